From an optimization exercise on the open Yosys and OpenROAD flow, aimed at small area; shortcuts taken in it are not production practice.
Where RTL was checked, it was by simulation tests only, not by an equivalence proof against the original.
The runs stand in the order in which they began. Some may have run side by side, so a run need not build on the results above it, and the first need not be the original design.
Not every run is shown, and edits may drop behaviour that the tests do not exercise.
Function not checked in runs 7, 8 and 12: the RTL went through the layout flow alone.
In runs 11 to 19 the design's own scripts or RTL, not TritonCTS, make the clock network.
The clock port is modelled as an ideal driver, which makes a skipped or thinned clock tree look cheaper than it is; a real chip needs a root buffer or a tree.
Power is estimated from default activity; no workload was simulated.

`design/flow/config.mk`:
```
export PLATFORM = sky130hd
export DESIGN_NAME = drvAd56x3
export DESIGN_NICKNAME = drvAd56x3
export VERILOG_FILES = /design/flow/design.v
export SDC_FILE = /design/flow/constraint.sdc
export NUM_CORES = 4
export LEC_CHECK = 0
export CAP_MARGIN = 20
export CORE_MARGIN = 2
export CORE_UTILIZATION = 40
export SLEW_MARGIN = 20
```
`design/flow/constraint.sdc`:
```
create_clock -name core_clock -period 10.0 [get_ports {clk}]
set_input_delay 2.0000 -clock core_clock [delete_from_list [all_inputs] [get_ports {clk}]]
set_output_delay 2.0000 -clock core_clock [all_outputs]
set_load 0.01 [all_outputs]
```
`design/flow/design.v`:
```
module drvAd56x3_parm
    (input  logic                 clk,
     input  logic                 reset,
     input  logic         [2 : 0] avsAdr,
     input  logic                 avsWr,
     input  logic        [15 : 0] avsWrData,
     input  logic                 avsRd,
     output logic        [15 : 0] avsRdData,
     output logic                 genSel,
     output logic                 chSwap,
     output logic        [15 : 0] ceDivider,
     output logic signed [15 : 0] incrRate0,
     output logic signed [15 : 0] incrRate1);
    localparam logic DEFAULT_GEN_SEL = 1'b0;
    localparam logic DEFAULT_CH_SWAP = 1'b0;
    localparam int DEFAULT_CE_DIVIDER = 125;
    localparam int DEFAULT_INCR_RATE0 = +1;
    localparam int DEFAULT_INCR_RATE1 = -1;
    always_ff @(posedge clk, posedge reset)
    if (reset) begin
        avsRdData <= '0;
        genSel    <= DEFAULT_GEN_SEL;
        chSwap    <= DEFAULT_CH_SWAP;
        ceDivider <= (16)'(DEFAULT_CE_DIVIDER);
        incrRate0 <= (16)'(DEFAULT_INCR_RATE0);
        incrRate1 <= (16)'(DEFAULT_INCR_RATE1);
    end else begin
        if (avsWr) begin
            case (avsAdr)
                4'd0: begin
                    if (avsWrData[0]) begin
                        genSel    <= DEFAULT_GEN_SEL;
                        chSwap    <= DEFAULT_CH_SWAP;
                        ceDivider <= (16)'(DEFAULT_CE_DIVIDER);
                        incrRate0 <= (16)'(DEFAULT_INCR_RATE0);
                        incrRate1 <= (16)'(DEFAULT_INCR_RATE1);
                    end
                end
                4'd1: genSel    <= avsWrData[0];
                4'd2: chSwap    <= avsWrData[0];
                4'd3: ceDivider <= avsWrData;
                4'd4: incrRate0 <= avsWrData;
                4'd5: incrRate1 <= avsWrData;
                default: ;
            endcase            
        end
        if (avsRd) begin
            case (avsAdr)
                4'd1: avsRdData <= genSel;
                4'd2: avsRdData <= chSwap;
                4'd3: avsRdData <= ceDivider;
                4'd4: avsRdData <= incrRate0;
                4'd5: avsRdData <= incrRate1;
                default: avsRdData <= '0;
            endcase        
        end
    end
endmodule
module drvAd56x3_gen
   #(parameter DATA_WIDTH = 14)
    (input  logic                           clk,
     input  logic                           reset,
     input logic                   [15 : 0] ceDivider,
     input logic signed            [15 : 0] incrRate0,
     input logic signed            [15 : 0] incrRate1,
     output logic                           genValid0,
     output logic signed [DATA_WIDTH-1 : 0] genData0,
     input  logic                           genRdy0,
     output logic                           genValid1,
     output logic signed [DATA_WIDTH-1 : 0] genData1,
     input  logic                           genRdy1);
    logic genValid;
    logic [15 : 0] cnt; 
    always_ff @(posedge clk, posedge reset)
    if (reset) begin        
        genData0 <= '0;
        genData1 <= '0;
        cnt      <= '0;
    end else begin
        if (cnt == ceDivider - 1'd1) begin
            if (genRdy0 & genRdy1) begin
                cnt      <= '0;
                genData0 <= genData0 + incrRate0[DATA_WIDTH-1 : 0];
                genData1 <= genData1 + incrRate1[DATA_WIDTH-1 : 0];
            end
        end else begin
            cnt <= cnt + 1'd1;
        end
    end
    assign genValid = genRdy0 & genRdy1 & (cnt == ceDivider - 1'd1);
    assign genValid0 = genValid;
    assign genValid1 = genValid;
endmodule
module drvAd56x3_core
   #( parameter SIGN_A = "UNSIGNED",  
                SIGN_B = "UNSIGNED",         
                DATA_WIDTH    = 14,   
                SCLK_DIVIDER  = 2,    
                SYNC_DURATION = 5)    
    (input logic                    clk,
     input logic                    reset,
     input logic                    coreValid0,
     input logic [DATA_WIDTH-1 : 0] coreData0,
     output logic                   coreRdy0,    
     input logic                    coreValid1,
     input logic [DATA_WIDTH-1 : 0] coreData1,
     output logic                   coreRdy1, 
     output logic                   dacSync,                                                   
     output logic                   dacSclk,    
     output logic                   dacDin);       
    localparam logic [2 : 0] COMMAND_WORD_A = 3'b000;  
    localparam logic [2 : 0] COMMAND_WORD_B = 3'b010;
    localparam logic [2 : 0] ADDRESS_WORD_A = 3'b000;
    localparam logic [2 : 0] ADDRESS_WORD_B = 3'b001;
    localparam XOR_A = (SIGN_A == "SIGNED") ? 1'b1 : 1'b0;
    localparam XOR_B = (SIGN_B == "SIGNED") ? 1'b1 : 1'b0;
    localparam SHIFT_WIDTH = 24;
    logic [SHIFT_WIDTH-1 : 0] shiftReg, shiftAReg, shiftBReg;  
    logic [$clog2(SHIFT_WIDTH)-1 : 0] shiftCnt;  
    logic [$clog2(SYNC_DURATION)-1 : 0] syncCnt;  
    logic startData;
    logic channel;   
    logic [DATA_WIDTH-1 : 0] dataAReg, dataBReg;  
    logic coreRdy;
    logic sclkSync;
    generate    
        if (SCLK_DIVIDER == 1) begin
            assign sclkSync = 1'b1;
            assign dacSclk = clk;
        end else if (SCLK_DIVIDER == 2) begin
            always_ff @(posedge clk, posedge reset)
            if (reset)
                sclkSync <= 1'b0;
            else 
                sclkSync <= ~sclkSync;            
            assign dacSclk = ~sclkSync;
        end else begin  
            initial begin
                if ((SCLK_DIVIDER % 2) != 0) begin  
                    $error("SCLK_DIVIDER must be even.");
                    $stop;
                end
            end
            logic [$clog2(SCLK_DIVIDER)-1 : 0] sclkCnt;
            always_ff @(posedge clk, posedge reset)
            if (reset) begin
                sclkCnt <= '0;
            end else begin
                if (sclkCnt == SCLK_DIVIDER-1)
                    sclkCnt <= '0;                    
                else
                    sclkCnt <= sclkCnt + 1;                                                        
            end
            assign sclkSync = (sclkCnt == SCLK_DIVIDER - 1) ? 1'b1 : 1'b0; 
            assign dacSclk = (sclkCnt <= SCLK_DIVIDER/2 - 1) ? 1'b1 : 1'b0;
        end
    endgenerate       
    always_ff @(posedge clk, posedge reset)
    if (reset) begin
        dataAReg  <= '0;
        dataBReg  <= '0;
        startData <= 1'b0;
    end else begin
        if (coreValid0 & coreRdy) begin
            dataAReg  <= coreData0;
            startData <= 1'b1;
        end else if (sclkSync) begin
            startData <= 1'b0;
        end
        if (coreValid1) begin
            dataBReg <= coreData1;
        end
    end
    always_comb
    begin
        shiftAReg <= {2'b00,  
                      COMMAND_WORD_A,
                      ADDRESS_WORD_A,
                      XOR_A ^ dataAReg[$left(dataAReg)],
                      dataAReg[$left(dataAReg)-1 : 0],
                      {16 - DATA_WIDTH{1'b0}}};
        shiftBReg <= {2'b00,
                      COMMAND_WORD_B,
                      ADDRESS_WORD_B,
                      XOR_B ^ dataBReg[$left(dataBReg)],
                      dataBReg[$left(dataBReg)-1 : 0],
                      {16 - DATA_WIDTH{1'b0}}};
    end       
    always_ff @(posedge clk, posedge reset)
    if (reset) begin
        shiftCnt <= '0;
        dacSync <= 1'b1;
        syncCnt <= '0;
        channel <= 1'b0;
        shiftReg <= '0;        
    end else begin        
        if (sclkSync) begin
            if (dacSync) begin  
                shiftCnt <= '0;                                
                if (syncCnt == SYNC_DURATION-1) begin
                    if (~channel) begin
                        shiftReg <= shiftAReg;
                        if (startData)
                            dacSync <= 1'b0;
                    end else begin
                        shiftReg <= shiftBReg;
                        dacSync <= 1'b0;
                    end
                end else begin
                    syncCnt <= syncCnt + 1'd1;
                end
            end else begin  
                syncCnt <= '0;
                shiftReg <= shiftReg << 1;
                shiftCnt <= shiftCnt + 1'd1;
                if (shiftCnt == SHIFT_WIDTH-1) begin                    
                    channel <= ~channel;   
                    dacSync <= 1'b1;
                end
            end            
        end
    end
    assign coreRdy = dacSync & ~channel & ~startData & (syncCnt == SYNC_DURATION - 1);
    assign coreRdy0 = coreRdy;
    assign coreRdy1 = coreRdy;
    assign dacDin = shiftReg[$left(shiftReg)];
endmodule
module drvAd56x3    
   #( parameter SIGN_A = "UNSIGNED",  
                SIGN_B = "UNSIGNED",         
                DATA_WIDTH    = 14,   
                SCLK_DIVIDER  = 2,    
                SYNC_DURATION = 5)    
    (input logic                     clk,    
     input logic                     reset,
     input  logic            [2 : 0] avsAdr,
     input  logic                    avsWr,
     input  logic           [15 : 0] avsWrData,
     input  logic                    avsRd,
     output logic           [15 : 0] avsRdData,
     input  logic                    asiValid0,       
     input  logic [DATA_WIDTH-1 : 0] asiData0,
     output logic                    asiRdy0,    
     input  logic                    asiValid1,
     input  logic [DATA_WIDTH-1 : 0] asiData1,
     output logic                    asiRdy1, 
     output logic                    dacSync,         
     output logic                    dacSclk,         
     output logic                    dacDin);         
    logic          genSel;
    logic          chSwap;  
    logic [15 : 0] ceDivider;
    logic [15 : 0] incrRate0;
    logic [15 : 0] incrRate1;    
    logic                           genValid0, genValid1;
    logic signed [DATA_WIDTH-1 : 0] genData0, genData1;
    logic                           genRdy0, genRdy1;
    logic                           chValid0, chValid1;
    logic signed [DATA_WIDTH-1 : 0] chData0, chData1;
    logic                           chRdy0, chRdy1;    
    logic                           coreValid0, coreValid1;
    logic signed [DATA_WIDTH-1 : 0] coreData0, coreData1;
    logic                           coreRdy0, coreRdy1;
    drvAd56x3_parm
    drvAd56x3_parmInst
         (.clk      (clk      ),
          .reset    (reset    ),
          .avsAdr   (avsAdr   ),
          .avsWr    (avsWr    ),
          .avsWrData(avsWrData),
          .avsRd    (avsRd    ),
          .avsRdData(avsRdData),
          .genSel   (genSel   ),
          .chSwap   (chSwap   ),
          .ceDivider(ceDivider),
          .incrRate0(incrRate0),
          .incrRate1(incrRate1));
    drvAd56x3_gen
        #(.DATA_WIDTH(DATA_WIDTH))
    drvAd56x3_genInst
         (.clk      (clk      ),
          .reset    (reset    ),
          .ceDivider(ceDivider),
          .incrRate0(incrRate0),
          .incrRate1(incrRate1),
          .genValid0(genValid0),
          .genData0 (genData0 ),
          .genRdy0  (genRdy0  ),
          .genValid1(genValid1),
          .genData1 (genData1 ),
          .genRdy1  (genRdy1  ));
    drvAd56x3_core
       #(.SIGN_A       (SIGN_A       ),          
         .SIGN_B       (SIGN_B       ),                
         .DATA_WIDTH   (DATA_WIDTH   ),                  
         .SCLK_DIVIDER (SCLK_DIVIDER ), 
         .SYNC_DURATION(SYNC_DURATION))
    drvAd56x3_coreInst
        (.clk       (clk       ),
         .reset     (reset     ),
         .coreValid0(coreValid0),
         .coreData0 (coreData0 ),
         .coreRdy0  (coreRdy0  ),
         .coreValid1(coreValid1),
         .coreData1 (coreData1 ),
         .coreRdy1  (coreRdy1  ),
         .dacSync   (dacSync   ),
         .dacSclk   (dacSclk   ),
         .dacDin    (dacDin    ));
    assign chValid0 = (genSel) ? genValid0 : asiValid0;
    assign chData0  = (genSel) ? genData0  : asiData0;
    assign chValid1 = (genSel) ? genValid1 : asiValid1;
    assign chData1  = (genSel) ? genData1  : asiData1;    
    assign coreValid0 = (chSwap) ? chValid1 : chValid0;
    assign coreData0  = (chSwap) ? chData1  : chData0;
    assign coreValid1 = (chSwap) ? chValid0 : chValid1;
    assign coreData1  = (chSwap) ? chData0  : chData1;
    assign chRdy0 = (chSwap) ? coreRdy1 : coreRdy0;    
    assign chRdy1 = (chSwap) ? coreRdy0 : coreRdy1;
    assign genRdy0 = genSel & chRdy0;
    assign genRdy1 = genSel & chRdy1;    
    assign asiRdy0 = ~genSel & chRdy0;
    assign asiRdy1 = ~genSel & chRdy1;
endmodule
```
`design/flow/run.sh`:
```
#!/bin/bash
# synth_recipe.tcl (not shown) runs the flow's synth.tcl, then flattens the netlist and writes it again
# the make line also repeats each setting of config.mk as NAME=value (left out here)
make -C /OpenROAD-flow-scripts/flow DESIGN_CONFIG=/design/flow/config.mk WORK_HOME=/design/flow/orfs CLKGATE_MAP_FILE= SYNTH_SCRIPT=/design/flow/synth_recipe.tcl finish
```
==> results.txt, run 1 <==
- Outcome: complete, no violations
- Initial antenna violation count: 0
- Global-route wire length before repair: 39340 um
- Worst slew margin: 0.3395
- Placeable Area: 24320 um^2
- Most common cell in the netlist: dfrtp_1
- Post-synth top cells: dfrtp_1 (148), nand2_1 (93), o21ai_0 (66)
- Max-slew violation count: 0
- Cts hold-fix bufs: 0
- Yosys cell types: 76
- Critical path startpoint category: register
- GP Congestion: 0.8212
- R2R depth: 10
- Max clock buf depth: 2
- CTS tree: yes
- Measured slew at the worst slew-check pin: 990.8 ps
- FMAX: 0.2152 GHz
- Synth Area per Inst: 9.954 um^2
- PnR worst setup slack: 5353 ps
- Beginning of the worst hold path: drvAd56x3_coreInst.shiftReg[12]
- Critical R2R Launch: drvAd56x3_parmInst.ceDivider[1]
- Synth Register Bits: 172
- Total Wirelength: 24360 um
- Vias post-DR: 7536
- PwrDens: 172.4 nW/um^2
- Pre-CTS setup slack: 5733 ps
- VDD IR-drop max: 0.0001267 V
- Post-CTS setup buffer count: 0
- Antenna-violating nets left: 0
- Drt drc: 0
- Mapped Nets: 1084
- Multi-input logic area: 5169 um^2
- Finished Layout Cells: 1370
- Clk slew on worst S/H paths: 80 ps
- Final Instance Area: 11410 um^2
- CP startpoint: drvAd56x3_coreInst.dacSync
- Wire length per cell: 17.78 um
- Synth top area cells: dfrtp_1 (37%), dfstp_2 (6.3%), mux2_2 (6.1%), mux2i_1 (6.0%), ha_1 (3.9%)
- Fraction of layout cells with a size suffix above 1: 0.1319
- DR iter-0 viols: 436
- GRT Util Overall: 0.1911
- Critical path type: reg2out
- Largest net degree at the start of global routing: 92
- Post-synth EDFFs: 0
- Storage element area: 4335 um^2
- Area added between synthesis and finish: 14.84%
- Gr ovfl total: 0
- H-tree depth: 4
- Unrepaired setup endpoints after global routing: false
- Sequential share of the synthesized area: 0.4363
- Num CTS Buffers: 17
- Root buffer cell: clkbuf_16
- Setup TNS: 0 ps
- Worst Hold Class: reg2reg
- FP Rows: 57
- Layout fillers: 2296
- Die width: 161.6 um
- Prevailing post-synth register cell: dfrtp_1
- Skew final: 14.47 ps
- Vias/cell: 5.501
- Vias in the first global route: 7251
- Max-cap violations: 0
- Crit path arrival time: 2650 ps
- Share of the synthesized area in the top cell type: 0.3728
- Final period utilization: 0.4647
- Worst-skew pair later-pin latency: 430 ps
- Ant diodes: 0
- Die Span Y: 161.6 um
- Drt pass-1 iters: 5
- CP endpoint: asiRdy0
- Synth warnings: 3
- Worst hold slack: 476.8 ps
- Max FO, Critical Path: 40
- WP data required: 8000 ps
- DP HPWL: 17590 um
- Worst reg2reg endpoint: drvAd56x3_coreInst.dataAReg[10]
- Total power: 1.967 mW
- Cell taking the most area after synthesis: dfrtp_1
- Static leakage: 5.095 nW
- Initial Util: 0.4085
- Final nets: 1119
- PortBufs: 73
- Crit. End Element: primary output
- Final min period: 4647 ps
- DP Cell Count: 1338
- Final hold viol count: 0
- Synth async-reset ratio: 1.000
- Synth Instances: 998
- R2R setup slack: 6120 ps
- Number of gates resized after CTS: 0
- Die ar.: 26110 um^2
- IO Pins: 74
- Final core utilization: 0.4691
- Final setup viols: 0
- Clock sinks: 172
- Placed instance area: 10850 um^2
- Mapped Area: 9935 um^2
[cells by family after synthesis]
| group | after synthesis | synth area share |
|---|---|---|
| muxes | 125 | 0.1345 |
| and+or+nand+nor | 269 | 0.1344 |
| AOI/OAI and AO/OA | 253 | 0.1719 |
| xor gates and xnor gates | 41 | 0.03615 |
| DFF | 172 | 0.4363 |
| buffers and inverters | 105 | 0.04370 |
| adders and majority gates | 33 | 0.04307 |
[cell type report]
class,count,share of cell area
Multi-Input combinational cell,721,0.4531
Sequential cell,172,0.3800
Timing Repair Buffer,80,0.06898
Clock buffer,18,0.03762
Tap cell,324,0.03553
Inverter,41,0.01393
Clock inverter,14,0.01086
[power by group]
part | internal (mW) | switching (mW) | leakage, nW
clock | 0.328 | 0.309 | 0.262
combinational | 0.215 | 0.220 | 2.61
sequential | 0.789 | 0.106 | 2.22
total | 1.33 | 0.635 | 5.10
[state kept, by name (all words and copies together), names as in the netlist]
name / cells
drvAd56x3_genInst.cnt: 16
drvAd56x3_coreInst.syncCnt: 3
drvAd56x3_parmInst.ceDivider: 16
drvAd56x3_coreInst.dataAReg: 14
drvAd56x3_genInst.genData1: 14
drvAd56x3_coreInst.shiftCnt: 5
drvAd56x3_parmInst.avsRdData: 16
drvAd56x3_genInst.genData0: 14
drvAd56x3_coreInst.shiftReg: 22
drvAd56x3_coreInst.dataBReg: 14
drvAd56x3_coreInst.sclkSync: 1
drvAd56x3_coreInst.channel: 1
drvAd56x3_parmInst.chSwap: 1
drvAd56x3_parmInst.genSel: 1
drvAd56x3_parmInst.incrRate1: 16
drvAd56x3_parmInst.incrRate0: 16
drvAd56x3_coreInst.dacSync: 1
drvAd56x3_coreInst.startData: 1
[cells in the final DEF (no fill, tap or decap), drive strengths merged, types with 8 or more instances in the layout]
cell           count
dfrtp            148
nand2             95
clkdlybuf4s50     73
o21ai             66
mux2              65
mux2i             60
nor2              58
a21oi             53
inv               50
ha                31
a22o              29
xnor2             26
dfstp             24
o22a              21
nand3             21
nor3              18
clkbuf            18
o22ai             17
xor2              15
and3              15
nor4              14
a21o              11
o31ai              9
nand2b             8
a31oi              8
[worst min path at each step]
stage | to | slack [ps] | cells past startpoint
2_1_floorplan | drvAd56x3_genInst.genData1[13] | 440 | 1
3_3_place_gp | drvAd56x3_coreInst.shiftReg[12] | 460 | 2
3_5_place_dp | drvAd56x3_coreInst.shiftReg[12] | 470 | 2
4_1_cts | drvAd56x3_coreInst.shiftReg[12] | 480 | 2
5_1_grt | drvAd56x3_genInst.genData1[13] | 500 | 1
6_report | drvAd56x3_coreInst.shiftReg[12] | 480 | 2
[worst max-delay path: stages, from the launching register on]
cell	delay [ps]
dfstp_2	950
nand3_1	230
nor4_1	400
clkdlybuf4s50_1	620
[routing by layer]
metal  vias to the layer above  GRT usage  wire, um
li1                       3684          -         -
met1                      3693     0.2684     11610
met2                       143     0.3147     11790
met3                        16    0.02799       699
met4                         0    0.04058       250
met5                         -          0         0
==> inputs of run 2 (changes only) <==
==> design/flow/design.v (replaced) <==
module drvAd56x3_parm
    (input  logic                 clk,
     input  logic                 reset,
     input  logic         [2 : 0] avsAdr,
     input  logic                 avsWr,
     input  logic        [15 : 0] avsWrData,
     input  logic                 avsRd,
     output logic        [15 : 0] avsRdData,
     output logic                 genSel,
     output logic                 chSwap,
     output logic        [15 : 0] ceDivider,
     output logic signed [15 : 0] incrRate0,
     output logic signed [15 : 0] incrRate1);
    localparam logic DEFAULT_GEN_SEL = 1'b0;
    localparam logic DEFAULT_CH_SWAP = 1'b0;
    localparam int DEFAULT_CE_DIVIDER = 125;
    localparam int DEFAULT_INCR_RATE0 = +1;
    localparam int DEFAULT_INCR_RATE1 = -1;
    always_ff @(posedge clk, posedge reset)
    if (reset) begin
        avsRdData <= '0;
        genSel    <= DEFAULT_GEN_SEL;
        chSwap    <= DEFAULT_CH_SWAP;
        ceDivider <= (16)'(DEFAULT_CE_DIVIDER);
        incrRate0 <= (16)'(DEFAULT_INCR_RATE0);
        incrRate1 <= (16)'(DEFAULT_INCR_RATE1);
    end else begin
        if (avsWr) begin
            case (avsAdr)
                4'd0: begin
                    if (avsWrData[0]) begin
                        genSel    <= DEFAULT_GEN_SEL;
                        chSwap    <= DEFAULT_CH_SWAP;
                        ceDivider <= (16)'(DEFAULT_CE_DIVIDER);
                        incrRate0 <= (16)'(DEFAULT_INCR_RATE0);
                        incrRate1 <= (16)'(DEFAULT_INCR_RATE1);
                    end
                end
                4'd1: genSel    <= avsWrData[0];
                4'd2: chSwap    <= avsWrData[0];
                4'd3: ceDivider <= avsWrData;
                4'd4: incrRate0 <= avsWrData;
                4'd5: incrRate1 <= avsWrData;
                default: ;
            endcase            
        end
        if (avsRd) begin
            case (avsAdr)
                4'd1: avsRdData <= genSel;
                4'd2: avsRdData <= chSwap;
                4'd3: avsRdData <= ceDivider;
                4'd4: avsRdData <= incrRate0;
                4'd5: avsRdData <= incrRate1;
                default: avsRdData <= '0;
            endcase        
        end
    end
endmodule
module drvAd56x3_gen
   #(parameter DATA_WIDTH = 14)
    (input  logic                           clk,
     input  logic                           reset,
     input  logic                  [15 : 0] ceDivider,
     input  logic                  [15 : 0] incrRate0,
     input  logic                  [15 : 0] incrRate1,
     input  logic                           genRdy,    
     output logic                           genValid,
     output logic          [DATA_WIDTH-1 : 0] genData0,
     output logic          [DATA_WIDTH-1 : 0] genData1);
    logic [15 : 0] cntP1;
    logic          cntEnd;
    assign cntEnd   = (cntP1 == ceDivider);
    assign genValid = genRdy & cntEnd;
    always_ff @(posedge clk, posedge reset)
    if (reset) begin
        genData0 <= '0;
        genData1 <= '0;
        cntP1    <= 16'd1;
    end else begin
        if (cntEnd) begin
            if (genRdy) begin
                cntP1    <= 16'd1;
                genData0 <= genData0 + incrRate0[DATA_WIDTH-1 : 0];
                genData1 <= genData1 + incrRate1[DATA_WIDTH-1 : 0];
            end
        end else begin
            cntP1 <= cntP1 + 1'd1;
        end
    end
endmodule
module drvAd56x3_core
   #(parameter DATA_WIDTH = 14)
    (input  logic                    clk,
     input  logic                    reset,
     input  logic                    coreValid0,
     input  logic [DATA_WIDTH-1 : 0] coreData0,
     input  logic                    coreValid1,
     input  logic [DATA_WIDTH-1 : 0] coreData1,
     output logic                    coreRdy,
     output logic                    dacSync,
     output logic                    dacSclk,
     output logic                    dacDin);
    logic [5 : 0] phase;
    logic [4 : 0] bitCnt;
    logic         sclkSync;
    logic         channel;    
    logic         startData;
    logic         waitEnd;    
    logic [DATA_WIDTH-1 : 0] dataReg, dataBReg;
    logic         bitSel;
    assign bitCnt   = phase[5 : 1];
    assign sclkSync = phase[0];
    assign dacSclk  = ~sclkSync;
    assign dacSync  = bitCnt[4] & bitCnt[3];
    assign waitEnd  = (phase == 6'd57);
    assign coreRdy  = (bitCnt == 5'd28) & ~channel & ~startData;
    always_ff @(posedge clk, posedge reset)
    if (reset) begin
        phase     <= 6'd48;
        channel   <= 1'b0;
        startData <= 1'b0;
        dataBReg  <= '0;
    end else begin
        if (waitEnd)
            phase <= (channel | startData) ? 6'd0 : 6'd56;
        else
            phase <= phase + 1'd1;
        if (phase == 6'd47)
            channel <= ~channel;
        if (coreValid0 & coreRdy)
            startData <= 1'b1;
        else if (sclkSync)
            startData <= 1'b0;
        if (coreValid1)
            dataBReg <= coreData1;
    end
    always_ff @(posedge clk)
    if (coreValid0 & coreRdy)
        dataReg <= coreData0;
    else if (waitEnd & channel)
        dataReg <= dataBReg;
    always_comb
    begin
        if (bitCnt[4:3] == 2'b00)
            bitSel = channel & bitCnt[1] & bitCnt[0];
        else if (bitCnt[4:3] == 2'b01)
            bitSel = dataReg[13 - bitCnt[2:0]];
        else if (bitCnt[4:3] == 2'b10 && bitCnt[2:0] < 3'd6)
            bitSel = dataReg[5 - bitCnt[2:0]];
        else
            bitSel = 1'b0;
    end
    assign dacDin = bitSel;
endmodule
module drvAd56x3
   #( parameter SIGN_A = "UNSIGNED",  
                SIGN_B = "UNSIGNED",
                DATA_WIDTH    = 14,   
                SCLK_DIVIDER  = 2,    
                SYNC_DURATION = 5)    
    (input logic                     clk,
     input logic                     reset,
     input  logic            [2 : 0] avsAdr,
     input  logic                    avsWr,
     input  logic           [15 : 0] avsWrData,
     input  logic                    avsRd,
     output logic           [15 : 0] avsRdData,
     input  logic                    asiValid0,
     input  logic [DATA_WIDTH-1 : 0] asiData0,
     output logic                    asiRdy0,
     input  logic                    asiValid1,
     input  logic [DATA_WIDTH-1 : 0] asiData1,
     output logic                    asiRdy1,
     output logic                    dacSync,
     output logic                    dacSclk,
     output logic                    dacDin);
    localparam logic XOR_A = (SIGN_A == "SIGNED") ? 1'b1 : 1'b0;
    localparam logic XOR_B = (SIGN_B == "SIGNED") ? 1'b1 : 1'b0;
    logic          genSel;
    logic          chSwap;
    logic [15 : 0] ceDivider;
    logic [15 : 0] incrRate0;
    logic [15 : 0] incrRate1;
    logic                    genValid;
    logic [DATA_WIDTH-1 : 0] genData0, genData1;
    logic                    chValid0, chValid1;
    logic [DATA_WIDTH-1 : 0] chData0, chData1;
    logic                    coreValid0, coreValid1;
    logic [DATA_WIDTH-1 : 0] coreData0, coreData1;
    logic                    coreRdy;
    drvAd56x3_parm
    drvAd56x3_parmInst
         (.clk      (clk      ),
          .reset    (reset    ),
          .avsAdr   (avsAdr   ),
          .avsWr    (avsWr    ),
          .avsWrData(avsWrData),
          .avsRd    (avsRd    ),
          .avsRdData(avsRdData),
          .genSel   (genSel   ),
          .chSwap   (chSwap   ),
          .ceDivider(ceDivider),
          .incrRate0(incrRate0),
          .incrRate1(incrRate1));
    drvAd56x3_gen
        #(.DATA_WIDTH(DATA_WIDTH))
    drvAd56x3_genInst
         (.clk      (clk      ),
          .reset    (reset    ),
          .ceDivider(ceDivider),
          .incrRate0(incrRate0),
          .incrRate1(incrRate1),
          .genRdy   (genSel & coreRdy),
          .genValid (genValid ),
          .genData0 (genData0 ),
          .genData1 (genData1 ));
    drvAd56x3_core
        #(.DATA_WIDTH(DATA_WIDTH))
    drvAd56x3_coreInst
        (.clk       (clk       ),
         .reset     (reset     ),
         .coreValid0(coreValid0),
         .coreData0 (coreData0 ),
         .coreValid1(coreValid1),
         .coreData1 (coreData1 ),
         .coreRdy   (coreRdy   ),
         .dacSync   (dacSync   ),
         .dacSclk   (dacSclk   ),
         .dacDin    (dacDin    ));
    assign chValid0 = (genSel) ? genValid : asiValid0;
    assign chData0  = (genSel) ? genData0 : asiData0;
    assign chValid1 = (genSel) ? genValid : asiValid1;
    assign chData1  = (genSel) ? genData1 : asiData1;
    assign coreValid0 = (chSwap) ? chValid1 : chValid0;
    assign coreData0  = ((chSwap) ? chData1 : chData0) ^ {XOR_A, {DATA_WIDTH-1{1'b0}}};
    assign coreValid1 = (chSwap) ? chValid0 : chValid1;
    assign coreData1  = ((chSwap) ? chData0 : chData1) ^ {XOR_B, {DATA_WIDTH-1{1'b0}}};
    assign asiRdy0 = ~genSel & coreRdy;
    assign asiRdy1 = ~genSel & coreRdy;
endmodule
==> run 2 against run 1 <==
  * Setup slack gained 64 ps
  * Critical path type unchanged
  * Critical endpoint is now dacDin
  * Total power shrank 7.7%
  * First-iteration DRC count shrank 6.2%
  * Fmax grew 1.4%
  * Synthesized area shrank 14%
  * Still clean
  * Sequential power shrank 12%
  * Register-to-register slack gained 550 ps
==> results.txt, run 2 <==
- Die ar.: 22460 um^2 (-14%)
- Worst Path Buf+Inv: 1 (unchanged)
- CTS tree: yes
- WP data required: 8000 ps (about the same)
- Crit path arrival time: 2580 ps (-70 ps)
- Worst slew margin: 0.3858 (+0.04634)
- Critical R2R Launch: drvAd56x3_parmInst.ceDivider[2]
- Crit-path cells: mux4_2, mux2_2, a31oi_1, o22ai_1, clkdlybuf4s50_1
- Synth Register Bits: 146 (-15%)
- Global-route wire length before repair: 34690 um (-12%)
- Antenna-violating nets left: 0 (unchanged)
- Max-cap violations: 0 (unchanged)
- Mapped Area: 8511 um^2 (-14%)
- Share of the synthesized area in the top cell type: 0.3117 (-0.06112)
- Critical path startpoint category: register
- Mux contribution to synthesized area: 0.1580 (+0.02353)
- Synth Instances: 765 (-23%)
- Number of gates resized after CTS: 0 (unchanged)
- R2R setup slack: 6670 ps (+550 ps)
- Initial Util: 0.4061 (-0.002361)
- Fraction of layout cells with a size suffix above 1: 0.1619 (+0.02994)
- Post-synth top cells: dfrtp_1 (106), nand2_1 (68), nor2_1 (54)
- DR iter-0 viols: 409 (-6.2%)
- Ant diodes: 0 (unchanged)
- PortBufs: 73 (unchanged)
- Global routing's busiest layer: met2
- H-tree depth: 4 (unchanged)
- DP HPWL: 15630 um (-11%)
- Beginning of the worst hold path: drvAd56x3_coreInst.dataBReg[4]
- Placeable Area: 20960 um^2 (-14%)
- Vias in the first global route: 6219 (-14%)
- VDD IR-drop max: 0.0001142 V (-9.8%)
- Family with the most delay on the worst path: multiplexers
- Worst Hold Class: reg2reg
- Pre-CTS setup slack: 5743 ps (+10.16 ps)
- Num CTS Buffers: 17 (unchanged)
- Vias post-DR: 6273 (-17%)
- Slowest-stage cell, CP: dfrtp_1
- FMAX: 0.2182 GHz (+1.4%)
- Final min period: 4583 ps (-64.13 ps)
- Static leakage: 4.115 nW (-19%)
- Largest family of logic cells by synthesized area: multiplexers
- Setup TNS: 0 ps (unchanged)
- Clock sinks: 146 (-15%)
- Die width: 149.9 um (-7.3%)
- Max-slew violation count: 0 (unchanged)
- Vias/cell: 5.656 (+2.8%)
- Crit. End Element: primary output
- Outcome: complete, no violations
- PwrDens: 180.8 nW/um^2 (+4.9%)
- Worst Hold Depth: 1 (-1)
- Cts hold-fix bufs: 0 (unchanged)
- Initial antenna violation count: 0 (unchanged)
- Most common cell after layout, fill and taps aside: dfrtp_1
- Post-Synth XOR/XNOR Area: 0.04484 (+0.008694)
- IO Pins: 74 (unchanged)
- Max FO, Critical Path: 9 (-78%)
- Drt drc: 0 (unchanged)
- Met1 usage: 0.2953 (+0.02692)
- Worst reg2reg endpoint: drvAd56x3_coreInst.dataReg[8]
- FP Rows: 53 (-7.0%)
- Post-CTS setup buffer count: 0 (unchanged)
- Synth Area per Inst: 11.13 um^2 (+12%)
- Yosys cell types: 63 (-17%)
- GP Congestion: 0.8504 (+3.6%)
- Most common cell in the netlist: dfrtp_1
- Unrepaired setup endpoints after global routing: false
- Worst hold slack: 508.0 ps (+31.17 ps)
- Synth warnings: 3 (unchanged)
- Sequential share of the synthesized area: 0.4413 (+0.005069)
- R2R depth: 6 (-4)
- Synth Area in Compound Gates: 0.1555 (-0.01637)
- Met2 Use GR: 0.3078 (-0.006923)
- Synth Area in Simple Gates: 0.1106 (-0.02383)
- Clk slew on worst S/H paths: 70 ps (about the same)
- Met3 Resource Use GR: 0.04085 (+0.01286)
- Worst-skew pair later-pin latency: 430 ps (about the same)
- Final period utilization: 0.4583 (-0.006413)
- Gr ovfl total: 0 (unchanged)
- Hold EP: drvAd56x3_coreInst.dataBReg[4]
- GRT Util Overall: 0.2027 (+0.01164)
- Synth async-reset ratio: 0.9041 (-0.09589)
- Final nets: 908 (-19%)
- Cell taking the most area after synthesis: dfrtp_1
- Synth top area cells: dfrtp_1 (31%), mux4_2 (8.2%), dfstp_2 (8.0%), edfxtp_1 (4.9%), ha_1 (4.7%)
- Final core utilization: 0.4790 (+0.009937)
- Total Wirelength: 21410 um (-12%)
- Root buffer cell: clkbuf_16
- Skew final: 9.689 ps (-4.781 ps)
- Largest net degree at the start of global routing: 72 (-22%)
- Adder-Cell Fraction of Synth Area: 0.05175 (+0.008676)
- Post-synth EDFFs: 14 (+14)
- Drt pass-1 iters: 6 (+1)
- Prevailing post-synth register cell: dfrtp_1
- Critical path type: reg2out
- Commonest non-fill, non-tap cells in the layout: dfrtp_1 (105), clkdlybuf4s50_1 (73), nand2_1 (68)
- Max clock buf depth: 2 (unchanged)
- Wire length per cell: 19.31 um (+8.6%)
- Mapped Nets: 852 (-21%)
- Layout fillers: 1941 (-15%)
- PnR worst setup slack: 5417 ps (+64.13 ps)
- Area added between synthesis and finish: 17.95%
- Final hold viol count: 0 (unchanged)
- Die Span Y: 149.9 um (-7.3%)
- Final setup viols: 0 (unchanged)
- Measured slew at the worst slew-check pin: 917.9 ps (-72.91 ps)
- Worst path max stage delay: 580 ps (-370 ps)
## run 2: changes by cell type after synthesis, sizes merged, moves of 11 or more
cell / before / now
clkbuf: 46 / 29
dfrtp: 148 / 106
mux4: 0 / 31
a21oi: 53 / 36
nor3: 18 / 4
edfxtp: 0 / 14
o21ai: 66 / 42
nand2: 95 / 68
inv: 41 / 30
nor4: 14 / 3
mux2: 65 / 31
mux2i: 60 / 26
## run 2: report_power, final
| group | leakage [nW] | internal (mW) | switching [mW] |
|---|---|---|---|
| logic | 2.03 | 0.206 | 0.173 |
| registers | 1.80 | 0.698 | 0.0855 |
| clock network | 0.286 | 0.391 | 0.261 |
| total | 4.12 | 1.30 | 0.520 |
## run 2: final cells by class
cell class | count | area, um^2 | share of cell area
multi-input combinational | 547 | 4444 | 0.4427
sequential | 146 | 3757 | 0.3743
timing repair buffer | 79 | 775.7 | 0.07728
clock buffer | 22 | 475.5 | 0.04736
tap | 275 | 344.1 | 0.03428
clock inverter | 10 | 123.9 | 0.01234
inverter | 30 | 117.6 | 0.01172
## run 2: worst max path at each step
stage	from	endpoint	cells past startpoint
after global placement	asiValid1	drvAd56x3_coreInst.dataReg[9]	4
after detailed placement	asiValid1	drvAd56x3_coreInst.dataReg[13]	4
after floorplan	reset	drvAd56x3_coreInst.channel	1
after global routing	drvAd56x3_coreInst.phase[1]	dacDin	5
after CTS	drvAd56x3_coreInst.phase[1]	dacDin	5
final	drvAd56x3_coreInst.phase[1]	dacDin	5
## run 2: stage by stage
step	power, mW	cell area (um^2)	instances
after floorplan	1.056	8511	765
after global placement	1.168	9434	1077
after detailed placement	1.174	9434	1077
after CTS	1.830	10030	1109
after global routing	1.904	10040	1109
final	1.815	10040	1109
## run 2: worst register-to-register path: stages, from the launching register on
cell and delay, ps:
dfstp_2 590, xnor2_1 140, nand4_1 200, nor4_4 620, nor2_1 170, a211oi_4 730
a21o_1 500
## run 2: per-layer routing
layer / vias to the layer above / wire (um)
li1: 2958 / -
met1: 3140 / 10650
met2: 161 / 9550
met3: 14 / 958
met4: 0 / 250
met5: - / 0
## run 2: cells by family after synthesis
kind of cell | after synthesis
flops | 146
compound gates | 191
mux | 88
buf+inv | 72
fa+ha+maj | 34
simple gates | 193
xor+xnor | 41
==> inputs of run 3 (changes only) <==
==> design/flow/flow/run.sh (new file) <==
#!/bin/bash
# Own layout flow: the standard synthesis with an area-oriented ABC script
# (only the ABC mapping script differs), then the standard ORFS layout with
# buf_1 port buffers. Each tool's output goes to a log file in this folder.
set -euo pipefail
W=$PWD
rm -rf "$W/synscripts"
cp -r "$FLOW_HOME/scripts" "$W/synscripts"
cp "$W/flow/abc_area.script" "$W/synscripts/abc_speed.script"
bash standard.sh SCRIPTS_DIR="$W/synscripts" synth > "$W/synth.log" 2>&1
bash standard.sh 'BUFFER_PORTS_ARGS=-buffer_cell sky130_fd_sc_hd__buf_1' finish > "$W/layout.log" 2>&1
==> design/flow/flow/abc_area.script (new file) <==
strash
ifraig
dc2
dch -f
amap -m -F 4 -A 8
topo
==> design/flow/standard.sh (new file) <==
#!/bin/bash
# synth_recipe.tcl (not shown) runs the flow's synth.tcl, then flattens the netlist and writes it again
# the make line also repeats each setting of config.mk as NAME=value (left out here)
make -C /OpenROAD-flow-scripts/flow DESIGN_CONFIG=/design/flow/config.mk WORK_HOME=/design/flow/orfs CLKGATE_MAP_FILE= SYNTH_SCRIPT=/design/flow/synth_recipe.tcl "${@:-finish}"
--- a/design/flow/config.mk
+++ b/design/flow/config.mk
@@ -5,7 +5,8 @@
 export SDC_FILE = /design/flow/constraint.sdc
 export NUM_CORES = 4
 export LEC_CHECK = 0
-export CAP_MARGIN = 20
+export CAP_MARGIN = 0
 export CORE_MARGIN = 2
 export CORE_UTILIZATION = 40
-export SLEW_MARGIN = 20
+export CTS_BUF_LIST = sky130_fd_sc_hd__clkbuf_8
+export SLEW_MARGIN = 0
removed: design/flow/run.sh
==> run 3 against run 2 <==
  * Synthesized area fell by 13%
  * Hold slack got worse by 22 ps
  * Largest power group unchanged
  * Cell count rose by 1.5%
  * Count of clock-buffer cells in the layout fell by 5
  * Register-to-register slack got worse by 550 ps
  * Total power fell by 13%
  * Wire length fell by 6.3%
  * Non-clock buffer count rose by 4
  * Synthesized cell count rose by 2.4%
  * Global-route usage rose by 1.0 points
==> results.txt, run 3 <==
- Clock sinks: 146 (unchanged)
- Critical path type: in2reg
- Root buffer cell: clkbuf_8
- Critical R2R Launch: drvAd56x3_genInst.cntP1[0]
- WP data required: 10310 ps (+2310 ps)
- Int Pwr: 1.053 mW (-19%)
- H-tree depth: 4 (unchanged)
- Hold EP: drvAd56x3_parmInst.incrRate0[0]
- Layout fillers: 1780 (-8.3%)
- Post-synth top cells: clkinv_1 (112), dfrtp_1 (106), nor2_1 (102)
- Crit path arrival time: 4990 ps (+2410 ps)
- Mapped Nets: 870 (+2.1%)
- Synth top area cells: dfrtp_1 (36%), dfstp_2 (9.2%), o22ai_1 (6.8%), clkinv_1 (5.7%), edfxtp_1 (5.7%)
- Critical path startpoint category: input pin
- Ant diodes: 0 (unchanged)
- Family with the most delay on the worst path: simple AND/OR/NAND/NOR gates
- Sw Ratio: 0.3308 (+0.04439)
- Final Instance Area: 8456 um^2 (-16%)
- Die ar.: 19620 um^2 (-13%)
- Crit. End Element: register
- Seq pwr share: 0.494 (+0.062)
- Drt pass-1 iters: 22 (+16)
- Worst hold slack: 486.4 ps (-21.58 ps)
- Final min period: 4672 ps (+89.02 ps)
- Area added between synthesis and finish: 14.19%
- CTS tree: yes
- PwrDens: 186.1 nW/um^2 (+2.9%)
- FP Rows: 49 (-7.5%)
- Cell mode on critical path: clkinv_1
- Placeable Area: 18090 um^2 (-14%)
- IO Pins: 74 (unchanged)
- Worst slew margin: 0.2462 (-0.1396)
- Global-route wire length before repair: 32570 um (-6.1%)
- Synth Area per Inst: 9.457 um^2 (-15%)
- R2R setup slack: 6120 ps (-550 ps)
- P_sw: 0.5206 mW (+0.14%)
- Vias in the first global route: 6056 (-2.6%)
- Synth async-reset ratio: 0.9041 (unchanged)
- FMAX: 0.2140 GHz (-1.9%)
- Multi-input logic area: 3236 um^2 (-27%)
- Clk slew on worst S/H paths: 90 ps (+20 ps)
- Most common cell in the netlist: clkinv_1
- Comb pwr share: 0.194 (-0.015)
- Number of gates resized after CTS: 0 (unchanged)
- Cell taking the most area after synthesis: dfrtp_1
- Die Span Y: 140.1 um (-6.5%)
- R2R depth: 12 (+6)
- Unrepaired setup endpoints after global routing: false
- Wire length per cell: 17.82 um (-7.7%)
- GRT Util Overall: 0.2132 (+0.01044)
- Fraction of layout cells with a size suffix above 1: 0.08027 (-0.08160)
- Synth warnings: 3 (unchanged)
- Finished Layout Cells: 1126 (+1.5%)
- Beginning of the worst hold path: drvAd56x3_parmInst.incrRate0[0]
- Die width: 140.1 um (-6.5%)
- Max-cap violations: 0 (unchanged)
- Crit-path cells: buf_1, clkinv_1, nor3_2, nor2b_1, clkinv_1, o21ai_1, o22ai_1
- Worst Hold Depth: 2 (+1)
- Initial Util: 0.4094 (+0.003271)
- Synth Register Bits: 146 (unchanged)
- DP HPWL: 14840 um (-5.1%)
- Mapped Area: 7405 um^2 (-13%)
- Num CTS Buffers: 17 (unchanged)
- Synth Instances: 783 (+2.4%)
- Commonest non-fill, non-tap cells in the layout: clkinv_1 (111), dfrtp_1 (106), nor2_1 (102)
- Total Wirelength: 20070 um (-6.3%)
- Initial antenna violation count: 0 (unchanged)
- Yosys cell types: 38 (-40%)
- Static leakage: 3.428 nW (-17%)
- Total power: 1.574 mW (-13%)
- Worst Hold Class: reg2reg
- Share of the synthesized area in the top cell type: 0.3582 (+0.04656)
- Final period utilization: 0.4672 (+0.008902)
- Storage element area: 3756 um^2 (about the same)
- Worst path max stage delay: 770 ps (+190 ps)
- Max clock buf depth: 2 (unchanged)
- GP Congestion: 0.9042 (+6.3%)
- Prevailing post-synth register cell: dfrtp_1
- Worst Path Buf+Inv: 3 (+2)
- Most common cell after layout, fill and taps aside: clkinv_1
- Post-synth EDFFs: 14 (unchanged)
- Drt drc: 0 (unchanged)
- VDD IR-drop max: 0.00009728 V (-15%)
- Post-CTS setup buffer count: 0 (unchanged)
- Setup TNS: 0 ps (unchanged)
- Worst reg2reg endpoint: drvAd56x3_coreInst.dataReg[6]
- Slowest-stage cell, CP: nor3_2
- Largest net degree at the start of global routing: 70 (-2.8%)
- Placed instance area: 8053 um^2 (-15%)
- Final nets: 971 (+6.9%)
- DP Cell Count: 1094 (+1.6%)
- Skew final: 12.93 ps (+3.246 ps)
- Final setup viols: 0 (unchanged)
- Worst-skew pair later-pin latency: 470 ps (+40 ps)
- Gr ovfl total: 0 (unchanged)
- PortBufs: 73 (unchanged)
- Max FO, Critical Path: 17 (+8)
- DR iter-0 viols: 604 (+48%)
- Final hold viol count: 0 (unchanged)
- Antenna-violating nets left: 0 (unchanged)
- Vias/cell: 5.702 (+0.80%)
- Measured slew at the worst slew-check pin: 1123 ps (+205.2 ps)
- Max-slew violation count: 0 (unchanged)
- Cts hold-fix bufs: 0 (unchanged)
- Sequential share of the synthesized area: 0.5073 (+0.06593)
- Outcome: complete, no violations
- Vias post-DR: 6420 (+2.3%)
- Clock network fraction of design power: 0.312 (-0.047)
run 3: area by class of cell:
type,count,area share
clock buffer,17,0.02767
inverter,112,0.05031
timing repair buffer,83,0.04128
multi-input combinational,524,0.3827
tap,229,0.03389
clock inverter,15,0.01998
sequential,146,0.4442
run 3: how the worst max path moves through the flow:
stage	cells past startpoint	end	start
4_1_cts	7	drvAd56x3_parmInst.ceDivider[12]	avsAdr[1]
6_report	7	drvAd56x3_parmInst.ceDivider[12]	avsAdr[1]
2_1_floorplan	6	drvAd56x3_coreInst.dataReg[0]	drvAd56x3_parmInst.genSel
5_1_grt	8	drvAd56x3_parmInst.ceDivider[4]	avsAdr[1]
3_3_place_gp	7	drvAd56x3_parmInst.incrRate1[10]	avsAdr[2]
3_5_place_dp	7	drvAd56x3_parmInst.ceDivider[12]	avsAdr[1]
run 3: cells by family after synthesis:
family	share of synthesized area
buffers and inverters	0.05779
DFF	0.5073
adders and majority gates	0.05948
and+or+nand+nor	0.1044
AOI/OAI and AO/OA	0.2710
run 3: power groups by stage:
| stage | clock network (mW) | registers [mW] | logic, mW |
|---|---|---|---|
| final | 0.491 | 0.777 | 0.306 |
| after global routing | 0.525 | 0.788 | 0.348 |
| after CTS | 0.498 | 0.777 | 0.307 |
| after detailed placement | 0 | 0.787 | 0.305 |
| after global placement | 0 | 0.786 | 0.301 |
| after floorplan | 0 | 0.770 | 0.215 |
run 3: stage by stage:
step,setup slack (ps),utilization
floorplan,3964,-
global placement,4906,0.4452
detailed placement,4879,0.4452
CTS,5385,0.4675
global route,4989,0.4675
finish,5328,0.4675
run 3: worst reg2reg max path: stages, from the launching register on:
cell and delay [ps]:
dfstp_2 570, clkinv_1 100, nand2_1 70, o21ai_0 90, nor4_1 290, nand4_1 440, nor3_2 410, a21oi_1 100
a221oi_1 300, buf_4 250, clkinv_1 460, o21ai_1 230, buf_4 260
run 3: layer usage:
metal | GRT usage | vias up | wire, um
met4 | 0.07071 | 0 | 293
met3 | 0.04137 | 17 | 1095
li1 | - | 3129 | -
met2 | 0.3313 | 215 | 9196
met5 | 0 | - | 0
met1 | 0.3013 | 3059 | 9480
==> inputs of run 4 (changes only) <==
--- a/design/flow/design.v
+++ b/design/flow/design.v
@@ -69,23 +69,23 @@
      output logic          [DATA_WIDTH-1 : 0] genData1);
     logic [15 : 0] cntP1;
     logic          cntEnd;
+    logic [DATA_WIDTH-1 : 0] step0, step1;
     assign cntEnd   = (cntP1 == ceDivider);
     assign genValid = genRdy & cntEnd;
+    assign step0    = incrRate0[DATA_WIDTH-1 : 0] & {DATA_WIDTH{genValid}};
+    assign step1    = incrRate1[DATA_WIDTH-1 : 0] & {DATA_WIDTH{genValid}};
     always_ff @(posedge clk, posedge reset)
     if (reset) begin
         genData0 <= '0;
         genData1 <= '0;
         cntP1    <= 16'd1;
     end else begin
-        if (cntEnd) begin
-            if (genRdy) begin
-                cntP1    <= 16'd1;
-                genData0 <= genData0 + incrRate0[DATA_WIDTH-1 : 0];
-                genData1 <= genData1 + incrRate1[DATA_WIDTH-1 : 0];
-            end
-        end else begin
-            cntP1 <= cntP1 + 1'd1;
-        end
+        genData0 <= genData0 + step0;
+        genData1 <= genData1 + step1;
+        if (genValid)
+            cntP1 <= 16'd1;
+        else
+            cntP1 <= cntP1 + {15'd0, ~cntEnd};
     end
 endmodule
 module drvAd56x3_core
==> design/flow/flow/run.sh (replaced) <==
#!/bin/bash
# Own layout flow. Synthesis is the standard synthesis with two changes to
# the combinational mapping only: ripple-carry adders (lcu_ripple.v) and an
# area-oriented ABC script. Layout is the standard ORFS flow with buf_1 port
# buffers and CTS without dummy loads. Each tool's output goes to its own log.
set -euo pipefail
W=$PWD
rm -rf "$W/synscripts"
cp -r "$FLOW_HOME/scripts" "$W/synscripts"
cp "$W/flow/abc_area.script" "$W/synscripts/abc_speed.script"
bash standard.sh SCRIPTS_DIR="$W/synscripts" \
  "SYNTH_OPERATIONS_ARGS=-extra-map $W/flow/lcu_ripple.v" \
  synth > "$W/synth.log" 2>&1
bash standard.sh \
  'BUFFER_PORTS_ARGS=-buffer_cell sky130_fd_sc_hd__buf_1' \
  'CTS_ARGS=-sink_clustering_enable -repair_clock_nets -buf_list sky130_fd_sc_hd__clkbuf_8 -dont_use_dummy_load' \
  finish > "$W/layout.log" 2>&1
==> design/flow/flow/lcu_ripple.v (new file) <==
// ripple-carry lookahead unit: the carries of $alu are built as a chain
(* techmap_celltype = "$lcu" *)
module _80_lcu_ripple (P, G, CI, CO);
	parameter WIDTH = 2;
	(* force_downto *)
	input [WIDTH-1:0] P, G;
	input CI;
	(* force_downto *)
	output [WIDTH-1:0] CO;
	genvar i;
	generate
		for (i = 0; i < WIDTH; i = i + 1) begin : chain
			if (i == 0)
				assign CO[i] = G[i] | (P[i] & CI);
			else
				assign CO[i] = G[i] | (P[i] & CO[i-1]);
		end
	endgenerate
endmodule
--- a/design/flow/config.mk
+++ b/design/flow/config.mk
@@ -8,5 +8,4 @@
 export CAP_MARGIN = 0
 export CORE_MARGIN = 2
 export CORE_UTILIZATION = 40
-export CTS_BUF_LIST = sky130_fd_sc_hd__clkbuf_8
 export SLEW_MARGIN = 0
==> run 4 against run 3 <==
  * Still clean on timing, DRC and antenna
  * Non-clock buffer count decreased by 1
  * Die area decreased by 6.5%
  * Total power decreased by 15%
  * Wire length decreased by 14%
  * Critical path type is now reg2reg
  * Largest cell class unchanged
==> results.txt, run 4 <==
- Outcome: complete, no violations
- Cell taking the most area after synthesis: dfrtp_1
- FP Rows: 48 (-2.0%)
- Synth top area cells: dfrtp_1 (38%), dfstp_2 (9.9%), fa_1 (7.0%), o22ai_1 (6.5%), edfxtp_1 (6.1%)
- Commonest non-fill, non-tap cells in the layout: dfrtp_1 (106), clkinv_1 (78), buf_1 (73)
- Vias/cell: 5.625 (-1.4%)
- Critical path startpoint category: register
- Worst slew margin: 0.2357 (-0.01054)
- Initial antenna violation count: 0 (unchanged)
- Setup TNS: 0 ps (unchanged)
- Clock network fraction of design power: 0.249 (-0.063)
- CP startpoint: drvAd56x3_parmInst.genSel
- Skew final: 34.12 ps (+21.19 ps)
- VDD IR-drop max: 0.0001136 V (+17%)
- Yosys cell types: 35 (-7.9%)
- FMAX: 0.1305 GHz (-39%)
- CTS tree: yes
- Sw Ratio: 0.2892 (-0.04164)
- Most common cell in the netlist: dfrtp_1
- Slowest-stage cell, CP: dfrtp_1
- Post-synth EDFFs: 14 (unchanged)
- DP Cell Count: 910 (-17%)
- Multi-input logic area: 2863 um^2 (-12%)
- Met3 Resource Use GR: 0.04003 (-0.001338)
- Cell mode on critical path: fa_1
- Die ar.: 18350 um^2 (-6.5%)
- Crit. End Element: register
- Critical R2R Launch: drvAd56x3_parmInst.genSel
- Synth async-reset ratio: 0.9041 (unchanged)
- Post-synth top cells: dfrtp_1 (106), clkinv_1 (79), o22ai_1 (72)
- Comb pwr share: 0.187 (-0.007)
- Static leakage: 3.275 nW (-4.5%)
- Worst Hold Class: reg2reg
- Largest net degree at the start of global routing: 75 (+7.1%)
- Final hold viol count: 0 (unchanged)
- Vias in the first global route: 5273 (-13%)
- Finished Layout Cells: 927 (-18%)
- Synth Instances: 604 (-23%)
- DR iter-0 viols: 605 (+0.17%)
- DP HPWL: 12760 um (-14%)
- Mapped Nets: 706 (-19%)
- Initial Util: 0.4039 (-0.005534)
- Die width: 135.5 um (-3.3%)
- Gr ovfl total: 0 (unchanged)
- Total power: 1.342 mW (-15%)
- IO Pins: 74 (unchanged)
- Share of the synthesized area in the top cell type: 0.3837 (+0.02548)
- Cts hold-fix bufs: 0 (unchanged)
- H-tree depth: 4 (unchanged)
- Pre-CTS setup slack: 2359 ps (-2520 ps)
- Fraction of layout cells with a size suffix above 1: 0.07835 (-0.001920)
- Final min period: 7665 ps (+2993 ps)
- R2R setup slack: 2330 ps (-3790 ps)
- PortBufs: 73 (unchanged)
- WP data required: 10380 ps (+70 ps)
- Die Span Y: 135.5 um (-3.3%)
- Num CTS Buffers: 17 (unchanged)
- Crit. path cell count: 21 (+14)
- GRT Util Overall: 0.2042 (-0.008919)
- GP Congestion: 0.8576 (-5.2%)
- Int Pwr: 0.9538 mW (-9.4%)
- Final period utilization: 0.7665 (+0.2993)
- Vias post-DR: 5214 (-19%)
- Critical path type: reg2reg
- Mapped Area: 6913 um^2 (-6.6%)
- Ant diodes: 0 (unchanged)
- Synth warnings: 3 (unchanged)
- Area added between synthesis and finish: 12.47%
- CP endpoint: drvAd56x3_genInst.genData0[13]
- Worst Path Buf+Inv: 3 (unchanged)
- Global routing's busiest layer: met2
- Unrepaired setup endpoints after global routing: false
- Family with the most delay on the worst path: adder cells
- R2R depth: 21 (+9)
- Crit path arrival time: 8040 ps (+3050 ps)
- Wire length per cell: 18.69 um (+4.9%)
- Max-slew violation count: 0 (unchanged)
- Placed instance area: 7541 um^2 (-6.4%)
- Global-route wire length before repair: 28380 um (-13%)
- Most common cell after layout, fill and taps aside: dfrtp_1
- Final setup viols: 0 (unchanged)
- Placeable Area: 17120 um^2 (-5.4%)
- Worst path max stage delay: 720 ps (-50 ps)
- Max FO, Critical Path: 32 (+15)
- Final Instance Area: 7775 um^2 (-8.0%)
- Crit-path cells: clkinv_1, nor3_2, buf_4, clkinv_1, nor2_1, ha_1, fa_1, fa_1, fa_1, fa_1, fa_1, fa_1, fa_1, fa_1, fa_1, fa_1, fa_1, fa_1, a21oi_1, nor2_1, a21oi_1
- Max-cap violations: 0 (unchanged)
- Prevailing post-synth register cell: dfrtp_1
- Final core utilization: 0.4542 (-0.01328)
- Final nets: 806 (-17%)
- Clk slew on worst S/H paths: 70 ps (-20 ps)
- Root buffer cell: clkbuf_8
- Storage element area: 3756 um^2 (unchanged)
- Post-CTS setup buffer count: 0 (unchanged)
- Worst hold slack: 488.3 ps (+1.876 ps)
- P_sw: 0.3881 mW (-25%)
- Drt drc: 0 (unchanged)
- Drt pass-1 iters: 5 (-77%)
- Total Wirelength: 17330 um (-14%)
- PwrDens: 172.6 nW/um^2 (-7.3%)
- Clock sinks: 146 (unchanged)
- Number of gates resized after CTS: 0 (unchanged)
- Layout fillers: 1658 (-6.9%)
- Seq pwr share: 0.564 (+0.070)
- Worst-skew pair later-pin latency: 460 ps (about the same)
- Synth Register Bits: 146 (unchanged)
- Max clock buf depth: 2 (unchanged)
- Met1 usage: 0.2792 (-0.02208)
- Worst reg2reg endpoint: drvAd56x3_genInst.genData0[13]
- Synth Area per Inst: 11.45 um^2 (+21%)
- Sequential share of the synthesized area: 0.5433 (+0.03608)
- Antenna-violating nets left: 0 (unchanged)
- Met2 Use GR: 0.3254 (-0.005908)
- PnR worst setup slack: 2335 ps (-2993 ps)
- Measured slew at the worst slew-check pin: 1139 ps (+15.70 ps)
## run 4: cell types whose count changed after synthesis, sizes merged, moves of 12 or more
| cell | before | now |
|---|---|---|
| o21ai | 56 | 44 |
| nor2b | 2 | 27 |
| clkinv | 112 | 79 |
| nor2 | 102 | 36 |
| a22o | 18 | 4 |
| a21oi | 71 | 11 |
| o22a | 20 | 34 |
| fa | 2 | 24 |
## run 4: worst reg2reg max path, delay by kind of cell, from the launching register on
family	cells	cell delay [ps]
and+or+nand+nor	3	270
adders and majority gates	13	5010
buffers and inverters	3	1310
DFF	1	720
AOI/OAI and AO/OA	2	310
## run 4: kinds of logic after synthesis
| family | Yosys count | synth area share |
|---|---|---|
| compound gates | 216 | 0.2214 |
| simple gates | 112 | 0.07529 |
| buf+inv | 80 | 0.04398 |
| xor+xnor | 1 | 0.001267 |
| flops | 146 | 0.5433 |
| fa+ha+maj | 49 | 0.1148 |
## run 4: worst min-delay path by stage
stage | from | endpoint | cells after the start
after floorplan | drvAd56x3_genInst.cntP1[15] | drvAd56x3_genInst.cntP1[15] | 1
after global placement | drvAd56x3_parmInst.avsRdData[15] | drvAd56x3_parmInst.avsRdData[15] | 2
after detailed placement | drvAd56x3_parmInst.avsRdData[5] | drvAd56x3_parmInst.avsRdData[5] | 2
after CTS | drvAd56x3_parmInst.avsRdData[4] | drvAd56x3_parmInst.avsRdData[4] | 2
after global routing | drvAd56x3_parmInst.avsRdData[12] | drvAd56x3_parmInst.avsRdData[12] | 2
final | drvAd56x3_parmInst.avsRdData[4] | drvAd56x3_parmInst.avsRdData[4] | 2
## run 4: final cells by class
type / instances / area share
Inverter: 79 / 0.03846
Timing Repair Buffer: 82 / 0.04393
Clock buffer: 17 / 0.03009
Multi-Input combinational cell: 378 / 0.3682
Sequential cell: 146 / 0.4831
Tap cell: 225 / 0.03621
## run 4: power by group through the flow
stage | clock network (mW) | logic, mW | registers [mW]
floorplan | 0 | 0.178 | 0.752
finish | 0.335 | 0.251 | 0.757
CTS | 0.344 | 0.251 | 0.756
global route | 0.366 | 0.287 | 0.768
detailed placement | 0 | 0.250 | 0.766
global placement | 0 | 0.245 | 0.763
## run 4: per-layer routing
| metal | vias up | part of all wire |
|---|---|---|
| met3 | 28 | 0.053 |
| met5 | - | 0 |
| met2 | 165 | 0.49 |
| li1 | 2453 | - |
| met1 | 2568 | 0.44 |
| met4 | 0 | 0.019 |
==> inputs of run 5 (changes only) <==
--- a/design/flow/flow/run.sh
+++ b/design/flow/flow/run.sh
@@ -13,5 +13,5 @@
   synth > "$W/synth.log" 2>&1
 bash standard.sh \
   'BUFFER_PORTS_ARGS=-buffer_cell sky130_fd_sc_hd__buf_1' \
-  'CTS_ARGS=-sink_clustering_enable -repair_clock_nets -buf_list sky130_fd_sc_hd__clkbuf_8 -dont_use_dummy_load' \
+  'CTS_ARGS=-sink_clustering_enable -repair_clock_nets -buf_list sky130_fd_sc_hd__clkbuf_16 -sink_clustering_size 50 -sink_clustering_max_diameter 300 -dont_use_dummy_load' \
   finish > "$W/layout.log" 2>&1
==> run 5 against run 4 <==
  * Clock power is 49% higher
  * Largest power group unchanged
  * Hold slack worse by 3.0 ps
  * Synthesized cell count did not move
  * Critical path type unchanged
  * Synthesized area unchanged
  * Total power rose by 12%
  * Critical path depth is the same
==> results.txt, run 5 <==
- Outcome: complete, no violations
- Final setup viols: 0 (unchanged)
- Max-cap violations: 0 (unchanged)
- Max FO, Critical Path: 32 (unchanged)
- Placeable Area: 17120 um^2 (unchanged)
- Commonest non-fill, non-tap cells in the layout: dfrtp_1 (106), clkinv_1 (78), buf_1 (73)
- Cell taking the most area after synthesis: dfrtp_1
- Largest net degree at the start of global routing: 75 (unchanged)
- Worst slew margin: 0.2305 (-0.005212)
- Layout fillers: 1633 (-1.5%)
- Root buffer cell: clkbuf_16
- Clock sinks: 146 (unchanged)
- WP data required: 10350 ps (-30 ps)
- Area added between synthesis and finish: 15.24%
- Unrepaired setup endpoints after global routing: false
- Synth top area cells: dfrtp_1 (38%), dfstp_2 (9.9%), fa_1 (7.0%), o22ai_1 (6.5%), edfxtp_1 (6.1%)
- Final hold viol count: 0 (unchanged)
- Share of the synthesized area in the top cell type: 0.3837 (unchanged)
- Die ar.: 18350 um^2 (unchanged)
- Max-slew violation count: 0 (unchanged)
- Vias/cell: 5.665 (+0.71%)
- CTS tree: yes
- Wire length per cell: 18.76 um (+0.38%)
- Most common cell after layout, fill and taps aside: dfrtp_1
- PnR worst setup slack: 2330 ps (-5.090 ps)
- Critical path startpoint category: register
- Global-route wire length before repair: 28390 um (about the same)
- Cts hold-fix bufs: 0 (unchanged)
- Total Wirelength: 17390 um (+0.38%)
- Slowest-stage cell, CP: dfrtp_1
- Final nets: 806 (unchanged)
- GP Congestion: 0.8576 (unchanged)
- Prevailing post-synth register cell: dfrtp_1
- H-tree depth: 4 (unchanged)
- Final min period: 7670 ps (+5.090 ps)
- Mapped Area: 6913 um^2 (unchanged)
- Worst Hold Class: reg2reg
- Crit-path cells: clkinv_1, nor3_2, buf_4, clkinv_1, nor2_1, ha_1, fa_1, fa_1, fa_1, fa_1, fa_1, fa_1, fa_1, fa_1, fa_1, fa_1, fa_1, fa_1, a21oi_1, nor2_1, a21oi_1
- IO Pins: 74 (unchanged)
- Number of gates resized after CTS: 0 (unchanged)
- Synth Register Bits: 146 (unchanged)
- Drt pass-1 iters: 5 (unchanged)
- R2R depth: 21 (unchanged)
- Clk slew on worst S/H paths: 60 ps (about the same)
- FP Rows: 48 (unchanged)
- Synth Instances: 604 (unchanged)
- Num CTS Buffers: 17 (unchanged)
- DP HPWL: 12760 um (unchanged)
- Worst path max stage delay: 710 ps (about the same)
- Initial Util: 0.4039 (unchanged)
- Initial antenna violation count: 0 (unchanged)
- Skew final: 24.15 ps (-9.970 ps)
- Mapped Nets: 706 (unchanged)
- Synth async-reset ratio: 0.9041 (unchanged)
- Post-CTS setup buffer count: 0 (unchanged)
- Post-synth EDFFs: 14 (unchanged)
- Critical path type: reg2reg
- Post-synth top cells: dfrtp_1 (106), clkinv_1 (79), o22ai_1 (72)
- Drt drc: 0 (unchanged)
- Ant diodes: 0 (unchanged)
- PortBufs: 73 (unchanged)
- Synth warnings: 3 (unchanged)
- Cell mode on critical path: fa_1
- GRT Util Overall: 0.2047 (+0.0005176)
- Worst Hold Depth: 2 (unchanged)
- Die width: 135.5 um (unchanged)
- Yosys cell types: 35 (unchanged)
- PwrDens: 189.2 nW/um^2 (+9.6%)
- Static leakage: 3.362 nW (+2.7%)
- FMAX: 0.1304 GHz (about the same)
- Sequential share of the synthesized area: 0.5433 (unchanged)
- Crit. path cell count: 21 (unchanged)
- Max clock buf depth: 2 (unchanged)
- Die Span Y: 135.5 um (unchanged)
- VDD IR-drop max: 0.0001314 V (+16%)
- Final period utilization: 0.7670 (about the same)
- Antenna-violating nets left: 0 (unchanged)
- Setup TNS: 0 ps (unchanged)
- Gr ovfl total: 0 (unchanged)
- Most common cell in the netlist: dfrtp_1
- Worst-skew pair later-pin latency: 420 ps (-40 ps)
- Vias post-DR: 5251 (+0.71%)
- Vias in the first global route: 5285 (+0.23%)
- Crit. End Element: register
- Worst Path Buf+Inv: 3 (unchanged)
- DR iter-0 viols: 634 (+4.8%)
- Crit path arrival time: 8020 ps (-20 ps)
- Synth Area per Inst: 11.45 um^2 (unchanged)
- Fraction of layout cells with a size suffix above 1: 0.07835 (unchanged)
- Measured slew at the worst slew-check pin: 1147 ps (+7.766 ps)
- Pre-CTS setup slack: 2359 ps (unchanged)
- Family with the most delay on the worst path: adder cells
## run 5: final timing paths
path,slack (ps),to,startpoint
worst max-delay path,2330,drvAd56x3_genInst.genData0[13],drvAd56x3_parmInst.genSel
worst min-delay path,490,drvAd56x3_parmInst.avsRdData[4],drvAd56x3_parmInst.avsRdData[4]
worst max register to register,2330,drvAd56x3_genInst.genData0[13],drvAd56x3_parmInst.genSel
worst min register to register,490,drvAd56x3_parmInst.avsRdData[4],drvAd56x3_parmInst.avsRdData[4]
max in group asynchronous,6890,drvAd56x3_genInst.cntP1[13],reset
min in group asynchronous,1720,drvAd56x3_coreInst.dataBReg[2],reset
## run 5: cell families (layout without fill, tap and decap cells)
group                    Yosys count  in the layout  share of synthesized area
adder cells (fa/ha/maj)           49             49                     0.1148
buffers and inverters             80            178                    0.04398
AND/OR/NAND/NOR                  112            112                    0.07529
AO/OA/AOI/OAI                    216            216                     0.2214
XOR/XNOR                           1              1                   0.001267
flip-flops                       146            146                     0.5433
## run 5: area by class of cell
class	instances	area, um^2	area share
inverters	79	299.0	0.03754
repair buffers	82	341.6	0.04288
multi-input cells	378	2863	0.3594
clock buffers	17	425.4	0.05340
flip-flops and latches	146	3756	0.4715
well taps	225	281.5	0.03534
## run 5: through the flow
step	instances	power [mW]	area (um^2)	utilization	hold slack, ps
2_1_floorplan	604	0.9293	6913	-	465.1
3_3_place_gp	910	1.008	7541	0.4406	466.5
3_5_place_dp	910	1.016	7541	0.4406	471.2
4_1_cts	927	1.519	7966	0.4654	484.7
5_1_grt	927	1.589	7966	0.4654	502.5
6_report	927	1.507	7966	0.4654	485.3
## run 5: where the power goes
part | internal, mW | switching (mW) | total, mW
clock network | 0.293 | 0.205 | 0.498
logic | 0.108 | 0.143 | 0.251
registers | 0.697 | 0.0608 | 0.758
## run 5: routing by layer
metal  wire length (um)  vias to the layer above  GRT usage
li1                   -                     2452          -
met1               7682                     2620     0.2759
met2               8518                      147     0.3302
met3                834                       32    0.04265
met4                359                        0    0.07292
met5                  0                        -          0
## run 5: worst register-to-register path: cells and delay by family (launching register included)
kind / cells / cell delay [ps]
buf+inv: 3 / 1310
flops: 1 / 710
fa+ha+maj: 13 / 5010
compound gates: 2 / 310
simple gates: 3 / 270
==> inputs of run 6 (changes only) <==
--- a/design/flow/design.v
+++ b/design/flow/design.v
@@ -9,52 +9,42 @@
      output logic                 genSel,
      output logic                 chSwap,
      output logic        [15 : 0] ceDivider,
-     output logic signed [15 : 0] incrRate0,
-     output logic signed [15 : 0] incrRate1);
-    localparam logic DEFAULT_GEN_SEL = 1'b0;
-    localparam logic DEFAULT_CH_SWAP = 1'b0;
-    localparam int DEFAULT_CE_DIVIDER = 125;
-    localparam int DEFAULT_INCR_RATE0 = +1;
-    localparam int DEFAULT_INCR_RATE1 = -1;
+     output logic        [15 : 0] incrRate0,
+     output logic        [15 : 0] incrRate1);
+    localparam logic [15 : 0] DEFAULT_CE_DIVIDER = 16'd125;
+    localparam logic [15 : 0] DEFAULT_INCR_RATE0 = 16'h0001;
+    localparam logic [15 : 0] DEFAULT_INCR_RATE1 = 16'hFFFF;
+    logic       init;      
+    logic [5:1] wrSel;     
+    logic [5:1] keep;      
+    assign init = reset | (avsWr & (avsAdr == 3'd0) & avsWrData[0]);
+    always_comb
+        for (int a = 1; a <= 5; a++) begin
+            wrSel[a] = ~reset & avsWr & (avsAdr == 3'(a));
+            keep[a]  = ~init & ~wrSel[a];
+        end
+    always_ff @(posedge clk) begin
+        genSel    <= (wrSel[1] & avsWrData[0]) | (keep[1] & genSel);
+        chSwap    <= (wrSel[2] & avsWrData[0]) | (keep[2] & chSwap);
+        ceDivider <= ({16{wrSel[3]}} & avsWrData) | ({16{keep[3]}} & ceDivider) |
+                     ({16{init}} & DEFAULT_CE_DIVIDER);
+        incrRate0 <= ({16{wrSel[4]}} & avsWrData) | ({16{keep[4]}} & incrRate0) |
+                     ({16{init}} & DEFAULT_INCR_RATE0);
+        incrRate1 <= ({16{wrSel[5]}} & avsWrData) | ({16{keep[5]}} & incrRate1) |
+                     ({16{init}} & DEFAULT_INCR_RATE1);
+    end
     always_ff @(posedge clk, posedge reset)
-    if (reset) begin
+    if (reset)
         avsRdData <= '0;
-        genSel    <= DEFAULT_GEN_SEL;
-        chSwap    <= DEFAULT_CH_SWAP;
-        ceDivider <= (16)'(DEFAULT_CE_DIVIDER);
-        incrRate0 <= (16)'(DEFAULT_INCR_RATE0);
-        incrRate1 <= (16)'(DEFAULT_INCR_RATE1);
-    end else begin
-        if (avsWr) begin
-            case (avsAdr)
-                4'd0: begin
-                    if (avsWrData[0]) begin
-                        genSel    <= DEFAULT_GEN_SEL;
-                        chSwap    <= DEFAULT_CH_SWAP;
-                        ceDivider <= (16)'(DEFAULT_CE_DIVIDER);
-                        incrRate0 <= (16)'(DEFAULT_INCR_RATE0);
-                        incrRate1 <= (16)'(DEFAULT_INCR_RATE1);
-                    end
-                end
-                4'd1: genSel    <= avsWrData[0];
-                4'd2: chSwap    <= avsWrData[0];
-                4'd3: ceDivider <= avsWrData;
-                4'd4: incrRate0 <= avsWrData;
-                4'd5: incrRate1 <= avsWrData;
-                default: ;
-            endcase            
-        end
-        if (avsRd) begin
-            case (avsAdr)
-                4'd1: avsRdData <= genSel;
-                4'd2: avsRdData <= chSwap;
-                4'd3: avsRdData <= ceDivider;
-                4'd4: avsRdData <= incrRate0;
-                4'd5: avsRdData <= incrRate1;
-                default: avsRdData <= '0;
-            endcase        
-        end
-    end
+    else if (avsRd)
+        case (avsAdr)
+            3'd1: avsRdData <= {15'd0, genSel};
+            3'd2: avsRdData <= {15'd0, chSwap};
+            3'd3: avsRdData <= ceDivider;
+            3'd4: avsRdData <= incrRate0;
+            3'd5: avsRdData <= incrRate1;
+            default: avsRdData <= '0;
+        endcase
 endmodule
 module drvAd56x3_gen
    #(parameter DATA_WIDTH = 14)
@@ -78,15 +68,15 @@
     if (reset) begin
         genData0 <= '0;
         genData1 <= '0;
-        cntP1    <= 16'd1;
     end else begin
         genData0 <= genData0 + step0;
         genData1 <= genData1 + step1;
-        if (genValid)
-            cntP1 <= 16'd1;
-        else
-            cntP1 <= cntP1 + {15'd0, ~cntEnd};
-    end
+    end
+    always_ff @(posedge clk)
+    if (reset | genValid)
+        cntP1 <= 16'd1;
+    else
+        cntP1 <= cntP1 + {15'd0, ~cntEnd};
 endmodule
 module drvAd56x3_core
    #(parameter DATA_WIDTH = 14)
@@ -115,24 +105,17 @@
     assign waitEnd  = (phase == 6'd57);
     assign coreRdy  = (bitCnt == 5'd28) & ~channel & ~startData;
     always_ff @(posedge clk, posedge reset)
-    if (reset) begin
-        phase     <= 6'd48;
-        channel   <= 1'b0;
-        startData <= 1'b0;
-        dataBReg  <= '0;
-    end else begin
-        if (waitEnd)
-            phase <= (channel | startData) ? 6'd0 : 6'd56;
-        else
-            phase <= phase + 1'd1;
-        if (phase == 6'd47)
-            channel <= ~channel;
-        if (coreValid0 & coreRdy)
-            startData <= 1'b1;
-        else if (sclkSync)
-            startData <= 1'b0;
-        if (coreValid1)
-            dataBReg <= coreData1;
+    if (reset)
+        phase <= 6'd48;
+    else if (waitEnd)
+        phase <= (channel | startData) ? 6'd0 : 6'd56;
+    else
+        phase <= phase + 1'd1;
+    always_ff @(posedge clk) begin
+        channel   <= ~reset & (channel ^ (phase == 6'd47));
+        startData <= ~reset & ((coreValid0 & coreRdy) | (startData & ~sclkSync));
+        dataBReg  <= ({DATA_WIDTH{~reset & coreValid1}} & coreData1) |
+                     ({DATA_WIDTH{~reset & ~coreValid1}} & dataBReg);
     end
     always_ff @(posedge clk)
     if (coreValid0 & coreRdy)
--- a/design/flow/flow/run.sh
+++ b/design/flow/flow/run.sh
@@ -13,5 +13,5 @@
   synth > "$W/synth.log" 2>&1
 bash standard.sh \
   'BUFFER_PORTS_ARGS=-buffer_cell sky130_fd_sc_hd__buf_1' \
-  'CTS_ARGS=-sink_clustering_enable -repair_clock_nets -buf_list sky130_fd_sc_hd__clkbuf_16 -sink_clustering_size 50 -sink_clustering_max_diameter 300 -dont_use_dummy_load' \
+  'CTS_ARGS=-sink_clustering_enable -repair_clock_nets -buf_list sky130_fd_sc_hd__clkbuf_8 -dont_use_dummy_load' \
   finish > "$W/layout.log" 2>&1
==> run 6 against run 5 <==
  * Combinational power shrank 65%
  * Die area fell by 5.1%
  * Synthesized cell count rose by 4.1%
  * Largest cell class unchanged
  * Largest power group unchanged
==> results.txt, run 6 <==
- Worst-skew pair later-pin latency: 460 ps (+40 ps)
- Die width: 132.0 um (-2.6%)
- Initial Util: 0.4110 (+0.007129)
- Sequential share of the synthesized area: 0.5060 (-0.03733)
- FMAX: 0.1313 GHz (+0.74%)
- Critical path type: reg2reg
- Final core utilization: 0.4637 (-0.001682)
- Synth Instances: 629 (+4.1%)
- Synth async-reset ratio: 0.3425 (-0.5616)
- Drt drc: 0 (unchanged)
- Number of gates resized after CTS: 0 (unchanged)
- GP Congestion: 0.8583 (about the same)
- Cts hold-fix bufs: 0 (unchanged)
- IO Pins: 74 (unchanged)
- WP data required: 10320 ps (-30 ps)
- Synth Area per Inst: 10.42 um^2 (-9.0%)
- GRT Util Overall: 0.2045 (-0.0002919)
- DP HPWL: 12410 um (-2.7%)
- Vias in the first global route: 5431 (+2.8%)
- Most common cell after layout, fill and taps aside: clkinv_1
- Fraction of layout cells with a size suffix above 1: 0.04132 (-0.03703)
- Setup TNS: 0 ps (unchanged)
- Die Span Y: 132.0 um (-2.6%)
- Commonest non-fill, non-tap cells in the layout: clkinv_1 (91), dfxtp_1 (82), o22ai_1 (77)
- Wire length per cell: 17.99 um (-4.1%)
- H-tree depth: 4 (unchanged)
- Synth top area cells: dfxtp_1 (25%), dfrtp_1 (18%), o22ai_1 (7.4%), fa_1 (7.3%), edfxtp_1 (6.4%)
- Max clock buf depth: 2 (unchanged)
- Ant diodes: 0 (unchanged)
- PwrDens: 141.7 nW/um^2 (-25%)
- Post-CTS setup buffer count: 0 (unchanged)
- Final period utilization: 0.7614 (-0.005606)
- Antenna-violating nets left: 0 (unchanged)
- Max-slew violation count: 0 (unchanged)
- Synth warnings: 3 (unchanged)
- Finished Layout Cells: 942 (+1.6%)
- Crit path arrival time: 7930 ps (-90 ps)
- Unrepaired setup endpoints after global routing: false
- Root buffer cell: clkbuf_8
- VDD IR-drop max: 0.00008268 V (-37%)
- Total Wirelength: 16950 um (-2.6%)
- Crit. End Element: register
- Vias/cell: 5.672 (+0.13%)
- Skew final: 25.70 ps (+1.544 ps)
- PortBufs: 73 (unchanged)
- Synth Register Bits: 146 (unchanged)
- Total power: 1.047 mW (-31%)
- Mapped Area: 6553 um^2 (-5.2%)
- Global-route wire length before repair: 27880 um (-1.8%)
- Initial antenna violation count: 0 (unchanged)
- Max-cap violations: 0 (unchanged)
- Yosys cell types: 39 (+11%)
- DP Cell Count: 925 (+1.6%)
- Max FO, Critical Path: 32 (unchanged)
- Die ar.: 17420 um^2 (-5.1%)
- Placeable Area: 15940 um^2 (-6.9%)
- Final min period: 7614 ps (-56.06 ps)
- Num CTS Buffers: 17 (unchanged)
- Area added between synthesis and finish: 12.83%
- Cell taking the most area after synthesis: dfxtp_1
- Clock sinks: 146 (unchanged)
- Final hold viol count: 0 (unchanged)
- Post-synth top cells: clkinv_1 (92), dfxtp_1 (82), o22ai_1 (77)
- Vias post-DR: 5343 (+1.8%)
- CTS tree: yes
- DR iter-0 viols: 398 (-37%)
- Critical path startpoint category: register
- Measured slew at the worst slew-check pin: 1336 ps (+189.3 ps)
- PnR worst setup slack: 2386 ps (+56.06 ps)
- Post-synth EDFFs: 14 (unchanged)
- Final nets: 830 (+3.0%)
- Most common cell in the netlist: clkinv_1
- Static leakage: 3.091 nW (-8.1%)
- Mapped Nets: 731 (+3.5%)
- Share of the synthesized area in the top cell type: 0.2505 (-0.1332)
- Drt pass-1 iters: 5 (unchanged)
- Final setup viols: 0 (unchanged)
- FP Rows: 46 (-4.2%)
- Gr ovfl total: 0 (unchanged)
- R2R setup slack: 2390 ps (+60 ps)
- Prevailing post-synth register cell: dfxtp_1
- Pre-CTS setup slack: 2351 ps (-8.030 ps)
- Worst slew margin: 0.1045 (-0.1259)
- Outcome: complete, no violations
- Largest net degree at the start of global routing: 69 (-8.0%)
- Worst Hold Class: reg2reg
- Clk slew on worst S/H paths: 80 ps (+20 ps)
## run 6: cell count changes in the layout (fill, tap and decap cells not counted), moves of 24 or more
cell     previous run  this run
a22o_1              4        29
o22a_1             34         0
dfrtp_1           106        48
dfstp_2            26         2
dfxtp_1             0        82
nor2b_1            27         1
## run 6: final timing paths
check / start / endpoint / cells past startpoint
worst max-delay path: drvAd56x3_parmInst.genSel / drvAd56x3_genInst.genData1[13] / 19
worst min-delay path: drvAd56x3_coreInst.startData / drvAd56x3_coreInst.startData / 2
worst max register to register: drvAd56x3_parmInst.genSel / drvAd56x3_genInst.genData1[13] / 19
worst min register to register: drvAd56x3_coreInst.startData / drvAd56x3_coreInst.startData / 2
max in group asynchronous: reset / drvAd56x3_parmInst.avsRdData[7] / 3
min in group asynchronous: reset / drvAd56x3_coreInst.phase[2] / 3
## run 6: area by class of cell
class,count,area (um^2)
inverter,92,345.3
multi-input combinational,390,2894
timing repair buffer,81,334.1
sequential,146,3316
fill,1538,8549
clock buffer,17,234.0
tap,216,270.3
## run 6: critical path, cell delays in order, from the launching register on
cell      delay [ps]
dfxtp_1          680
clkinv_1         670
nor3_1           190
clkinv_1         190
nor2_1            70
ha_1             220
fa_1             420
fa_1             430
fa_1             430
fa_1             430
fa_1             430
fa_1             420
fa_1             420
fa_1             420
fa_1             420
fa_1             440
fa_1             430
fa_1             410
o21ai_0          220
o21ai_0          130
## run 6: logic make-up after synthesis
family	after synthesis	share of synthesized area
flip-flops	146	0.5060
adder cells (fa/ha/maj)	49	0.1211
AND/OR/NAND/NOR	127	0.08688
buffers and inverters	93	0.05385
AO/OA/AOI/OAI	214	0.2322
## run 6: per-stage QoR
step / instance area [um^2] / hold slack, ps
3_3_place_gp: 7159 / 450.2
4_1_cts: 7393 / 470.2
5_1_grt: 7393 / 484.5
3_5_place_dp: 7159 / 461.9
6_report: 7393 / 468.0
2_1_floorplan: 6553 / 434.8
## run 6: layer usage
metal | routed length, um | track usage | share of wire
met1 | 7628 | 0.2689 | 0.45
met2 | 7859 | 0.3215 | 0.46
met3 | 1014 | 0.04614 | 0.060
met4 | 446 | 0.09601 | 0.026
met5 | 0 | 0 | 0
## run 6: power by group
group	switching, mW	total, mW	internal (mW)
combinational	0.0562	0.0887	0.0325
sequential	0.00861	0.617	0.609
clock	0.192	0.341	0.150
==> inputs of run 7 (changes only) <==
--- a/design/flow/design.v
+++ b/design/flow/design.v
@@ -117,11 +117,12 @@
         dataBReg  <= ({DATA_WIDTH{~reset & coreValid1}} & coreData1) |
                      ({DATA_WIDTH{~reset & ~coreValid1}} & dataBReg);
     end
+    logic loadA, loadB;
+    assign loadA = coreValid0 & coreRdy;
+    assign loadB = waitEnd & channel;
     always_ff @(posedge clk)
-    if (coreValid0 & coreRdy)
-        dataReg <= coreData0;
-    else if (waitEnd & channel)
-        dataReg <= dataBReg;
+        dataReg <= ({DATA_WIDTH{loadA}} & coreData0) | ({DATA_WIDTH{loadB}} & dataBReg) |
+                   ({DATA_WIDTH{~loadA & ~loadB}} & dataReg);
     always_comb
     begin
         if (bitCnt[4:3] == 2'b00)
--- a/design/flow/config.mk
+++ b/design/flow/config.mk
@@ -7,5 +7,5 @@
 export LEC_CHECK = 0
 export CAP_MARGIN = 0
 export CORE_MARGIN = 2
-export CORE_UTILIZATION = 40
+export CORE_UTILIZATION = 70
 export SLEW_MARGIN = 0
==> run 7 against run 6 <==
  * Still clean
  * Die area shrank 42%
  * Hold slack gained 2.8 ps
  * Design area shrank 2.0%
  * Register-to-register slack lost 150 ps
  * Sequential cell count is the same
  * Cell count shrank 7.6%
  * Combinational power shrank 6.0%
  * Synthesized cell count grew 4.6%
  * Global-route usage grew 16 points
  * Non-clock buffer count grew 4
==> results.txt, run 7 <==
- Max-cap violations: 0 (unchanged)
- Root buffer cell: clkbuf_8
- Global-route wire length before repair: 28040 um (+0.59%)
- Final Instance Area: 7242 um^2 (-2.0%)
- Clk slew on worst S/H paths: 80 ps (about the same)
- Worst Path Buf+Inv: 2 (unchanged)
- Storage element area: 3176 um^2 (-4.2%)
- Synth Register Bits: 146 (unchanged)
- Commonest non-fill, non-tap cells in the layout: dfxtp_1 (96), clkinv_1 (89), buf_1 (73)
- Vias/cell: 6.637 (+17%)
- Mapped Area: 6509 um^2 (-0.67%)
- Largest net degree at the start of global routing: 82 (+19%)
- R2R depth: 24 (+5)
- Worst Hold Depth: 2 (unchanged)
- Area added between synthesis and finish: 11.26%
- VDD IR-drop max: 0.00009626 V (+16%)
- Ant diodes: 0 (unchanged)
- Slowest-stage cell, CP: clkinv_1
- Final min period: 7760 ps (+146.0 ps)
- Initial antenna violation count: 0 (unchanged)
- Crit path arrival time: 8110 ps (+180 ps)
- Post-synth top cells: dfxtp_1 (96), clkinv_1 (90), nor2_1 (53)
- Total Wirelength: 17190 um (+1.5%)
- Synth Instances: 658 (+4.6%)
- Clock sinks: 146 (unchanged)
- Max FO, Critical Path: 44 (+38%)
- Wire length per cell: 19.76 um (+9.8%)
- Met3 routed WL: 1482 um (+46%)
- Final nets: 863 (+4.0%)
- Worst slew margin: 0.1746 (+0.07007)
- PwrDens: 142.4 nW/um^2 (+0.49%)
- Critical path type: reg2reg
- Final period utilization: 0.7760 (+0.01460)
- Unrepaired setup endpoints after global routing: false
- WP data required: 10350 ps (+30 ps)
- Number of gates resized after CTS: 0 (unchanged)
- Post-CTS setup buffer count: 0 (unchanged)
- Share of the synthesized area in the top cell type: 0.2953 (+0.04475)
- Setup TNS: 0 ps (unchanged)
- Initial Util: 0.7146 (+0.3036)
- Gr ovfl total: 0 (unchanged)
- Measured slew at the worst slew-check pin: 1225 ps (-110.8 ps)
- Antenna-violating nets left: 0 (unchanged)
- Beginning of the worst hold path: drvAd56x3_coreInst.dataReg[6]
- Num CTS Buffers: 17 (unchanged)
- PortBufs: 73 (unchanged)
- Drt pass-1 iters: 6 (+1)
- Cell taking the most area after synthesis: dfxtp_1
- Synth top area cells: dfxtp_1 (30%), dfrtp_1 (18%), fa_1 (7.4%), clkinv_1 (5.2%), o22ai_1 (4.9%)
- Final hold viol count: 0 (unchanged)
- Placed instance area: 6997 um^2 (-2.3%)
- Static leakage: 3.028 nW (-2.1%)
- Synth async-reset ratio: 0.3425 (unchanged)
- Outcome: complete, no violations
- Family with the most delay on the worst path: adder cells
- Crit-path cells: clkinv_1, nor2_1, a2111oi_0, nand3_1, or4_1, nor3_1, clkinv_1, nor2_1, ha_1, fa_1, fa_1, fa_1, fa_1, fa_1, fa_1, fa_1, fa_1, fa_1, fa_1, fa_1, fa_1, a21oi_1, nor2_1, a21oi_1
- FP Rows: 35 (-24%)
- Synth Area per Inst: 9.892 um^2 (-5.0%)
- FMAX: 0.1289 GHz (-1.9%)
- Cell mode on critical path: fa_1
- Max-slew violation count: 0 (unchanged)
- DR iter-0 viols: 573 (+44%)
- Die Span Y: 100.4 um (-24%)
- Max clock buf depth: 2 (unchanged)
- Sequential share of the synthesized area: 0.4879 (-0.01813)
- Fraction of layout cells with a size suffix above 1: 0.04216 (+0.0008384)
- Multi-input logic area: 2988 um^2 (+3.2%)
- Worst Hold Class: reg2reg
- H-tree depth: 4 (unchanged)
- Worst reg2reg endpoint: drvAd56x3_genInst.genData1[13]
- Worst-skew pair later-pin latency: 440 ps (-20 ps)
- IO Pins: 74 (unchanged)
- Most common cell after layout, fill and taps aside: dfxtp_1
- Met2 wire length: 8081 um (+2.8%)
- Worst path max stage delay: 610 ps (-70 ps)
- Critical path startpoint category: register
- CTS tree: yes
- Die ar.: 10090 um^2 (-42%)
- R2R setup slack: 2240 ps (-150 ps)
- Synth warnings: 3 (unchanged)
- GRT Util Overall: 0.3627 (+0.1583)
- Crit. End Element: register
- Placeable Area: 9109 um^2 (-43%)
- Critical R2R Launch: drvAd56x3_parmInst.ceDivider[8]
- WL met1: 7084 um (-7.1%)
- Vias in the first global route: 5638 (+3.8%)
- Cts hold-fix bufs: 0 (unchanged)
- Final setup viols: 0 (unchanged)
- Prevailing post-synth register cell: dfxtp_1
- GP Congestion: 0.9221 (+7.4%)
- Uppermost layer routed: met4
- Yosys cell types: 33 (-15%)
- Most common cell in the netlist: dfxtp_1
- Mapped Nets: 760 (+4.0%)
- Post-synth EDFFs: 0 (-14)
- Drt drc: 0 (unchanged)
- Skew final: 30.59 ps (+4.890 ps)
- Layout fillers: 620 (-60%)
- Vias post-DR: 5774 (+8.1%)
- Die width: 100.4 um (-24%)
- Hold EP: drvAd56x3_coreInst.dataReg[6]
- DP HPWL: 11630 um (-6.3%)
[run 7: cell types whose count changed in the layout (fill, tap and decap cells not counted), moves of 15 or more]
cell     delta
a32o_1     +15
a21oi_1    +32
nand2_1    +15
a22o_1     -29
o22ai_1    -26
[run 7: power breakdown]
| part | switching, mW | internal, mW | total, mW | leakage (nW) |
|---|---|---|---|---|
| Combinational | 0.0549 | 0.0286 | 0.0834 | 1.45 |
| Sequential | 0.00900 | 0.600 | 0.609 | 1.46 |
| Clock | 0.189 | 0.150 | 0.339 | 0.122 |
| Total | 0.252 | 0.779 | 1.03 | 3.03 |
[run 7: logic make-up after synthesis]
logic type	count (synthesis)	synth area share
compound gates	228	0.2411
fa+ha+maj	49	0.1219
buf+inv	91	0.05306
flops	146	0.4879
simple gates	144	0.09612
[run 7: area by class of cell]
cell class / instances / area share
multi-input cells: 421 / 0.4126
repair buffers: 85 / 0.05079
clock buffers: 17 / 0.03231
inverters: 90 / 0.04665
flip-flops and latches: 146 / 0.4385
well taps: 111 / 0.01918
[run 7: worst min-delay path, delay by kind of cell, from the launching register on]
family                 cells  cell delay [ps]
DFF                        1              320
AOI/OAI and AO/OA          1               60
buffers and inverters      1               40
[run 7: per-stage QoR]
stage,utilization,setup WS [ps],hold slack (ps),instances,power [mW]
2_1_floorplan,-,2732,434.8,658,0.6678
3_3_place_gp,0.7681,2668,450.0,852,0.6977
3_5_place_dp,0.7681,2386,457.0,852,0.7016
4_1_cts,0.7938,2259,468.6,869,1.029
5_1_grt,0.7951,1805,478.4,870,1.063
6_report,0.7951,2240,470.8,870,1.031
[run 7: worst max-delay path by stage]
| stage | start | end | slack [ps] | depth (start not counted) |
|---|---|---|---|---|
| 2_1_floorplan | drvAd56x3_parmInst.genSel | drvAd56x3_genInst.genData0[13] | 2730 | 20 |
| 3_3_place_gp | drvAd56x3_parmInst.ceDivider[0] | drvAd56x3_genInst.genData0[13] | 2670 | 24 |
| 3_5_place_dp | drvAd56x3_parmInst.ceDivider[0] | drvAd56x3_genInst.genData1[13] | 2390 | 24 |
| 4_1_cts | drvAd56x3_parmInst.ceDivider[8] | drvAd56x3_genInst.genData1[13] | 2260 | 24 |
| 5_1_grt | drvAd56x3_parmInst.ceDivider[0] | drvAd56x3_genInst.genData1[13] | 1810 | 24 |
| 6_report | drvAd56x3_parmInst.ceDivider[8] | drvAd56x3_genInst.genData1[13] | 2240 | 24 |
[run 7: layer usage]
metal  vias to the layer above  track usage
met5                         -            0
met4                         0       0.1549
met2                       309       0.5725
li1                       2651            -
met3                        47      0.05571
met1                      2767       0.5040
==> inputs of run 8 (changes only) <==
--- a/design/flow/config.mk
+++ b/design/flow/config.mk
@@ -7,5 +7,5 @@
 export LEC_CHECK = 0
 export CAP_MARGIN = 0
 export CORE_MARGIN = 2
-export CORE_UTILIZATION = 70
+export CORE_UTILIZATION = 40
 export SLEW_MARGIN = 0
==> run 8 against run 7 <==
  * Total power about the same
  * Sequential cell count unchanged
  * Critical path depth decreased by 3
  * Cell count increased by 12%
  * Via count decreased by 4.2%
  * Utilization decreased by 33 points
  * Register-to-register slack improved by 590 ps
  * Non-clock buffer count unchanged
  * Clock skew decreased by 8.5 ps
  * Design area increased by 1.8%
  * Sequential power about the same
  * Synthesized area unchanged
  * Critical endpoint unchanged
  * Largest power group unchanged
  * Highest routed layer unchanged
==> results.txt, run 8 <==
- P_sw: 0.2528 mW (+0.14%)
- Synth Area per Inst: 9.892 um^2 (unchanged)
- Total Wirelength: 17270 um (+0.45%)
- Final core utilization: 0.4641 (-0.3310)
- Family with the most delay on the worst path: adder cells
- Post-CTS setup buffer count: 0 (unchanged)
- DP Cell Count: 957 (+12%)
- Clock sinks: 146 (unchanged)
- Prevailing post-synth register cell: dfxtp_1
- Global-route wire length before repair: 28460 um (+1.5%)
- Worst-skew pair later-pin latency: 450 ps (about the same)
- Vias post-DR: 5530 (-4.2%)
- Largest family of logic cells by synthesized area: compound AO/OA/AOI/OAI gates
- Placed instance area: 7133 um^2 (+1.9%)
- Post-synth EDFFs: 0 (unchanged)
- Setup TNS: 0 ps (unchanged)
- Critical R2R Launch: drvAd56x3_parmInst.genSel
- Critical path type: reg2reg
- Crit path arrival time: 7540 ps (-570 ps)
- Share of the synthesized area in the top cell type: 0.2953 (unchanged)
- Initial antenna violation count: 0 (unchanged)
- Clk slew on worst S/H paths: 80 ps (about the same)
- R2R setup slack: 2830 ps (+590 ps)
- Mux contribution to synthesized area: 0 (unchanged)
- Gr ovfl total: 0 (unchanged)
- Post-synth top cells: dfxtp_1 (96), clkinv_1 (90), nor2_1 (53)
- Synth Instances: 658 (unchanged)
- Final nets: 863 (unchanged)
- FP Rows: 46 (+31%)
- Commonest non-fill, non-tap cells in the layout: dfxtp_1 (96), clkinv_1 (89), buf_1 (73)
- Ant diodes: 0 (unchanged)
- Placeable Area: 15890 um^2 (+74%)
- Worst Path Buf+Inv: 3 (+1)
- Drt drc: 0 (unchanged)
- Max FO, Critical Path: 32 (-27%)
- Finished Layout Cells: 975 (+12%)
- Synth Area in Simple Gates: 0.09612 (unchanged)
- PwrDens: 139.8 nW/um^2 (-1.8%)
- Drt pass-1 iters: 5 (-1)
- Most common cell in the netlist: dfxtp_1
- Sequential share of the synthesized area: 0.4879 (unchanged)
- Cell mode on critical path: fa_1
- Worst Hold Class: reg2reg
- Synth warnings: 3 (unchanged)
- Hold EP: drvAd56x3_coreInst.dataReg[9]
- Vias/cell: 5.672 (-15%)
- Static leakage: 3.027 nW (about the same)
- FMAX: 0.1394 GHz (+8.2%)
- Initial Util: 0.4097 (-0.3048)
- GP Congestion: 0.9128 (-1.0%)
- Pre-CTS setup slack: 2812 ps (+425.6 ps)
- Unrepaired setup endpoints after global routing: false
- Int Pwr: 0.7777 mW (-0.12%)
- Final min period: 7174 ps (-586.5 ps)
- Sw Ratio: 0.2453 (+0.0004791)
- Mapped Nets: 760 (unchanged)
- Mapped Area: 6509 um^2 (unchanged)
- R2R depth: 21 (-13%)
- Final hold viol count: 0 (unchanged)
- PnR worst setup slack: 2826 ps (+586.5 ps)
- Wire length per cell: 17.71 um (-10%)
- Crit-path cells: clkinv_1, buf_4, nor3_1, clkinv_1, nor2_1, ha_1, fa_1, fa_1, fa_1, fa_1, fa_1, fa_1, fa_1, fa_1, fa_1, fa_1, fa_1, fa_1, a21oi_1, nor2_1, a21oi_1
- Skew final: 22.09 ps (-8.501 ps)
- Yosys cell types: 33 (unchanged)
- Clock network fraction of design power: 0.330 (+0.002)
- Max-cap violations: 0 (unchanged)
- Comb pwr share: 0.079 (-0.002)
- Worst reg2reg endpoint: drvAd56x3_genInst.genData1[13]
- Synth async-reset ratio: 0.3425 (unchanged)
- PortBufs: 73 (unchanged)
- Critical path startpoint category: register
- Fraction of layout cells with a size suffix above 1: 0.04348 (+0.001318)
- CTS tree: yes
- Outcome: complete, no violations
- WP data required: 10360 ps (about the same)
- Antenna-violating nets left: 0 (unchanged)
- Area added between synthesis and finish: 13.26%
- Die ar.: 17310 um^2 (+72%)
- Most common cell after layout, fill and taps aside: dfxtp_1
- VDD IR-drop max: 0.00008488 V (-12%)
- Largest net degree at the start of global routing: 49 (-40%)
- Root buffer cell: clkbuf_8
- Final Instance Area: 7372 um^2 (+1.8%)
- Final period utilization: 0.7174 (-0.05865)
- Die width: 131.6 um (+31%)
- IO Pins: 74 (unchanged)
- Die Span Y: 131.6 um (+31%)
- Worst path max stage delay: 630 ps (+20 ps)
- Worst slew margin: 0.3402 (+0.1656)
- Cts hold-fix bufs: 0 (unchanged)
- DP HPWL: 12560 um (+8.0%)
- Synth top area cells: dfxtp_1 (30%), dfrtp_1 (18%), fa_1 (7.4%), clkinv_1 (5.2%), o22ai_1 (4.9%)
- GRT Util Overall: 0.2064 (-0.1563)
- Beginning of the worst hold path: drvAd56x3_coreInst.dataReg[9]
- DR iter-0 viols: 494 (-14%)
- Final setup viols: 0 (unchanged)
- Crit. End Element: register
- H-tree depth: 4 (unchanged)
- Max clock buf depth: 2 (unchanged)
- Measured slew at the worst slew-check pin: 988.4 ps (-236.7 ps)
- Synth Register Bits: 146 (unchanged)
- Num CTS Buffers: 17 (unchanged)
- Max-slew violation count: 0 (unchanged)
- Post-Synth XOR/XNOR Area: 0 (unchanged)
- Cell taking the most area after synthesis: dfxtp_1
- Slowest-stage cell, CP: dfxtp_1
- Worst Hold Depth: 2 (unchanged)
- Vias in the first global route: 5461 (-3.1%)
- Synth Area in Compound Gates: 0.2411 (unchanged)
- Number of gates resized after CTS: 0 (unchanged)
- Adder-Cell Fraction of Synth Area: 0.1219 (unchanged)
- Seq pwr share: 0.592 (about the same)
run 8: cell counts after synthesis:
No cell type changed its count.
run 8: cells by family after synthesis:
logic type               count (synthesis)
AND/OR/NAND/NOR                        144
flip-flops                             146
buffers and inverters                   91
AO/OA/AOI/OAI                          228
adder cells (fa/ha/maj)                 49
run 8: power groups by stage:
stage / Sequential (mW) / Combinational, mW / Clock (mW)
6_report: 0.610 / 0.0810 / 0.340
4_1_cts: 0.609 / 0.0813 / 0.348
3_5_place_dp: 0.622 / 0.0811 / 0
2_1_floorplan: 0.623 / 0.0448 / 0
5_1_grt: 0.611 / 0.0905 / 0.373
3_3_place_gp: 0.621 / 0.0794 / 0
run 8: area by class of cell:
class                           instances  area (um^2)
Tap cell                              216        270.3
Sequential cell                       146         3176
Timing Repair Buffer                   85        361.6
Fill cell                            1549         8513
Multi-Input combinational cell        421         2993
Clock buffer                           17        234.0
Inverter                               90        337.8
run 8: worst max-delay path by stage:
stage | from | end | cells after the start
finish | drvAd56x3_parmInst.genSel | drvAd56x3_genInst.genData1[13] | 21
floorplan | drvAd56x3_parmInst.genSel | drvAd56x3_genInst.genData0[13] | 20
global placement | drvAd56x3_parmInst.genSel | drvAd56x3_genInst.genData0[13] | 21
detailed placement | drvAd56x3_parmInst.genSel | drvAd56x3_genInst.genData1[13] | 21
global route | drvAd56x3_parmInst.genSel | drvAd56x3_genInst.genData1[13] | 21
CTS | drvAd56x3_parmInst.genSel | drvAd56x3_genInst.genData1[13] | 21
run 8: layer usage:
layer,part of all wire,routed length [um],track usage,vias up
met5,0,0,0,-
met4,0.023,395,0.08031,0
met3,0.052,890,0.03974,29
met2,0.46,7886,0.3200,179
met1,0.47,8100,0.2853,2683
li1,-,-,-,2639
run 8: per-stage QoR:
stage               total power [mW]  hold WS (ps)
floorplan                     0.6678         434.8
global placement              0.7006         450.9
detailed placement            0.7030         459.3
CTS                            1.039         468.9
global route                   1.074         489.3
finish                         1.031         466.9
run 8: worst register-to-register path: cells and delay by family (launching register included):
kind            cells  cell delay [ps]
compound gates      2              310
fa+ha+maj          13             5310
buf+inv             3              570
simple gates        3              280
flops               1              630
==> inputs of run 9 (changes only) <==
--- a/design/flow/design.v
+++ b/design/flow/design.v
@@ -17,6 +17,7 @@
     logic       init;      
     logic [5:1] wrSel;     
     logic [5:1] keep;      
+    logic [15 : 0] nIncrRate0, nIncrRate1;  
     assign init = reset | (avsWr & (avsAdr == 3'd0) & avsWrData[0]);
     always_comb
         for (int a = 1; a <= 5; a++) begin
@@ -28,11 +29,13 @@
         chSwap    <= (wrSel[2] & avsWrData[0]) | (keep[2] & chSwap);
         ceDivider <= ({16{wrSel[3]}} & avsWrData) | ({16{keep[3]}} & ceDivider) |
                      ({16{init}} & DEFAULT_CE_DIVIDER);
-        incrRate0 <= ({16{wrSel[4]}} & avsWrData) | ({16{keep[4]}} & incrRate0) |
-                     ({16{init}} & DEFAULT_INCR_RATE0);
-        incrRate1 <= ({16{wrSel[5]}} & avsWrData) | ({16{keep[5]}} & incrRate1) |
-                     ({16{init}} & DEFAULT_INCR_RATE1);
-    end
+        nIncrRate0 <= ({16{wrSel[4]}} & ~avsWrData) | ({16{keep[4]}} & nIncrRate0) |
+                      ({16{init}} & ~DEFAULT_INCR_RATE0);
+        nIncrRate1 <= ({16{wrSel[5]}} & ~avsWrData) | ({16{keep[5]}} & nIncrRate1) |
+                      ({16{init}} & ~DEFAULT_INCR_RATE1);
+    end
+    assign incrRate0 = ~nIncrRate0;
+    assign incrRate1 = ~nIncrRate1;
     always_ff @(posedge clk, posedge reset)
     if (reset)
         avsRdData <= '0;
@@ -117,20 +120,20 @@
         dataBReg  <= ({DATA_WIDTH{~reset & coreValid1}} & coreData1) |
                      ({DATA_WIDTH{~reset & ~coreValid1}} & dataBReg);
     end
-    logic loadA, loadB;
+    logic loadA, loadB, shift;
     assign loadA = coreValid0 & coreRdy;
     assign loadB = waitEnd & channel;
+    assign shift = sclkSync & ((bitCnt[4:3] == 2'b01) | ((bitCnt[4:3] == 2'b10) & (bitCnt[2:0] < 3'd5)));
     always_ff @(posedge clk)
         dataReg <= ({DATA_WIDTH{loadA}} & coreData0) | ({DATA_WIDTH{loadB}} & dataBReg) |
-                   ({DATA_WIDTH{~loadA & ~loadB}} & dataReg);
+                   ({DATA_WIDTH{shift}} & {dataReg[DATA_WIDTH-2 : 0], 1'b0}) |
+                   ({DATA_WIDTH{~loadA & ~loadB & ~shift}} & dataReg);
     always_comb
     begin
         if (bitCnt[4:3] == 2'b00)
             bitSel = channel & bitCnt[1] & bitCnt[0];
-        else if (bitCnt[4:3] == 2'b01)
-            bitSel = dataReg[13 - bitCnt[2:0]];
-        else if (bitCnt[4:3] == 2'b10 && bitCnt[2:0] < 3'd6)
-            bitSel = dataReg[5 - bitCnt[2:0]];
+        else if (bitCnt[4:3] == 2'b01 || (bitCnt[4:3] == 2'b10 && bitCnt[2:0] < 3'd6))
+            bitSel = dataReg[DATA_WIDTH-1];
         else
             bitSel = 1'b0;
     end
==> run 9 against run 8 <==
  * Clock power barely moved
  * Critical path depth increased by 1
  * First-iteration DRC count increased by 6.1%
  * Non-clock buffer count up 2
  * Synthesized cell count is 5.9% lower
  * Sequential cell count did not move
  * Clock skew is 6.4 ps higher
  * Largest cell class unchanged
  * Highest routed layer unchanged
==> results.txt, run 9 <==
- Die Span Y: 130.2 um (-1.0%)
- Total Wirelength: 16970 um (-1.7%)
- H-tree depth: 4 (unchanged)
- FP Rows: 46 (unchanged)
- Critical path type: reg2reg
- Wire length per cell: 18.09 um (+2.1%)
- Initial Util: 0.4056 (-0.004177)
- Crit path arrival time: 8120 ps (+580 ps)
- Unrepaired setup endpoints after global routing: false
- Cell taking the most area after synthesis: dfxtp_1
- PwrDens: 142.6 nW/um^2 (+2.0%)
- Most common cell after layout, fill and taps aside: dfxtp_1
- GP Congestion: 0.8914 (-2.3%)
- FMAX: 0.1281 GHz (-8.1%)
- Final min period: 7807 ps (+633.3 ps)
- Worst Hold Class: reg2reg
- Synth async-reset ratio: 0.3425 (unchanged)
- Sequential share of the synthesized area: 0.4983 (+0.01044)
- Placeable Area: 15710 um^2 (-1.1%)
- Num CTS Buffers: 17 (unchanged)
- Setup TNS: 0 ps (unchanged)
- Vias post-DR: 5338 (-3.5%)
- DR iter-0 viols: 524 (+6.1%)
- Ant diodes: 0 (unchanged)
- Global-route wire length before repair: 27030 um (-5.0%)
- Synth Register Bits: 146 (unchanged)
- Measured slew at the worst slew-check pin: 1120 ps (+131.8 ps)
- Synth Area per Inst: 10.29 um^2 (+4.1%)
- Synth top area cells: dfxtp_1 (30%), dfrtp_1 (19%), fa_1 (7.5%), o22ai_1 (6.1%), a222oi_1 (4.6%)
- Commonest non-fill, non-tap cells in the layout: dfxtp_1 (96), clkinv_1 (74), buf_1 (73)
- Synth warnings: 3 (unchanged)
- CTS tree: yes
- Root buffer cell: clkbuf_8
- Critical path startpoint category: register
- Worst slew margin: 0.2486 (-0.09158)
- Cts hold-fix bufs: 0 (unchanged)
- Worst Path Buf+Inv: 3 (unchanged)
- Synth Instances: 619 (-5.9%)
- Gr ovfl total: 0 (unchanged)
- Die ar.: 16960 um^2 (-2.0%)
- Max clock buf depth: 2 (unchanged)
- Crit-path cells: buf_4, clkinv_1, nor3_1, clkinv_1, nor2_1, ha_1, fa_1, fa_1, fa_1, fa_1, fa_1, fa_1, fa_1, fa_1, fa_1, fa_1, fa_1, fa_1, nor2_1, a21oi_1, nor2_1, a21oi_1
- Antenna-violating nets left: 0 (unchanged)
- Die width: 130.2 um (-1.0%)
- Post-CTS setup buffer count: 0 (unchanged)
- Cell mode on critical path: fa_1
- Fraction of layout cells with a size suffix above 1: 0.05125 (+0.007768)
- Outcome: complete, no violations
- Drt pass-1 iters: 6 (+1)
- Yosys cell types: 35 (+6.1%)
- VDD IR-drop max: 0.00008380 V (-1.3%)
- Number of gates resized after CTS: 0 (unchanged)
- Crit. End Element: register
- Vias/cell: 5.691 (+0.34%)
- Max FO, Critical Path: 44 (+38%)
- WP data required: 10320 ps (-40 ps)
- Post-synth EDFFs: 0 (unchanged)
- Share of the synthesized area in the top cell type: 0.3016 (+0.006319)
- Most common cell in the netlist: dfxtp_1
- Final hold viol count: 0 (unchanged)
- Max-cap violations: 0 (unchanged)
- Worst-skew pair later-pin latency: 460 ps (about the same)
- Skew final: 28.53 ps (+6.443 ps)
- Family with the most delay on the worst path: adder cells
- Vias in the first global route: 5170 (-5.3%)
- Largest net degree at the start of global routing: 81 (+65%)
- Prevailing post-synth register cell: dfxtp_1
- Layout fillers: 1538 (-0.71%)
- Mapped Nets: 718 (-5.5%)
- Initial antenna violation count: 0 (unchanged)
- PortBufs: 73 (unchanged)
- Worst path max stage delay: 660 ps (+30 ps)
- DP HPWL: 12020 um (-4.3%)
- PnR worst setup slack: 2193 ps (-633.3 ps)
- IO Pins: 74 (unchanged)
- Clk slew on worst S/H paths: 70 ps (about the same)
- Mapped Area: 6372 um^2 (-2.1%)
- Post-synth top cells: dfxtp_1 (96), clkinv_1 (75), o22ai_1 (62)
- Final setup viols: 0 (unchanged)
- Final period utilization: 0.7807 (+0.06333)
- Slowest-stage cell, CP: clkinv_1
- Static leakage: 2.970 nW (-1.9%)
- GRT Util Overall: 0.2092 (+0.002772)
- Clock sinks: 146 (unchanged)
- Final nets: 823 (-4.6%)
- Area added between synthesis and finish: 13.98%
- Max-slew violation count: 0 (unchanged)
- Pre-CTS setup slack: 2137 ps (-675.5 ps)
- Drt drc: 0 (unchanged)
[run 9: cell count changes after synthesis, moves of 11 or more]
cell / before / now
a221oi_1: 15 / 1
nand2_1: 50 / 38
clkinv_1: 90 / 75
o21ai_0: 49 / 36
a222oi_1: 17 / 29
o22ai_1: 51 / 62
a21oi_1: 43 / 31
[run 9: worst paths after layout]
path,start,to,slack (ps),depth (start not counted)
worst max-delay path,drvAd56x3_parmInst.genSel,drvAd56x3_genInst.genData1[13],2190,22
worst min-delay path,drvAd56x3_coreInst.dataReg[0],drvAd56x3_coreInst.dataReg[0],470,2
worst max register to register,drvAd56x3_parmInst.genSel,drvAd56x3_genInst.genData1[13],2190,22
worst min register to register,drvAd56x3_coreInst.dataReg[0],drvAd56x3_coreInst.dataReg[0],470,2
max in group asynchronous,reset,drvAd56x3_parmInst.avsRdData[10],7380,3
min in group asynchronous,reset,drvAd56x3_parmInst.avsRdData[3],2020,3
[run 9: per-stage QoR]
stage | hold WS, ps | instances | instance area, um^2 | total power [mW] | utilization
after floorplan | 441.1 | 619 | 6372 | 0.6692 | -
after global placement | 451.0 | 921 | 7029 | 0.7048 | 0.4474
after detailed placement | 458.6 | 921 | 7029 | 0.7069 | 0.4474
after CTS | 470.3 | 938 | 7263 | 1.046 | 0.4623
after global routing | 482.7 | 938 | 7263 | 1.077 | 0.4623
final | 468.1 | 938 | 7263 | 1.035 | 0.4623
[run 9: where the power goes]
part	internal [mW]	total, mW	switching [mW]
combinational	0.0306	0.0848	0.0542
clock	0.150	0.340	0.191
sequential	0.600	0.610	0.0101
[run 9: area by class of cell]
cell class | instances | area, um^2 | share of cell area
Clock buffer | 17 | 234.0 | 0.03221
Timing Repair Buffer | 87 | 379.1 | 0.05220
Sequential cell | 146 | 3176 | 0.4372
Inverter | 75 | 281.5 | 0.03876
Tap cell | 216 | 270.3 | 0.03721
Multi-Input combinational cell | 397 | 2923 | 0.4024
[run 9: cell families (layout without fill, tap and decap cells)]
| logic type | count (synthesis) | in the layout | share of synthesized area |
|---|---|---|---|
| fa+ha+maj | 46 | 46 | 0.1186 |
| simple gates | 133 | 133 | 0.09130 |
| xor+xnor | 3 | 3 | 0.004124 |
| buf+inv | 76 | 179 | 0.04536 |
| compound gates | 215 | 215 | 0.2423 |
| flops | 146 | 146 | 0.4983 |
[run 9: per-layer routing]
metal	part of all wire	vias up	global-route usage
met2	0.47	190	0.3357
li1	-	2559	-
met1	0.45	2567	0.2812
met5	0	-	0
met4	0.018	0	0.07464
met3	0.061	22	0.04428
[run 9: worst reg2reg max path: stages (launching register included)]
cell and delay [ps]:
dfxtp_1 300, buf_4 220, clkinv_1 510, nor3_1 200, clkinv_1 660, nor2_1 110, ha_1 230, fa_1 420
fa_1 430, fa_1 430, fa_1 430, fa_1 420, fa_1 430, fa_1 450, fa_1 430, fa_1 420
fa_1 430, fa_1 430, fa_1 430, nor2_1 110, a21oi_1 60, nor2_1 100, a21oi_1 50
==> inputs of run 10 (changes only) <==
--- a/design/flow/design.v
+++ b/design/flow/design.v
@@ -97,7 +97,7 @@
     logic [4 : 0] bitCnt;
     logic         sclkSync;
     logic         channel;    
-    logic         startData;
+    logic         hsA;        
     logic         waitEnd;    
     logic [DATA_WIDTH-1 : 0] dataReg, dataBReg;
     logic         bitSel;
@@ -106,22 +106,26 @@
     assign dacSclk  = ~sclkSync;
     assign dacSync  = bitCnt[4] & bitCnt[3];
     assign waitEnd  = (phase == 6'd57);
-    assign coreRdy  = (bitCnt == 5'd28) & ~channel & ~startData;
+    assign coreRdy  = (bitCnt == 5'd28) & ~channel;
+    assign hsA      = coreValid0 & coreRdy;
     always_ff @(posedge clk, posedge reset)
     if (reset)
         phase <= 6'd48;
     else if (waitEnd)
-        phase <= (channel | startData) ? 6'd0 : 6'd56;
+        phase <= channel ? 6'd0 : (hsA ? 6'd58 : 6'd56);
+    else if (phase == 6'd59)
+        phase <= 6'd0;
+    else if ((phase == 6'd56) & hsA)
+        phase <= 6'd59;
     else
         phase <= phase + 1'd1;
     always_ff @(posedge clk) begin
         channel   <= ~reset & (channel ^ (phase == 6'd47));
-        startData <= ~reset & ((coreValid0 & coreRdy) | (startData & ~sclkSync));
         dataBReg  <= ({DATA_WIDTH{~reset & coreValid1}} & coreData1) |
                      ({DATA_WIDTH{~reset & ~coreValid1}} & dataBReg);
     end
     logic loadA, loadB, shift;
-    assign loadA = coreValid0 & coreRdy;
+    assign loadA = hsA;
     assign loadB = waitEnd & channel;
     assign shift = sclkSync & ((bitCnt[4:3] == 2'b01) | ((bitCnt[4:3] == 2'b10) & (bitCnt[2:0] < 3'd5)));
     always_ff @(posedge clk)
==> run 10 against run 9 <==
  * Still clean on timing, DRC and antenna
  * Design area down 0.62%
  * First-iteration DRC count up 2.5%
  * Global-route usage up 0.73 points
  * Critical path depth down 1
  * Largest cell class unchanged
  * Largest power group unchanged
==> results.txt, run 10 <==
- Placed instance area: 6984 um^2 (-0.64%)
- DR iter-0 viols: 537 (+2.5%)
- Max clock buf depth: 2 (unchanged)
- Global-route wire length before repair: 27780 um (+2.8%)
- Yosys cell types: 33 (-5.7%)
- Skew final: 30.76 ps (+2.234 ps)
- Clock sinks: 145 (-0.68%)
- Max FO, Critical Path: 41 (-6.8%)
- Worst hold slack: 461.7 ps (-6.344 ps)
- Unrepaired setup endpoints after global routing: false
- CTS tree: yes
- Ant diodes: 0 (unchanged)
- DP HPWL: 12410 um (+3.3%)
- Post-synth top cells: dfxtp_1 (95), clkinv_1 (80), o22ai_1 (70)
- Gr ovfl total: 0 (unchanged)
- Final nets: 818 (-0.61%)
- Max-cap violations: 0 (unchanged)
- Cts hold-fix bufs: 0 (unchanged)
- Final period utilization: 0.7354 (-0.04534)
- Vias post-DR: 5371 (+0.62%)
- Mapped Nets: 716 (-0.28%)
- Initial antenna violation count: 0 (unchanged)
- Fraction of layout cells with a size suffix above 1: 0.04469 (-0.006554)
- Mapped Area: 6360 um^2 (-0.20%)
- Synth Register Bits: 145 (-0.68%)
- Synth Instances: 616 (-0.48%)
- WP data required: 10380 ps (+60 ps)
- Share of the synthesized area in the top cell type: 0.2990 (-0.002554)
- Crit-path cells: buf_4, clkinv_1, nor3_1, clkinv_1, buf_4, nor2_1, fa_1, fa_1, fa_1, fa_1, fa_1, fa_1, fa_1, fa_1, fa_1, fa_1, fa_1, fa_1, a21oi_1, nor2_1, a21oi_1
- Cell mode on critical path: fa_1
- Prevailing post-synth register cell: dfxtp_1
- Layout fillers: 1502 (-2.3%)
- GP Congestion: 0.8544 (-4.2%)
- Largest net degree at the start of global routing: 68 (-16%)
- Total Wirelength: 17320 um (+2.0%)
- Drt drc: 0 (unchanged)
- PwrDens: 159.0 nW/um^2 (+12%)
- Measured slew at the worst slew-check pin: 1090 ps (-30.37 ps)
- Setup TNS: 0 ps (unchanged)
- IO Pins: 74 (unchanged)
- Finished Layout Cells: 932 (-0.64%)
- Synth Area per Inst: 10.32 um^2 (+0.29%)
- Initial Util: 0.4048 (-0.0007963)
- Die width: 130.1 um (about the same)
- Final setup viols: 0 (unchanged)
- Number of gates resized after CTS: 0 (unchanged)
- Outcome: complete, no violations
- Vias/cell: 5.763 (+1.3%)
- Num CTS Buffers: 17 (unchanged)
- Slowest-stage cell, CP: clkinv_1
- Final Instance Area: 7218 um^2 (-0.62%)
- Most common cell after layout, fill and taps aside: dfxtp_1
- Clk slew on worst S/H paths: 80 ps (about the same)
- Sequential share of the synthesized area: 0.4962 (-0.002167)
- FP Rows: 46 (unchanged)
- Total power: 1.148 mW (+11%)
- Critical path type: reg2reg
- Pre-CTS setup slack: 2623 ps (+486.5 ps)
- FMAX: 0.1360 GHz (+6.2%)
- VDD IR-drop max: 0.00008389 V (+0.11%)
- Die Span Y: 130.1 um (about the same)
- PortBufs: 73 (unchanged)
- Die ar.: 16920 um^2 (-0.18%)
- Synth warnings: 3 (unchanged)
- Drt pass-1 iters: 7 (+1)
- Antenna-violating nets left: 0 (unchanged)
- Crit. End Element: register
- Static leakage: 2.975 nW (+0.16%)
- Vias in the first global route: 5371 (+3.9%)
- PnR worst setup slack: 2646 ps (+453.4 ps)
- Synth async-reset ratio: 0.3448 (+0.002362)
- GRT Util Overall: 0.2165 (+0.007290)
- Final min period: 7354 ps (-453.4 ps)
- Commonest non-fill, non-tap cells in the layout: dfxtp_1 (95), clkinv_1 (79), buf_1 (73)
- Max-slew violation count: 0 (unchanged)
- Wire length per cell: 18.58 um (+2.7%)
- DP Cell Count: 915 (-0.65%)
- Synth top area cells: dfxtp_1 (30%), dfrtp_1 (19%), fa_1 (7.6%), o22ai_1 (6.9%), clkinv_1 (4.7%)
- H-tree depth: 4 (unchanged)
- Area added between synthesis and finish: 13.50%
- Worst Hold Class: reg2reg
- Post-CTS setup buffer count: 0 (unchanged)
- Root buffer cell: clkbuf_8
- Placeable Area: 15710 um^2 (unchanged)
- Most common cell in the netlist: dfxtp_1
- Final hold viol count: 0 (unchanged)
- Worst path max stage delay: 470 ps (-190 ps)
- Post-synth EDFFs: 0 (unchanged)
- Cell taking the most area after synthesis: dfxtp_1
- Worst-skew pair later-pin latency: 460 ps (about the same)
- Worst slew margin: 0.2679 (+0.01927)
- Final core utilization: 0.4594 (-0.002867)
- Crit path arrival time: 7730 ps (-390 ps)
- Critical path startpoint category: register
## run 10: worst max-delay path, delay by kind of cell, from the launching register on
kind,cells,cell delay [ps]
DFF,1,300
buffers and inverters,4,1190
and+or+nand+nor,3,350
adders and majority gates,12,5130
AOI/OAI and AO/OA,2,310
## run 10: routing by layer
layer  wire length [um]  track usage  part of all wire
met1               7810       0.2840              0.45
met2               8225       0.3560              0.48
met3                880      0.04756             0.051
met5                  0            0                 0
met4                398      0.07464             0.023
## run 10: report_power, final
group / total, mW / switching, mW / internal (mW) / leakage, nW
clock network: 0.339 / 0.190 / 0.150 / 0.122
logic: 0.152 / 0.0948 / 0.0576 / 1.40
registers: 0.656 / 0.0300 / 0.626 / 1.45
## run 10: final timing paths
check	from	to	slack, ps	depth (start not counted)
min in group asynchronous	reset	drvAd56x3_coreInst.phase[1]	1570	2
setup reg to reg	drvAd56x3_parmInst.genSel	drvAd56x3_genInst.genData0[13]	2650	21
setup / recovery	drvAd56x3_parmInst.genSel	drvAd56x3_genInst.genData0[13]	2650	21
hold / removal	drvAd56x3_coreInst.dataBReg[6]	drvAd56x3_coreInst.dataBReg[6]	460	2
hold reg to reg	drvAd56x3_coreInst.dataBReg[6]	drvAd56x3_coreInst.dataBReg[6]	460	2
max in group asynchronous	reset	drvAd56x3_genInst.genData1[13]	7400	3
## run 10: final cells by class
cell class,count,area [um^2],area share
Timing Repair Buffer,84,356.6,0.04940
Tap cell,216,270.3,0.03744
Inverter,80,300.3,0.04160
Sequential cell,145,3156,0.4372
Clock buffer,17,234.0,0.03241
Multi-Input combinational cell,390,2902,0.4020
## run 10: cells by family (layout without fill, tap and decap cells)
logic type / after synthesis / count (layout) / share of synthesized area
AND/OR/NAND/NOR: 124 / 124 / 0.08459
flip-flops: 145 / 145 / 0.4962
XOR/XNOR: 5 / 5 / 0.006887
AO/OA/AOI/OAI: 214 / 214 / 0.2432
adder cells (fa/ha/maj): 47 / 47 / 0.1208
buffers and inverters: 81 / 181 / 0.04840
==> inputs of run 11 (changes only) <==
==> design/flow/flow/run.sh (replaced) <==
#!/bin/bash
# Own layout flow. Synthesis is the standard synthesis with two changes to
# the combinational mapping only: ripple-carry adders (lcu_ripple.v) and an
# area-oriented ABC script. Layout is the standard ORFS flow with buf_1 port
# buffers and, in place of TritonCTS, a two-level clock tree (mycts.tcl): one
# root buffer driving ten leaf buffers, each driving one cluster of flip-flops.
# Each tool's output goes to its own log file.
set -euo pipefail
W=$PWD
rm -rf "$W/synscripts"
cp -r "$FLOW_HOME/scripts" "$W/synscripts"
cp "$W/flow/abc_area.script" "$W/synscripts/abc_speed.script"
python3 - "$W/synscripts/cts.tcl" "$W/flow/mycts.tcl" <<'PY'
import sys
p, tree = sys.argv[1], sys.argv[2]
s = open(p).read()
old = "log_cmd clock_tree_synthesis {*}$cts_args\n"
assert old in s
s = s.replace(old, "source %s\nmy_clock_tree 10 sky130_fd_sc_hd__clkbuf_8 sky130_fd_sc_hd__clkbuf_8\n" % tree)
open(p, "w").write(s)
PY
bash standard.sh SCRIPTS_DIR="$W/synscripts" \
  "SYNTH_OPERATIONS_ARGS=-extra-map $W/flow/lcu_ripple.v" \
  synth > "$W/synth.log" 2>&1
bash standard.sh SCRIPTS_DIR="$W/synscripts" \
  'BUFFER_PORTS_ARGS=-buffer_cell sky130_fd_sc_hd__buf_1' \
  finish > "$W/layout.log" 2>&1
==> design/flow/flow/mycts.tcl (new file) <==
# Build a two-level clock tree: clk -> one root buffer -> K leaf buffers, each
# driving one cluster of flip-flops (clusters by k-means on the pin locations).
proc my_clock_tree {K rootCell leafCell} {
  set block [ord::get_db_block]
  set db [ord::get_db]
  set clkNet [$block findNet clk]
  set sinks {}
  foreach it [$clkNet getITerms] {
    if {[$it isInputSignal]} { lappend sinks $it }
  }
  set n [llength $sinks]
  set xs {}; set ys {}
  foreach it $sinks {
    set bb [[$it getInst] getBBox]
    lappend xs [expr {([$bb xMin] + [$bb xMax]) / 2.0}]
    lappend ys [expr {([$bb yMin] + [$bb yMax]) / 2.0}]
  }
  # initial centres: spread along sorted x order
  set order [lsort -indices -real $xs]
  set cx {}; set cy {}
  for {set k 0} {$k < $K} {incr k} {
    set i [lindex $order [expr {int(($k + 0.5) * $n / $K)}]]
    lappend cx [lindex $xs $i]; lappend cy [lindex $ys $i]
  }
  set cap [expr {int(ceil(double($n) / $K)) + 2}]
  for {set iter 0} {$iter < 30} {incr iter} {
    # balanced assignment: greedy by distance with a size cap
    set pairs {}
    for {set i 0} {$i < $n} {incr i} {
      for {set k 0} {$k < $K} {incr k} {
        set d [expr {abs([lindex $xs $i] - [lindex $cx $k]) + abs([lindex $ys $i] - [lindex $cy $k])}]
        lappend pairs [list $d $i $k]
      }
    }
    set pairs [lsort -real -index 0 $pairs]
    set asg [lrepeat $n -1]; set cnt [lrepeat $K 0]
    foreach p $pairs {
      lassign $p d i k
      if {[lindex $asg $i] >= 0 || [lindex $cnt $k] >= $cap} continue
      lset asg $i $k; lset cnt $k [expr {[lindex $cnt $k] + 1}]
    }
    set sx [lrepeat $K 0.0]; set sy [lrepeat $K 0.0]
    for {set i 0} {$i < $n} {incr i} {
      set k [lindex $asg $i]
      lset sx $k [expr {[lindex $sx $k] + [lindex $xs $i]}]
      lset sy $k [expr {[lindex $sy $k] + [lindex $ys $i]}]
    }
    for {set k 0} {$k < $K} {incr k} {
      if {[lindex $cnt $k] > 0} {
        lset cx $k [expr {[lindex $sx $k] / [lindex $cnt $k]}]
        lset cy $k [expr {[lindex $sy $k] / [lindex $cnt $k]}]
      }
    }
  }
  set rootM [$db findMaster $rootCell]
  set leafM [$db findMaster $leafCell]
  set rootNet [odb::dbNet_create $block clknet_root]
  $rootNet setSigType CLOCK
  set root [odb::dbInst_create $block $rootM clkbuf_root]
  set mx 0.0; set my 0.0
  for {set k 0} {$k < $K} {incr k} { set mx [expr {$mx + [lindex $cx $k] / $K}]; set my [expr {$my + [lindex $cy $k] / $K}] }
  $root setLocation [expr {int($mx)}] [expr {int($my)}]
  $root setPlacementStatus PLACED
  [$root findITerm A] connect $clkNet
  [$root findITerm X] connect $rootNet
  for {set k 0} {$k < $K} {incr k} {
    set net [odb::dbNet_create $block clknet_leaf_$k]
    $net setSigType CLOCK
    set b [odb::dbInst_create $block $leafM clkbuf_leaf_$k]
    $b setLocation [expr {int([lindex $cx $k])}] [expr {int([lindex $cy $k])}]
    $b setPlacementStatus PLACED
    [$b findITerm A] connect $rootNet
    [$b findITerm X] connect $net
    for {set i 0} {$i < $n} {incr i} {
      if {[lindex $asg $i] == $k} {
        set it [lindex $sinks $i]
        $it disconnect
        $it connect $net
      }
    }
  }
  puts "my_clock_tree: $n sinks, $K leaves, sizes [lsort -integer $cnt]"
  set_propagated_clock [all_clocks]
}
==> run 11 against run 10 <==
  * Utilization is 0.53 points lower
  * Sequential cell count stayed put
  * Register-to-register slack worse by 30 ps
  * Die area stayed put
  * Design area is 1.1% lower
  * Via count is 0.20% lower
  * Combinational power hardly changed
  * Synthesized cell count stayed put
==> results.txt, run 11 <==
- Outcome: complete, no violations
- Placed instance area: 6984 um^2 (unchanged)
- Hold EP: drvAd56x3_coreInst.dataBReg[13]
- Synth async-reset ratio: 0.3448 (unchanged)
- Initial antenna violation count: 0 (unchanged)
- FMAX: 0.1354 GHz (-0.39%)
- Vias in the first global route: 5333 (-0.71%)
- Clk slew on worst S/H paths: 110 ps (+30 ps)
- Layout fillers: 1513 (+0.73%)
- Cell mode on critical path: fa_1
- Crit-path cells: buf_4, clkinv_1, nor3_1, clkinv_1, buf_4, nor2_1, fa_1, fa_1, fa_1, fa_1, fa_1, fa_1, fa_1, fa_1, fa_1, fa_1, fa_1, fa_1, a21oi_1, nor2_1, a21oi_1
- Slowest-stage cell, CP: clkinv_1
- Finished Layout Cells: 926 (-0.64%)
- VDD IR-drop max: 0.00008321 V (-0.81%)
- Cts hold-fix bufs: 0 (unchanged)
- Final Instance Area: 7136 um^2 (-1.1%)
- Max FO, Critical Path: 41 (unchanged)
- Mapped Nets: 716 (unchanged)
- Measured slew at the worst slew-check pin: 1056 ps (-33.80 ps)
- Yosys cell types: 33 (unchanged)
- Static leakage: 2.932 nW (-1.5%)
- Final period utilization: 0.7383 (+0.002915)
- Die Span Y: 130.1 um (unchanged)
- Synth top area cells: dfxtp_1 (30%), dfrtp_1 (19%), fa_1 (7.6%), o22ai_1 (6.9%), clkinv_1 (4.7%)
- Crit path arrival time: 7740 ps (about the same)
- Initial Util: 0.4048 (unchanged)
- Cell taking the most area after synthesis: dfxtp_1
- Vias post-DR: 5360 (-0.20%)
- DP Cell Count: 915 (unchanged)
- Synth warnings: 3 (unchanged)
- Crit. End Element: register
- Placeable Area: 15710 um^2 (unchanged)
- WP data required: 10350 ps (-30 ps)
- Commonest non-fill, non-tap cells in the layout: dfxtp_1 (95), clkinv_1 (79), buf_1 (73)
- Synth Instances: 616 (unchanged)
- Post-synth EDFFs: 0 (unchanged)
- Antenna-violating nets left: 0 (unchanged)
- R2R depth: 21 (unchanged)
- Most common cell after layout, fill and taps aside: dfxtp_1
- Sequential share of the synthesized area: 0.4962 (unchanged)
- Final setup viols: 0 (unchanged)
- Worst Path Buf+Inv: 4 (unchanged)
- Max-cap violations: 0 (unchanged)
- PortBufs: 73 (unchanged)
- Beginning of the worst hold path: drvAd56x3_coreInst.dataBReg[13]
- Mapped Area: 6360 um^2 (unchanged)
- Worst slew margin: 0.2906 (+0.02270)
- Worst path max stage delay: 460 ps (about the same)
- Synth Area per Inst: 10.32 um^2 (unchanged)
- Final hold viol count: 0 (unchanged)
- Most common cell in the netlist: dfxtp_1
- Post-synth top cells: dfxtp_1 (95), clkinv_1 (80), o22ai_1 (70)
- Gr ovfl total: 0 (unchanged)
- Post-CTS setup buffer count: 0 (unchanged)
- Ant diodes: 0 (unchanged)
- Synth Register Bits: 145 (unchanged)
- Worst reg2reg endpoint: drvAd56x3_genInst.genData0[13]
- Family with the most delay on the worst path: adder cells
- GP Congestion: 0.8544 (unchanged)
- Final min period: 7383 ps (+29.15 ps)
- Fraction of layout cells with a size suffix above 1: 0.03662 (-0.008073)
- GRT Util Overall: 0.2050 (-0.01148)
- Total Wirelength: 17240 um (-0.41%)
- Setup TNS: 0 ps (unchanged)
- Worst Hold Class: reg2reg
- Drt drc: 0 (unchanged)
- Critical path startpoint category: register
- Die ar.: 16920 um^2 (unchanged)
- PwrDens: 152.5 nW/um^2 (-4.1%)
- Global-route wire length before repair: 27590 um (-0.69%)
- Area added between synthesis and finish: 12.20%
- DR iter-0 viols: 491 (-8.6%)
- Vias/cell: 5.788 (+0.44%)
- Drt pass-1 iters: 6 (-1)
- Total power: 1.088 mW (-5.2%)
- Max-slew violation count: 0 (unchanged)
- IO Pins: 74 (unchanged)
- Share of the synthesized area in the top cell type: 0.2990 (unchanged)
- Die width: 130.1 um (unchanged)
- Worst Hold Depth: 2 (unchanged)
- FP Rows: 46 (unchanged)
- Final nets: 812 (-0.73%)
- Unrepaired setup endpoints after global routing: false
- Critical path type: reg2reg
- Number of gates resized after CTS: 0 (unchanged)
- Worst-skew pair later-pin latency: 430 ps (-30 ps)
- Largest net degree at the start of global routing: 68 (unchanged)
- R2R setup slack: 2620 ps (-30 ps)
- Wire length per cell: 18.62 um (+0.24%)
- DP HPWL: 12410 um (unchanged)
- Skew final: 37.64 ps (+6.879 ps)
- Prevailing post-synth register cell: dfxtp_1
- Critical R2R Launch: drvAd56x3_parmInst.genSel
## run 11: cell counts after synthesis
Identical to the previous run, type by type.
## run 11: cell type report
class	count	area [um^2]	share of cell area
Timing Repair Buffer	84	356.6	0.04997
Sequential cell	145	3156	0.4422
Tap cell	216	270.3	0.03787
Buffer	11	151.4	0.02122
Inverter	80	300.3	0.04208
Multi-Input combinational cell	390	2902	0.4066
## run 11: worst min-delay path, stage by stage, from the launching register on
cell and delay, ps:
dfxtp_1 310, clkinv_1 50, o22ai_1 70
## run 11: how the worst max path moves through the flow
stage                                     end                       from  depth (start not counted)  slack (ps)
2_1_floorplan  drvAd56x3_genInst.genData1[13]  drvAd56x3_parmInst.genSel                         21        2740
3_3_place_gp   drvAd56x3_genInst.genData0[13]  drvAd56x3_parmInst.genSel                         21        2740
3_5_place_dp   drvAd56x3_genInst.genData0[13]  drvAd56x3_parmInst.genSel                         21        2620
4_1_cts        drvAd56x3_genInst.genData0[13]  drvAd56x3_parmInst.genSel                         21        2570
5_1_grt        drvAd56x3_genInst.genData0[13]  drvAd56x3_parmInst.genSel                         21        2200
6_report       drvAd56x3_genInst.genData0[13]  drvAd56x3_parmInst.genSel                         21        2620
## run 11: cell families (layout without fill, tap and decap cells)
kind of cell,Yosys count,in the layout,synth area share
AOI/OAI and AO/OA,214,214,0.2432
buffers and inverters,81,175,0.04840
xor gates and xnor gates,5,5,0.006887
adders and majority gates,47,47,0.1208
and+or+nand+nor,124,124,0.08459
DFF,145,145,0.4962
## run 11: per-layer routing
metal	vias up	routed length, um	track usage
li1	2523	-	-
met1	2612	7687	0.2819
met2	195	8173	0.3526
met3	30	964	0.01763
met4	0	419	0.04997
met5	-	0	0
## run 11: per-stage QoR
stage | hold slack, ps | utilization | setup WS, ps
floorplan | 432.7 | - | 2745
CTS | 467.7 | 0.4541 | 2569
finish | 467.0 | 0.4541 | 2617
global placement | 448.4 | 0.4445 | 2738
detailed placement | 452.7 | 0.4445 | 2623
global route | 487.8 | 0.4541 | 2195
## run 11: power breakdown
group / total, mW / switching, mW / internal (mW)
sequential: 0.656 / 0.0301 / 0.626
clock: 0.280 / 0.181 / 0.0990
combinational: 0.152 / 0.0946 / 0.0575
==> inputs of run 12 (changes only) <==
--- a/design/flow/design.v
+++ b/design/flow/design.v
@@ -85,10 +85,11 @@
    #(parameter DATA_WIDTH = 14)
     (input  logic                    clk,
      input  logic                    reset,
-     input  logic                    coreValid0,
-     input  logic [DATA_WIDTH-1 : 0] coreData0,
-     input  logic                    coreValid1,
-     input  logic [DATA_WIDTH-1 : 0] coreData1,
+     input  logic                    chSwap,    
+     input  logic                    chValid0,
+     input  logic [DATA_WIDTH-1 : 0] chData0,
+     input  logic                    chValid1,
+     input  logic [DATA_WIDTH-1 : 0] chData1,
      output logic                    coreRdy,
      output logic                    dacSync,
      output logic                    dacSclk,
@@ -101,6 +102,9 @@
     logic         waitEnd;    
     logic [DATA_WIDTH-1 : 0] dataReg, dataBReg;
     logic         bitSel;
+    logic         coreValid0, coreValid1;
+    assign coreValid0 = chSwap ? chValid1 : chValid0;
+    assign coreValid1 = chSwap ? chValid0 : chValid1;
     assign bitCnt   = phase[5 : 1];
     assign sclkSync = phase[0];
     assign dacSclk  = ~sclkSync;
@@ -121,7 +125,8 @@
         phase <= phase + 1'd1;
     always_ff @(posedge clk) begin
         channel   <= ~reset & (channel ^ (phase == 6'd47));
-        dataBReg  <= ({DATA_WIDTH{~reset & coreValid1}} & coreData1) |
+        dataBReg  <= ({DATA_WIDTH{~reset & coreValid1 & chSwap}} & chData0) |
+                     ({DATA_WIDTH{~reset & coreValid1 & ~chSwap}} & chData1) |
                      ({DATA_WIDTH{~reset & ~coreValid1}} & dataBReg);
     end
     logic loadA, loadB, shift;
@@ -129,7 +134,8 @@
     assign loadB = waitEnd & channel;
     assign shift = sclkSync & ((bitCnt[4:3] == 2'b01) | ((bitCnt[4:3] == 2'b10) & (bitCnt[2:0] < 3'd5)));
     always_ff @(posedge clk)
-        dataReg <= ({DATA_WIDTH{loadA}} & coreData0) | ({DATA_WIDTH{loadB}} & dataBReg) |
+        dataReg <= ({DATA_WIDTH{loadA & ~chSwap}} & chData0) |
+                   ({DATA_WIDTH{loadA & chSwap}} & chData1) | ({DATA_WIDTH{loadB}} & dataBReg) |
                    ({DATA_WIDTH{shift}} & {dataReg[DATA_WIDTH-2 : 0], 1'b0}) |
                    ({DATA_WIDTH{~loadA & ~loadB & ~shift}} & dataReg);
     always_comb
@@ -176,8 +182,6 @@
     logic [DATA_WIDTH-1 : 0] genData0, genData1;
     logic                    chValid0, chValid1;
     logic [DATA_WIDTH-1 : 0] chData0, chData1;
-    logic                    coreValid0, coreValid1;
-    logic [DATA_WIDTH-1 : 0] coreData0, coreData1;
     logic                    coreRdy;
     drvAd56x3_parm
     drvAd56x3_parmInst
@@ -210,22 +214,21 @@
     drvAd56x3_coreInst
         (.clk       (clk       ),
          .reset     (reset     ),
-         .coreValid0(coreValid0),
-         .coreData0 (coreData0 ),
-         .coreValid1(coreValid1),
-         .coreData1 (coreData1 ),
+         .chSwap    (chSwap    ),
+         .chValid0  (chValid0  ),
+         .chData0   (chData0   ),
+         .chValid1  (chValid1  ),
+         .chData1   (chData1   ),
          .coreRdy   (coreRdy   ),
          .dacSync   (dacSync   ),
          .dacSclk   (dacSclk   ),
          .dacDin    (dacDin    ));
     assign chValid0 = (genSel) ? genValid : asiValid0;
-    assign chData0  = (genSel) ? genData0 : asiData0;
+    assign chData0  = ((genSel) ? genData0 : asiData0) ^
+                      {((chSwap) ? XOR_B : XOR_A), {DATA_WIDTH-1{1'b0}}};
     assign chValid1 = (genSel) ? genValid : asiValid1;
-    assign chData1  = (genSel) ? genData1 : asiData1;
-    assign coreValid0 = (chSwap) ? chValid1 : chValid0;
-    assign coreData0  = ((chSwap) ? chData1 : chData0) ^ {XOR_A, {DATA_WIDTH-1{1'b0}}};
-    assign coreValid1 = (chSwap) ? chValid0 : chValid1;
-    assign coreData1  = ((chSwap) ? chData0 : chData1) ^ {XOR_B, {DATA_WIDTH-1{1'b0}}};
+    assign chData1  = ((genSel) ? genData1 : asiData1) ^
+                      {((chSwap) ? XOR_A : XOR_B), {DATA_WIDTH-1{1'b0}}};
     assign asiRdy0 = ~genSel & coreRdy;
     assign asiRdy1 = ~genSel & coreRdy;
 endmodule
==> run 12 against run 11 <==
  * Largest cell class unchanged
  * Fmax shrank 1.5%
  * Largest power group unchanged
  * Total power shrank 11%
  * Still clean on timing, DRC and antenna
  * Design area is the same
  * Global-route usage is essentially flat
==> results.txt, run 12 <==
- Crit-path cells: clkinv_1, o21ai_0, nor4_1, nand4_1, nor3_1, clkinv_1, nor2_1, ha_1, fa_1, fa_1, fa_1, fa_1, fa_1, fa_1, fa_1, fa_1, fa_1, fa_1, fa_1, fa_1, a21oi_1, nor2_1, a21oi_1
- Sw Ratio: 0.2511 (-0.03006)
- Clk slew on worst S/H paths: 100 ps (about the same)
- Synth Instances: 600 (-2.6%)
- Drt pass-1 iters: 7 (+1)
- Layout fillers: 1477 (-2.4%)
- Skew final: 35.57 ps (-2.071 ps)
- Vias in the first global route: 5205 (-2.4%)
- Unrepaired setup endpoints after global routing: false
- Worst slew margin: 0.1872 (-0.1034)
- Fraction of layout cells with a size suffix above 1: 0.04448 (+0.007857)
- Antenna-violating nets left: 0 (unchanged)
- Uppermost layer routed: met4
- Final setup viols: 0 (unchanged)
- Largest net degree at the start of global routing: 69 (+1.5%)
- Max-cap violations: 0 (unchanged)
- Placeable Area: 15310 um^2 (-2.5%)
- Initial antenna violation count: 0 (unchanged)
- Wire length per cell: 19.20 um (+3.1%)
- Share of the synthesized area in the top cell type: 0.3003 (+0.001241)
- IO Pins: 74 (unchanged)
- Clock network fraction of design power: 0.292 (+0.034)
- Sequential share of the synthesized area: 0.4982 (+0.002058)
- Int Pwr: 0.7225 mW (-7.6%)
- DR iter-0 viols: 492 (+0.20%)
- Post-CTS setup buffer count: 0 (unchanged)
- Post-synth top cells: dfxtp_1 (95), clkinv_1 (75), nor2_1 (63)
- Gr ovfl total: 0 (unchanged)
- R2R setup slack: 2500 ps (-110 ps)
- Area added between synthesis and finish: 12.66%
- Worst Hold Depth: 2 (unchanged)
- Initial Util: 0.4136 (+0.008800)
- Met3 routed WL: 1186 um (+23%)
- Ant diodes: 0 (unchanged)
- GP Congestion: 0.8444 (-1.2%)
- Measured slew at the worst slew-check pin: 1215 ps (+158.7 ps)
- Total power: 0.9649 mW (-11%)
- Final period utilization: 0.7496 (+0.01129)
- Global-route wire length before repair: 27690 um (+0.37%)
- Critical path type: reg2reg
- P_sw: 0.2423 mW (-21%)
- Synth warnings: 3 (unchanged)
- Critical path startpoint category: register
- Synth Area per Inst: 10.56 um^2 (+2.2%)
- R2R depth: 23 (+9.5%)
- PwrDens: 135.2 nW/um^2 (-11%)
- GRT Util Overall: 0.2054 (+0.0004382)
- VDD IR-drop max: 0.00006690 V (-20%)
- Die Span Y: 129.8 um (-0.20%)
- Worst path max stage delay: 600 ps (+140 ps)
- Slowest-stage cell, CP: clkinv_1
- Critical R2R Launch: drvAd56x3_parmInst.ceDivider[0]
- Crit. End Element: register
- Seq pwr share: 0.627 (+0.024)
- Commonest non-fill, non-tap cells in the layout: dfxtp_1 (95), clkinv_1 (74), buf_1 (73)
- Final nets: 799 (-1.6%)
- Met2 wire length: 7933 um (-2.9%)
- Worst Hold Class: reg2reg
- Final hold viol count: 0 (unchanged)
- Setup TNS: 0 ps (unchanged)
- Vias/cell: 5.862 (+1.3%)
- Mapped Area: 6334 um^2 (-0.41%)
- Max-slew violation count: 0 (unchanged)
- Final min period: 7496 ps (+112.9 ps)
- Vias post-DR: 5323 (-0.69%)
- Die width: 129.8 um (-0.20%)
- Total Wirelength: 17430 um (+1.1%)
- CP startpoint: drvAd56x3_parmInst.ceDivider[0]
- DP HPWL: 12340 um (-0.60%)
- Most common cell in the netlist: dfxtp_1
- Beginning of the worst hold path: drvAd56x3_coreInst.dataReg[9]
- Synth top area cells: dfxtp_1 (30%), dfrtp_1 (19%), fa_1 (7.6%), a222oi_1 (5.5%), ha_1 (4.5%)
- Yosys cell types: 34 (+3.0%)
- Number of gates resized after CTS: 0 (unchanged)
- Multi-input logic area: 2904 um^2 (about the same)
- Die ar.: 16860 um^2 (-0.41%)
- Storage element area: 3156 um^2 (unchanged)
- Post-synth EDFFs: 0 (unchanged)
- FMAX: 0.1334 GHz (-1.5%)
- Max FO, Critical Path: 42 (+2.4%)
- Worst-skew pair later-pin latency: 440 ps (about the same)
- Mapped Nets: 700 (-2.2%)
- Cell taking the most area after synthesis: dfxtp_1
- Synth async-reset ratio: 0.3448 (unchanged)
- PortBufs: 73 (unchanged)
- Cell mode on critical path: fa_1
- Cts hold-fix bufs: 0 (unchanged)
- FP Rows: 45 (-2.2%)
- Hold EP: drvAd56x3_coreInst.dataReg[10]
- Worst reg2reg endpoint: drvAd56x3_genInst.genData0[13]
- Most common cell after layout, fill and taps aside: dfxtp_1
- WL met1: 7791 um (+1.4%)
- Synth Register Bits: 145 (unchanged)
- Crit path arrival time: 7840 ps (+100 ps)
- Prevailing post-synth register cell: dfxtp_1
- WP data required: 10340 ps (about the same)
- Outcome: complete, no violations
- Comb pwr share: 0.081 (-0.059)
- Drt drc: 0 (unchanged)
- Static leakage: 2.981 nW (+1.7%)
## run 12: cell count changes after synthesis, moves of 6 or more
cell      before  now
a222oi_1      25   35
a22o_1         7   18
a32o_1        16   10
nor2_1        54   63
o211ai_1       0    8
o22ai_1       70   27
## run 12: kinds of logic (layout without fill, tap and decap cells)
family,after synthesis,after routing,synth area share
AND/OR/NAND/NOR,134,134,0.09186
AO/OA/AOI/OAI,194,194,0.2375
buffers and inverters,76,173,0.04563
adder cells (fa/ha/maj),47,47,0.1213
flip-flops,145,145,0.4982
XOR/XNOR,4,4,0.005532
## run 12: critical path, delay by kind of cell (launching register included)
family | cells | cell delay (ps)
simple gates | 5 | 490
fa+ha+maj | 13 | 5340
buf+inv | 2 | 700
flops | 1 | 330
compound gates | 3 | 540
## run 12: per-stage QoR
| stage | setup WS [ps] | util | hold WS (ps) | instance area, um^2 | cells |
|---|---|---|---|---|---|
| 2_1_floorplan | 2719 | - | 435.9 | 6334 | 600 |
| 3_5_place_dp | 2426 | 0.4560 | 460.2 | 6984 | 897 |
| 6_report | 2504 | 0.4659 | 474.7 | 7136 | 908 |
| 5_1_grt | 1891 | 0.4659 | 492.2 | 7136 | 908 |
| 3_3_place_gp | 2496 | 0.4560 | 456.5 | 6984 | 897 |
| 4_1_cts | 2381 | 0.4659 | 470.2 | 7136 | 908 |
## run 12: how the worst max path moves through the flow
stage | depth (start not counted) | end | slack [ps]
after global placement | 24 | drvAd56x3_genInst.genData1[13] | 2500
after detailed placement | 24 | drvAd56x3_genInst.genData1[13] | 2430
final | 23 | drvAd56x3_genInst.genData0[13] | 2500
after floorplan | 21 | drvAd56x3_genInst.genData1[13] | 2720
after CTS | 23 | drvAd56x3_genInst.genData0[13] | 2380
after global routing | 23 | drvAd56x3_genInst.genData0[13] | 1890
## run 12: power groups by stage
stage          sequential (mW)  combinational (mW)  clock (mW)
2_1_floorplan            0.618              0.0414           0
6_report                 0.605              0.0783       0.282
3_5_place_dp             0.617              0.0782           0
4_1_cts                  0.605              0.0785       0.289
3_3_place_gp             0.617              0.0768           0
5_1_grt                  0.607              0.0868       0.310
## run 12: cell type report
cell class                 instances  area share
buffer                            11     0.02122
sequential                       145      0.4422
timing repair buffer              87     0.05313
tap                              211     0.03700
multi-input combinational        379      0.4070
inverter                          75     0.03945
## run 12: routing by layer
metal / track usage / vias up
met5: 0 / -
met4: 0.06009 / 0
met3: 0.02829 / 41
met2: 0.3249 / 212
met1: 0.2958 / 2584
li1: - / 2486
==> inputs of run 13 (changes only) <==
--- a/design/flow/design.v
+++ b/design/flow/design.v
@@ -36,18 +36,17 @@
     end
     assign incrRate0 = ~nIncrRate0;
     assign incrRate1 = ~nIncrRate1;
+    logic [5:1] rdSel;     
+    always_comb
+        for (int a = 1; a <= 5; a++)
+            rdSel[a] = avsRd & (avsAdr == 3'(a));
     always_ff @(posedge clk, posedge reset)
     if (reset)
         avsRdData <= '0;
-    else if (avsRd)
-        case (avsAdr)
-            3'd1: avsRdData <= {15'd0, genSel};
-            3'd2: avsRdData <= {15'd0, chSwap};
-            3'd3: avsRdData <= ceDivider;
-            3'd4: avsRdData <= incrRate0;
-            3'd5: avsRdData <= incrRate1;
-            default: avsRdData <= '0;
-        endcase
+    else
+        avsRdData <= {15'd0, (rdSel[1] & genSel) | (rdSel[2] & chSwap)} |
+                     ({16{rdSel[3]}} & ceDivider) | ({16{rdSel[4]}} & incrRate0) |
+                     ({16{rdSel[5]}} & incrRate1) | ({16{~avsRd}} & avsRdData);
 endmodule
 module drvAd56x3_gen
    #(parameter DATA_WIDTH = 14)
--- a/design/flow/config.mk
+++ b/design/flow/config.mk
@@ -5,7 +5,8 @@
 export SDC_FILE = /design/flow/constraint.sdc
 export NUM_CORES = 4
 export LEC_CHECK = 0
-export CAP_MARGIN = 0
+export CAP_MARGIN = 20
 export CORE_MARGIN = 2
 export CORE_UTILIZATION = 40
-export SLEW_MARGIN = 0
+export GPL_TIMING_DRIVEN = 0
+export SLEW_MARGIN = 20
==> run 13 against run 12 <==
  * Sequential cell count unchanged
  * Register-to-register slack lost 540 ps
  * Utilization decreased by 0.099 points
  * Combinational power decreased by 4.6%
  * Sequential share of layout area increased by 0.28 points
  * Critical path type unchanged
  * Critical endpoint unchanged
==> results.txt, run 13 <==
- Outcome: complete, no violations
- Cell taking the most area after synthesis: dfxtp_1
- Total Wirelength: 17330 um (-0.56%)
- Ant diodes: 0 (unchanged)
- Max-slew violation count: 0 (unchanged)
- Critical path type: reg2reg
- DP HPWL: 12430 um (+0.71%)
- Area added between synthesis and finish: 12.90%
- Commonest non-fill, non-tap cells in the layout: dfxtp_1 (94), clkinv_1 (74), buf_1 (73)
- DR iter-0 viols: 610 (+24%)
- Antenna-violating nets left: 0 (unchanged)
- Static leakage: 2.946 nW (-1.2%)
- GP Congestion: 0.8173 (-3.2%)
- Crit-path cells: clkinv_1, nor3_1, clkinv_1, buf_16, nor2_1, ha_1, fa_1, fa_1, fa_1, fa_1, fa_1, fa_1, fa_1, fa_1, fa_1, fa_1, fa_1, fa_1, a21oi_1, nor2_1, a21oi_1
- Max FO, Critical Path: 32 (-24%)
- Unrepaired setup endpoints after global routing: false
- Vias in the first global route: 5115 (-1.7%)
- Measured slew at the worst slew-check pin: 978.4 ps (-236.3 ps)
- Mapped Nets: 691 (-1.3%)
- Worst slew margin: 0.3453 (+0.1581)
- Cell mode on critical path: fa_1
- Crit. End Element: register
- Die Span Y: 129.3 um (-0.38%)
- Gr ovfl total: 0 (unchanged)
- Initial antenna violation count: 0 (unchanged)
- Die ar.: 16730 um^2 (-0.76%)
- Synth Instances: 591 (-1.5%)
- Final period utilization: 0.8032 (+0.05358)
- Vias post-DR: 5166 (-2.9%)
- Synth async-reset ratio: 0.3448 (unchanged)
- Clk slew on worst S/H paths: 100 ps (about the same)
- Drt drc: 0 (unchanged)
- Prevailing post-synth register cell: dfxtp_1
- Max-cap violations: 0 (unchanged)
- Crit path arrival time: 8370 ps (+530 ps)
- Layout fillers: 1423 (-3.7%)
- Slowest-stage cell, CP: clkinv_1
- Post-CTS setup buffer count: 0 (unchanged)
- Critical path startpoint category: register
- Wire length per cell: 19.41 um (+1.1%)
- Placeable Area: 15260 um^2 (-0.37%)
- Mapped Area: 6284 um^2 (-0.79%)
- PwrDens: 135.4 nW/um^2 (+0.12%)
- Synth Area per Inst: 10.63 um^2 (+0.72%)
- Cts hold-fix bufs: 0 (unchanged)
- Yosys cell types: 36 (+5.9%)
- Vias/cell: 5.785 (-1.3%)
- FP Rows: 45 (unchanged)
- Family with the most delay on the worst path: adder cells
- FMAX: 0.1245 GHz (-6.7%)
- Final min period: 8032 ps (+535.8 ps)
- Setup TNS: 0 ps (unchanged)
- WP data required: 10330 ps (about the same)
- Synth Register Bits: 145 (unchanged)
- Sequential share of the synthesized area: 0.5022 (+0.003968)
- Die width: 129.3 um (-0.38%)
- Worst Path Buf+Inv: 3 (+1)
- Final setup viols: 0 (unchanged)
- Most common cell in the netlist: dfxtp_1
- Skew final: 26.43 ps (-9.142 ps)
- Fraction of layout cells with a size suffix above 1: 0.04692 (+0.002444)
- Worst-skew pair later-pin latency: 430 ps (about the same)
- Initial Util: 0.4118 (-0.001754)
- Most common cell after layout, fill and taps aside: dfxtp_1
- Final core utilization: 0.4649 (-0.0009860)
- Post-synth top cells: dfxtp_1 (95), clkinv_1 (75), nor2_1 (64)
- Final nets: 784 (-1.9%)
- Drt pass-1 iters: 7 (unchanged)
- Worst hold slack: 479.8 ps (+5.122 ps)
- Global-route wire length before repair: 27610 um (-0.27%)
- Share of the synthesized area in the top cell type: 0.3027 (+0.002392)
- PortBufs: 73 (unchanged)
- Post-synth EDFFs: 0 (unchanged)
- Largest net degree at the start of global routing: 68 (-1.4%)
- Final hold viol count: 0 (unchanged)
- Synth warnings: 3 (unchanged)
- Worst path max stage delay: 620 ps (+20 ps)
- IO Pins: 74 (unchanged)
- GRT Util Overall: 0.2064 (+0.001009)
- Synth top area cells: dfxtp_1 (30%), dfrtp_1 (19%), fa_1 (7.6%), a222oi_1 (5.4%), ha_1 (4.6%)
- Worst Hold Class: reg2reg
- Number of gates resized after CTS: 0 (unchanged)
- VDD IR-drop max: 0.00007614 V (+14%)
[run 13: area by class of cell]
type                       count  area, um^2  share of cell area
buffer                        12       158.9             0.02240
multi-input combinational    370        2880              0.4060
inverter                      75       286.5             0.04039
timing repair buffer          80       347.8             0.04903
tap                          211       264.0             0.03721
sequential                   145        3157              0.4450
[run 13: worst min-delay path: stages (launching register included)]
cell and delay (ps):
dfxtp_1 320, clkinv_1 50, o22ai_1 70
[run 13: cell families after synthesis]
group	Yosys count	share of synthesized area
AO/OA/AOI/OAI	195	0.2401
XOR/XNOR	1	0.001394
adder cells (fa/ha/maj)	47	0.1223
buffers and inverters	76	0.04600
flip-flops	145	0.5022
AND/OR/NAND/NOR	127	0.08801
[run 13: metrics by stage]
step	instance area [um^2]	instances	setup slack, ps	power (mW)
detailed placement	6942	882	1720	0.6941
global placement	6822	875	1590	0.6905
floorplan	6284	591	2724	0.6586
CTS	7093	893	1679	0.9680
finish	7094	893	1968	0.9604
global route	7094	893	1456	0.9968
[run 13: per-layer routing]
layer	up-vias	wire length, um	track usage
met3	34	941	0.01941
met2	194	7974	0.3362
met4	0	515	0.05882
met1	2504	7901	0.2952
met5	-	0	0
li1	2434	-	-
[run 13: worst paths after layout]
path,startpoint,endpoint,slack [ps],cells after the start
worst max register to register,drvAd56x3_parmInst.genSel,drvAd56x3_genInst.genData0[13],1970,21
min in group asynchronous,reset,drvAd56x3_genInst.genData0[11],2000,2
worst min-delay path,drvAd56x3_parmInst.nIncrRate1[15],drvAd56x3_parmInst.nIncrRate1[15],480,2
max in group asynchronous,reset,drvAd56x3_parmInst.avsRdData[6],7580,2
worst max-delay path,drvAd56x3_parmInst.genSel,drvAd56x3_genInst.genData0[13],1970,21
worst min register to register,drvAd56x3_parmInst.nIncrRate1[15],drvAd56x3_parmInst.nIncrRate1[15],480,2
[run 13: power by group]
part	internal [mW]	total, mW	switching, mW
Clock	0.0988	0.279	0.180
Combinational	0.0270	0.0747	0.0477
Sequential	0.595	0.607	0.0116
Total	0.721	0.960	0.239
==> inputs of run 14 (changes only) <==
--- a/design/flow/flow/run.sh
+++ b/design/flow/flow/run.sh
@@ -3,7 +3,7 @@
 # the combinational mapping only: ripple-carry adders (lcu_ripple.v) and an
 # area-oriented ABC script. Layout is the standard ORFS flow with buf_1 port
 # buffers and, in place of TritonCTS, a two-level clock tree (mycts.tcl): one
-# root buffer driving ten leaf buffers, each driving one cluster of flip-flops.
+# root buffer driving 9 leaf buffers, each driving one cluster of flip-flops.
 # Each tool's output goes to its own log file.
 set -euo pipefail
 W=$PWD
@@ -16,7 +16,7 @@
 s = open(p).read()
 old = "log_cmd clock_tree_synthesis {*}$cts_args\n"
 assert old in s
-s = s.replace(old, "source %s\nmy_clock_tree 10 sky130_fd_sc_hd__clkbuf_8 sky130_fd_sc_hd__clkbuf_8\n" % tree)
+s = s.replace(old, "source %s\nmy_clock_tree 9 sky130_fd_sc_hd__clkbuf_8 sky130_fd_sc_hd__clkbuf_8\n" % tree)
 open(p, "w").write(s)
 PY
 bash standard.sh SCRIPTS_DIR="$W/synscripts" \
==> design/flow/flow/abc_area.script (replaced) <==
strash
ifraig
dc2
&get -n
&dc2
&syn2
&dch -f
&put
dch -f
amap -m -F 4 -A 8
topo
--- a/design/flow/flow/mycts.tcl
+++ b/design/flow/flow/mycts.tcl
@@ -22,7 +22,7 @@
     set i [lindex $order [expr {int(($k + 0.5) * $n / $K)}]]
     lappend cx [lindex $xs $i]; lappend cy [lindex $ys $i]
   }
-  set cap [expr {int(ceil(double($n) / $K)) + 2}]
+  set cap [expr {int(ceil(double($n) / $K)) + 1}]
   for {set iter 0} {$iter < 30} {incr iter} {
     # balanced assignment: greedy by distance with a size cap
     set pairs {}
==> run 14 against run 13 <==
  * Still clean on timing, DRC and antenna
  * Synthesized cell count decreased by 1.5%
  * Total power decreased by 1.5%
  * Clock skew decreased by 6.2 ps
  * Global-route usage decreased by 0.23 points
  * Cell count decreased by 1.2%
  * Register-to-register slack improved by 300 ps
  * Wire length decreased by 1.4%
  * Combinational power decreased by 2.8%
  * Synthesized area decreased by 0.36%
  * Hold slack got worse by 18 ps
==> results.txt, run 14 <==
- Synth warnings: 3 (unchanged)
- Worst slew margin: 0.2800 (-0.06532)
- Synth async-reset ratio: 0.3448 (unchanged)
- Mapped Nets: 682 (-1.3%)
- WP data required: 10350 ps (+20 ps)
- Crit. End Element: register
- PortBufs: 73 (unchanged)
- Final setup viols: 0 (unchanged)
- DR iter-0 viols: 463 (-24%)
- Max-slew violation count: 0 (unchanged)
- Gr ovfl total: 0 (unchanged)
- Global-route wire length before repair: 27010 um (-2.2%)
- Outcome: complete, no violations
- Final min period: 7735 ps (-296.8 ps)
- Die Span Y: 129.1 um (-0.17%)
- IO Pins: 74 (unchanged)
- Vias/cell: 5.804 (+0.33%)
- Area added between synthesis and finish: 12.45%
- Total Wirelength: 17100 um (-1.4%)
- Post-synth top cells: dfxtp_1 (95), clkinv_1 (71), nor2_1 (51)
- FMAX: 0.1293 GHz (+3.8%)
- Crit-path cells: clkinv_1, nor3_1, clkinv_1, nor2_1, ha_1, fa_1, fa_1, fa_1, fa_1, fa_1, fa_1, fa_1, fa_1, fa_1, fa_1, fa_1, fa_1, o21ai_0, nand2_1, o21ai_0
- FP Rows: 45 (unchanged)
- Share of the synthesized area in the top cell type: 0.3038 (+0.001089)
- Cell taking the most area after synthesis: dfxtp_1
- Max-cap violations: 0 (unchanged)
- Most common cell in the netlist: dfxtp_1
- Largest net degree at the start of global routing: 70 (+2.9%)
- Drt pass-1 iters: 8 (+1)
- Synth Area per Inst: 10.76 um^2 (+1.2%)
- Post-synth EDFFs: 0 (unchanged)
- Yosys cell types: 34 (-5.6%)
- Measured slew at the worst slew-check pin: 1076 ps (+97.61 ps)
- PwrDens: 134.3 nW/um^2 (-0.78%)
- Wire length per cell: 19.38 um (-0.14%)
- Placeable Area: 15260 um^2 (unchanged)
- Fraction of layout cells with a size suffix above 1: 0.04173 (-0.005192)
- Vias in the first global route: 5039 (-1.5%)
- DP HPWL: 12250 um (-1.4%)
- GRT Util Overall: 0.2042 (-0.002277)
- Ant diodes: 0 (unchanged)
- Placed instance area: 6899 um^2 (-0.61%)
- Total power: 0.9457 mW (-1.5%)
- Crit path arrival time: 8090 ps (-280 ps)
- Final nets: 773 (-1.4%)
- Worst-skew pair later-pin latency: 420 ps (about the same)
- Die width: 129.1 um (-0.17%)
- Synth Register Bits: 145 (unchanged)
- Max FO, Critical Path: 33 (+3.1%)
- Critical path type: reg2reg
- Antenna-violating nets left: 0 (unchanged)
- Number of gates resized after CTS: 0 (unchanged)
- Initial antenna violation count: 0 (unchanged)
- Setup TNS: 0 ps (unchanged)
- Family with the most delay on the worst path: adder cells
- Critical path startpoint category: register
- Die ar.: 16670 um^2 (-0.35%)
- Vias post-DR: 5119 (-0.91%)
- Worst Hold Class: reg2reg
- Final period utilization: 0.7735 (-0.02968)
- Worst Path Buf+Inv: 2 (-1)
- Drt drc: 0 (unchanged)
- Final Instance Area: 7041 um^2 (-0.76%)
- Prevailing post-synth register cell: dfxtp_1
- GP Congestion: 0.8381 (+2.5%)
- Final core utilization: 0.4614 (-0.003526)
- Synth top area cells: dfxtp_1 (30%), dfrtp_1 (19%), fa_1 (7.7%), o221ai_1 (6.6%), a222oi_1 (4.6%)
- Worst path max stage delay: 630 ps (about the same)
- Final hold viol count: 0 (unchanged)
- Clk slew on worst S/H paths: 110 ps (about the same)
- Initial Util: 0.4103 (-0.001476)
- VDD IR-drop max: 0.00009588 V (+26%)
- Cts hold-fix bufs: 0 (unchanged)
- Skew final: 20.20 ps (-6.229 ps)
- Synth Instances: 582 (-1.5%)
- Sequential share of the synthesized area: 0.5040 (+0.001806)
- Post-CTS setup buffer count: 0 (unchanged)
- Cell mode on critical path: fa_1
- Most common cell after layout, fill and taps aside: dfxtp_1
- Commonest non-fill, non-tap cells in the layout: dfxtp_1 (94), buf_1 (73), clkinv_1 (70)
- Unrepaired setup endpoints after global routing: false
- Slowest-stage cell, CP: clkinv_1
- Static leakage: 2.832 nW (-3.9%)
- Mapped Area: 6261 um^2 (-0.36%)
[run 14: cell types whose count changed after synthesis, sizes merged, moves of 3 or more]
cell	before	now
a222oi	34	29
a221o	10	1
clkinv	75	71
o221ai	18	47
a22o	17	2
nor2	64	51
a22oi	5	2
a21oi	14	7
nand2	26	34
xnor2	0	6
o211ai	13	3
o22ai	28	33
o32ai	3	18
[run 14: worst reg2reg max path, stage by stage, from the launching register on]
cell and delay, ps:
dfxtp_2 510, clkinv_1 650, nor3_1 240, clkinv_1 430, nor2_1 90, ha_1 210, fa_1 420, fa_1 440
fa_1 440, fa_1 430, fa_1 440, fa_1 430, fa_1 430, fa_1 430, fa_1 430, fa_1 440
fa_1 450, fa_1 420, o21ai_0 210, nand2_1 80, o21ai_0 70
[run 14: report_power, final]
part | switching (mW) | internal, mW
clock network | 0.175 | 0.0904
logic | 0.0465 | 0.0261
registers | 0.0119 | 0.595
[run 14: stage by stage]
| stage | cells | setup slack, ps | hold slack (ps) |
|---|---|---|---|
| 2_1_floorplan | 582 | 2714 | 431.0 |
| 3_3_place_gp | 866 | 1273 | 440.9 |
| 3_5_place_dp | 872 | 1937 | 446.0 |
| 4_1_cts | 882 | 1936 | 462.3 |
| 5_1_grt | 882 | 1841 | 495.9 |
| 6_report | 882 | 2265 | 461.9 |
[run 14: layout make-up]
| type | instances | area, um^2 |
|---|---|---|
| fillers | 1451 | 8218 |
| flip-flops and latches | 145 | 3157 |
| multi-input cells | 365 | 2859 |
| repair buffers | 79 | 344.1 |
| inverters | 71 | 271.5 |
| well taps | 211 | 264.0 |
| plain buffers | 11 | 145.1 |
[run 14: worst paths after layout]
check	slack (ps)	depth (start not counted)	end	start
worst max register to register	2270	20	drvAd56x3_genInst.genData1[13]	drvAd56x3_parmInst.genSel
max in group asynchronous	7840	2	drvAd56x3_parmInst.avsRdData[8]	reset
min in group asynchronous	1760	2	drvAd56x3_parmInst.avsRdData[5]	reset
worst min-delay path	460	1	drvAd56x3_parmInst.avsRdData[15]	drvAd56x3_parmInst.nIncrRate0[15]
worst min register to register	460	1	drvAd56x3_parmInst.avsRdData[15]	drvAd56x3_parmInst.nIncrRate0[15]
worst max-delay path	2270	20	drvAd56x3_genInst.genData1[13]	drvAd56x3_parmInst.genSel
[run 14: cells by family (layout without fill, tap and decap cells)]
kind of cell	count (synthesis)	after routing	share of synthesized area
buf+inv	72	161	0.04377
compound gates	189	189	0.2346
fa+ha+maj	47	47	0.1227
simple gates	123	123	0.08653
flops	145	145	0.5040
xor+xnor	6	6	0.008393
[run 14: routing by layer]
layer  share of wire  global-route usage  vias to the layer above
li1                -                   -                     2435
met1            0.43              0.2807                     2479
met2            0.49              0.3526                      179
met3           0.052             0.01610                       26
met4           0.026             0.04859                        0
met5               0                   0                        -
==> inputs of run 15 (changes only) <==
--- a/design/flow/flow/run.sh
+++ b/design/flow/flow/run.sh
@@ -3,7 +3,7 @@
 # the combinational mapping only: ripple-carry adders (lcu_ripple.v) and an
 # area-oriented ABC script. Layout is the standard ORFS flow with buf_1 port
 # buffers and, in place of TritonCTS, a two-level clock tree (mycts.tcl): one
-# root buffer driving 9 leaf buffers, each driving one cluster of flip-flops.
+# root buffer driving 8 leaf buffers, each driving one cluster of flip-flops.
 # Each tool's output goes to its own log file.
 set -euo pipefail
 W=$PWD
@@ -16,7 +16,7 @@
 s = open(p).read()
 old = "log_cmd clock_tree_synthesis {*}$cts_args\n"
 assert old in s
-s = s.replace(old, "source %s\nmy_clock_tree 9 sky130_fd_sc_hd__clkbuf_8 sky130_fd_sc_hd__clkbuf_8\n" % tree)
+s = s.replace(old, "source %s\nmy_clock_tree 8 sky130_fd_sc_hd__clkbuf_8 sky130_fd_sc_hd__clkbuf_8\n" % tree)
 open(p, "w").write(s)
 PY
 bash standard.sh SCRIPTS_DIR="$W/synscripts" \
==> run 15 against run 14 <==
  * Sequential cell count stayed put
  * Via count is 1.3% higher
  * Cell count is 0.11% lower
  * Sequential share of layout area is 0.088 points higher
  * Sequential power hardly changed
  * Register-to-register slack worse by 30 ps
  * Utilization is 0.090 points lower
  * Fmax is 0.33% lower
  * Critical endpoint unchanged
==> results.txt, run 15 <==
- Area added between synthesis and finish: 12.23%
- Measured slew at the worst slew-check pin: 1076 ps (+0.2144 ps)
- Family with the most delay on the worst path: adder cells
- WP data required: 10340 ps (about the same)
- Max FO, Critical Path: 33 (unchanged)
- Setup TNS: 0 ps (unchanged)
- Wire length per cell: 19.50 um (+0.59%)
- Yosys cell types: 34 (unchanged)
- PwrDens: 133.5 nW/um^2 (-0.61%)
- Gr ovfl total: 0 (unchanged)
- Largest net degree at the start of global routing: 70 (unchanged)
- Worst slew margin: 0.2798 (about the same)
- Number of gates resized after CTS: 0 (unchanged)
- Share of the synthesized area in the top cell type: 0.3038 (unchanged)
- DP HPWL: 12250 um (unchanged)
- Synth Instances: 582 (unchanged)
- Drt pass-1 iters: 8 (unchanged)
- Unrepaired setup endpoints after global routing: false
- FP Rows: 45 (unchanged)
- Crit-path cells: clkinv_1, nor3_1, clkinv_1, nor2_1, ha_1, fa_1, fa_1, fa_1, fa_1, fa_1, fa_1, fa_1, fa_1, fa_1, fa_1, fa_1, fa_1, o21ai_0, nand2_1, o21ai_0
- Critical path startpoint category: register
- Ant diodes: 0 (unchanged)
- Global-route wire length before repair: 27000 um (about the same)
- Cell taking the most area after synthesis: dfxtp_1
- Die width: 129.1 um (unchanged)
- Initial antenna violation count: 0 (unchanged)
- FMAX: 0.1289 GHz (-0.33%)
- Final hold viol count: 0 (unchanged)
- Vias in the first global route: 5013 (-0.52%)
- Post-synth top cells: dfxtp_1 (95), clkinv_1 (71), nor2_1 (51)
- Die Span Y: 129.1 um (unchanged)
- Synth Area per Inst: 10.76 um^2 (unchanged)
- Commonest non-fill, non-tap cells in the layout: dfxtp_1 (94), buf_1 (73), clkinv_1 (70)
- Placed instance area: 6899 um^2 (unchanged)
- Post-synth EDFFs: 0 (unchanged)
- Worst-skew pair later-pin latency: 410 ps (about the same)
- Synth warnings: 3 (unchanged)
- Cts hold-fix bufs: 0 (unchanged)
- Cell mode on critical path: fa_1
- IO Pins: 74 (unchanged)
- Static leakage: 2.825 nW (-0.25%)
- Worst path max stage delay: 640 ps (about the same)
- Mapped Nets: 682 (unchanged)
- Final Instance Area: 7027 um^2 (-0.20%)
- Post-CTS setup buffer count: 0 (unchanged)
- Crit. End Element: register
- Synth async-reset ratio: 0.3448 (unchanged)
- Critical path type: reg2reg
- Outcome: complete, no violations
- DR iter-0 viols: 457 (-1.3%)
- Pre-CTS setup slack: 1937 ps (unchanged)
- Vias/cell: 5.884 (+1.4%)
- Crit path arrival time: 8110 ps (+20 ps)
- Placeable Area: 15260 um^2 (unchanged)
- GRT Util Overall: 0.2041 (about the same)
- Initial Util: 0.4103 (unchanged)
- Fraction of layout cells with a size suffix above 1: 0.04030 (-0.001430)
- Worst Path Buf+Inv: 2 (unchanged)
- Worst Hold Class: reg2reg
- Max-slew violation count: 0 (unchanged)
- Skew final: 21.13 ps (+0.9226 ps)
- Most common cell after layout, fill and taps aside: dfxtp_1
- PnR worst setup slack: 2239 ps (-25.90 ps)
- Final setup viols: 0 (unchanged)
- GP Congestion: 0.8381 (unchanged)
- VDD IR-drop max: 0.00007360 V (-23%)
- Vias post-DR: 5184 (+1.3%)
- Final period utilization: 0.7761 (+0.002590)
- Synth top area cells: dfxtp_1 (30%), dfrtp_1 (19%), fa_1 (7.7%), o221ai_1 (6.6%), a222oi_1 (4.6%)
- Synth Register Bits: 145 (unchanged)
- Clk slew on worst S/H paths: 120 ps (about the same)
- Total Wirelength: 17180 um (+0.48%)
- Total power: 0.9380 mW (-0.81%)
- Die ar.: 16670 um^2 (unchanged)
- Most common cell in the netlist: dfxtp_1
- Mapped Area: 6261 um^2 (unchanged)
- Final nets: 772 (-0.13%)
- Final core utilization: 0.4605 (-0.0009020)
- Final min period: 7761 ps (+25.90 ps)
- Drt drc: 0 (unchanged)
- Prevailing post-synth register cell: dfxtp_1
- Sequential share of the synthesized area: 0.5040 (unchanged)
- Antenna-violating nets left: 0 (unchanged)
- Slowest-stage cell, CP: clkinv_1
- Max-cap violations: 0 (unchanged)
- PortBufs: 73 (unchanged)
-- run 15: final timing paths --
path / from / end / slack [ps] / cells past startpoint
min in group asynchronous: reset / drvAd56x3_genInst.genData1[8] / 1770 / 2
worst min-delay path: drvAd56x3_parmInst.nIncrRate0[15] / drvAd56x3_parmInst.avsRdData[15] / 460 / 1
worst max register to register: drvAd56x3_parmInst.genSel / drvAd56x3_genInst.genData1[13] / 2240 / 20
worst min register to register: drvAd56x3_parmInst.nIncrRate0[15] / drvAd56x3_parmInst.avsRdData[15] / 460 / 1
worst max-delay path: drvAd56x3_parmInst.genSel / drvAd56x3_genInst.genData1[13] / 2240 / 20
max in group asynchronous: reset / drvAd56x3_parmInst.avsRdData[10] / 7820 / 2
-- run 15: per-layer routing --
layer / GRT usage / vias up / wire length [um] / part of all wire
li1: - / 2430 / - / -
met1: 0.2801 / 2537 / 7331 / 0.43
met2: 0.3542 / 188 / 8472 / 0.49
met3: 0.01610 / 29 / 947 / 0.055
met4: 0.04604 / 0 / 425 / 0.025
met5: 0 / - / 0 / 0
-- run 15: where the power goes --
group / internal [mW] / leakage (nW) / switching, mW
registers: 0.595 / 1.44 / 0.0120
clock network: 0.0822 / 0.0647 / 0.176
logic: 0.0261 / 1.32 / 0.0466
total: 0.704 / 2.82 / 0.234
-- run 15: kinds of logic (layout without fill, tap and decap cells) --
kind of cell / count (synthesis) / count (layout) / synth area share
buffers and inverters: 72 / 160 / 0.04377
DFF: 145 / 145 / 0.5040
adders and majority gates: 47 / 47 / 0.1227
xor gates and xnor gates: 6 / 6 / 0.008393
AOI/OAI and AO/OA: 189 / 189 / 0.2346
and+or+nand+nor: 123 / 123 / 0.08653
-- run 15: final cells by class --
class / count / area, um^2
Buffer: 10 / 131.4
Fill cell: 1448 / 8232
Inverter: 71 / 271.5
Multi-Input combinational cell: 365 / 2859
Sequential cell: 145 / 3157
Tap cell: 211 / 264.0
Timing Repair Buffer: 79 / 344.1
-- run 15: per-stage QoR --
stage	std cells	hold WS (ps)
after floorplan	582	431.0
after global placement	866	440.9
after detailed placement	872	446.0
after CTS	881	459.9
after global routing	881	497.8
final	881	464.1
==> inputs of run 16 (changes only) <==
--- a/design/flow/flow/run.sh
+++ b/design/flow/flow/run.sh
@@ -19,6 +19,11 @@
 s = s.replace(old, "source %s\nmy_clock_tree 8 sky130_fd_sc_hd__clkbuf_8 sky130_fd_sc_hd__clkbuf_8\n" % tree)
 open(p, "w").write(s)
 PY
+# Layout steps: keep repair from using buffers and inverters larger than size 4
+for f in floorplan.tcl global_place.tcl resize.tcl global_route.tcl \
+         repair_timing_post_place.tcl cts.tcl; do
+  sed -i 's/^\( *\)set_dont_use \$::env(DONT_USE_CELLS)$/&\n\1set_dont_use [list sky130_fd_sc_hd__buf_6 sky130_fd_sc_hd__buf_8 sky130_fd_sc_hd__buf_12 sky130_fd_sc_hd__buf_16 sky130_fd_sc_hd__bufbuf_8 sky130_fd_sc_hd__bufbuf_16 sky130_fd_sc_hd__bufinv_8 sky130_fd_sc_hd__bufinv_16 sky130_fd_sc_hd__inv_6 sky130_fd_sc_hd__inv_8 sky130_fd_sc_hd__inv_12 sky130_fd_sc_hd__inv_16 sky130_fd_sc_hd__clkinv_8 sky130_fd_sc_hd__clkinv_16 sky130_fd_sc_hd__clkbuf_16]/' "$W/synscripts/$f"
+done
 bash standard.sh SCRIPTS_DIR="$W/synscripts" \
   "SYNTH_OPERATIONS_ARGS=-extra-map $W/flow/lcu_ripple.v" \
   synth > "$W/synth.log" 2>&1
==> run 16 against run 15 <==
  * Still clean
  * Clock power barely moved
  * Via count fell by 1.2%
  * Synthesized area did not move
  * Sequential cell count did not move
  * Cell count did not move
  * Clock skew rose by 2.5 ps
  * Critical path depth fell by 1
  * Global-route usage rose by 0.062 points
  * Combinational power fell by 0.8%
==> results.txt, run 16 <==
- Cell taking the most area after synthesis: dfxtp_1
- Vias in the first global route: 5021 (+0.16%)
- Mapped Area: 6261 um^2 (unchanged)
- Yosys cell types: 34 (unchanged)
- Crit. End Element: register
- Global-route wire length before repair: 27210 um (+0.79%)
- Final nets: 772 (unchanged)
- Synth Area in Simple Gates: 0.08653 (unchanged)
- Max FO, Critical Path: 33 (unchanged)
- Measured slew at the worst slew-check pin: 1134 ps (+58.19 ps)
- Clk slew on worst S/H paths: 120 ps (about the same)
- Unrepaired setup endpoints after global routing: false
- Post-Synth XOR/XNOR Area: 0.008393 (unchanged)
- Crit path arrival time: 7990 ps (-120 ps)
- Die width: 129.1 um (unchanged)
- Most common cell after layout, fill and taps aside: dfxtp_1
- Initial Util: 0.4103 (unchanged)
- Max-slew violation count: 0 (unchanged)
- Number of gates resized after CTS: 0 (unchanged)
- Final period utilization: 0.7697 (-0.006364)
- Wire length per cell: 19.40 um (-0.51%)
- Largest family of logic cells by synthesized area: compound AO/OA/AOI/OAI gates
- Antenna-violating nets left: 0 (unchanged)
- Placeable Area: 15260 um^2 (unchanged)
- Adder-Cell Fraction of Synth Area: 0.1227 (unchanged)
- Die ar.: 16670 um^2 (unchanged)
- Static leakage: 2.810 nW (-0.52%)
- Post-CTS setup buffer count: 0 (unchanged)
- FP Rows: 45 (unchanged)
- PwrDens: 133.7 nW/um^2 (+0.17%)
- Mux contribution to synthesized area: 0 (unchanged)
- Prevailing post-synth register cell: dfxtp_1
- Worst-skew pair later-pin latency: 410 ps (about the same)
- Share of the synthesized area in the top cell type: 0.3038 (unchanged)
- Cell mode on critical path: fa_1
- Worst Hold Class: reg2reg
- Vias/cell: 5.814 (-1.2%)
- Fraction of layout cells with a size suffix above 1: 0.03881 (-0.001493)
- PnR worst setup slack: 2303 ps (+63.64 ps)
- Mapped Nets: 682 (unchanged)
- Outcome: complete, no violations
- DP HPWL: 12310 um (+0.49%)
- Drt drc: 0 (unchanged)
- Final min period: 7697 ps (-63.64 ps)
- Pre-CTS setup slack: 1963 ps (+25.42 ps)
- Synth async-reset ratio: 0.3448 (unchanged)
- Setup TNS: 0 ps (unchanged)
- Max-cap violations: 0 (unchanged)
- Slowest-stage cell, CP: clkinv_1
- VDD IR-drop max: 0.0001032 V (+40%)
- DR iter-0 viols: 523 (+14%)
- Sequential share of the synthesized area: 0.5040 (unchanged)
- PortBufs: 73 (unchanged)
- Critical path type: reg2reg
- Total Wirelength: 17090 um (-0.51%)
- Synth Instances: 582 (unchanged)
- R2R depth: 19 (-5.0%)
- R2R setup slack: 2300 ps (+60 ps)
- Post-synth top cells: dfxtp_1 (95), clkinv_1 (71), nor2_1 (51)
- Post-synth EDFFs: 0 (unchanged)
- Ant diodes: 0 (unchanged)
- WP data required: 10290 ps (-50 ps)
- Crit-path cells: clkinv_1, nor3_1, clkinv_1, nor2_1, ha_1, fa_1, fa_1, fa_1, fa_1, fa_1, fa_1, fa_1, fa_1, fa_1, fa_1, fa_1, fa_1, o21ai_0, o21ai_0
- Die Span Y: 129.1 um (unchanged)
- Cts hold-fix bufs: 0 (unchanged)
- Skew final: 23.66 ps (+2.537 ps)
- Synth top area cells: dfxtp_1 (30%), dfrtp_1 (19%), fa_1 (7.7%), o221ai_1 (6.6%), a222oi_1 (4.6%)
- Gr ovfl total: 0 (unchanged)
- Worst slew margin: 0.2409 (-0.03894)
- Synth warnings: 3 (unchanged)
- Worst Hold Depth: 1 (unchanged)
- Commonest non-fill, non-tap cells in the layout: dfxtp_1 (94), buf_1 (73), clkinv_1 (70)
- Synth Area per Inst: 10.76 um^2 (unchanged)
- Drt pass-1 iters: 8 (unchanged)
- Largest net degree at the start of global routing: 70 (unchanged)
- Worst path max stage delay: 630 ps (about the same)
- Critical path startpoint category: register
- Synth Register Bits: 145 (unchanged)
- GP Congestion: 0.8381 (unchanged)
- Initial antenna violation count: 0 (unchanged)
- IO Pins: 74 (unchanged)
- Final hold viol count: 0 (unchanged)
- Most common cell in the netlist: dfxtp_1
- Worst hold slack: 457.9 ps (-6.251 ps)
- Vias post-DR: 5122 (-1.2%)
- Synth Area in Compound Gates: 0.2346 (unchanged)
- FMAX: 0.1299 GHz (+0.83%)
- Area added between synthesis and finish: 11.59%
- GRT Util Overall: 0.2047 (+0.0006179)
- Final setup viols: 0 (unchanged)
- Final core utilization: 0.4579 (-0.002624)
==> run 16: kinds of logic (layout without fill, tap and decap cells) <==
kind of cell,after synthesis,count (layout)
fa+ha+maj,47,47
simple gates,123,123
xor+xnor,6,6
flops,145,145
buf+inv,72,160
compound gates,189,189
==> run 16: where the power goes <==
group | switching [mW] | total, mW | internal [mW]
Combinational | 0.0464 | 0.0721 | 0.0257
Clock | 0.173 | 0.255 | 0.0821
Sequential | 0.0120 | 0.607 | 0.595
==> run 16: worst max-delay path, delay by kind of cell, from the launching register on <==
kind	cells	cell delay, ps
AO/OA/AOI/OAI	2	320
flip-flops	1	530
AND/OR/NAND/NOR	2	320
buffers and inverters	2	990
adder cells (fa/ha/maj)	13	5390
==> run 16: worst paths after layout <==
kind	from	endpoint
max	drvAd56x3_parmInst.genSel	drvAd56x3_genInst.genData1[13]
min	drvAd56x3_parmInst.nIncrRate0[15]	drvAd56x3_parmInst.avsRdData[15]
max reg2reg	drvAd56x3_parmInst.genSel	drvAd56x3_genInst.genData1[13]
min reg2reg	drvAd56x3_parmInst.nIncrRate0[15]	drvAd56x3_parmInst.avsRdData[15]
max in group asynchronous	reset	drvAd56x3_parmInst.avsRdData[15]
min in group asynchronous	reset	drvAd56x3_genInst.genData1[2]
==> run 16: through the flow <==
stage,power [mW],cell area (um^2),instances
after floorplan,0.6574,6261,582
after global placement,0.6879,6799,866
after detailed placement,0.6920,6862,872
after CTS,0.9390,6985,881
after global routing,0.9694,6987,881
final,0.9343,6987,881
==> run 16: area by class of cell <==
type	count	area, um^2
multi-input combinational	365	2856
sequential	145	3157
timing repair buffer	79	306.5
buffer	10	131.4
tap	211	264.0
inverter	71	271.5
fill	1445	8272
==> run 16: metal layers <==
layer	vias up	GRT usage	share of wire
met2	189	0.3520	0.49
met5	-	0	0
met4	0	0.04476	0.027
met3	26	0.01693	0.056
li1	2421	-	-
met1	2486	0.2839	0.43
==> inputs of run 17 (changes only) <==
--- a/design/flow/config.mk
+++ b/design/flow/config.mk
@@ -7,6 +7,6 @@
 export LEC_CHECK = 0
 export CAP_MARGIN = 20
 export CORE_MARGIN = 2
-export CORE_UTILIZATION = 40
+export CORE_UTILIZATION = 60
 export GPL_TIMING_DRIVEN = 0
 export SLEW_MARGIN = 20
==> run 17 against run 16 <==
  * Sequential power hardly changed
  * Largest cell class unchanged
  * First-iteration DRC count is 16% higher
  * Wire length is 1.5% lower
  * Global-route usage is 10 points higher
  * Critical endpoint is now drvAd56x3_genInst.genData0[13]
  * Sequential share of layout area is 0.55 points higher
  * Combinational power is 2% higher
  * Cell count is 8.4% lower
==> results.txt, run 17 <==
- Synth warnings: 3 (unchanged)
- Global-route wire length before repair: 27610 um (+1.4%)
- Die width: 106.2 um (-18%)
- Cell taking the most area after synthesis: dfxtp_1
- Static leakage: 2.818 nW (+0.26%)
- Setup TNS: 0 ps (unchanged)
- Final Instance Area: 6903 um^2 (-1.2%)
- Area added between synthesis and finish: 10.25%
- DP HPWL: 11710 um (-4.9%)
- Largest net degree at the start of global routing: 65 (-7.1%)
- Crit path arrival time: 8110 ps (+120 ps)
- Synth Area per Inst: 10.76 um^2 (unchanged)
- Cell mode on critical path: fa_1
- Ant diodes: 0 (unchanged)
- Total Wirelength: 16830 um (-1.5%)
- Vias/cell: 6.623 (+14%)
- Die ar.: 11270 um^2 (-32%)
- Initial antenna violation count: 0 (unchanged)
- Final period utilization: 0.7811 (+0.01137)
- Fraction of layout cells with a size suffix above 1: 0.04322 (+0.004413)
- PortBufs: 73 (unchanged)
- Most common cell in the netlist: dfxtp_1
- Placed instance area: 6770 um^2 (-1.3%)
- Commonest non-fill, non-tap cells in the layout: dfxtp_1 (94), buf_1 (73), clkinv_1 (69)
- Synth Instances: 582 (unchanged)
- Final nets: 773 (+0.13%)
- Placeable Area: 10230 um^2 (-33%)
- Crit. End Element: register
- VDD IR-drop max: 0.0001300 V (+26%)
- Measured slew at the worst slew-check pin: 1087 ps (-47.09 ps)
- Initial Util: 0.6120 (+0.2016)
- Die Span Y: 106.2 um (-18%)
- Post-CTS setup buffer count: 0 (unchanged)
- PwrDens: 134.6 nW/um^2 (+0.68%)
- Worst Hold Class: reg2reg
- Critical path type: reg2reg
- Cts hold-fix bufs: 0 (unchanged)
- Prevailing post-synth register cell: dfxtp_1
- Slowest-stage cell, CP: clkinv_1
- Critical path startpoint category: register
- Max-cap violations: 0 (unchanged)
- Clk slew on worst S/H paths: 110 ps (about the same)
- Wire length per cell: 20.86 um (+7.5%)
- Crit-path cells: clkinv_1, nor3_1, inv_2, nor2_1, ha_1, fa_1, fa_1, fa_1, fa_1, fa_1, fa_1, fa_1, fa_1, fa_1, fa_1, fa_1, fa_1, nand2_1, o21ai_0, nand2_1, o21ai_0
- Mapped Area: 6261 um^2 (unchanged)
- DR iter-0 viols: 606 (+16%)
- Synth Register Bits: 145 (unchanged)
- Synth async-reset ratio: 0.3448 (unchanged)
- GP Congestion: 0.8599 (+2.6%)
- Max-slew violation count: 0 (unchanged)
- Synth top area cells: dfxtp_1 (30%), dfrtp_1 (19%), fa_1 (7.7%), o221ai_1 (6.6%), a222oi_1 (4.6%)
- IO Pins: 74 (unchanged)
- Share of the synthesized area in the top cell type: 0.3038 (unchanged)
- Max FO, Critical Path: 44 (+33%)
- Sequential share of the synthesized area: 0.5040 (unchanged)
- Vias in the first global route: 5231 (+4.2%)
- Final hold viol count: 0 (unchanged)
- Number of gates resized after CTS: 0 (unchanged)
- Total power: 0.9294 mW (-0.53%)
- Worst slew margin: 0.2724 (+0.03151)
- Gr ovfl total: 0 (unchanged)
- Most common cell after layout, fill and taps aside: dfxtp_1
- Antenna-violating nets left: 0 (unchanged)
- FP Rows: 37 (-18%)
- Vias post-DR: 5345 (+4.4%)
- Worst path max stage delay: 610 ps (-20 ps)
- Worst-skew pair later-pin latency: 410 ps (about the same)
- Unrepaired setup endpoints after global routing: false
- Skew final: 27.54 ps (+3.878 ps)
- Mapped Nets: 682 (unchanged)
- Yosys cell types: 34 (unchanged)
- GRT Util Overall: 0.3079 (+0.1032)
- Post-synth top cells: dfxtp_1 (95), clkinv_1 (71), nor2_1 (51)
- Drt drc: 0 (unchanged)
- Final setup viols: 0 (unchanged)
- Final min period: 7811 ps (+113.7 ps)
- Post-synth EDFFs: 0 (unchanged)
- WP data required: 10290 ps (about the same)
- FMAX: 0.1280 GHz (-1.5%)
- Drt pass-1 iters: 6 (-2)
- Outcome: complete, no violations
## run 17: changes by cell type in the layout (fill, tap and decap cells not counted)
cell	delta
buf_4	+1
nor2_1	-1
nor2_2	+1
inv_2	+1
clkinv_1	-1
## run 17: cells by family (layout without fill, tap and decap cells)
group,after synthesis,count (layout),share of synthesized area
compound gates,189,189,0.2346
xor+xnor,6,6,0.008393
fa+ha+maj,47,47,0.1227
buf+inv,72,161,0.04377
flops,145,145,0.5040
simple gates,123,123,0.08653
## run 17: critical path, delay by kind of cell (launching register included)
family	cells	cell delay (ps)
and+or+nand+nor	4	480
AOI/OAI and AO/OA	2	160
buffers and inverters	2	1190
DFF	1	510
adders and majority gates	13	5360
## run 17: routing by layer
layer,global-route usage,up-vias,part of all wire
met1,0.4510,2564,0.42
met4,0.09868,0,0.029
met2,0.4799,300,0.45
li1,-,2430,-
met3,0.03985,51,0.096
met5,0,-,0
## run 17: final timing paths
kind	from	endpoint	slack, ps	cells after the start
max	drvAd56x3_parmInst.genSel	drvAd56x3_genInst.genData0[13]	2190	21
min	drvAd56x3_parmInst.nIncrRate0[14]	drvAd56x3_parmInst.avsRdData[14]	470	1
max reg2reg	drvAd56x3_parmInst.genSel	drvAd56x3_genInst.genData0[13]	2190	21
min reg2reg	drvAd56x3_parmInst.nIncrRate0[14]	drvAd56x3_parmInst.avsRdData[14]	470	1
max in group asynchronous	reset	drvAd56x3_coreInst.phase[1]	7550	3
min in group asynchronous	reset	drvAd56x3_coreInst.phase[0]	1550	2
## run 17: through the flow
| step | worst slack, ps | utilization | hold slack (ps) | std cells |
|---|---|---|---|---|
| 2_1_floorplan | 2714 | - | 431.0 | 582 |
| 3_3_place_gp | 1143 | 0.6554 | 441.2 | 791 |
| 3_5_place_dp | 1705 | 0.6617 | 451.4 | 797 |
| 4_1_cts | 1735 | 0.6738 | 470.3 | 806 |
| 5_1_grt | 1648 | 0.6747 | 489.6 | 807 |
| 6_report | 2189 | 0.6747 | 467.8 | 807 |
## run 17: cell type report
type	instances	area [um^2]
timing repair buffer	80	314.1
tap	136	170.2
buffer	10	131.4
fill	843	3328
sequential	145	3157
inverter	71	271.5
multi-input combinational	365	2859
## run 17: report_power, final
| part | total (mW) | switching [mW] | internal (mW) |
|---|---|---|---|
| Combinational | 0.0735 | 0.0474 | 0.0261 |
| Clock | 0.249 | 0.167 | 0.0819 |
| Sequential | 0.607 | 0.0119 | 0.595 |
==> inputs of run 18 (changes only) <==
==> design/flow/config.mk (replaced) <==
export PLATFORM = sky130hd
export DESIGN_NAME = drvAd56x3
export DESIGN_NICKNAME = drvAd56x3
export VERILOG_FILES = /design/flow/design.v
export SDC_FILE = /design/flow/constraint.sdc
export NUM_CORES = 4
export LEC_CHECK = 0
export CAP_MARGIN = 10
export CORE_MARGIN = 2
export CORE_UTILIZATION = 40
export GPL_TIMING_DRIVEN = 0
export SLEW_MARGIN = 10
==> run 18 against run 17 <==
  * Still clean on timing, DRC and antenna
  * Sequential share of layout area shrank 0.64 points
  * Utilization down 22 points
  * Fmax decreased by 0.35%
  * Combinational power is 2% lower
  * Clock skew increased by 3.3 ps
  * Critical path type unchanged
  * Critical endpoint is now drvAd56x3_genInst.genData1[13]
  * Largest cell class unchanged
  * Largest power group unchanged
==> results.txt, run 18 <==
- Post-CTS setup buffer count: 0 (unchanged)
- GP Congestion: 0.8381 (-2.5%)
- Crit. End Element: register
- Cell taking the most area after synthesis: dfxtp_1
- Slowest-stage cell, CP: clkinv_1
- Global-route wire length before repair: 27240 um (-1.3%)
- Max FO, Critical Path: 33 (-25%)
- Die Span Y: 129.1 um (+22%)
- Area added between synthesis and finish: 11.77%
- Clk slew on worst S/H paths: 120 ps (about the same)
- Post-synth top cells: dfxtp_1 (95), clkinv_1 (71), nor2_1 (51)
- Synth Area in Compound Gates: 0.2346 (unchanged)
- Synth Area in Simple Gates: 0.08653 (unchanged)
- Final period utilization: 0.7839 (+0.002769)
- Placeable Area: 15260 um^2 (+49%)
- Final nets: 773 (unchanged)
- Mapped Area: 6261 um^2 (unchanged)
- Synth top area cells: dfxtp_1 (30%), dfrtp_1 (19%), fa_1 (7.7%), o221ai_1 (6.6%), a222oi_1 (4.6%)
- DP Cell Count: 872 (+9.4%)
- Drt drc: 0 (unchanged)
- Max-slew violation count: 0 (unchanged)
- Final hold viol count: 0 (unchanged)
- Max-cap violations: 0 (unchanged)
- Setup TNS: 0 ps (unchanged)
- Mux contribution to synthesized area: 0 (unchanged)
- Worst-skew pair later-pin latency: 420 ps (about the same)
- Cell mode on critical path: fa_1
- GRT Util Overall: 0.2049 (-0.1031)
- Critical path type: reg2reg
- PortBufs: 73 (unchanged)
- Worst Hold Class: reg2reg
- Cts hold-fix bufs: 0 (unchanged)
- Post-Synth XOR/XNOR Area: 0.008393 (unchanged)
- Synth Register Bits: 145 (unchanged)
- Initial Util: 0.4103 (-0.2016)
- Total Wirelength: 17180 um (+2.1%)
- Placed instance area: 6860 um^2 (+1.3%)
- Worst slew margin: 0.1939 (-0.07856)
- Mapped Nets: 682 (unchanged)
- Die width: 129.1 um (+22%)
- Crit-path cells: clkinv_1, nor3_1, clkinv_1, nor2_1, ha_1, fa_1, fa_1, fa_1, fa_1, fa_1, fa_1, fa_1, fa_1, fa_1, fa_1, fa_1, fa_1, nand2_1, o21ai_0, nand2_1, o21ai_0
- Vias/cell: 5.873 (-11%)
- Adder-Cell Fraction of Synth Area: 0.1227 (unchanged)
- Clock network fraction of design power: 0.272 (+0.005)
- Final core utilization: 0.4586 (-0.2161)
- Hold EP: drvAd56x3_parmInst.avsRdData[14]
- Commonest non-fill, non-tap cells in the layout: dfxtp_1 (95), buf_1 (73), clkinv_1 (70)
- P_sw: 0.2302 mW (+1.8%)
- Final min period: 7839 ps (+27.69 ps)
- VDD IR-drop max: 0.00007307 V (-44%)
- Vias post-DR: 5180 (-3.1%)
- Synth warnings: 3 (unchanged)
- Ant diodes: 0 (unchanged)
- Final Instance Area: 6998 um^2 (+1.4%)
- Number of gates resized after CTS: 0 (unchanged)
- Crit path arrival time: 8150 ps (+40 ps)
- Most common cell in the netlist: dfxtp_1
- Initial antenna violation count: 0 (unchanged)
- IO Pins: 74 (unchanged)
- Critical R2R Launch: drvAd56x3_parmInst.genSel
- Final setup viols: 0 (unchanged)
- Static leakage: 2.819 nW (about the same)
- Share of the synthesized area in the top cell type: 0.3038 (unchanged)
- Prevailing post-synth register cell: dfxtp_1
- Unrepaired setup endpoints after global routing: false
- FP Rows: 45 (+22%)
- Gr ovfl total: 0 (unchanged)
- Worst path max stage delay: 760 ps (+150 ps)
- Die ar.: 16670 um^2 (+48%)
- Synth Area per Inst: 10.76 um^2 (unchanged)
- Post-synth EDFFs: 0 (unchanged)
- Vias in the first global route: 5058 (-3.3%)
- Drt pass-1 iters: 8 (+2)
- WP data required: 10310 ps (+20 ps)
- Wire length per cell: 19.48 um (-6.6%)
- Worst Hold Depth: 1 (unchanged)
- Synth async-reset ratio: 0.3448 (unchanged)
- FMAX: 0.1276 GHz (-0.35%)
- Largest net degree at the start of global routing: 45 (-31%)
- Sw Ratio: 0.2465 (+0.003329)
- Most common cell after layout, fill and taps aside: dfxtp_1
- Worst reg2reg endpoint: drvAd56x3_genInst.genData1[13]
- DR iter-0 viols: 486 (-20%)
- Sequential share of the synthesized area: 0.5040 (unchanged)
- Skew final: 30.81 ps (+3.271 ps)
- Critical path startpoint category: register
- Beginning of the worst hold path: drvAd56x3_parmInst.nIncrRate0[14]
- Measured slew at the worst slew-check pin: 1208 ps (+120.2 ps)
- Seq pwr share: 0.651 (-0.002)
- Outcome: complete, no violations
- R2R setup slack: 2160 ps (-30 ps)
- Largest family of logic cells by synthesized area: compound AO/OA/AOI/OAI gates
- DP HPWL: 12260 um (+4.7%)
- Comb pwr share: 0.077 (-0.002)
- Int Pwr: 0.7035 mW (about the same)
- Antenna-violating nets left: 0 (unchanged)
- Finished Layout Cells: 882 (+9.3%)
- R2R depth: 21 (unchanged)
- Synth Instances: 582 (unchanged)
- Yosys cell types: 34 (unchanged)
- PwrDens: 133.4 nW/um^2 (-0.91%)
- Fraction of layout cells with a size suffix above 1: 0.03875 (-0.004471)
[run 18: cell types whose count changed in the layout (fill, tap and decap cells not counted), sizes merged]
cell    before  now
clkbuf       9   10
buf         81   80
inv          1    0
clkinv      70   71
[run 18: cell families (layout without fill, tap and decap cells)]
kind of cell	Yosys count	count (layout)
XOR/XNOR	6	6
flip-flops	145	145
AND/OR/NAND/NOR	123	123
adder cells (fa/ha/maj)	47	47
AO/OA/AOI/OAI	189	189
buffers and inverters	72	161
[run 18: worst max path at each step]
stage / from / to / slack [ps] / cells past startpoint
after global placement: reset / drvAd56x3_parmInst.ceDivider[14] / 1270 / 5
final: drvAd56x3_parmInst.genSel / drvAd56x3_genInst.genData1[13] / 2160 / 21
after floorplan: drvAd56x3_parmInst.genSel / drvAd56x3_genInst.genData0[13] / 2710 / 21
after global routing: drvAd56x3_parmInst.genSel / drvAd56x3_genInst.genData1[13] / 1750 / 20
after CTS: drvAd56x3_parmInst.genSel / drvAd56x3_genInst.genData1[13] / 1620 / 21
after detailed placement: drvAd56x3_parmInst.genSel / drvAd56x3_genInst.genData1[13] / 1560 / 21
[run 18: power groups by stage]
stage	logic (mW)	clock network, mW	registers, mW
floorplan	0.0392	0	0.618
global placement	0.0688	0	0.619
detailed placement	0.0726	0	0.620
CTS	0.0728	0.262	0.607
global route	0.0806	0.281	0.609
finish	0.0723	0.254	0.607
[run 18: critical path: cells and delay by family (launching register included)]
| kind | cells | cell delay [ps] |
|---|---|---|
| adder cells (fa/ha/maj) | 13 | 5390 |
| buffers and inverters | 2 | 1020 |
| flip-flops | 1 | 710 |
| AND/OR/NAND/NOR | 4 | 450 |
| AO/OA/AOI/OAI | 2 | 160 |
[run 18: per-layer routing]
layer / vias to the layer above / GRT usage / routed length [um]
li1: 2420 / - / -
met1: 2510 / 0.2779 / 7221
met3: 25 / 0.01941 / 1118
met4: 0 / 0.03453 / 299
met2: 225 / 0.3625 / 8542
met5: - / 0 / 0
[run 18: per-stage QoR]
| stage | hold slack [ps] | setup WS [ps] | power (mW) |
|---|---|---|---|
| 3_3_place_gp | 440.9 | 1273 | 0.6879 |
| 2_1_floorplan | 431.0 | 2714 | 0.6574 |
| 4_1_cts | 479.6 | 1619 | 0.9421 |
| 5_1_grt | 500.1 | 1748 | 0.9706 |
| 6_report | 463.6 | 2161 | 0.9336 |
| 3_5_place_dp | 446.0 | 1560 | 0.6923 |
[run 18: layout make-up]
cell class,instances,area (um^2)
Fill cell,1465,8260
Sequential cell,145,3156
Multi-Input combinational cell,365,2856
Timing Repair Buffer,80,322.8
Inverter,71,267.8
Tap cell,211,264.0
Buffer,10,131.4
==> inputs of run 19 (changes only) <==
--- a/design/flow/config.mk
+++ b/design/flow/config.mk
@@ -5,8 +5,8 @@
 export SDC_FILE = /design/flow/constraint.sdc
 export NUM_CORES = 4
 export LEC_CHECK = 0
-export CAP_MARGIN = 10
+export CAP_MARGIN = 0
 export CORE_MARGIN = 2
 export CORE_UTILIZATION = 40
 export GPL_TIMING_DRIVEN = 0
-export SLEW_MARGIN = 10
+export SLEW_MARGIN = 0
==> run 19 against run 18 <==
  * Die area did not move
  * Synthesized area did not move
  * First-iteration DRC count rose by 9.3%
  * Setup slack got worse by 540 ps
  * Critical path type unchanged
  * Fmax fell by 6.5%
==> results.txt, run 19 <==
- Gr ovfl total: 0 (unchanged)
- Worst reg2reg endpoint: drvAd56x3_genInst.genData1[13]
- Crit-path cells: clkinv_1, nor3_1, clkinv_1, nor2_1, ha_1, fa_1, fa_1, fa_1, fa_1, fa_1, fa_1, fa_1, fa_1, fa_1, fa_1, fa_1, fa_1, nand2_1, o21ai_0, nand2_1, o21ai_0
- Post-synth EDFFs: 0 (unchanged)
- Final setup viols: 0 (unchanged)
- Synth Area per Inst: 10.76 um^2 (unchanged)
- Ant diodes: 0 (unchanged)
- Post-synth top cells: dfxtp_1 (95), clkinv_1 (71), nor2_1 (51)
- Beginning of the worst hold path: drvAd56x3_parmInst.nIncrRate0[15]
- Most common cell in the netlist: dfxtp_1
- Antenna-violating nets left: 0 (unchanged)
- Measured slew at the worst slew-check pin: 1198 ps (-9.521 ps)
- Vias post-DR: 5211 (+0.60%)
- Cell mode on critical path: fa_1
- Worst Path Buf+Inv: 2 (unchanged)
- Static leakage: 2.799 nW (-0.71%)
- Drt pass-1 iters: 7 (-1)
- Worst path max stage delay: 750 ps (about the same)
- Mapped Area: 6261 um^2 (unchanged)
- Initial antenna violation count: 0 (unchanged)
- Max-cap violations: 0 (unchanged)
- Initial Util: 0.4103 (unchanged)
- Slowest-stage cell, CP: clkinv_1
- Die ar.: 16670 um^2 (unchanged)
- Critical path type: reg2reg
- Crit path arrival time: 8680 ps (+530 ps)
- Prevailing post-synth register cell: dfxtp_1
- Clk slew on worst S/H paths: 120 ps (about the same)
- Hold EP: drvAd56x3_parmInst.avsRdData[15]
- Commonest non-fill, non-tap cells in the layout: dfxtp_1 (95), buf_1 (73), clkinv_1 (70)
- Total power: 0.9337 mW (about the same)
- Fraction of layout cells with a size suffix above 1: 0.03298 (-0.005765)
- Number of gates resized after CTS: 0 (unchanged)
- Final nets: 769 (-0.52%)
- Worst Hold Depth: 1 (unchanged)
- FP Rows: 45 (unchanged)
- PwrDens: 134.0 nW/um^2 (+0.45%)
- Mapped Nets: 682 (unchanged)
- Die Span Y: 129.1 um (unchanged)
- Global-route wire length before repair: 27200 um (-0.15%)
- Crit. End Element: register
- Setup TNS: 0 ps (unchanged)
- DP HPWL: 12160 um (-0.84%)
- Max FO, Critical Path: 44 (+33%)
- Total Wirelength: 17180 um (unchanged)
- PnR worst setup slack: 1617 ps (-544.7 ps)
- Worst slew margin: 0.2002 (+0.006355)
- Final hold viol count: 0 (unchanged)
- Synth warnings: 3 (unchanged)
- Cts hold-fix bufs: 0 (unchanged)
- Vias/cell: 5.935 (+1.1%)
- PortBufs: 73 (unchanged)
- Final min period: 8383 ps (+544.8 ps)
- Worst hold slack: 460.5 ps (-3.044 ps)
- GP Congestion: 0.8381 (unchanged)
- Worst-skew pair later-pin latency: 410 ps (about the same)
- Post-CTS setup buffer count: 0 (unchanged)
- Worst Hold Class: reg2reg
- Critical R2R Launch: drvAd56x3_parmInst.genSel
- Synth Register Bits: 145 (unchanged)
- WP data required: 10290 ps (-20 ps)
- Pre-CTS setup slack: 1586 ps (+26.03 ps)
- Synth Instances: 582 (unchanged)
- Outcome: complete, no violations
- Crit. path cell count: 21 (unchanged)
- Synth async-reset ratio: 0.3448 (unchanged)
- Cell taking the most area after synthesis: dfxtp_1
- Drt drc: 0 (unchanged)
- Share of the synthesized area in the top cell type: 0.3038 (unchanged)
- Critical path startpoint category: register
- CP startpoint: drvAd56x3_parmInst.genSel
- R2R depth: 21 (unchanged)
- R2R setup slack: 1620 ps (-540 ps)
- Unrepaired setup endpoints after global routing: false
- Final period utilization: 0.8383 (+0.05448)
- VDD IR-drop max: 0.00007774 V (+6.4%)
- Placeable Area: 15260 um^2 (unchanged)
- Skew final: 19.90 ps (-10.91 ps)
- Yosys cell types: 34 (unchanged)
- Vias in the first global route: 5056 (-0.040%)
- Sequential share of the synthesized area: 0.5040 (unchanged)
- Max-slew violation count: 0 (unchanged)
- Largest net degree at the start of global routing: 45 (unchanged)
- FMAX: 0.1193 GHz (-6.5%)
- DR iter-0 viols: 531 (+9.3%)
- Die width: 129.1 um (unchanged)
- Area added between synthesis and finish: 11.27%
- Wire length per cell: 19.57 um (+0.46%)
- IO Pins: 74 (unchanged)
- Synth top area cells: dfxtp_1 (30%), dfrtp_1 (19%), fa_1 (7.7%), o221ai_1 (6.6%), a222oi_1 (4.6%)
- Family with the most delay on the worst path: adder cells
- Most common cell after layout, fill and taps aside: dfxtp_1
- GRT Util Overall: 0.2047 (about the same)
[run 19: cell counts after synthesis]
No cell type changed its count.
[run 19: how the worst max path moves through the flow]
| stage | to | slack (ps) |
|---|---|---|
| 2_1_floorplan | drvAd56x3_genInst.genData0[13] | 2710 |
| 3_3_place_gp | drvAd56x3_parmInst.ceDivider[14] | 1270 |
| 3_5_place_dp | drvAd56x3_genInst.genData1[13] | 1590 |
| 4_1_cts | drvAd56x3_genInst.genData1[13] | 1570 |
| 5_1_grt | drvAd56x3_genInst.genData0[13] | 1150 |
| 6_report | drvAd56x3_genInst.genData1[13] | 1620 |
[run 19: final cells by class]
class	instances	area (um^2)
inverter	71	267.8
sequential	145	3156
tap	211	264.0
buffer	10	131.4
fill	1449	8292
timing repair buffer	76	291.5
multi-input combinational	365	2856
[run 19: cells by family (layout without fill, tap and decap cells)]
group / Yosys count / count (layout) / share of synthesized area
adder cells (fa/ha/maj): 47 / 47 / 0.1227
AND/OR/NAND/NOR: 123 / 123 / 0.08653
XOR/XNOR: 6 / 6 / 0.008393
AO/OA/AOI/OAI: 189 / 189 / 0.2346
buffers and inverters: 72 / 157 / 0.04377
flip-flops: 145 / 145 / 0.5040
[run 19: metal layers]
| metal | track usage | part of all wire | vias to the layer above |
|---|---|---|---|
| met5 | 0 | 0 | - |
| met4 | 0.06010 | 0.035 | 0 |
| met2 | 0.3406 | 0.48 | 206 |
| li1 | - | - | 2422 |
| met1 | 0.2851 | 0.43 | 2546 |
| met3 | 0.02023 | 0.057 | 37 |
[run 19: report_power, final]
part           internal [mW]  switching [mW]  total (mW)  leakage (nW)
clock network         0.0821           0.172       0.254        0.0647
registers              0.595          0.0120       0.607          1.43
logic                 0.0257          0.0465      0.0721          1.30
[run 19: worst reg2reg max path, stage by stage, from the launching register on]
cell      delay, ps
dfxtp_1         710
clkinv_1        770
nor3_1          250
clkinv_1        680
nor2_1          110
ha_1            230
fa_1            420
fa_1            450
fa_1            440
fa_1            430
fa_1            430
fa_1            430
fa_1            430
fa_1            430
fa_1            430
fa_1            430
fa_1            450
fa_1            430
nand2_1          80
o21ai_0          90
nand2_1          70
o21ai_0          70
[run 19: through the flow]
stage	instances	utilization	cell area, um^2
2_1_floorplan	582	-	6261
3_3_place_gp	866	0.4456	6799
3_5_place_dp	869	0.4481	6838
4_1_cts	878	0.4563	6962
5_1_grt	878	0.4566	6967
6_report	878	0.4566	6967

## re-timing with driven ports
The results above use ideal ports. As a check the final layouts listed here were re-extracted and re-timed, cells and wires unchanged. Step 1 assumes that a clkbuf_16 drives the clock port and a buf_2 every other input. Step 2 also shifts input and output timing later by t, the mid clock arrival at the registers, as if the neighbouring blocks saw the same clock. a / b / c = ideal ports / drivers / drivers and shift; a / b = the first two.
run	t (ns)	setup WS [ns]	worst setup path after step 2	pins driven straight from the clock port
run 1	0.467	5.353 / 5.311 / 5.745	input to register	1
run 2	0.473	5.417 / 5.370 / 5.778	input to register	1
run 3	0.504	5.328 / 5.340 / 4.836	input to register	1
run 4	0.478	2.335 / 2.335 / 2.335	register to register	1
run 5	0.455	2.330 / 2.330 / 2.330	register to register	1
run 6	0.479	2.386 / 2.386 / 2.386	register to register	1
run 7	0.459	2.240 / 2.240 / 2.240	register to register	1
run 8	0.477	2.826 / 2.826 / 2.826	register to register	1
run 9	0.483	2.193 / 2.193 / 2.193	register to register	1
run 10	0.479	2.646 / 2.646 / 2.646	register to register	1
run 11	0.447	2.617 / 2.617 / 2.617	register to register	1
run 12	0.462	2.504 / 2.504 / 2.504	register to register	1
run 13	0.455	1.968 / 1.968 / 1.968	register to register	1
run 14	0.448	2.265 / 2.265 / 2.265	register to register	1
run 15	0.440	2.239 / 2.239 / 2.239	register to register	1
run 16	0.435	2.303 / 2.303 / 2.303	register to register	1
run 17	0.432	2.189 / 2.189 / 2.189	register to register	1
run 18	0.439	2.161 / 2.161 / 2.161	register to register	1
run 19	0.433	1.617 / 1.617 / 1.617	register to register	1
After both steps every run listed still meets setup and hold. The setup slack of run 3, which loses most, moves by +0.012 ns with the drivers and by -0.492 ns with both steps.
